Source: an optimization exercise on an open RTL-to-GDS flow (aim: small area). Production flows keep margins and buffers that such runs may drop.
RTL that was checked went through simulation tests only; none was proved equivalent to the original.
Runs are listed by start time; runs that overlapped did not see each other's results, and the first one shown may already differ from the original design.
The series may have gaps, and a smaller design here may also do less where the tests do not look.
Only the layout flow was run in runs 4 to 6, 16 and 17; the RTL was not checked for function there.

==> design.v <==
`timescale 1ns/10ps
module firfilt (
    sig_in,
    sig_out,
    clk,
    rst
);
input signed [15:0] sig_in;
output signed [15:0] sig_out;
reg signed [15:0] sig_out;
input clk;
input rst;
reg signed [15:0] taps [0:33-1];
always @(posedge clk) begin: FIRFILT_HDL_SOP
    integer ii;
    integer sop;
    integer c;
    if (rst) begin
        for (ii=0; ii<33; ii=ii+1) begin
            taps[ii] <= 0;
        end
        sig_out <= 0;
    end
    else begin
        sop = 0;
        for (ii=0; ii<33; ii=ii+1) begin
            if ((ii == 0)) begin
                taps[ii] <= sig_in;
            end
            else begin
                taps[ii] <= taps[(ii - 1)];
            end
            case (ii)
                0: c = 7;
                1: c = 40;
                2: c = 82;
                3: c = 120;
                4: c = 117;
                5: c = 27;
                6: c = -174;
                7: c = -453;
                8: c = -701;
                9: c = -746;
                10: c = -416;
                11: c = 391;
                12: c = 1645;
                13: c = 3154;
                14: c = 4607;
                15: c = 5659;
                16: c = 6043;
                17: c = 5659;
                18: c = 4607;
                19: c = 3154;
                20: c = 1645;
                21: c = 391;
                22: c = -416;
                23: c = -746;
                24: c = -701;
                25: c = -453;
                26: c = -174;
                27: c = 27;
                28: c = 117;
                29: c = 120;
                30: c = 82;
                31: c = 40;
                default: c = 7;
            endcase
            sop = ($signed({1'b0, sop}) + (taps[ii] * c));
        end
        sig_out <= $signed(sop >>> 15);
    end
end
endmodule
==> run.sh <==
#!/bin/bash
# synth_recipe.tcl (not shown) runs the flow's synth.tcl, then flattens the netlist and writes it again
# the make line also repeats each setting of config.mk as NAME=value (left out here)
make -C /OpenROAD-flow-scripts/flow DESIGN_CONFIG=/design/flow/config.mk WORK_HOME=/design/flow/orfs CLKGATE_MAP_FILE= SYNTH_SCRIPT=/design/flow/synth_recipe.tcl finish
==> config.mk <==
export PLATFORM = sky130hd
export DESIGN_NAME = firfilt
export DESIGN_NICKNAME = firfilt
export VERILOG_FILES = /design/flow/design.v
export SDC_FILE = /design/flow/constraint.sdc
export NUM_CORES = 4
export LEC_CHECK = 0
export CAP_MARGIN = 20
export CORE_MARGIN = 2
export CORE_UTILIZATION = 40
export SLEW_MARGIN = 20
==> constraint.sdc <==
create_clock -name core_clock -period 14.0 [get_ports {clk}]
set_input_delay 2.8000 -clock core_clock [delete_from_list [all_inputs] [get_ports {clk}]]
set_output_delay 2.8000 -clock core_clock [all_outputs]
set_load 0.01 [all_outputs]
==> results of run 1 <==
per-stage QoR:
stage          setup slack (ns)  cell area, um2  hold slack (ns)  cells   util
2_1_floorplan              3.50          131000            0.445  11800      -
3_3_place_gp               2.68          136000            0.460  16100  0.420
3_5_place_dp               2.63          136000            0.461  16100  0.420
4_1_cts                    2.60          139000            0.469  16200  0.430
5_1_grt                    2.14          139000            0.492  16200  0.430
6_report                   2.60          139000            0.469  16200  0.430
cells in the mapped netlist (2+ instances only):
master and n:
nor3_1 8, nand2_1 13, fa_1 3352, xnor2_1 68, nand3_1 2, mux2i_1 2, o21ai_0 5, ha_1 2464
o21a_1 4, nand4_1 5, nor2_1 244, or2_2 14, clkbuf_1 59, o21bai_1 4, inv_1 4589, nand2b_1 2
a31oi_1 3, a21o_1 9, dfxtp_1 544, o31ai_4 2, o21ai_1 2, nor2b_1 327, and2_1 4, a21oi_1 20
xor2_1 13
final timing paths:
path	to	depth (start not counted)	from	slack, ns
worst min-delay path	taps[32][14]$_SDFF_PP0_	1	taps[31][14]$_SDFF_PP0_	0.47
worst min register to register	taps[32][14]$_SDFF_PP0_	1	taps[31][14]$_SDFF_PP0_	0.47
worst max register to register	sig_out[10]$_SDFF_PP0_	37	taps[25][1]$_SDFF_PP0_	2.60
worst max-delay path	sig_out[10]$_SDFF_PP0_	37	taps[25][1]$_SDFF_PP0_	2.60
sequential cells by signal, indices dropped and copies added, names as in the netlist:
name,flops
sig_out,16
taps,528
per-layer routing:
layer / GRT usage / routed length, um / vias up
met2: 0.381 / 173000 / 1388
met4: 0.0749 / 13600 / 2
met3: 0.0335 / 18200 / 353
li1: - / - / 33300
met5: 0 / 11 / -
met1: 0.316 / 160000 / 39000
layout make-up:
| class | count | area, um2 |
|---|---|---|
| timing repair buffer | 46 | 445 |
| tap | 4325 | 5410 |
| antenna | 2 | 5.00 |
| clock inverter | 49 | 733 |
| inverter | 4589 | 17200 |
| multi-input combinational | 6577 | 102000 |
| sequential | 544 | 10900 |
| clock buffer | 112 | 2450 |
| fill | 31000 | 185000 |
logic make-up after synthesis:
logic type      synth area share
simple gates              0.0250
flops                     0.0833
buf+inv                    0.134
xor+xnor                 0.00543
compound gates           0.00304
fa+ha+maj                  0.750
mux                     0.000153
==> flow_metrics.py, run 1 <==
metrics = {
    "global_route": {
        "grt_pass1_wl_um": 557000,
        "gr-usage-all-layers": 0.232,
        "grt_overflow": 0,
        "grt_start_max_net_pins": 116,
        "vias_in_the_first_global_route": 85600,
        "antenna_found_initial": 4,
    },
    "sta": {
        "finalSetupViolCount": 0,
        "timing_max_transition_violations_final": 0,
        "relSlewSlack": 0.200,
        "timing.final.crit_share": 0.814,
        "report.final.hold_viol_count": 0,
        "skew_ns": 0.0567,
        "setup_tns_ns": 0,
        "rsz0062_at_grt": "no",
        "timing_worst_slew_pin_value_ns": 1.19,
        "achievable-frequency_mhz": 87.8,
        "timing.final.crit_period_ns": 11.40,
    },
    "clocking": {
        "clkTransAtPathRegs_ns": 0.06,
        "cts.sink_count": 544,
        "cts_made_buffers": 88,
        "worst_skew_pair.late_latency_ns": 0.79,
        "tritoncts_clock_tree": "yes",
        "postCtsHoldBufs": 0,
        "cts-htree-levels": 3,
        "clock_tree.buffer_depth": 3,
        "ctsRootBufferMaster": "clkbuf_16",
        "cts_resized": 0,
        "post-cts-setup-buffer-count": 0,
    },
    "worst_setup_path": {
        "crit_path_top_delay_cell": "fa_1",
        "path_delay_family": "adder cells",
        "critPathKind": "reg -> reg",
        "crit_path_frequent_cell": "fa_1",
        "timing.critical_path.to_type": "register",
        "critical_path.max_stage_delay_ns": 0.75,
        "path_max_fanout": 6,
        "worst_ep_required_time_ns": 14.65,
        "crit_path_buffers_inverters": 12,
        "startpoint_type": "register",
        "critPathArrivalTime_ns": 12.05,
    },
    "run_status": {
        "status": "complete, no violations",
    },
    "floorplanning": {
        "die_y_um": 576,
        "die_width_um": 576,
        "placementRows": 209,
        "core_mm2": 0.325,
        "start_util": 0.403,
        "floorplan.io_pins": 34,
        "die_area_mm2": 0.331,
    },
    "yosys": {
        "netlist_top_cells_area": "fa_1, ha_1, inv_1",
        "flop_and_latch_count_out_of_synthesis": 544,
        "synth_cells": 11800,
        "synth.cell_area_mm2": 0.131,
        "synth_sequential_area_ratio": 0.0833,
        "synthDominantCellAreaShare": 0.514,
        "synth_cell_types": 36,
        "synth_enable_flop_cells": 0,
        "synthDominantAreaCellType": "fa_1",
        "synth-warning-count": 2,
        "syn_area_per_cell_um2": 11.1,
        "dominantRegCellSynth": "dfxtp_1",
        "asyncSetResetFlopFracSynth": 0,
    },
    "detailed_routing": {
        "detail_route.wl_per_cell_um": 22.4,
        "vias_per_cell": 4.56,
        "vias": 74100,
        "drtIter0Drc": 3857,
        "remaining_drc_errors": 0,
        "firstDrtPassIters": 7,
        "antenna_violating_nets_post_route": 0,
        "wl_um": 364000,
    },
    "final_layout": {
        "share_of_layout_cells_above_drive_strength_1": 0.0159,
        "final_common_cell": "inv_1",
        "layout_common_cells": "inv_1, fa_1, ha_1",
        "synthToLayoutAreaGrowth_pct": 6.75,
        "post_layout_net_count": 17700,
    },
    "placement": {
        "hpwlAfterDp_um": 335000,
        "routabilityCongestion": 0.976,
        "io_buffer_count": 33,
    },
    "flow_run": {
        "drv.max_cap_violation_count": 0,
    },
    "hold_path": {
        "hold_path_class": "reg -> reg",
    },
}
Power of run 1 is not shown: the default activity estimate is doubtful for this run.
--- run 2: outline of the changes from run 1 ---
design.v: 73 -> 2524 lines; modules unchanged: 0
  firfilt: edited, 72 -> 2516 lines, shown in part
  fa: new, 4 lines
  ha: new, 4 lines
  code outside the modules changed too, not shown
==> module firfilt as of run 2, first 68 of 2516 lines <==
module firfilt (sig_in, sig_out, clk, rst);
  input signed [15:0] sig_in;
  output signed [15:0] sig_out;
  input clk;
  input rst;
  reg signed [15:0] sig_out;
  reg [15:0] d0;   
  reg [15:0] d1;   
  reg [15:0] d2;   
  reg [15:0] d3;   
  reg [15:0] d4;   
  reg [15:0] d5;   
  reg [15:0] d6;   
  reg [15:0] d7;   
  reg [15:0] d8;   
  reg [15:0] d9;   
  reg [15:0] d10;   
  reg [15:0] d11;   
  reg [15:0] d12;   
  reg [15:0] d13;   
  reg [15:0] d14;   
  reg [15:0] d15;   
  reg [15:0] d16;   
  reg [15:0] d17;   
  reg [15:0] d18;   
  reg [15:0] d19;   
  reg [15:0] d20;   
  reg [15:0] d21;   
  reg [15:0] d22;   
  reg [15:0] d23;   
  reg [15:0] d24;   
  reg [15:0] d25;   
  reg [15:0] d26;   
  reg [15:0] d27;   
  reg [15:0] d28;   
  reg [15:0] d29;   
  reg [15:0] d30;   
  reg [15:0] d31;   
  reg [15:0] d32;   
  wire [15:0] sum;
  always @(posedge clk) begin
    d0 <= rst ? 16'hffff : ~sig_in;
    d1 <= rst ? 16'h0000 : ~d0;
    d2 <= rst ? 16'hffff : ~d1;
    d3 <= rst ? 16'h0000 : ~d2;
    d4 <= rst ? 16'hffff : ~d3;
    d5 <= rst ? 16'h0000 : ~d4;
    d6 <= rst ? 16'hffff : ~d5;
    d7 <= rst ? 16'h0000 : ~d6;
    d8 <= rst ? 16'hffff : ~d7;
    d9 <= rst ? 16'h0000 : ~d8;
    d10 <= rst ? 16'hffff : ~d9;
    d11 <= rst ? 16'h0000 : ~d10;
    d12 <= rst ? 16'hffff : ~d11;
    d13 <= rst ? 16'h0000 : ~d12;
    d14 <= rst ? 16'hffff : ~d13;
    d15 <= rst ? 16'h0000 : ~d14;
    d16 <= rst ? 16'hffff : ~d15;
    d17 <= rst ? 16'h0000 : ~d16;
    d18 <= rst ? 16'hffff : ~d17;
    d19 <= rst ? 16'h0000 : ~d18;
    d20 <= rst ? 16'hffff : ~d19;
    d21 <= rst ? 16'h0000 : ~d20;
    d22 <= rst ? 16'hffff : ~d21;
    d23 <= rst ? 16'h0000 : ~d22;
    d24 <= rst ? 16'hffff : ~d23;
    d25 <= rst ? 16'h0000 : ~d24;
    d26 <= rst ? 16'hffff : ~d25;
==> module fa as of run 2 <==
module fa (input a, input b, input c, output s, output co);
  assign s = a ^ b ^ c;
  assign co = (a & b) | (a & c) | (b & c);
endmodule
==> module ha as of run 2 <==
module ha (input a, input b, output s, output co);
  assign s = a ^ b;
  assign co = a & b;
endmodule
--- a/config.mk
+++ b/config.mk
@@ -7,5 +7,7 @@
 export LEC_CHECK = 0
+export ABC_AREA = 1
 export CAP_MARGIN = 20
 export CORE_MARGIN = 2
-export CORE_UTILIZATION = 40
+export CORE_UTILIZATION = 55
 export SLEW_MARGIN = 20
+export SYNTH_HIERARCHICAL = 1
==> run 2 against run 1 <==
Effect of this change: synthesized cell count decreased by 79%; synthesized area decreased by 72%; final cell count decreased by 79%; global-route usage increased by 12 points; first-iteration DRC count decreased by 69%; die area decreased by 79%; clock skew decreased by 0.034 ns; utilization increased by 17 points; non-clock buffer count decreased by 6; maximum frequency decreased by 14%; critical endpoint is now sig_out[12]$_SDFF_PP0_; largest cell class unchanged; highest routed layer is now met4.
==> flow_metrics.py, run 2 <==
metrics = {
    "sta": {
        "rsz0062_at_grt": "no",
        "timing_max_transition_violations_final": 0,
        "achievable-frequency_mhz": 75.5,
        "relSlewSlack": 0.270,
        "timing.final.crit_share": 0.946,
        "skew_ns": 0.0229,
        "finalHoldWorstSlack_ns": 0.382,
        "timing.final.crit_period_ns": 13.24,
        "report.final.hold_viol_count": 0,
        "timing_worst_slew_pin_value_ns": 1.10,
        "finalSetupViolCount": 0,
        "setup_tns_ns": 0,
    },
    "run_status": {
        "status": "complete, no violations",
    },
    "detailed_routing": {
        "detail_route.wl_per_cell_um": 31.8,
        "drtIter0Drc": 1184,
        "vias_per_cell": 5.36,
        "wl_um": 110000,
        "vias": 18500,
        "antenna_violating_nets_post_route": 0,
        "firstDrtPassIters": 7,
        "remaining_drc_errors": 0,
    },
    "yosys": {
        "largest_family_of_logic_cells_by_synthesized_area": "adder cells",
        "synth_cells": 2496,
        "asyncSetResetFlopFracSynth": 0,
        "flop_and_latch_count_out_of_synthesis": 544,
        "synth_sequential_area_ratio": 0.299,
        "synth_cell_types": 24,
        "dominantRegCellSynth": "dfxtp_1",
        "post_synthesis_xor_xnor_area_fraction": 0.000721,
        "post_synth_fa_ha_maj_area_fraction": 0.611,
        "synth_compound_area_frac": 0.00223,
        "netlist_top_cells_area": "fa_1, dfxtp_1, nand2_1",
        "synthDominantAreaCellType": "fa_1",
        "synth-warning-count": 7,
        "yosys.cell_count.top_type": "fa_1",
        "simple_logic_cell_fraction_of_the_synthesized_area": 0.0616,
        "synth.cell_area_mm2": 0.0364,
        "synthDominantCellAreaShare": 0.591,
        "syn_area_per_cell_um2": 14.6,
        "synth.mux.area_fraction": 0,
        "synth_top_cells_by_count": "fa_1, dfxtp_1, nand2_1, nor2_1, inv_1",
        "synth_enable_flop_cells": 0,
    },
    "global_route": {
        "gr-usage-all-layers": 0.351,
        "vias_in_the_first_global_route": 22600,
        "grt_pass1_wl_um": 161000,
        "grt_start_max_net_pins": 103,
        "antenna_found_initial": 0,
        "grt_overflow": 0,
    },
    "worst_setup_path": {
        "critPathArrivalTime_ns": 13.79,
        "path_max_fanout": 3,
        "crit_path_frequent_cell": "fa_1",
        "reg_to_reg_start": "d7[0]$_SDFF_PP0_",
        "critical_path.max_stage_delay_ns": 0.72,
        "setup.worst_path.start": "d7[0]$_SDFF_PP0_",
        "timing.critical_path.to_type": "register",
        "startpoint_type": "register",
        "worst_ep_required_time_ns": 14.55,
        "critPathKind": "reg -> reg",
        "crit_path_top_delay_cell": "fa_1",
    },
    "floorplanning": {
        "floorplan.io_pins": 34,
        "die_width_um": 261,
        "start_util": 0.555,
        "die_area_mm2": 0.0683,
        "die_y_um": 261,
        "core_mm2": 0.0656,
        "placementRows": 94,
    },
    "placement": {
        "hpwlAfterDp_um": 99500,
        "io_buffer_count": 33,
        "routabilityCongestion": 0.997,
    },
    "clocking": {
        "cts_made_buffers": 56,
        "cts_resized": 0,
        "tritoncts_clock_tree": "yes",
        "worst_skew_pair.late_latency_ns": 0.63,
        "post-cts-setup-buffer-count": 0,
        "clock_tree.buffer_depth": 3,
        "postCtsHoldBufs": 0,
        "ctsRootBufferMaster": "clkbuf_16",
        "cts-htree-levels": 2,
        "cts.sink_count": 544,
        "clkTransAtPathRegs_ns": 0.06,
    },
    "final_layout": {
        "final_common_cell": "fa_1",
        "synthToLayoutAreaGrowth_pct": 8.62,
        "layout_common_cells": "fa_1, dfxtp_1, nand2_1",
        "n_antenna_cell": 0,
        "share_of_layout_cells_above_drive_strength_1": 0.0417,
        "post_layout_net_count": 3700,
    },
    "hold_path": {
        "hold_path_class": "reg -> reg",
        "worst_hold_startpoint": "d27[15]$_SDFF_PP0_",
    },
    "flow_run": {
        "drv.max_cap_violation_count": 0,
    },
}
-- run 2: changes by cell type in the layout (fill, tap and decap cells not counted), moves of 17 or more --
cell / before / now
fa_1: 3352 / 1075
nand2_1: 13 / 299
a21oi_1: 20 / 3
ha_1: 2464 / 60
nor2_1: 244 / 274
clkbuf_16: 88 / 57
xnor2_1: 68 / 3
nor2b_1: 327 / 0
inv_1: 4589 / 151
-- run 2: kinds of logic (layout without fill, tap and decap cells) --
family,count (synthesis),in the layout
adder cells (fa/ha/maj),1135,1135
AO/OA/AOI/OAI,13,13
flip-flops,544,544
buffers and inverters,213,295
other,1,14
XOR/XNOR,3,3
AND/OR/NAND/NOR,587,587
-- run 2: Yosys stat by module (local to each module, per instance) --
module   cells inside  flops+latches  area, um2
ha                  1              0       12.5
fa                  1              0       20.0
firfilt          1381            544      14500
-- run 2: per-layer routing --
metal / GRT usage / wire length, um / up-vias
li1: - / - / 7544
met3: 0.0422 / 3350 / 343
met1: 0.366 / 34600 / 10100
met2: 0.633 / 59900 / 543
met4: 0.293 / 12100 / 0
met5: 0 / 0 / -
-- run 2: final cells by class --
cell class / count / area (um2)
Clock inverter: 18 / 253
Multi-Input combinational cell: 1752 / 24700
Inverter: 153 / 582
Clock buffer: 84 / 1700
Tap cell: 864 / 1080
Sequential cell: 544 / 10900
Fill cell: 5099 / 26100
Timing Repair Buffer: 40 / 388
-- run 2: worst max-delay path, delay by kind of cell, from the launching register on --
family,cells,cell delay (ns)
buffers and inverters,1,0.05
adders and majority gates,29,12.06
AOI/OAI and AO/OA,2,0.39
and+or+nand+nor,3,0.39
DFF,1,0.32
-- run 2: metrics by stage --
stage                     instances  utilization  worst slack (ns)  instance area, um2
after global placement         3353        0.573             0.732               37600
after global routing           3455        0.603             0.261               39600
after floorplan                2509            -              1.46               36500
after CTS                      3455        0.603             0.664               39600
after detailed placement       3353        0.573             0.670               37600
final                          3455        0.603             0.757               39600
-- run 2: final timing paths --
| kind | to | slack, ns | depth (start not counted) |
|---|---|---|---|
| worst max-delay path | sig_out[12]$_SDFF_PP0_ | 0.76 | 35 |
| worst min-delay path | d28[15]$_SDFF_PP1_ | 0.38 | 1 |
| worst max register to register | sig_out[12]$_SDFF_PP0_ | 0.76 | 35 |
| worst min register to register | d28[15]$_SDFF_PP1_ | 0.38 | 1 |
Power of run 2 is not shown: the default activity estimate is doubtful for this run.
==> run 3: changes to the inputs <==
--- a/config.mk
+++ b/config.mk
@@ -10,3 +10,4 @@
 export CORE_MARGIN = 2
-export CORE_UTILIZATION = 55
+export CORE_UTILIZATION = 65
+export GPL_TIMING_DRIVEN = 0
 export SLEW_MARGIN = 20
==> run 3 against run 2 <==
Effect of this change: still clean; worst hold slack better by 0.0093 ns; final area up 0.39%; routed wire length about the same; first-iteration DRC count up 42%; global-route usage up 5.7 points; synthesized area unchanged; sequential cell count unchanged; critical path type unchanged; critical endpoint unchanged.
==> flow_metrics.py, run 3 <==
metrics = {
    "detailed_routing": {
        "drtIter0Drc": 1678,
        "firstDrtPassIters": 5,
        "wl_um": 110000,
        "detail_route.wl_per_cell_um": 32.4,
        "vias_per_cell": 5.79,
        "remaining_drc_errors": 0,
        "antenna_violating_nets_post_route": 0,
        "vias": 19700,
    },
    "sta": {
        "rsz0062_at_grt": "no",
        "report.final.hold_viol_count": 0,
        "setup_tns_ns": 0,
        "relSlewSlack": 0.572,
        "achievable-frequency_mhz": 73.1,
        "timing_max_transition_violations_final": 0,
        "timing.final.crit_period_ns": 13.68,
        "skew_ns": 0.0273,
        "finalSetupViolCount": 0,
        "timing_worst_slew_pin_value_ns": 0.642,
        "fin_ws_ns": 0.321,
        "timing.final.crit_share": 0.977,
    },
    "hold_path": {
        "worst_hold_path.endpoint": "d22[15]$_SDFF_PP1_",
        "worst_hold_startpoint": "d21[15]$_SDFF_PP0_",
        "hold_path_class": "reg -> reg",
        "min_delay_path_depth": 1,
    },
    "clocking": {
        "clock_tree.buffer_depth": 3,
        "cts_made_buffers": 57,
        "cts.sink_count": 544,
        "worst_skew_pair.late_latency_ns": 0.63,
        "postCtsHoldBufs": 0,
        "post-cts-setup-buffer-count": 0,
        "cts-htree-levels": 2,
        "tritoncts_clock_tree": "yes",
        "ctsRootBufferMaster": "clkbuf_16",
        "clkTransAtPathRegs_ns": 0.06,
        "cts_resized": 0,
    },
    "worst_setup_path": {
        "critPathArrivalTime_ns": 14.21,
        "critical_path.max_stage_delay_ns": 0.73,
        "path_delay_family": "adder cells",
        "crit_path_top_delay_cell": "fa_1",
        "timing.critical_path.to_type": "register",
        "critPathKind": "reg -> reg",
        "number_of_cells_traversed_by_the_worst_register_to_register_path": 35,
        "critical_path.reg2reg.endpoint": "sig_out[12]$_SDFF_PP0_",
        "path_max_fanout": 4,
        "reg_to_reg_start": "d12[0]$_SDFF_PP1_",
        "crit_path_buffers_inverters": 1,
        "r2r_slack_ns": 0.32,
        "worst_ep_required_time_ns": 14.53,
        "crit_path_frequent_cell": "fa_1",
        "startpoint_type": "register",
    },
    "yosys": {
        "synthDominantAreaCellType": "fa_1",
        "yosys.cell_count.top_type": "fa_1",
        "synth_cells": 2496,
        "synthDominantCellAreaShare": 0.591,
        "synth_sequential_area_ratio": 0.299,
        "netlist_top_cells_area": "fa_1, dfxtp_1, nand2_1",
        "synth-warning-count": 7,
        "synth_cell_types": 24,
        "synth_enable_flop_cells": 0,
        "dominantRegCellSynth": "dfxtp_1",
        "flop_and_latch_count_out_of_synthesis": 544,
        "synth_top_cells_by_count": "fa_1, dfxtp_1, nand2_1, nor2_1, inv_1",
        "syn_area_per_cell_um2": 14.6,
        "synth.cell_area_mm2": 0.0364,
        "asyncSetResetFlopFracSynth": 0,
    },
    "final_layout": {
        "final_cell_area_mm2": 0.0397,
        "layout_common_cells": "fa_1, dfxtp_1, nand2_1",
        "final.fill_count": 3540,
        "post_layout_net_count": 3754,
        "final_common_cell": "fa_1",
        "synthToLayoutAreaGrowth_pct": 9.05,
        "share_of_layout_cells_above_drive_strength_1": 0.0624,
    },
    "global_route": {
        "grt_start_max_net_pins": 16,
        "grt_overflow": 0,
        "gr-usage-all-layers": 0.408,
        "grt_pass1_wl_um": 156000,
        "vias_in_the_first_global_route": 23500,
        "antenna_found_initial": 2,
    },
    "placement": {
        "pre_cts_slack_ns": 0.265,
        "hpwlAfterDp_um": 97300,
        "detailed_place.area_mm2": 0.0377,
        "io_buffer_count": 33,
        "routabilityCongestion": 1.03,
    },
    "floorplanning": {
        "die_area_mm2": 0.0580,
        "die_y_um": 241,
        "start_util": 0.660,
        "floorplan.io_pins": 34,
        "die_width_um": 241,
        "placementRows": 86,
        "core_mm2": 0.0552,
    },
    "flow_run": {
        "drv.max_cap_violation_count": 0,
    },
    "run_status": {
        "status": "complete, no violations",
    },
}
[run 3: kinds of logic after synthesis]
group / Yosys count / share of synthesized area
AO/OA/AOI/OAI: 13 / 0.00223
XOR/XNOR: 3 / 0.000721
adder cells (fa/ha/maj): 1135 / 0.611
buffers and inverters: 213 / 0.0249
flip-flops: 544 / 0.299
other: 1 / 0.000103
AND/OR/NAND/NOR: 587 / 0.0616
[run 3: worst max-delay path by stage]
stage                             end  cells after the start              start  slack (ns)
6_report       sig_out[12]$_SDFF_PP0_                     35  d12[0]$_SDFF_PP1_        0.32
4_1_cts        sig_out[12]$_SDFF_PP0_                     35  d15[0]$_SDFF_PP0_        0.16
3_3_place_gp   sig_out[12]$_SDFF_PP0_                     35  d15[0]$_SDFF_PP0_        0.54
3_5_place_dp   sig_out[12]$_SDFF_PP0_                     35  d15[0]$_SDFF_PP0_        0.26
2_1_floorplan  sig_out[12]$_SDFF_PP0_                     35  d15[0]$_SDFF_PP0_        1.46
5_1_grt        sig_out[12]$_SDFF_PP0_                     35  d11[0]$_SDFF_PP0_        0.02
[run 3: worst register-to-register path, delay by kind of cell (launching register included)]
kind | cells | cell delay (ns)
compound gates | 2 | 0.46
fa+ha+maj | 29 | 12.21
buf+inv | 1 | 0.06
flops | 1 | 0.32
simple gates | 3 | 0.51
[run 3: routing by layer]
| metal | wire length [um] | track usage |
|---|---|---|
| met2 | 46400 | 0.564 |
| met3 | 19500 | 0.276 |
| met5 | 127 | 0.0143 |
| met4 | 2470 | 0.0932 |
| met1 | 41500 | 0.536 |
[run 3: area by class of cell]
type                    count  area (um2)  area share
repair buffers             33         330     0.00832
flip-flops and latches    544       10900       0.274
well taps                 748         936      0.0236
plain buffers              60         334     0.00841
multi-input cells        1752       24700       0.622
diodes                      3        7.51    0.000189
inverters                 153         574      0.0145
clock inverters            26         375     0.00945
clock buffers              75        1580      0.0399
[run 3: per-module statistics from Yosys, one instance, submodules excluded]
module | times used | flip-flops and latches
ha | 56 | 0
firfilt | 1 | 544
fa | 1059 | 0
[run 3: metrics by stage]
step | hold WS (ns) | utilization | instances
2_1_floorplan | 0.366 | - | 2509
3_3_place_gp | 0.371 | 0.684 | 3290
3_5_place_dp | 0.375 | 0.684 | 3290
4_1_cts | 0.393 | 0.719 | 3391
5_1_grt | 0.396 | 0.719 | 3391
6_report | 0.392 | 0.720 | 3394
Power of run 3 is not shown: the default activity estimate is doubtful for this run.
==> run 4: changes to the inputs <==
--- a/design.v
+++ b/design.v
@@ -1783,4 +1783,4 @@
   wire n3550 = n3480 & n3547;
-  wire n3562, n3563;
-  fa un3562 (.a(1'b1), .b(d16[2]), .c(n1499), .s(n3562), .co(n3563));
+  wire n3562 = ~(d16[2] ^ n1499);
+  wire n3563 = d16[2] | n1499;
   wire n3565, n3566;
@@ -1803,8 +1803,8 @@
   wire n3603 = (n3600 & n3574) | (n3600 & n3482) | (n3574 & n3482);
-  wire n3620, n3621;
-  fa un3620 (.a(1'b1), .b(d16[4]), .c(n416), .s(n3620), .co(n3621));
+  wire n3620 = ~(d16[4] ^ n416);
+  wire n3621 = d16[4] | n416;
   wire n3623, n3624;
-  fa un3623 (.a(n3589), .b(n34), .c(n354), .s(n3623), .co(n3624));
+  fa un3623 (.a(n3620), .b(n3589), .c(n34), .s(n3623), .co(n3624));
   wire n3626, n3627;
-  fa un3626 (.a(n3620), .b(n3623), .c(n8), .s(n3626), .co(n3627));
+  fa un3626 (.a(n354), .b(n3623), .c(n8), .s(n3626), .co(n3627));
   wire n3629, n3630;
@@ -1821,7 +1821,7 @@
   wire n3666, n3667;
-  fa un3666 (.a(n320), .b(n619), .c(n3621), .s(n3666), .co(n3667));
+  fa un3666 (.a(n320), .b(n3621), .c(n619), .s(n3666), .co(n3667));
   wire n3669, n3670;
-  fa un3669 (.a(n3663), .b(n838), .c(n36), .s(n3669), .co(n3670));
+  fa un3669 (.a(n3663), .b(n838), .c(n3666), .s(n3669), .co(n3670));
   wire n3672, n3673;
-  fa un3672 (.a(n356), .b(n3666), .c(n3624), .s(n3672), .co(n3673));
+  fa un3672 (.a(n36), .b(n356), .c(n3624), .s(n3672), .co(n3673));
   wire n3675, n3676;
@@ -1844,5 +1844,5 @@
   wire n3725, n3726;
-  fa un3725 (.a(n624), .b(n3719), .c(n38), .s(n3725), .co(n3726));
+  fa un3725 (.a(n624), .b(n3719), .c(n3722), .s(n3725), .co(n3726));
   wire n3728, n3729;
-  fa un3728 (.a(n358), .b(n3722), .c(n3670), .s(n3728), .co(n3729));
+  fa un3728 (.a(n3670), .b(n38), .c(n358), .s(n3728), .co(n3729));
   wire n3731, n3732;
@@ -1860,6 +1860,6 @@
   wire n3749 = (n3485 & n3690) | (n3485 & n3746) | (n3690 & n3746);
-  wire n3779, n3780;
-  fa un3779 (.a(1'b1), .b(d16[7]), .c(n96), .s(n3779), .co(n3780));
+  wire n3779 = ~(d16[7] ^ n96);
+  wire n3780 = d16[7] | n96;
   wire n3782, n3783;
-  fa un3782 (.a(n3717), .b(n226), .c(n3779), .s(n3782), .co(n3783));
+  fa un3782 (.a(n3779), .b(n3717), .c(n226), .s(n3782), .co(n3783));
   wire n3785, n3786;
@@ -1871,5 +1871,5 @@
   wire n3794, n3795;
-  fa un3794 (.a(n1614), .b(n40), .c(n360), .s(n3794), .co(n3795));
+  fa un3794 (.a(n3726), .b(n1614), .c(n40), .s(n3794), .co(n3795));
   wire n3797, n3798;
-  fa un3797 (.a(n3726), .b(n3729), .c(n849), .s(n3797), .co(n3798));
+  fa un3797 (.a(n360), .b(n3729), .c(n849), .s(n3797), .co(n3798));
   wire n3800, n3801;
@@ -1918,6 +1918,6 @@
   wire n3896 = n3818 & n3893;
-  wire n3933, n3934;
-  fa un3933 (.a(1'b1), .b(d16[9]), .c(n320), .s(n3933), .co(n3934));
+  wire n3933 = ~(d16[9] ^ n320);
+  wire n3934 = d16[9] | n320;
   wire n3936, n3937;
-  fa un3936 (.a(n3852), .b(n290), .c(n3933), .s(n3936), .co(n3937));
+  fa un3936 (.a(n3933), .b(n3852), .c(n290), .s(n3936), .co(n3937));
   wire n3939, n3940;
@@ -2027,10 +2027,10 @@
   wire n4171 = (n4075 & n4168) | (n4075 & n4077) | (n4168 & n4077);
-  wire n4211, n4212;
-  fa un4211 (.a(1'b1), .b(d16[12]), .c(n326), .s(n4211), .co(n4212));
+  wire n4211 = ~(d16[12] ^ n326);
+  wire n4212 = d16[12] | n326;
   wire n4214, n4215;
-  fa un4214 (.a(n4118), .b(n296), .c(n4211), .s(n4214), .co(n4215));
+  fa un4214 (.a(n4118), .b(n4211), .c(n296), .s(n4214), .co(n4215));
   wire n4217, n4218;
-  fa un4217 (.a(n4121), .b(n106), .c(n4124), .s(n4217), .co(n4218));
+  fa un4217 (.a(n4121), .b(n106), .c(n4214), .s(n4217), .co(n4218));
   wire n4220, n4221;
-  fa un4220 (.a(n4214), .b(n236), .c(n4127), .s(n4220), .co(n4221));
+  fa un4220 (.a(n4124), .b(n236), .c(n4127), .s(n4220), .co(n4221));
   wire n4223, n4224;
@@ -2064,8 +2064,8 @@
   wire n4265 = (n4169 & n4171) | (n4169 & n4262) | (n4171 & n4262);
-  wire n4306, n4307;
-  fa un4306 (.a(1'b1), .b(d16[13]), .c(n328), .s(n4306), .co(n4307));
+  wire n4306 = ~(d16[13] ^ n4212);
+  wire n4307 = d16[13] | n4212;
   wire n4309, n4310;
-  fa un4309 (.a(n4212), .b(n298), .c(n4215), .s(n4309), .co(n4310));
+  fa un4309 (.a(n328), .b(n4306), .c(n298), .s(n4309), .co(n4310));
   wire n4312, n4313;
-  fa un4312 (.a(n4306), .b(n108), .c(n4218), .s(n4312), .co(n4313));
+  fa un4312 (.a(n4215), .b(n108), .c(n4218), .s(n4312), .co(n4313));
   wire n4315, n4316;
@@ -2103,8 +2103,8 @@
   wire n4363 = n4265 & n4360;
-  wire n4405, n4406;
-  fa un4405 (.a(1'b1), .b(d16[14]), .c(n330), .s(n4405), .co(n4406));
+  wire n4405 = ~(d16[14] ^ n4307);
+  wire n4406 = d16[14] | n4307;
   wire n4408, n4409;
-  fa un4408 (.a(n4307), .b(n300), .c(n4310), .s(n4408), .co(n4409));
+  fa un4408 (.a(n4405), .b(n330), .c(n300), .s(n4408), .co(n4409));
   wire n4411, n4412;
-  fa un4411 (.a(n4405), .b(n110), .c(n4313), .s(n4411), .co(n4412));
+  fa un4411 (.a(n4310), .b(n110), .c(n4313), .s(n4411), .co(n4412));
   wire n4414, n4415;
@@ -2112,3 +2112,3 @@
   wire n4417, n4418;
-  fa un4417 (.a(n1396), .b(n4411), .c(n50), .s(n4417), .co(n4418));
+  fa un4417 (.a(n4411), .b(n1396), .c(n50), .s(n4417), .co(n4418));
   wire n4420, n4421;
@@ -2143,7 +2143,7 @@
   wire n4501, n4502;
-  fa un4501 (.a(n332), .b(n4406), .c(n302), .s(n4501), .co(n4502));
+  fa un4501 (.a(n4406), .b(n332), .c(n302), .s(n4501), .co(n4502));
   wire n4504, n4505;
-  fa un4504 (.a(n4409), .b(n112), .c(n4501), .s(n4504), .co(n4505));
+  fa un4504 (.a(n4409), .b(n112), .c(n4412), .s(n4504), .co(n4505));
   wire n4507, n4508;
-  fa un4507 (.a(n4412), .b(n242), .c(n4415), .s(n4507), .co(n4508));
+  fa un4507 (.a(n4501), .b(n242), .c(n4415), .s(n4507), .co(n4508));
   wire n4510, n4511;
@@ -2248,6 +2248,6 @@
   fa un4727 (.a(n4721), .b(n4642), .c(n4724), .s(n4727), .co(n4728));
-  wire n4766, n4767;
-  fa un4766 (.a(1'b1), .b(n338), .c(n308), .s(n4766), .co(n4767));
+  wire n4766 = ~(n338 ^ n308);
+  wire n4767 = n338 | n308;
   wire n4769, n4770;
-  fa un4769 (.a(n4680), .b(n118), .c(n4766), .s(n4769), .co(n4770));
+  fa un4769 (.a(n4680), .b(n4766), .c(n118), .s(n4769), .co(n4770));
   wire n4772, n4773;
@@ -2284,8 +2284,8 @@
   ha un4817 (.a(n4728), .b(n4814), .s(n4817), .co(n4818));
-  wire n4854, n4855;
-  fa un4854 (.a(1'b1), .b(n340), .c(n310), .s(n4854), .co(n4855));
+  wire n4854 = ~(n340 ^ n4767);
+  wire n4855 = n340 | n4767;
   wire n4857, n4858;
-  fa un4857 (.a(n4767), .b(n120), .c(n4770), .s(n4857), .co(n4858));
+  fa un4857 (.a(n310), .b(n4854), .c(n120), .s(n4857), .co(n4858));
   wire n4860, n4861;
-  fa un4860 (.a(n4854), .b(n250), .c(n4773), .s(n4860), .co(n4861));
+  fa un4860 (.a(n4770), .b(n250), .c(n4773), .s(n4860), .co(n4861));
   wire n4863, n4864;
@@ -2319,3 +2319,3 @@
   wire n4936, n4937;
-  fa un4936 (.a(n342), .b(n312), .c(n4855), .s(n4936), .co(n4937));
+  fa un4936 (.a(n342), .b(n4855), .c(n312), .s(n4936), .co(n4937));
   wire n4939, n4940;
@@ -2388,4 +2388,4 @@
   fa un5082 (.a(n3511), .b(n5079), .c(n5033), .s(n5082), .co(n5083));
-  wire n5103, n5104;
-  fa un5103 (.a(1'b1), .b(n348), .c(n351), .s(n5103), .co(n5104));
+  wire n5103 = ~(n348 ^ n351);
+  wire n5104 = n348 | n351;
   wire n5106, n5107;
@@ -2393,3 +2393,3 @@
   wire n5109, n5110;
-  fa un5109 (.a(n5062), .b(n1589), .c(n5106), .s(n5109), .co(n5110));
+  fa un5109 (.a(n5062), .b(n5106), .c(n1589), .s(n5109), .co(n5110));
   wire n5112, n5113;
@@ -2407,3 +2407,3 @@
   wire n5142, n5143;
-  fa un5142 (.a(n5110), .b(n5139), .c(n1456), .s(n5142), .co(n5143));
+  fa un5142 (.a(n5139), .b(n5110), .c(n1456), .s(n5142), .co(n5143));
   wire n5145, n5146;
@@ -2414,4 +2414,4 @@
   fa un5151 (.a(n5148), .b(n3514), .c(n5122), .s(n5151), .co(n5152));
-  wire n5166, n5167;
-  fa un5166 (.a(1'b1), .b(n479), .c(n511), .s(n5166), .co(n5167));
+  wire n5166 = ~(n479 ^ n511);
+  wire n5167 = n479 | n511;
   wire n5169, n5170;
@@ -2424,4 +2424,4 @@
   fa un5178 (.a(n3515), .b(n3516), .c(n5175), .s(n5178), .co(n5179));
-  wire n5189, n5190;
-  fa un5189 (.a(1'b1), .b(n5167), .c(n1468), .s(n5189), .co(n5190));
+  wire n5189 = ~(n5167 ^ n1468);
+  wire n5190 = n5167 | n1468;
   wire n5192, n5193;
@@ -2430,4 +2430,4 @@
   fa un5195 (.a(n5192), .b(n5176), .c(n3517), .s(n5195), .co(n5196));
-  wire n5205, n5206;
-  fa un5205 (.a(1'b1), .b(n1474), .c(n5190), .s(n5205), .co(n5206));
+  wire n5205 = ~(n5190 ^ n1474);
+  wire n5206 = n5190 | n1474;
   wire n5208, n5209;
@@ -2436,6 +2436,6 @@
   fa un5211 (.a(n3519), .b(n5196), .c(n5208), .s(n5211), .co(n5212));
-  wire n5221, n5222;
-  fa un5221 (.a(1'b1), .b(n479), .c(n1479), .s(n5221), .co(n5222));
+  wire n5221 = ~(n479 ^ n5206);
+  wire n5222 = n479 | n5206;
   wire n5224, n5225;
-  fa un5224 (.a(n5206), .b(n5221), .c(n5209), .s(n5224), .co(n5225));
+  fa un5224 (.a(n1479), .b(n5221), .c(n5209), .s(n5224), .co(n5225));
   wire n5227, n5228;
@@ -2443,3 +2443,3 @@
   wire n5236, n5237;
-  fa un5236 (.a(n1483), .b(n5222), .c(n3521), .s(n5236), .co(n5237));
+  fa un5236 (.a(n5222), .b(n1483), .c(n3521), .s(n5236), .co(n5237));
   wire n5239, n5240;
--- a/config.mk
+++ b/config.mk
@@ -10,4 +10,6 @@
 export CORE_MARGIN = 2
-export CORE_UTILIZATION = 65
-export GPL_TIMING_DRIVEN = 0
+export CORE_UTILIZATION = 55
+export CTS_BUF_LIST = sky130_fd_sc_hd__clkbuf_4 sky130_fd_sc_hd__clkbuf_8
+export CTS_CLUSTER_DIAMETER = 50
+export CTS_CLUSTER_SIZE = 25
 export SLEW_MARGIN = 20
==> run 4 against run 3 <==
Effect of this change: still clean; critical path depth unchanged; utilization decreased by 13 points; worst hold slack got worse by 0.019 ns; first-iteration DRC count decreased by 32%; die area increased by 18%.
==> flow_metrics.py, run 4 <==
metrics = {
    "worst_setup_path": {
        "critical_path.reg2reg.endpoint": "sig_out[12]$_SDFF_PP0_",
        "critPathArrivalTime_ns": 13.82,
        "path_max_fanout": 3,
        "startpoint_type": "register",
        "reg_to_reg_start": "d7[0]$_SDFF_PP0_",
        "r2r_slack_ns": 0.75,
        "worst_ep_required_time_ns": 14.57,
        "crit_path_frequent_cell": "fa_1",
        "number_of_cells_traversed_by_the_worst_register_to_register_path": 35,
        "crit_path_top_delay_cell": "fa_1",
        "critical_path.max_stage_delay_ns": 0.72,
        "timing.critical_path.to_type": "register",
        "critPathKind": "reg -> reg",
    },
    "clocking": {
        "clkTransAtPathRegs_ns": 0.10,
        "post-cts-setup-buffer-count": 0,
        "cts_resized": 0,
        "cts_made_buffers": 57,
        "worst_skew_pair.late_latency_ns": 0.72,
        "clock_tree.buffer_depth": 3,
        "postCtsHoldBufs": 0,
        "cts-htree-levels": 2,
        "tritoncts_clock_tree": "yes",
        "ctsRootBufferMaster": "clkbuf_8",
        "cts.sink_count": 544,
    },
    "sta": {
        "achievable-frequency_mhz": 75.5,
        "skew_ns": 0.0658,
        "finalSetupViolCount": 0,
        "timing.final.crit_period_ns": 13.25,
        "relSlewSlack": 0.339,
        "timing_worst_slew_pin_value_ns": 0.991,
        "report.final.hold_viol_count": 0,
        "finalHoldWorstSlack_ns": 0.373,
        "timing_max_transition_violations_final": 0,
        "timing.final.crit_share": 0.947,
        "rsz0062_at_grt": "no",
        "setup_tns_ns": 0,
    },
    "final_layout": {
        "post_route_core_utilization": 0.594,
        "post_layout_net_count": 3719,
        "seq_cell_area_mm2": 0.0109,
        "layout_common_cells": "fa_1, dfxtp_1, nand2_1",
        "final_common_cell": "fa_1",
        "share_of_layout_cells_above_drive_strength_1": 0.0467,
        "multi_input_combinational_cell_area_mm2": 0.0245,
        "synthToLayoutAreaGrowth_pct": 6.93,
        "final.fill_count": 5174,
    },
    "yosys": {
        "synthDominantCellAreaShare": 0.583,
        "synthDominantAreaCellType": "fa_1",
        "synth_cell_types": 25,
        "dominantRegCellSynth": "dfxtp_1",
        "synth_sequential_area_ratio": 0.299,
        "asyncSetResetFlopFracSynth": 0,
        "synth_enable_flop_cells": 0,
        "syn_area_per_cell_um2": 14.4,
        "synth_cells": 2527,
        "synth.cell_area_mm2": 0.0364,
        "flop_and_latch_count_out_of_synthesis": 544,
        "synth_top_cells_by_count": "fa_1, dfxtp_1, nand2_1, nor2_1, inv_1",
        "yosys.cell_count.top_type": "fa_1",
        "netlist_top_cells_area": "fa_1, dfxtp_1, nand2_1",
        "synth-warning-count": 7,
    },
    "detailed_routing": {
        "antenna_violating_nets_post_route": 0,
        "detail_route.wl_per_cell_um": 31.4,
        "drtIter0Drc": 1141,
        "vias_per_cell": 5.33,
        "vias": 18500,
        "firstDrtPassIters": 5,
        "wl_um": 109000,
        "remaining_drc_errors": 0,
    },
    "placement": {
        "routabilityCongestion": 0.987,
        "io_buffer_count": 33,
        "hpwlAfterDp_um": 99100,
    },
    "global_route": {
        "grt_overflow": 0,
        "antenna_found_initial": 1,
        "vias_in_the_first_global_route": 22700,
        "grt_pass1_wl_um": 160000,
        "gr-usage-all-layers": 0.348,
        "grt_start_max_net_pins": 126,
    },
    "floorplanning": {
        "floorplan.io_pins": 34,
        "die_y_um": 261,
        "core_mm2": 0.0656,
        "die_area_mm2": 0.0683,
        "die_width_um": 261,
        "placementRows": 94,
        "start_util": 0.555,
    },
    "flow_run": {
        "drv.max_cap_violation_count": 0,
    },
    "hold_path": {
        "worst_hold_path.endpoint": "d4[8]$_SDFF_PP1_",
        "hold_path_class": "reg -> reg",
        "min_delay_path_depth": 1,
        "worst_hold_startpoint": "d3[8]$_SDFF_PP0_",
    },
    "run_status": {
        "status": "complete, no violations",
    },
}
[run 4: how the worst max path moves through the flow]
stage                      startpoint                     end  slack [ns]  cells past startpoint
finish               d7[0]$_SDFF_PP0_  sig_out[12]$_SDFF_PP0_        0.75                     35
global route         d7[0]$_SDFF_PP0_  sig_out[12]$_SDFF_PP0_        0.27                     35
CTS                  d7[0]$_SDFF_PP0_  sig_out[12]$_SDFF_PP0_        0.66                     35
detailed placement   d7[0]$_SDFF_PP0_  sig_out[12]$_SDFF_PP0_        0.67                     35
global placement     d7[0]$_SDFF_PP0_  sig_out[12]$_SDFF_PP0_        0.78                     35
floorplan           d15[0]$_SDFF_PP0_  sig_out[12]$_SDFF_PP0_        1.46                     35
[run 4: area by class of cell]
class,instances,share of cell area
Sequential cell,544,0.280
Timing Repair Buffer,40,0.00995
Clock inverter,42,0.0132
Clock buffer,64,0.0221
Antenna cell,1,0.0000642
Multi-Input combinational cell,1736,0.629
Inverter,187,0.0182
Tap cell,864,0.0277
[run 4: kinds of logic after synthesis]
family,after synthesis,share of synthesized area
DFF,544,0.299
adders and majority gates,1136,0.609
xor gates and xnor gates,3,0.000721
buffers and inverters,247,0.0284
AOI/OAI and AO/OA,12,0.00209
and+or+nand+nor,585,0.0614
[run 4: per-stage QoR]
stage / worst slack [ns] / instances / instance area [um2]
after detailed placement: 0.670 / 3371 / 37600
after floorplan: 1.46 / 2527 / 36400
after CTS: 0.660 / 3477 / 39000
final: 0.748 / 3478 / 39000
after global placement: 0.775 / 3371 / 37600
after global routing: 0.272 / 3478 / 39000
[run 4: routing by layer]
| metal | vias to the layer above | track usage | part of all wire |
|---|---|---|---|
| li1 | 7623 | - | - |
| met1 | 10100 | 0.362 | 0.32 |
| met2 | 532 | 0.638 | 0.55 |
| met3 | 308 | 0.0373 | 0.029 |
| met4 | 0 | 0.277 | 0.10 |
| met5 | - | 0 | 0 |
[run 4: per-module statistics from Yosys (local to each module, per instance)]
module   cells inside  area, um2  copies in the design  flops+latches
firfilt          1426      14800                     1            544
ha                  1       12.5                    56              0
fa                  1       20.0                  1045              0
[run 4: worst max-delay path, delay by kind of cell, from the launching register on]
kind	cells	cell delay, ns
buffers and inverters	1	0.05
flip-flops	1	0.33
AND/OR/NAND/NOR	4	0.47
AO/OA/AOI/OAI	1	0.22
adder cells (fa/ha/maj)	29	12.04
Power of run 4 is not shown: the default activity estimate is doubtful for this run.
==> run 5: changes to the inputs <==
--- a/config.mk
+++ b/config.mk
@@ -11,5 +11,5 @@
 export CORE_UTILIZATION = 55
-export CTS_BUF_LIST = sky130_fd_sc_hd__clkbuf_4 sky130_fd_sc_hd__clkbuf_8
-export CTS_CLUSTER_DIAMETER = 50
-export CTS_CLUSTER_SIZE = 25
+export CTS_BUF_LIST = sky130_fd_sc_hd__clkbuf_16
+export CTS_CLUSTER_DIAMETER = 45
+export CTS_CLUSTER_SIZE = 24
 export SLEW_MARGIN = 20
==> run 5 against run 4 <==
Effect of this change: still clean on timing, DRC and antenna; synthesized cell count unchanged; critical path depth unchanged; worst hold slack better by 0.019 ns; global-route usage up 0.35 points; final area up 2.8%; routed wire length up 0.98%; utilization up 1.6 points; highest routed layer unchanged.
==> flow_metrics.py, run 5 <==
metrics = {
    "run_status": {
        "status": "complete, no violations",
    },
    "final_layout": {
        "post_route_core_utilization": 0.610,
        "post_layout_net_count": 3731,
        "final_cell_area_mm2": 0.0400,
        "final_common_cell": "fa_1",
        "share_of_layout_cells_above_drive_strength_1": 0.0505,
        "n_antenna_cell": 0,
        "synthToLayoutAreaGrowth_pct": 9.88,
        "layout_common_cells": "fa_1, dfxtp_1, nand2_1",
    },
    "detailed_routing": {
        "drtIter0Drc": 1190,
        "wl_um": 110000,
        "vias_per_cell": 5.34,
        "detail_route.wl_per_cell_um": 31.5,
        "vias": 18700,
        "antenna_violating_nets_post_route": 0,
        "remaining_drc_errors": 0,
        "firstDrtPassIters": 7,
    },
    "sta": {
        "timing.final.crit_share": 0.951,
        "relSlewSlack": 0.363,
        "setup_tns_ns": 0,
        "timing_worst_slew_pin_value_ns": 0.955,
        "timing.final.crit_period_ns": 13.32,
        "finalSetupViolCount": 0,
        "timing_max_transition_violations_final": 0,
        "skew_ns": 0.0253,
        "report.final.hold_viol_count": 0,
        "rsz0062_at_grt": "no",
        "fin_ws_ns": 0.684,
        "achievable-frequency_mhz": 75.1,
    },
    "yosys": {
        "flop_and_latch_count_out_of_synthesis": 544,
        "synth_top_cells_by_count": "fa_1, dfxtp_1, nand2_1, nor2_1, inv_1",
        "yosys.cell_count.top_type": "fa_1",
        "synth.cell_area_mm2": 0.0364,
        "dominantRegCellSynth": "dfxtp_1",
        "synth-warning-count": 7,
        "syn_area_per_cell_um2": 14.4,
        "synthDominantCellAreaShare": 0.583,
        "synthDominantAreaCellType": "fa_1",
        "synth_sequential_area_ratio": 0.299,
        "synth_enable_flop_cells": 0,
        "asyncSetResetFlopFracSynth": 0,
        "netlist_top_cells_area": "fa_1, dfxtp_1, nand2_1",
        "synth_cell_types": 25,
        "synth_cells": 2527,
    },
    "worst_setup_path": {
        "timing.critical_path.to_type": "register",
        "critical_path.max_stage_delay_ns": 0.77,
        "path_delay_family": "adder cells",
        "path_max_fanout": 3,
        "critPathArrivalTime_ns": 13.77,
        "crit_path_top_delay_cell": "fa_1",
        "startpoint_type": "register",
        "critPathKind": "reg -> reg",
        "crit_path_buffers_inverters": 1,
        "crit_path_frequent_cell": "fa_1",
        "worst_ep_required_time_ns": 14.45,
    },
    "clocking": {
        "clock_tree.buffer_depth": 3,
        "cts_resized": 0,
        "ctsRootBufferMaster": "clkbuf_16",
        "postCtsHoldBufs": 0,
        "cts-htree-levels": 3,
        "worst_skew_pair.late_latency_ns": 0.61,
        "post-cts-setup-buffer-count": 0,
        "clkTransAtPathRegs_ns": 0.06,
        "cts_made_buffers": 69,
        "tritoncts_clock_tree": "yes",
        "cts.sink_count": 544,
    },
    "global_route": {
        "grt_pass1_wl_um": 161000,
        "grt_overflow": 0,
        "antenna_found_initial": 0,
        "gr-usage-all-layers": 0.351,
        "grt_start_max_net_pins": 126,
        "vias_in_the_first_global_route": 22800,
    },
    "floorplanning": {
        "die_area_mm2": 0.0683,
        "start_util": 0.555,
        "floorplan.io_pins": 34,
        "die_width_um": 261,
        "die_y_um": 261,
        "placementRows": 94,
        "core_mm2": 0.0656,
    },
    "placement": {
        "hpwlAfterDp_um": 99100,
        "detailed_place.area_mm2": 0.0376,
        "routabilityCongestion": 0.987,
        "io_buffer_count": 33,
        "pre_cts_slack_ns": 0.670,
    },
    "flow_run": {
        "drv.max_cap_violation_count": 0,
    },
    "hold_path": {
        "hold_path_class": "reg -> reg",
    },
}
-- run 5: worst paths after layout --
check | start | end | slack, ns | cells past startpoint
setup / recovery | d7[0]$_SDFF_PP0_ | sig_out[12]$_SDFF_PP0_ | 0.68 | 35
hold / removal | d25[15]$_SDFF_PP0_ | d26[15]$_SDFF_PP1_ | 0.39 | 1
setup reg to reg | d7[0]$_SDFF_PP0_ | sig_out[12]$_SDFF_PP0_ | 0.68 | 35
hold reg to reg | d25[15]$_SDFF_PP0_ | d26[15]$_SDFF_PP1_ | 0.39 | 1
-- run 5: cells by family after synthesis --
group | count (synthesis) | share of synthesized area
buf+inv | 247 | 0.0284
fa+ha+maj | 1136 | 0.609
flops | 544 | 0.299
xor+xnor | 3 | 0.000721
simple gates | 585 | 0.0614
compound gates | 12 | 0.00209
-- run 5: per-stage QoR --
stage          hold slack [ns]  instances
2_1_floorplan            0.366       2527
3_3_place_gp             0.375       3371
3_5_place_dp             0.379       3371
4_1_cts                  0.393       3496
5_1_grt                  0.403       3496
6_report                 0.393       3496
-- run 5: layout make-up --
class                      instances  area (um2)
tap                              864        1080
clock inverter                    55         704
fill                            5021       25600
clock buffer                      70        1750
inverter                         187         709
sequential                       544       10900
timing repair buffer              40         388
multi-input combinational       1736       24500
-- run 5: worst register-to-register path, delay by kind of cell (launching register included) --
family,cells,cell delay (ns)
fa+ha+maj,29,12.10
simple gates,4,0.47
flops,1,0.32
compound gates,1,0.22
buf+inv,1,0.05
-- run 5: modules after synthesis (local to each module, per instance) --
module   area [um2]  cells
fa             20.0      1
firfilt       14800   1426
ha             12.5      1
-- run 5: routing by layer --
layer | global-route usage | wire length, um | vias to the layer above
met1 | 0.362 | 34200 | 10100
met3 | 0.0424 | 3420 | 314
met4 | 0.281 | 11400 | 0
met5 | 0 | 0 | -
li1 | - | - | 7646
met2 | 0.645 | 61200 | 569
Power of run 5 is not shown: the default activity estimate is doubtful for this run.
==> run 6: changes to the inputs <==
--- a/config.mk
+++ b/config.mk
@@ -11,5 +11,5 @@
 export CORE_UTILIZATION = 55
-export CTS_BUF_LIST = sky130_fd_sc_hd__clkbuf_16
-export CTS_CLUSTER_DIAMETER = 45
-export CTS_CLUSTER_SIZE = 24
+export CTS_BUF_LIST = sky130_fd_sc_hd__clkbuf_8
+export CTS_CLUSTER_DIAMETER = 35
+export CTS_CLUSTER_SIZE = 16
 export SLEW_MARGIN = 20
==> run 6 against run 5 <==
Effect of this change: worst hold slack got worse by 0.0015 ns; highest routed layer unchanged; critical endpoint unchanged; critical path depth unchanged; largest cell class unchanged; count of clock-buffer cells in the layout up 29.
==> flow_metrics.py, run 6 <==
metrics = {
    "hold_path": {
        "min_delay_path_depth": 1,
        "hold_path_class": "reg -> reg",
        "worst_hold_startpoint": "d1[0]$_SDFF_PP0_",
        "worst_hold_path.endpoint": "d2[0]$_SDFF_PP1_",
    },
    "final_layout": {
        "post_layout_net_count": 3749,
        "synthToLayoutAreaGrowth_pct": 8.69,
        "layout_common_cells": "fa_1, dfxtp_1, nand2_1",
        "share_of_layout_cells_above_drive_strength_1": 0.0637,
        "final_common_cell": "fa_1",
        "final.fill_count": 5126,
    },
    "detailed_routing": {
        "detail_route.wl_per_cell_um": 31.1,
        "remaining_drc_errors": 0,
        "vias": 18700,
        "routed-wl-met2_um": 61000,
        "wl_um": 110000,
        "drt-met1-wl_um": 34400,
        "drtIter0Drc": 1194,
        "firstDrtPassIters": 7,
        "top_signal_layer_used": "met4",
        "antenna_violating_nets_post_route": 0,
        "wl_met3_um": 3500,
        "vias_per_cell": 5.29,
    },
    "sta": {
        "timing.final.crit_share": 0.945,
        "timing_worst_slew_pin_value_ns": 0.973,
        "setup_tns_ns": 0,
        "relSlewSlack": 0.351,
        "achievable-frequency_mhz": 75.6,
        "timing.final.crit_period_ns": 13.23,
        "rsz0062_at_grt": "no",
        "report.final.hold_viol_count": 0,
        "skew_ns": 0.0270,
        "timing_max_transition_violations_final": 0,
        "finalSetupViolCount": 0,
    },
    "yosys": {
        "synth_top_cells_by_count": "fa_1, dfxtp_1, nand2_1, nor2_1, inv_1",
        "synthDominantAreaCellType": "fa_1",
        "synth-warning-count": 7,
        "netlist_top_cells_area": "fa_1, dfxtp_1, nand2_1",
        "synth.cell_area_mm2": 0.0364,
        "dominantRegCellSynth": "dfxtp_1",
        "synth_sequential_area_ratio": 0.299,
        "asyncSetResetFlopFracSynth": 0,
        "flop_and_latch_count_out_of_synthesis": 544,
        "synthDominantCellAreaShare": 0.583,
        "syn_area_per_cell_um2": 14.4,
        "yosys.cell_count.top_type": "fa_1",
        "synth_cells": 2527,
        "synth_enable_flop_cells": 0,
        "synth_cell_types": 25,
    },
    "worst_setup_path": {
        "startpoint_type": "register",
        "critPathKind": "reg -> reg",
        "timing.critical_path.to_type": "register",
        "critical_path.max_stage_delay_ns": 0.71,
        "critical_path.reg2reg.endpoint": "sig_out[12]$_SDFF_PP0_",
        "crit_path_frequent_cell": "fa_1",
        "worst_ep_required_time_ns": 14.55,
        "reg_to_reg_start": "d7[0]$_SDFF_PP0_",
        "path_max_fanout": 3,
        "number_of_cells_traversed_by_the_worst_register_to_register_path": 35,
        "crit_path_top_delay_cell": "fa_1",
        "r2r_slack_ns": 0.77,
        "crit_path_buffers_inverters": 1,
        "critPathArrivalTime_ns": 13.78,
        "path_delay_family": "adder cells",
    },
    "run_status": {
        "status": "complete, no violations",
    },
    "clocking": {
        "ctsRootBufferMaster": "clkbuf_8",
        "cts_made_buffers": 87,
        "cts.sink_count": 544,
        "cts-htree-levels": 3,
        "postCtsHoldBufs": 0,
        "clkTransAtPathRegs_ns": 0.07,
        "worst_skew_pair.late_latency_ns": 0.71,
        "tritoncts_clock_tree": "yes",
        "post-cts-setup-buffer-count": 0,
        "cts_resized": 0,
        "clock_tree.buffer_depth": 3,
    },
    "placement": {
        "routabilityCongestion": 0.987,
        "hpwlAfterDp_um": 99100,
        "io_buffer_count": 33,
    },
    "global_route": {
        "vias_in_the_first_global_route": 23000,
        "grt_overflow": 0,
        "antenna_found_initial": 1,
        "grt_pass1_wl_um": 161000,
        "gr-usage-all-layers": 0.351,
        "grt_start_max_net_pins": 126,
    },
    "floorplanning": {
        "start_util": 0.555,
        "die_width_um": 261,
        "placementRows": 94,
        "die_y_um": 261,
        "die_area_mm2": 0.0683,
        "floorplan.io_pins": 34,
        "core_mm2": 0.0656,
    },
    "flow_run": {
        "drv.max_cap_violation_count": 0,
    },
}
==> run 6: cell counts after synthesis <==
No cell type changed its count.
==> run 6: cells by family after synthesis <==
group           synth area share
buf+inv                   0.0284
flops                      0.299
xor+xnor                0.000721
fa+ha+maj                  0.609
compound gates           0.00209
simple gates              0.0614
==> run 6: how the worst max path moves through the flow <==
stage                      startpoint                     end  slack (ns)  cells past startpoint
global placement     d7[0]$_SDFF_PP0_  sig_out[12]$_SDFF_PP0_        0.78                     35
detailed placement   d7[0]$_SDFF_PP0_  sig_out[12]$_SDFF_PP0_        0.67                     35
floorplan           d15[0]$_SDFF_PP0_  sig_out[12]$_SDFF_PP0_        1.46                     35
CTS                  d7[0]$_SDFF_PP0_  sig_out[12]$_SDFF_PP0_        0.66                     35
global route         d7[0]$_SDFF_PP0_  sig_out[12]$_SDFF_PP0_        0.28                     35
finish               d7[0]$_SDFF_PP0_  sig_out[12]$_SDFF_PP0_        0.77                     35
==> run 6: area by class of cell <==
class	count	area, um2	area share
clock buffer	99	1360	0.0344
timing repair buffer	40	388	0.00979
antenna	1	2.50	0.0000632
sequential	544	10900	0.275
multi-input combinational	1736	24500	0.619
inverter	187	709	0.0179
clock inverter	64	656	0.0166
tap	864	1080	0.0273
==> run 6: through the flow <==
step | setup slack (ns) | instances | instance area (um2) | utilization | hold WS, ns
final | 0.771 | 3535 | 39600 | 0.603 | 0.391
after global routing | 0.277 | 3535 | 39600 | 0.603 | 0.405
after CTS | 0.656 | 3534 | 39600 | 0.603 | 0.393
after detailed placement | 0.670 | 3371 | 37600 | 0.573 | 0.379
after global placement | 0.775 | 3371 | 37600 | 0.573 | 0.375
after floorplan | 1.46 | 2527 | 36400 | - | 0.366
==> run 6: layer usage <==
| metal | vias to the layer above | GRT usage |
|---|---|---|
| met5 | - | 0 |
| li1 | 7706 | - |
| met3 | 325 | 0.0457 |
| met2 | 561 | 0.642 |
| met1 | 10100 | 0.361 |
| met4 | 0 | 0.281 |
==> run 6: per-module statistics from Yosys (local to each module, per instance) <==
module / cell area [um2] / cells / copies in the design / flops+latches
firfilt: 14800 / 1426 / 1 / 544
fa: 20.0 / 1 / 1045 / 0
ha: 12.5 / 1 / 56 / 0
Power of run 6 is not shown: the default activity estimate is doubtful for this run.
## Run 7: large edit since run 6, in outline
design.v: 2524 -> 2442 lines; modules unchanged: 2
  firfilt: edited, 2516 -> 2434 lines, shown in part
==> module firfilt, changes in run 7, first 44 of 3478 lines <==
@@ -660,1857 +660,1775 @@
   fa un714 (.a(n615), .b(n616), .c(n709), .s(n714), .co(n715));
-  wire n718 = ~n223;
-  wire n719 = ~n287;
-  wire n724, n725;
-  ha un724 (.a(n256), .b(n196), .s(n724), .co(n725));
-  wire n729, n730;
-  fa un729 (.a(n258), .b(n725), .c(n198), .s(n729), .co(n730));
-  wire n735, n736;
-  fa un735 (.a(n260), .b(n200), .c(n730), .s(n735), .co(n736));
-  wire n741, n742;
-  fa un741 (.a(n262), .b(n202), .c(n736), .s(n741), .co(n742));
-  wire n747, n748;
-  fa un747 (.a(n264), .b(n204), .c(n742), .s(n747), .co(n748));
-  wire n753, n754;
-  fa un753 (.a(n266), .b(n206), .c(n748), .s(n753), .co(n754));
-  wire n759, n760;
-  fa un759 (.a(n268), .b(n208), .c(n754), .s(n759), .co(n760));
-  wire n765, n766;
-  fa un765 (.a(n270), .b(n210), .c(n760), .s(n765), .co(n766));
-  wire n771, n772;
-  fa un771 (.a(n272), .b(n212), .c(n766), .s(n771), .co(n772));
-  wire n777, n778;
-  fa un777 (.a(n274), .b(n214), .c(n772), .s(n777), .co(n778));
-  wire n783, n784;
-  fa un783 (.a(n276), .b(n216), .c(n778), .s(n783), .co(n784));
-  wire n789, n790;
-  fa un789 (.a(n278), .b(n218), .c(n784), .s(n789), .co(n790));
-  wire n795, n796;
-  fa un795 (.a(n280), .b(n220), .c(n790), .s(n795), .co(n796));
-  wire n801, n802;
-  fa un801 (.a(n282), .b(n222), .c(n796), .s(n801), .co(n802));
-  wire n807, n808;
-  fa un807 (.a(n284), .b(n718), .c(n802), .s(n807), .co(n808));
+  wire n718 = ~n255;
+  wire n723, n724;
+  ha un723 (.a(n224), .b(n527), .s(n723), .co(n724));
+  wire n728, n729;
+  fa un728 (.a(n226), .b(n724), .c(n533), .s(n728), .co(n729));
+  wire n734, n735;
+  fa un734 (.a(n228), .b(n539), .c(n729), .s(n734), .co(n735));
+  wire n740, n741;
+  fa un740 (.a(n230), .b(n545), .c(n735), .s(n740), .co(n741));
+  wire n746, n747;
removed: run.sh
==> flow/run.sh (new file) <==
#!/bin/bash
# Own flow: the standard layout (standard.sh), with CTS told not to add dummy
# loads and the port buffers made with the smallest buffer cell.
set -e
cp standard.sh standard_sh.log
cp config.mk config_mk_orig.log
cat >> config.mk <<'EOC'
export CTS_ARGS = -sink_clustering_enable -repair_clock_nets -dont_use_dummy_load -sink_clustering_size 18 -sink_clustering_max_diameter 45 -buf_list {sky130_fd_sc_hd__clkbuf_8 sky130_fd_sc_hd__clkbuf_16}
export BUFFER_PORTS_ARGS = -buffer_cell sky130_fd_sc_hd__buf_1
EOC
bash standard.sh > standard.log 2>&1
==> standard.sh (new file) <==
#!/bin/bash
# synth_recipe.tcl (not shown) runs the flow's synth.tcl, then flattens the netlist and writes it again
# the make line also repeats each setting of config.mk as NAME=value (left out here)
make -C /OpenROAD-flow-scripts/flow DESIGN_CONFIG=/design/flow/config.mk WORK_HOME=/design/flow/orfs CLKGATE_MAP_FILE= SYNTH_SCRIPT=/design/flow/synth_recipe.tcl "${@:-finish}"
--- a/config.mk
+++ b/config.mk
@@ -11,6 +11,8 @@
 export CORE_UTILIZATION = 55
-export CTS_BUF_LIST = sky130_fd_sc_hd__clkbuf_8
-export CTS_CLUSTER_DIAMETER = 35
-export CTS_CLUSTER_SIZE = 16
+export CTS_BUF_LIST = sky130_fd_sc_hd__clkbuf_4 sky130_fd_sc_hd__clkbuf_8
+export CTS_CLUSTER_DIAMETER = 50
+export CTS_CLUSTER_SIZE = 25
 export SLEW_MARGIN = 20
 export SYNTH_HIERARCHICAL = 1
+export CTS_ARGS = -sink_clustering_enable -repair_clock_nets -dont_use_dummy_load -sink_clustering_size 18 -sink_clustering_max_diameter 45 -buf_list {sky130_fd_sc_hd__clkbuf_8 sky130_fd_sc_hd__clkbuf_16}
+export BUFFER_PORTS_ARGS = -buffer_cell sky130_fd_sc_hd__buf_1
==> run 7 against run 6 <==
Effect of this change: maximum frequency shrank 3.7%; final cell count shrank 3.2%; synthesized cell count shrank 0.91%; clock skew grew 0.052 ns; register-to-register slack lost 0.50 ns; count of clock-buffer cells in the layout shrank 38; final area shrank 4.2%; sequential share of layout area grew 1.2 points; critical endpoint is now sig_out[9]$_SDFF_PP0_; critical path depth is the same; sequential cell count is the same.
==> flow_metrics.py, run 7 <==
metrics = {
    "yosys": {
        "synth_top_cells_by_count": "fa_1, dfxtp_1, nand2_1, nor2_1, inv_1",
        "synth_sequential_area_ratio": 0.309,
        "synth.cell_area_mm2": 0.0352,
        "synth_enable_flop_cells": 0,
        "synth-warning-count": 7,
        "syn_area_per_cell_um2": 14.1,
        "dominantRegCellSynth": "dfxtp_1",
        "flop_and_latch_count_out_of_synthesis": 544,
        "post_synth_fa_ha_maj_area_fraction": 0.590,
        "largest_family_of_logic_cells_by_synthesized_area": "adder cells",
        "simple_logic_cell_fraction_of_the_synthesized_area": 0.0642,
        "netlist_top_cells_area": "fa_1, dfxtp_1, nand2_1",
        "synthDominantAreaCellType": "fa_1",
        "synth_cell_types": 25,
        "asyncSetResetFlopFracSynth": 0,
        "synth_cells": 2504,
        "synthDominantCellAreaShare": 0.560,
        "synth_compound_area_frac": 0.00238,
        "post_synthesis_xor_xnor_area_fraction": 0.000995,
        "yosys.cell_count.top_type": "fa_1",
        "synth.mux.area_fraction": 0,
    },
    "detailed_routing": {
        "wl_um": 104000,
        "antenna_violating_nets_post_route": 0,
        "routed-wl-met2_um": 57500,
        "wl_met3_um": 3560,
        "firstDrtPassIters": 5,
        "drtIter0Drc": 1106,
        "vias": 18100,
        "detail_route.wl_per_cell_um": 30.3,
        "vias_per_cell": 5.29,
        "remaining_drc_errors": 0,
        "drt-met1-wl_um": 33100,
        "top_signal_layer_used": "met4",
    },
    "clocking": {
        "cts_resized": 0,
        "post-cts-setup-buffer-count": 0,
        "cts-htree-levels": 2,
        "clock_tree.buffer_depth": 3,
        "ctsRootBufferMaster": "clkbuf_16",
        "worst_skew_pair.late_latency_ns": 0.65,
        "cts.sink_count": 544,
        "tritoncts_clock_tree": "yes",
        "cts_made_buffers": 61,
        "postCtsHoldBufs": 0,
        "clkTransAtPathRegs_ns": 0.07,
    },
    "floorplanning": {
        "core_mm2": 0.0632,
        "die_area_mm2": 0.0661,
        "floorplan.io_pins": 34,
        "die_width_um": 257,
        "start_util": 0.557,
        "die_y_um": 257,
        "placementRows": 92,
    },
    "sta": {
        "timing_max_transition_violations_final": 0,
        "timing.final.crit_period_ns": 13.73,
        "finalSetupViolCount": 0,
        "relSlewSlack": 0.306,
        "rsz0062_at_grt": "no",
        "skew_ns": 0.0787,
        "timing_worst_slew_pin_value_ns": 1.04,
        "timing.final.crit_share": 0.981,
        "achievable-frequency_mhz": 72.8,
        "report.final.hold_viol_count": 0,
        "setup_tns_ns": 0,
    },
    "worst_setup_path": {
        "critPathArrivalTime_ns": 14.20,
        "critPathKind": "reg -> reg",
        "path_max_fanout": 2,
        "worst_ep_required_time_ns": 14.47,
        "crit_path_top_delay_cell": "fa_1",
        "critical_path.max_stage_delay_ns": 0.61,
        "crit_path_frequent_cell": "fa_1",
        "timing.critical_path.to_type": "register",
        "startpoint_type": "register",
    },
    "placement": {
        "routabilityCongestion": 0.995,
        "hpwlAfterDp_um": 93600,
        "io_buffer_count": 33,
    },
    "final_layout": {
        "synthToLayoutAreaGrowth_pct": 7.71,
        "post_layout_net_count": 3665,
        "final_common_cell": "fa_1",
        "n_antenna_cell": 0,
        "share_of_layout_cells_above_drive_strength_1": 0.0485,
        "layout_common_cells": "fa_1, dfxtp_1, nand2_1",
    },
    "global_route": {
        "grt_start_max_net_pins": 120,
        "grt_pass1_wl_um": 157000,
        "antenna_found_initial": 0,
        "grt_overflow": 0,
        "vias_in_the_first_global_route": 22700,
        "gr-usage-all-layers": 0.343,
    },
    "run_status": {
        "status": "complete, no violations",
    },
    "flow_run": {
        "drv.max_cap_violation_count": 0,
    },
    "hold_path": {
        "hold_path_class": "reg -> reg",
    },
}
==> run 7: layout make-up <==
cell class | instances | area (um2)
timing repair buffer | 70 | 405
multi-input combinational | 1677 | 23200
sequential | 544 | 10900
tap | 846 | 1060
clock buffer | 61 | 1530
inverter | 223 | 845
fill | 4835 | 25300
==> run 7: per-module statistics from Yosys, one instance, submodules excluded <==
| module | cells | times used | area [um2] |
|---|---|---|---|
| firfilt | 1467 | 1 | 15000 |
| ha | 1 | 68 | 12.5 |
| fa | 1 | 969 | 20.0 |
==> run 7: path summary, 6_finish.rpt <==
kind	from	endpoint	slack, ns	cells after the start
worst max register to register	d4[0]$_SDFF_PP1_	sig_out[9]$_SDFF_PP0_	0.27	35
worst min-delay path	d27[8]$_SDFF_PP0_	d28[8]$_SDFF_PP1_	0.34	1
worst min register to register	d27[8]$_SDFF_PP0_	d28[8]$_SDFF_PP1_	0.34	1
worst max-delay path	d4[0]$_SDFF_PP1_	sig_out[9]$_SDFF_PP0_	0.27	35
==> run 7: worst max-delay path: cells and delay by family (launching register included) <==
kind | cells | cell delay (ns)
adders and majority gates | 29 | 12.31
buffers and inverters | 3 | 0.28
DFF | 1 | 0.32
and+or+nand+nor | 3 | 0.65
==> run 7: stage by stage <==
stage          hold WS, ns   util  instances  area (um2)  setup slack, ns
4_1_cts              0.336  0.600       3421       37900           0.0154
3_3_place_gp         0.373  0.575       3360       36400            0.150
3_5_place_dp         0.376  0.575       3360       36400           0.0921
6_report             0.338  0.600       3421       37900            0.268
5_1_grt              0.379  0.600       3421       37900          0.00622
2_1_floorplan        0.366      -       2504       35200             1.23
==> run 7: metal layers <==
layer  GRT usage  up-vias
li1            -     7546
met1       0.361     9743
met2       0.635      520
met3      0.0429      300
met4       0.241        0
met5           0        -
==> run 7: cells by family (layout without fill, tap and decap cells) <==
family / count (synthesis) / after routing
adders and majority gates: 1070 / 1070
and+or+nand+nor: 589 / 589
buffers and inverters: 283 / 354
DFF: 544 / 544
AOI/OAI and AO/OA: 14 / 14
xor gates and xnor gates: 4 / 4
Power of run 7 is not shown: the default activity estimate is doubtful for this run.
==> run 8: changes to the inputs <==
--- a/flow/run.sh
+++ b/flow/run.sh
@@ -7,3 +7,3 @@
 cat >> config.mk <<'EOC'
-export CTS_ARGS = -sink_clustering_enable -repair_clock_nets -dont_use_dummy_load -sink_clustering_size 18 -sink_clustering_max_diameter 45 -buf_list {sky130_fd_sc_hd__clkbuf_8 sky130_fd_sc_hd__clkbuf_16}
+export CTS_ARGS = -sink_clustering_enable -repair_clock_nets -dont_use_dummy_load -sink_clustering_size 20 -sink_clustering_max_diameter 40 -buf_list {sky130_fd_sc_hd__clkbuf_8}
 export BUFFER_PORTS_ARGS = -buffer_cell sky130_fd_sc_hd__buf_1
--- a/config.mk
+++ b/config.mk
@@ -16,3 +16,3 @@
 export SYNTH_HIERARCHICAL = 1
-export CTS_ARGS = -sink_clustering_enable -repair_clock_nets -dont_use_dummy_load -sink_clustering_size 18 -sink_clustering_max_diameter 45 -buf_list {sky130_fd_sc_hd__clkbuf_8 sky130_fd_sc_hd__clkbuf_16}
+export CTS_ARGS = -sink_clustering_enable -repair_clock_nets -dont_use_dummy_load -sink_clustering_size 20 -sink_clustering_max_diameter 40 -buf_list {sky130_fd_sc_hd__clkbuf_8}
 export BUFFER_PORTS_ARGS = -buffer_cell sky130_fd_sc_hd__buf_1
==> run 8 against run 7 <==
Effect of this change: via count down 0.96%; clock skew decreased by 0.0068 ns; sequential share of layout area rose by 0.38 points; setup slack better by 0.11 ns; utilization shrank 0.78 points; sequential cell count stayed put; first-iteration DRC count down 9.2%; worst hold slack gained 0.017 ns; routed wire length is 0.30% lower; critical endpoint is now sig_out[14]$_SDFF_PP0_.
==> flow_metrics.py, run 8 <==
metrics = {
    "placement": {
        "routabilityCongestion": 0.995,
        "io_buffer_count": 33,
        "hpwlAfterDp_um": 93600,
    },
    "floorplanning": {
        "floorplan.io_pins": 34,
        "die_width_um": 257,
        "die_area_mm2": 0.0661,
        "placementRows": 92,
        "die_y_um": 257,
        "start_util": 0.557,
        "core_mm2": 0.0632,
    },
    "clocking": {
        "postCtsHoldBufs": 0,
        "clkTransAtPathRegs_ns": 0.08,
        "cts_made_buffers": 75,
        "cts.sink_count": 544,
        "tritoncts_clock_tree": "yes",
        "worst_skew_pair.late_latency_ns": 0.67,
        "cts-htree-levels": 3,
        "post-cts-setup-buffer-count": 0,
        "ctsRootBufferMaster": "clkbuf_8",
        "clock_tree.buffer_depth": 3,
    },
    "yosys": {
        "synthDominantCellAreaShare": 0.560,
        "asyncSetResetFlopFracSynth": 0,
        "yosys.cell_count.top_type": "fa_1",
        "synth_cells": 2504,
        "netlist_top_cells_area": "fa_1, dfxtp_1, nand2_1",
        "dominantRegCellSynth": "dfxtp_1",
        "flop_and_latch_count_out_of_synthesis": 544,
        "synth_top_cells_by_count": "fa_1, dfxtp_1, nand2_1, nor2_1, inv_1",
        "synth-warning-count": 7,
        "synth_sequential_area_ratio": 0.309,
        "synth_cell_types": 25,
        "syn_area_per_cell_um2": 14.1,
        "synthDominantAreaCellType": "fa_1",
        "synth_enable_flop_cells": 0,
        "synth.cell_area_mm2": 0.0352,
    },
    "detailed_routing": {
        "remaining_drc_errors": 0,
        "firstDrtPassIters": 5,
        "drtIter0Drc": 1004,
        "vias": 17900,
        "wl_um": 103000,
        "antenna_violating_nets_post_route": 0,
        "detail_route.wl_per_cell_um": 30.1,
        "vias_per_cell": 5.22,
    },
    "global_route": {
        "grt_overflow": 0,
        "vias_in_the_first_global_route": 22600,
        "grt_start_max_net_pins": 120,
        "grt_pass1_wl_um": 156000,
        "antenna_found_initial": 1,
        "gr-usage-all-layers": 0.344,
    },
    "sta": {
        "timing_max_transition_violations_final": 0,
        "timing.final.crit_share": 0.973,
        "achievable-frequency_mhz": 73.4,
        "skew_ns": 0.0719,
        "timing.final.crit_period_ns": 13.62,
        "relSlewSlack": 0.298,
        "finalSetupViolCount": 0,
        "rsz0062_at_grt": "no",
        "timing_worst_slew_pin_value_ns": 1.05,
        "setup_tns_ns": 0,
        "report.final.hold_viol_count": 0,
    },
    "worst_setup_path": {
        "worst_ep_required_time_ns": 14.47,
        "timing.critical_path.to_type": "register",
        "path_max_fanout": 2,
        "crit_path_frequent_cell": "fa_1",
        "critical_path.max_stage_delay_ns": 0.60,
        "startpoint_type": "register",
        "crit_path_top_delay_cell": "fa_1",
        "critPathKind": "reg -> reg",
        "critPathArrivalTime_ns": 14.09,
    },
    "flow_run": {
        "drv.max_cap_violation_count": 0,
    },
    "final_layout": {
        "final_common_cell": "fa_1",
        "layout_common_cells": "fa_1, dfxtp_1, nand2_1",
        "share_of_layout_cells_above_drive_strength_1": 0.0537,
        "synthToLayoutAreaGrowth_pct": 6.31,
        "post_layout_net_count": 3679,
    },
    "run_status": {
        "status": "complete, no violations",
    },
    "hold_path": {
        "hold_path_class": "reg -> reg",
    },
}
==> run 8: what timing repair did <==
action	4_1_cts	5_1_grt
setup endpoints to repair	0	7
endpoints found under the hold margin	0	0
gates resized for setup	0	18
==> run 8: path summary, 6_finish.rpt <==
check                         start                     end  slack (ns)  cells after the start
setup / recovery   d4[0]$_SDFF_PP1_  sig_out[14]$_SDFF_PP0_        0.38                     37
hold / removal    d27[8]$_SDFF_PP0_       d28[8]$_SDFF_PP1_        0.35                      1
setup reg to reg   d4[0]$_SDFF_PP1_  sig_out[14]$_SDFF_PP0_        0.38                     37
hold reg to reg   d27[8]$_SDFF_PP0_       d28[8]$_SDFF_PP1_        0.35                      1
==> run 8: final cells by class <==
cell class	count	area, um2
antenna	1	2.50
fill	4912	25800
inverter	223	845
sequential	544	10900
clock buffer	75	1030
timing repair buffer	70	405
multi-input combinational	1677	23200
tap	846	1060
==> run 8: cell families after synthesis <==
family	synth area share
adders and majority gates	0.590
and+or+nand+nor	0.0642
DFF	0.309
buffers and inverters	0.0331
AOI/OAI and AO/OA	0.00238
xor gates and xnor gates	0.000995
==> run 8: through the flow <==
step	util	setup slack (ns)	hold WS [ns]	instance area, um2	std cells
floorplan	-	1.23	0.366	35200	2504
detailed placement	0.575	0.0921	0.376	36400	3360
global placement	0.575	0.150	0.373	36400	3360
global route	0.592	0.0320	0.391	37400	3436
finish	0.592	0.382	0.355	37400	3436
CTS	0.592	0.0885	0.357	37400	3435
==> run 8: Yosys stat by module, one instance, submodules excluded <==
module	area, um2	flops+latches	copies in the design	cells inside
firfilt	15000	544	1	1467
fa	20.0	0	969	1
ha	12.5	0	68	1
==> run 8: worst max-delay path: cells and delay by family, from the launching register on <==
kind	cells	cell delay (ns)
flops	1	0.32
xor+xnor	1	0.16
simple gates	5	0.52
fa+ha+maj	29	12.15
buf+inv	2	0.25
==> run 8: per-layer routing <==
layer  track usage  vias to the layer above  wire, um
met3        0.0539                      282      3710
li1              -                     7559         -
met4         0.236                        0      8960
met2         0.636                      469     57700
met1         0.356                     9626     33000
met5             0                        -         0
Power of run 8 is not shown: the default activity estimate is doubtful for this run.
==> run 9: changes to the inputs <==
--- a/config.mk
+++ b/config.mk
@@ -8,9 +8,6 @@
 export ABC_AREA = 1
-export CAP_MARGIN = 20
+export CAP_MARGIN = 0
 export CORE_MARGIN = 2
-export CORE_UTILIZATION = 55
-export CTS_BUF_LIST = sky130_fd_sc_hd__clkbuf_4 sky130_fd_sc_hd__clkbuf_8
-export CTS_CLUSTER_DIAMETER = 50
-export CTS_CLUSTER_SIZE = 25
-export SLEW_MARGIN = 20
+export CORE_UTILIZATION = 65
+export SLEW_MARGIN = 0
 export SYNTH_HIERARCHICAL = 1
==> run 9 against run 8 <==
Effect of this change: still clean; worst hold slack better by 0.0017 ns; sequential share of layout area is 0.26 points higher; sequential cell count stayed put; final area is 0.87% lower; critical path depth is 3 lower; via count is 6.7% higher; routed wire length is 1.7% lower; maximum frequency is 0.12% lower; final cell count is 4.9% lower; highest routed layer is now met5.
==> flow_metrics.py, run 9 <==
metrics = {
    "run_status": {
        "status": "complete, no violations",
    },
    "yosys": {
        "yosys.cell_count.top_type": "fa_1",
        "flop_and_latch_count_out_of_synthesis": 544,
        "asyncSetResetFlopFracSynth": 0,
        "synth.cell_area_mm2": 0.0352,
        "syn_area_per_cell_um2": 14.1,
        "netlist_top_cells_area": "fa_1, dfxtp_1, nand2_1",
        "synthDominantCellAreaShare": 0.560,
        "synth_enable_flop_cells": 0,
        "synth_cells": 2504,
        "synth_sequential_area_ratio": 0.309,
        "synthDominantAreaCellType": "fa_1",
        "synth_cell_types": 25,
        "dominantRegCellSynth": "dfxtp_1",
        "synth-warning-count": 7,
        "synth_top_cells_by_count": "fa_1, dfxtp_1, nand2_1, nor2_1, inv_1",
    },
    "sta": {
        "timing_worst_slew_pin_value_ns": 1.03,
        "report.final.hold_viol_count": 0,
        "achievable-frequency_mhz": 73.3,
        "skew_ns": 0.0822,
        "relSlewSlack": 0.311,
        "timing_max_transition_violations_final": 0,
        "timing.final.crit_period_ns": 13.63,
        "finalSetupViolCount": 0,
        "timing.final.crit_share": 0.974,
    },
    "final_layout": {
        "layout_common_cells": "fa_1, dfxtp_1, nand2_1",
        "final_common_cell": "fa_1",
        "post_layout_net_count": 3660,
        "synthToLayoutAreaGrowth_pct": 5.39,
        "final_cell_area_mm2": 0.0371,
        "post_route_core_utilization": 0.691,
        "share_of_layout_cells_above_drive_strength_1": 0.0502,
    },
    "worst_setup_path": {
        "crit_path_frequent_cell": "fa_1",
        "startpoint_type": "register",
        "crit_path_top_delay_cell": "fa_1",
        "critPathKind": "reg -> reg",
        "timing.critical_path.to_type": "register",
        "path_delay_family": "adder cells",
        "worst_ep_required_time_ns": 14.48,
        "path_max_fanout": 3,
        "critical_path.max_stage_delay_ns": 0.81,
        "critPathArrivalTime_ns": 14.11,
        "crit_path_buffers_inverters": 0,
    },
    "floorplanning": {
        "die_area_mm2": 0.0561,
        "die_y_um": 237,
        "placementRows": 85,
        "floorplan.io_pins": 34,
        "die_width_um": 237,
        "core_mm2": 0.0537,
        "start_util": 0.656,
    },
    "placement": {
        "hpwlAfterDp_um": 88900,
        "detailed_place.area_mm2": 0.0360,
        "routabilityCongestion": 1.04,
        "io_buffer_count": 33,
    },
    "clocking": {
        "cts.sink_count": 544,
        "cts-htree-levels": 3,
        "ctsRootBufferMaster": "clkbuf_8",
        "postCtsHoldBufs": 0,
        "clkTransAtPathRegs_ns": 0.08,
        "tritoncts_clock_tree": "yes",
        "clock_tree.buffer_depth": 3,
        "worst_skew_pair.late_latency_ns": 0.65,
        "cts_made_buffers": 71,
    },
    "detailed_routing": {
        "detail_route.wl_per_cell_um": 31.1,
        "vias": 19100,
        "antenna_violating_nets_post_route": 0,
        "vias_per_cell": 5.86,
        "remaining_drc_errors": 0,
        "firstDrtPassIters": 6,
        "drtIter0Drc": 1683,
        "wl_um": 102000,
    },
    "global_route": {
        "grt_overflow": 0,
        "vias_in_the_first_global_route": 22100,
        "gr-usage-all-layers": 0.389,
        "antenna_found_initial": 2,
        "grt_pass1_wl_um": 149000,
        "grt_start_max_net_pins": 108,
    },
    "hold_path": {
        "hold_path_class": "reg -> reg",
    },
    "flow_run": {
        "drv.max_cap_violation_count": 0,
    },
}
[run 9: cell counts after synthesis]
No cell type changed its count.
[run 9: logic make-up after synthesis]
family	share of synthesized area
AO/OA/AOI/OAI	0.00238
XOR/XNOR	0.000995
adder cells (fa/ha/maj)	0.590
buffers and inverters	0.0331
flip-flops	0.309
AND/OR/NAND/NOR	0.0642
[run 9: Yosys stat by module, one instance, submodules excluded]
module	cells	area (um2)	copies in the design	flip-flops and latches
firfilt	1467	15000	1	544
fa	1	20.0	969	0
ha	1	12.5	68	0
[run 9: final timing paths]
kind	start	endpoint	slack, ns	cells after the start
worst min register to register	d29[12]$_SDFF_PP0_	d30[12]$_SDFF_PP1_	0.36	1
worst max-delay path	d8[0]$_SDFF_PP1_	sig_out[14]$_SDFF_PP0_	0.37	34
worst min-delay path	d29[12]$_SDFF_PP0_	d30[12]$_SDFF_PP1_	0.36	1
worst max register to register	d8[0]$_SDFF_PP1_	sig_out[14]$_SDFF_PP0_	0.37	34
[run 9: area by class of cell]
cell class / instances / area (um2)
fillers: 3645 / 16600
repair buffers: 55 / 293
inverters: 223 / 845
multi-input cells: 1677 / 23200
flip-flops and latches: 544 / 10900
clock buffers: 71 / 977
well taps: 696 / 871
diodes: 1 / 2.50
[run 9: per-layer routing]
layer  part of all wire  wire, um  GRT usage  up-vias
li1                   -         -          -     7531
met3               0.16     16500      0.216       62
met2               0.40     40200      0.492      982
met5            0.00013        13          0        -
met4             0.0099      1010     0.0556        2
met1               0.43     43900      0.603    10600
[run 9: repair_timing]
action / 4_1_cts / 5_1_grt
buffers inserted: 0 / 6
pin swaps: 0 / 6
endpoints found under the setup margin: 1 / 7
resized for setup: 1 / 26
[run 9: worst register-to-register path: cells and delay by family, from the launching register on]
kind                     cells  cell delay [ns]
AND/OR/NAND/NOR              5             0.45
flip-flops                   1             0.32
XOR/XNOR                     1             0.12
adder cells (fa/ha/maj)     28            12.61
[run 9: through the flow]
step | TNS (ns) | cells | worst slack (ns) | hold slack, ns
global route | -0.00825 | 3267 | -0.00825 | 0.376
CTS | 0 | 3260 | 0.0353 | 0.366
global placement | 0 | 3189 | 0.174 | 0.373
floorplan | 0 | 2504 | 1.23 | 0.366
finish | 0 | 3267 | 0.367 | 0.356
detailed placement | 0 | 3189 | 0.105 | 0.379
Power of run 9 is not shown: the default activity estimate is doubtful for this run.
--- run 10: outline of the changes from run 9 ---
design.v: 2442 -> 2426 lines; modules unchanged: 2
  firfilt: edited, 2434 -> 2418 lines, shown in part
==> module firfilt, changes in run 10, first 52 of 3579 lines <==
@@ -41,35 +41,35 @@
   always @(posedge clk) begin
-    d0 <= rst ? 16'hffff : ~sig_in;
-    d1 <= rst ? 16'h0000 : ~d0;
-    d2 <= rst ? 16'hffff : ~d1;
-    d3 <= rst ? 16'h0000 : ~d2;
-    d4 <= rst ? 16'hffff : ~d3;
-    d5 <= rst ? 16'h0000 : ~d4;
-    d6 <= rst ? 16'hffff : ~d5;
-    d7 <= rst ? 16'h0000 : ~d6;
-    d8 <= rst ? 16'hffff : ~d7;
-    d9 <= rst ? 16'h0000 : ~d8;
-    d10 <= rst ? 16'hffff : ~d9;
-    d11 <= rst ? 16'h0000 : ~d10;
-    d12 <= rst ? 16'hffff : ~d11;
-    d13 <= rst ? 16'h0000 : ~d12;
-    d14 <= rst ? 16'hffff : ~d13;
-    d15 <= rst ? 16'h0000 : ~d14;
-    d16 <= rst ? 16'hffff : ~d15;
-    d17 <= rst ? 16'h0000 : ~d16;
-    d18 <= rst ? 16'hffff : ~d17;
-    d19 <= rst ? 16'h0000 : ~d18;
-    d20 <= rst ? 16'hffff : ~d19;
-    d21 <= rst ? 16'h0000 : ~d20;
-    d22 <= rst ? 16'hffff : ~d21;
-    d23 <= rst ? 16'h0000 : ~d22;
-    d24 <= rst ? 16'hffff : ~d23;
-    d25 <= rst ? 16'h0000 : ~d24;
-    d26 <= rst ? 16'hffff : ~d25;
-    d27 <= rst ? 16'h0000 : ~d26;
-    d28 <= rst ? 16'hffff : ~d27;
-    d29 <= rst ? 16'h0000 : ~d28;
-    d30 <= rst ? 16'hffff : ~d29;
-    d31 <= rst ? 16'h0000 : ~d30;
-    d32 <= rst ? 16'hffff : ~d31;
+    d0 <= rst ? 16'h0000 : sig_in;
+    d1 <= rst ? 16'hffff : ~d0;
+    d2 <= rst ? 16'h0000 : ~d1;
+    d3 <= rst ? 16'hffff : ~d2;
+    d4 <= rst ? 16'h0000 : ~d3;
+    d5 <= rst ? 16'hffff : ~d4;
+    d6 <= rst ? 16'h0000 : ~d5;
+    d7 <= rst ? 16'hffff : ~d6;
+    d8 <= rst ? 16'h0000 : ~d7;
+    d9 <= rst ? 16'hffff : ~d8;
+    d10 <= rst ? 16'h0000 : ~d9;
+    d11 <= rst ? 16'hffff : ~d10;
+    d12 <= rst ? 16'h0000 : ~d11;
+    d13 <= rst ? 16'hffff : ~d12;
+    d14 <= rst ? 16'h0000 : ~d13;
+    d15 <= rst ? 16'hffff : ~d14;
+    d16 <= rst ? 16'h0000 : ~d15;
==> run 10 against run 9 <==
Effect of this change: still clean on timing, DRC and antenna; count of clock-buffer cells in the layout increased by 2; final cell count is 0.61% higher; utilization shrank 0.17 points; non-clock buffer count fell by 5; sequential cell count unchanged; clock skew rose by 0.053 ns; setup slack better by 0.0023 ns; final area fell by 0.45%; sequential share of layout area grew 0.13 points; die area down 0.22%; critical path type unchanged.
==> flow_metrics.py, run 10 <==
metrics = {
    "yosys": {
        "post_synthesis_xor_xnor_area_fraction": 0.000997,
        "synth_sequential_area_ratio": 0.310,
        "flop_and_latch_count_out_of_synthesis": 544,
        "post_synth_fa_ha_maj_area_fraction": 0.586,
        "netlist_top_cells_area": "fa_1, dfxtp_1, nand2_1",
        "synth_compound_area_frac": 0.00207,
        "dominantRegCellSynth": "dfxtp_1",
        "synth_cell_types": 24,
        "yosys.cell_count.top_type": "fa_1",
        "asyncSetResetFlopFracSynth": 0,
        "synth_top_cells_by_count": "fa_1, dfxtp_1, nand2_1, nor2_1, inv_1",
        "synthDominantAreaCellType": "fa_1",
        "synth_cells": 2525,
        "synth-warning-count": 7,
        "syn_area_per_cell_um2": 13.9,
        "simple_logic_cell_fraction_of_the_synthesized_area": 0.0650,
        "largest_family_of_logic_cells_by_synthesized_area": "adder cells",
        "synth.cell_area_mm2": 0.0351,
        "synthDominantCellAreaShare": 0.554,
        "synth.mux.area_fraction": 0,
        "synth_enable_flop_cells": 0,
    },
    "hold_path": {
        "hold_path_class": "reg -> reg",
        "worst_hold_startpoint": "d21[0]$_SDFF_PP1_",
    },
    "sta": {
        "timing_max_transition_violations_final": 0,
        "achievable-frequency_mhz": 73.4,
        "finalSetupViolCount": 0,
        "rsz0062_at_grt": "no",
        "report.final.hold_viol_count": 0,
        "timing.final.crit_share": 0.974,
        "timing_worst_slew_pin_value_ns": 1.16,
        "relSlewSlack": 0.227,
        "skew_ns": 0.135,
        "timing.final.crit_period_ns": 13.63,
        "setup_tns_ns": 0,
    },
    "placement": {
        "detailed_place.area_mm2": 0.0359,
        "hpwlAfterDp_um": 90600,
        "io_buffer_count": 33,
        "post-place-cells": 3211,
        "routabilityCongestion": 1.07,
    },
    "flow_run": {
        "drv.max_cap_violation_count": 0,
    },
    "worst_setup_path": {
        "startpoint_type": "register",
        "reg_to_reg_start": "d22[0]$_SDFF_PP0_",
        "critical_path.max_stage_delay_ns": 0.72,
        "critPathKind": "reg -> reg",
        "setup.worst_path.start": "d22[0]$_SDFF_PP0_",
        "critPathArrivalTime_ns": 14.13,
        "crit_path_frequent_cell": "fa_1",
        "crit_path_top_delay_cell": "fa_1",
        "timing.critical_path.to_type": "register",
        "path_delay_family": "adder cells",
        "worst_ep_required_time_ns": 14.50,
        "crit_path_buffers_inverters": 1,
        "path_max_fanout": 3,
    },
    "final_layout": {
        "final_cell_area_mm2": 0.0369,
        "post_layout_net_count": 3670,
        "synthToLayoutAreaGrowth_pct": 5.14,
        "final.fill_count": 3811,
        "stdcell_count": 3287,
        "final_common_cell": "fa_1",
        "share_of_layout_cells_above_drive_strength_1": 0.0398,
        "layout_common_cells": "fa_1, dfxtp_1, nand2_1",
    },
    "floorplanning": {
        "floorplan.io_pins": 34,
        "die_width_um": 237,
        "die_area_mm2": 0.0559,
        "placementRows": 85,
        "die_y_um": 237,
        "start_util": 0.656,
        "core_mm2": 0.0536,
    },
    "clocking": {
        "cts_made_buffers": 73,
        "tritoncts_clock_tree": "yes",
        "ctsRootBufferMaster": "clkbuf_8",
        "cts-htree-levels": 3,
        "cts.sink_count": 544,
        "clock_tree.buffer_depth": 3,
        "postCtsHoldBufs": 0,
        "clkTransAtPathRegs_ns": 0.10,
        "worst_skew_pair.late_latency_ns": 0.69,
    },
    "global_route": {
        "antenna_found_initial": 4,
        "vias_in_the_first_global_route": 21900,
        "grt_start_max_net_pins": 165,
        "grt_overflow": 0,
        "gr-usage-all-layers": 0.389,
        "grt_pass1_wl_um": 149000,
    },
    "detailed_routing": {
        "antenna_violating_nets_post_route": 0,
        "vias": 19000,
        "detail_route.wl_per_cell_um": 30.8,
        "wl_um": 101000,
        "remaining_drc_errors": 0,
        "drtIter0Drc": 1669,
        "vias_per_cell": 5.78,
        "firstDrtPassIters": 5,
    },
    "run_status": {
        "status": "complete, no violations",
    },
}
[run 10: changes by cell type in the layout (fill, tap and decap cells not counted), moves of 4 or more]
cell	before	now
nand3_1	2	7
fa_2	24	6
inv_1	222	237
buf_4	22	16
nor2_1	274	291
ha_1	85	89
a21oi_1	1	5
fa_1	961	967
[run 10: per-module statistics from Yosys (local to each module, per instance)]
module | times used | flip-flops and latches
firfilt | 1 | 544
fa | 957 | 0
ha | 74 | 0
[run 10: per-layer routing]
| metal | global-route usage | up-vias | wire length [um] |
|---|---|---|---|
| li1 | - | 7564 | - |
| met1 | 0.521 | 10400 | 38300 |
| met2 | 0.609 | 809 | 48000 |
| met3 | 0.0977 | 256 | 9140 |
| met4 | 0.183 | 0 | 5720 |
| met5 | 0 | - | 0 |
[run 10: cell type report]
type | instances | area [um2] | area share
Multi-Input combinational cell | 1681 | 23000 | 0.622
Sequential cell | 544 | 10900 | 0.295
Clock buffer | 73 | 1000 | 0.0272
Inverter | 240 | 908 | 0.0246
Tap cell | 696 | 871 | 0.0236
Timing Repair Buffer | 50 | 268 | 0.00725
Antenna cell | 3 | 7.51 | 0.000203
[run 10: final timing paths]
| check | endpoint | slack [ns] | depth (start not counted) |
|---|---|---|---|
| min reg2reg | d22[0]$_SDFF_PP0_ | 0.34 | 1 |
| max | sig_out[14]$_SDFF_PP0_ | 0.37 | 36 |
| min | d22[0]$_SDFF_PP0_ | 0.34 | 1 |
| max reg2reg | sig_out[14]$_SDFF_PP0_ | 0.37 | 36 |
[run 10: cell families (layout without fill, tap and decap cells)]
family,count (synthesis),after routing
compound gates,13,13
xor+xnor,4,4
fa+ha+maj,1062,1062
buf+inv,300,363
flops,544,544
other cells,0,3
simple gates,602,602
[run 10: metrics by stage]
stage | hold WS [ns] | util | setup WS [ns]
floorplan | 0.365 | - | 1.70
global placement | 0.372 | 0.670 | 0.541
detailed placement | 0.376 | 0.670 | 0.415
CTS | 0.333 | 0.689 | 0.271
global route | 0.349 | 0.689 | 0.00399
finish | 0.339 | 0.689 | 0.369
[run 10: what timing repair did]
| action | 4_1_cts | 5_1_grt |
|---|---|---|
| endpoints found under the setup margin | 0 | 3 |
| setup buffers | 0 | 0 |
| gates resized for setup | 0 | 6 |
Power of run 10 is not shown: the default activity estimate is doubtful for this run.
==> run 11: changes to the inputs <==
--- a/flow/run.sh
+++ b/flow/run.sh
@@ -7,3 +7,3 @@
 cat >> config.mk <<'EOC'
-export CTS_ARGS = -sink_clustering_enable -repair_clock_nets -dont_use_dummy_load -sink_clustering_size 20 -sink_clustering_max_diameter 40 -buf_list {sky130_fd_sc_hd__clkbuf_8}
+export CTS_ARGS = -sink_clustering_enable -repair_clock_nets -dont_use_dummy_load -sink_clustering_size 30 -sink_clustering_max_diameter 60 -buf_list {sky130_fd_sc_hd__clkbuf_16}
 export BUFFER_PORTS_ARGS = -buffer_cell sky130_fd_sc_hd__buf_1
--- a/config.mk
+++ b/config.mk
@@ -13,3 +13,3 @@
 export SYNTH_HIERARCHICAL = 1
-export CTS_ARGS = -sink_clustering_enable -repair_clock_nets -dont_use_dummy_load -sink_clustering_size 20 -sink_clustering_max_diameter 40 -buf_list {sky130_fd_sc_hd__clkbuf_8}
+export CTS_ARGS = -sink_clustering_enable -repair_clock_nets -dont_use_dummy_load -sink_clustering_size 30 -sink_clustering_max_diameter 60 -buf_list {sky130_fd_sc_hd__clkbuf_16}
 export BUFFER_PORTS_ARGS = -buffer_cell sky130_fd_sc_hd__buf_1
==> run 11 against run 10 <==
Effect of this change: sequential cell count unchanged; synthesized cell count stayed put; first-iteration DRC count is 7.4% lower; setup slack better by 0.036 ns; maximum frequency rose by 0.26%; critical path type unchanged.
==> flow_metrics.py, run 11 <==
metrics = {
    "placement": {
        "io_buffer_count": 33,
        "hpwlAfterDp_um": 90600,
        "routabilityCongestion": 1.07,
    },
    "worst_setup_path": {
        "critical_path.max_stage_delay_ns": 0.82,
        "worst_ep_required_time_ns": 14.45,
        "critPathKind": "reg -> reg",
        "reg_to_reg_start": "d12[0]$_SDFF_PP0_",
        "startpoint_type": "register",
        "path_max_fanout": 3,
        "crit_path_frequent_cell": "fa_1",
        "setup.worst_path.start": "d12[0]$_SDFF_PP0_",
        "number_of_cells_traversed_by_the_worst_register_to_register_path": 39,
        "critPathArrivalTime_ns": 14.04,
        "crit_path_top_delay_cell": "fa_1",
        "timing.critical_path.to_type": "register",
        "r2r_slack_ns": 0.40,
    },
    "yosys": {
        "largest_family_of_logic_cells_by_synthesized_area": "adder cells",
        "synth_compound_area_frac": 0.00207,
        "simple_logic_cell_fraction_of_the_synthesized_area": 0.0650,
        "post_synthesis_xor_xnor_area_fraction": 0.000997,
        "asyncSetResetFlopFracSynth": 0,
        "synthDominantAreaCellType": "fa_1",
        "synth_cells": 2525,
        "netlist_top_cells_area": "fa_1, dfxtp_1, nand2_1",
        "dominantRegCellSynth": "dfxtp_1",
        "flop_and_latch_count_out_of_synthesis": 544,
        "synth_enable_flop_cells": 0,
        "synth.mux.area_fraction": 0,
        "post_synth_fa_ha_maj_area_fraction": 0.586,
        "syn_area_per_cell_um2": 13.9,
        "synth_sequential_area_ratio": 0.310,
        "synth-warning-count": 7,
        "synthDominantCellAreaShare": 0.554,
        "yosys.cell_count.top_type": "fa_1",
        "synth.cell_area_mm2": 0.0351,
        "synth_cell_types": 24,
        "synth_top_cells_by_count": "fa_1, dfxtp_1, nand2_1, nor2_1, inv_1",
    },
    "sta": {
        "timing_worst_slew_pin_value_ns": 1.11,
        "timing.final.crit_period_ns": 13.60,
        "relSlewSlack": 0.258,
        "timing.final.crit_share": 0.971,
        "timing_max_transition_violations_final": 0,
        "finalSetupViolCount": 0,
        "skew_ns": 0.101,
        "report.final.hold_viol_count": 0,
        "rsz0062_at_grt": "no",
        "achievable-frequency_mhz": 73.6,
        "setup_tns_ns": 0,
    },
    "global_route": {
        "vias_in_the_first_global_route": 21600,
        "antenna_found_initial": 2,
        "grt_pass1_wl_um": 148000,
        "gr-usage-all-layers": 0.386,
        "grt_start_max_net_pins": 165,
        "grt_overflow": 0,
    },
    "floorplanning": {
        "die_area_mm2": 0.0559,
        "die_width_um": 237,
        "placementRows": 85,
        "core_mm2": 0.0536,
        "start_util": 0.656,
        "die_y_um": 237,
        "floorplan.io_pins": 34,
    },
    "clocking": {
        "cts-htree-levels": 2,
        "clkTransAtPathRegs_ns": 0.10,
        "cts.sink_count": 544,
        "post-cts-setup-buffer-count": 0,
        "clock_tree.buffer_depth": 3,
        "cts_resized": 0,
        "tritoncts_clock_tree": "yes",
        "ctsRootBufferMaster": "clkbuf_16",
        "cts_made_buffers": 35,
        "worst_skew_pair.late_latency_ns": 0.60,
        "postCtsHoldBufs": 0,
    },
    "final_layout": {
        "final.fill_count": 3811,
        "share_of_layout_cells_above_drive_strength_1": 0.0239,
        "layout_common_cells": "fa_1, dfxtp_1, nand2_1",
        "post_layout_net_count": 3632,
        "final_common_cell": "fa_1",
        "synthToLayoutAreaGrowth_pct": 4.74,
    },
    "detailed_routing": {
        "vias_per_cell": 5.78,
        "detail_route.wl_per_cell_um": 30.9,
        "remaining_drc_errors": 0,
        "wl_um": 100000,
        "firstDrtPassIters": 5,
        "drtIter0Drc": 1545,
        "antenna_violating_nets_post_route": 0,
        "vias": 18800,
    },
    "hold_path": {
        "hold_path_class": "reg -> reg",
        "min_delay_path_depth": 1,
        "worst_hold_startpoint": "d28[13]$_SDFF_PP0_",
    },
    "run_status": {
        "status": "complete, no violations",
    },
    "flow_run": {
        "drv.max_cap_violation_count": 0,
    },
}
## run 11: cell counts after synthesis
Identical to the previous run, type by type.
## run 11: final timing paths
check	end
worst max-delay path	sig_out[14]$_SDFF_PP0_
worst min-delay path	d29[13]$_SDFF_PP1_
worst max register to register	sig_out[14]$_SDFF_PP0_
worst min register to register	d29[13]$_SDFF_PP1_
## run 11: metal layers
metal	vias to the layer above	wire, um	GRT usage
met5	-	13	0
li1	7490	-	-
met4	2	5860	0.177
met3	253	9240	0.102
met1	10300	37800	0.517
met2	741	47400	0.602
## run 11: logic make-up (layout without fill, tap and decap cells)
| kind of cell | after synthesis | after routing |
|---|---|---|
| other | 0 | 1 |
| and+or+nand+nor | 602 | 602 |
| xor gates and xnor gates | 4 | 4 |
| DFF | 544 | 544 |
| AOI/OAI and AO/OA | 13 | 13 |
| adders and majority gates | 1062 | 1062 |
| buffers and inverters | 300 | 325 |
## run 11: through the flow
stage,worst slack (ns),util,cell area (um2),instances,hold WS [ns]
2_1_floorplan,1.70,-,35100,2525,0.365
3_3_place_gp,0.541,0.670,35900,3211,0.372
3_5_place_dp,0.415,0.670,35900,3211,0.376
4_1_cts,0.336,0.687,36800,3246,0.341
5_1_grt,0.0140,0.687,36800,3246,0.348
6_report,0.405,0.687,36800,3247,0.343
## run 11: final cells by class
cell class / instances / area (um2) / area share
Antenna cell: 1 / 2.50 / 0.0000680
Multi-Input combinational cell: 1681 / 23000 / 0.625
Clock buffer: 35 / 876 / 0.0238
Timing Repair Buffer: 50 / 268 / 0.00727
Tap cell: 696 / 871 / 0.0237
Inverter: 240 / 908 / 0.0247
Sequential cell: 544 / 10900 / 0.296
## run 11: worst max-delay path: cells and delay by family, from the launching register on
kind | cells | cell delay [ns]
flops | 1 | 0.33
buf+inv | 2 | 0.15
compound gates | 1 | 0.13
simple gates | 7 | 0.76
fa+ha+maj | 29 | 12.09
## run 11: per-module statistics from Yosys (local to each module, per instance)
module   times used  cells inside  flip-flops and latches
firfilt           1          1494                     544
fa              957             1                       0
ha               74             1                       0
Power of run 11 is not shown: the default activity estimate is doubtful for this run.
--- run 12: outline of the changes from run 11 ---
design.v: 2426 -> 2357 lines; modules unchanged: 2
  firfilt: edited, 2418 -> 2349 lines, shown in part
==> module firfilt, changes in run 12, first 52 of 3526 lines <==
@@ -41,35 +41,35 @@
   always @(posedge clk) begin
-    d0 <= rst ? 16'h0000 : sig_in;
-    d1 <= rst ? 16'hffff : ~d0;
-    d2 <= rst ? 16'h0000 : ~d1;
-    d3 <= rst ? 16'hffff : ~d2;
-    d4 <= rst ? 16'h0000 : ~d3;
-    d5 <= rst ? 16'hffff : ~d4;
-    d6 <= rst ? 16'h0000 : ~d5;
-    d7 <= rst ? 16'hffff : ~d6;
-    d8 <= rst ? 16'h0000 : ~d7;
-    d9 <= rst ? 16'hffff : ~d8;
-    d10 <= rst ? 16'h0000 : ~d9;
-    d11 <= rst ? 16'hffff : ~d10;
-    d12 <= rst ? 16'h0000 : ~d11;
-    d13 <= rst ? 16'hffff : ~d12;
-    d14 <= rst ? 16'h0000 : ~d13;
-    d15 <= rst ? 16'hffff : ~d14;
-    d16 <= rst ? 16'h0000 : ~d15;
-    d17 <= rst ? 16'hffff : ~d16;
-    d18 <= rst ? 16'h0000 : ~d17;
-    d19 <= rst ? 16'hffff : ~d18;
-    d20 <= rst ? 16'h0000 : ~d19;
-    d21 <= rst ? 16'hffff : ~d20;
-    d22 <= rst ? 16'h0000 : ~d21;
-    d23 <= rst ? 16'hffff : ~d22;
-    d24 <= rst ? 16'h0000 : ~d23;
-    d25 <= rst ? 16'hffff : ~d24;
-    d26 <= rst ? 16'h0000 : ~d25;
-    d27 <= rst ? 16'hffff : ~d26;
-    d28 <= rst ? 16'h0000 : ~d27;
-    d29 <= rst ? 16'hffff : ~d28;
-    d30 <= rst ? 16'h0000 : ~d29;
-    d31 <= rst ? 16'hffff : ~d30;
-    d32 <= rst ? 16'h0000 : ~d31;
+    d0 <= rst ? 16'hffff : ~sig_in;
+    d1 <= rst ? 16'h0000 : ~d0;
+    d2 <= rst ? 16'hffff : ~d1;
+    d3 <= rst ? 16'h0000 : ~d2;
+    d4 <= rst ? 16'hffff : ~d3;
+    d5 <= rst ? 16'h0000 : ~d4;
+    d6 <= rst ? 16'hffff : ~d5;
+    d7 <= rst ? 16'h0000 : ~d6;
+    d8 <= rst ? 16'hffff : ~d7;
+    d9 <= rst ? 16'h0000 : ~d8;
+    d10 <= rst ? 16'hffff : ~d9;
+    d11 <= rst ? 16'h0000 : ~d10;
+    d12 <= rst ? 16'hffff : ~d11;
+    d13 <= rst ? 16'h0000 : ~d12;
+    d14 <= rst ? 16'hffff : ~d13;
+    d15 <= rst ? 16'h0000 : ~d14;
+    d16 <= rst ? 16'hffff : ~d15;
==> run 12 against run 11 <==
Effect of this change: routed wire length shrank 7.2%; maximum frequency barely moved; still clean; utilization increased by 0.14 points.
==> flow_metrics.py, run 12 <==
metrics = {
    "final_layout": {
        "final_common_cell": "fa_1",
        "n_antenna_cell": 0,
        "layout_common_cells": "fa_1, dfxtp_1, nand2_1",
        "synthToLayoutAreaGrowth_pct": 4.80,
        "post_layout_net_count": 3544,
        "post_route_core_utilization": 0.688,
        "share_of_layout_cells_above_drive_strength_1": 0.0257,
    },
    "worst_setup_path": {
        "r2r_slack_ns": 0.40,
        "timing.critical_path.to_type": "register",
        "setup.worst_path.start": "d15[0]$_SDFF_PP0_",
        "path_max_fanout": 3,
        "critPathKind": "reg -> reg",
        "crit_path_top_delay_cell": "fa_1",
        "reg_to_reg_start": "d15[0]$_SDFF_PP0_",
        "critical_path.reg2reg.endpoint": "sig_out[12]$_SDFF_PP0_",
        "critical_path.max_stage_delay_ns": 0.65,
        "crit_path_frequent_cell": "fa_1",
        "startpoint_type": "register",
        "worst_ep_required_time_ns": 14.48,
        "number_of_cells_traversed_by_the_worst_register_to_register_path": 37,
        "critPathArrivalTime_ns": 14.07,
    },
    "detailed_routing": {
        "antenna_violating_nets_post_route": 0,
        "wl_um": 93000,
        "drtIter0Drc": 1141,
        "vias": 17500,
        "remaining_drc_errors": 0,
        "vias_per_cell": 5.51,
        "detail_route.wl_per_cell_um": 29.3,
        "firstDrtPassIters": 5,
    },
    "floorplanning": {
        "floorplan.io_pins": 34,
        "die_area_mm2": 0.0549,
        "die_width_um": 234,
        "core_mm2": 0.0526,
        "die_y_um": 234,
        "start_util": 0.657,
        "placementRows": 84,
    },
    "sta": {
        "setup_tns_ns": 0,
        "relSlewSlack": 0.273,
        "achievable-frequency_mhz": 73.5,
        "rsz0062_at_grt": "no",
        "timing_max_transition_violations_final": 0,
        "finalSetupViolCount": 0,
        "timing.final.crit_share": 0.971,
        "report.final.hold_viol_count": 0,
        "timing_worst_slew_pin_value_ns": 1.09,
        "skew_ns": 0.0944,
        "timing.final.crit_period_ns": 13.60,
    },
    "yosys": {
        "synth_top_cells_by_count": "fa_1, dfxtp_1, nand2_1, nor2_1, inv_1",
        "asyncSetResetFlopFracSynth": 0,
        "syn_area_per_cell_um2": 14.0,
        "synthDominantCellAreaShare": 0.546,
        "dominantRegCellSynth": "dfxtp_1",
        "simple_logic_cell_fraction_of_the_synthesized_area": 0.0651,
        "synth_enable_flop_cells": 0,
        "synth_cell_types": 27,
        "post_synthesis_xor_xnor_area_fraction": 0.00102,
        "synth_compound_area_frac": 0.00326,
        "flop_and_latch_count_out_of_synthesis": 544,
        "synth.cell_area_mm2": 0.0345,
        "largest_family_of_logic_cells_by_synthesized_area": "adder cells",
        "yosys.cell_count.top_type": "fa_1",
        "post_synth_fa_ha_maj_area_fraction": 0.580,
        "synthDominantAreaCellType": "fa_1",
        "synth-warning-count": 7,
        "synth_cells": 2471,
        "netlist_top_cells_area": "fa_1, dfxtp_1, ha_1",
        "synth_sequential_area_ratio": 0.316,
        "synth.mux.area_fraction": 0,
    },
    "global_route": {
        "gr-usage-all-layers": 0.371,
        "grt_pass1_wl_um": 138000,
        "grt_overflow": 0,
        "antenna_found_initial": 0,
        "vias_in_the_first_global_route": 21000,
        "grt_start_max_net_pins": 150,
    },
    "placement": {
        "hpwlAfterDp_um": 83300,
        "io_buffer_count": 33,
        "routabilityCongestion": 1.03,
    },
    "clocking": {
        "cts_made_buffers": 37,
        "cts.sink_count": 544,
        "post-cts-setup-buffer-count": 0,
        "worst_skew_pair.late_latency_ns": 0.60,
        "clock_tree.buffer_depth": 3,
        "ctsRootBufferMaster": "clkbuf_16",
        "tritoncts_clock_tree": "yes",
        "cts-htree-levels": 2,
        "clkTransAtPathRegs_ns": 0.10,
    },
    "run_status": {
        "status": "complete, no violations",
    },
    "hold_path": {
        "min_delay_path_depth": 1,
        "worst_hold_startpoint": "d8[15]$_SDFF_PP1_",
        "worst_hold_path.endpoint": "d9[15]$_SDFF_PP0_",
        "hold_path_class": "reg -> reg",
    },
    "flow_run": {
        "drv.max_cap_violation_count": 0,
    },
}
-- run 12: changes by cell type after synthesis, sizes merged, moves of 3 or more --
cell	delta
inv	-10
ha	+4
o21ai	+3
nor2	-18
nand3	-7
fa	-32
-- run 12: critical path, delay by kind of cell, from the launching register on --
kind,cells,cell delay [ns]
adders and majority gates,28,12.24
buffers and inverters,3,0.20
and+or+nand+nor,4,0.39
DFF,1,0.31
AOI/OAI and AO/OA,2,0.35
-- run 12: worst max path at each step --
stage / endpoint / slack [ns] / depth (start not counted)
after floorplan: sig_out[12]$_SDFF_PP0_ / 1.40 / 36
after global placement: sig_out[12]$_SDFF_PP0_ / 0.49 / 37
after detailed placement: sig_out[12]$_SDFF_PP0_ / 0.34 / 37
after CTS: sig_out[12]$_SDFF_PP0_ / 0.34 / 37
after global routing: sig_out[12]$_SDFF_PP0_ / 0.02 / 36
final: sig_out[12]$_SDFF_PP0_ / 0.40 / 37
-- run 12: area by class of cell --
type | instances | area [um2]
Tap cell | 688 | 861
Sequential cell | 544 | 10900
Inverter | 230 | 871
Clock buffer | 37 | 926
Timing Repair Buffer | 42 | 208
Fill cell | 3736 | 16400
Multi-Input combinational cell | 1637 | 22400
-- run 12: layer usage --
| metal | global-route usage | up-vias | share of wire |
|---|---|---|---|
| met1 | 0.404 | 9419 | 0.33 |
| met4 | 0.259 | 0 | 0.089 |
| met5 | 0 | - | 0 |
| met2 | 0.673 | 487 | 0.55 |
| met3 | 0.0463 | 287 | 0.035 |
| li1 | - | 7332 | - |
-- run 12: repair_timing --
item,CTS,global route
hold buffers,0,0
gates resized for setup,0,2
setup endpoints to repair,0,1
-- run 12: cell families (layout without fill, tap and decap cells) --
group	count (synthesis)	after routing
xor+xnor	4	4
compound gates	18	18
flops	544	544
fa+ha+maj	1034	1034
simple gates	581	581
buf+inv	290	309
-- run 12: stage by stage --
step	worst slack [ns]	hold slack, ns	instances	instance area [um2]
3_3_place_gp	0.489	0.372	3141	35200
2_1_floorplan	1.40	0.366	2471	34500
6_report	0.403	0.370	3178	36200
4_1_cts	0.339	0.376	3178	36200
3_5_place_dp	0.336	0.373	3141	35200
5_1_grt	0.0227	0.385	3178	36200
-- run 12: Yosys stat by module (local to each module, per instance) --
module | copies in the design | area, um2 | flops+latches | cells inside
firfilt | 1 | 15100 | 544 | 1476
fa | 925 | 20.0 | 0 | 1
ha | 70 | 12.5 | 0 | 1
Power of run 12 is not shown: the default activity estimate is doubtful for this run.
--- run 13: outline of the changes from run 12 ---
design.v: 2357 -> 2341 lines; modules unchanged: 2
  firfilt: edited, 2349 -> 2333 lines, shown in part
==> module firfilt, changes in run 13, first 52 of 3606 lines <==
@@ -41,35 +41,35 @@
   always @(posedge clk) begin
-    d0 <= rst ? 16'hffff : ~sig_in;
-    d1 <= rst ? 16'h0000 : ~d0;
-    d2 <= rst ? 16'hffff : ~d1;
-    d3 <= rst ? 16'h0000 : ~d2;
-    d4 <= rst ? 16'hffff : ~d3;
-    d5 <= rst ? 16'h0000 : ~d4;
-    d6 <= rst ? 16'hffff : ~d5;
-    d7 <= rst ? 16'h0000 : ~d6;
-    d8 <= rst ? 16'hffff : ~d7;
-    d9 <= rst ? 16'h0000 : ~d8;
-    d10 <= rst ? 16'hffff : ~d9;
-    d11 <= rst ? 16'h0000 : ~d10;
-    d12 <= rst ? 16'hffff : ~d11;
-    d13 <= rst ? 16'h0000 : ~d12;
-    d14 <= rst ? 16'hffff : ~d13;
-    d15 <= rst ? 16'h0000 : ~d14;
-    d16 <= rst ? 16'hffff : ~d15;
-    d17 <= rst ? 16'h0000 : ~d16;
-    d18 <= rst ? 16'hffff : ~d17;
-    d19 <= rst ? 16'h0000 : ~d18;
-    d20 <= rst ? 16'hffff : ~d19;
-    d21 <= rst ? 16'h0000 : ~d20;
-    d22 <= rst ? 16'hffff : ~d21;
-    d23 <= rst ? 16'h0000 : ~d22;
-    d24 <= rst ? 16'hffff : ~d23;
-    d25 <= rst ? 16'h0000 : ~d24;
-    d26 <= rst ? 16'hffff : ~d25;
-    d27 <= rst ? 16'h0000 : ~d26;
-    d28 <= rst ? 16'hffff : ~d27;
-    d29 <= rst ? 16'h0000 : ~d28;
-    d30 <= rst ? 16'hffff : ~d29;
-    d31 <= rst ? 16'h0000 : ~d30;
-    d32 <= rst ? 16'hffff : ~d31;
+    d0 <= rst ? 16'h7fff : sig_in ^ 16'h7fff;
+    d1 <= rst ? 16'h8000 : ~d0;
+    d2 <= rst ? 16'h7fff : ~d1;
+    d3 <= rst ? 16'h8000 : ~d2;
+    d4 <= rst ? 16'h7fff : ~d3;
+    d5 <= rst ? 16'h8000 : ~d4;
+    d6 <= rst ? 16'h7fff : ~d5;
+    d7 <= rst ? 16'h8000 : ~d6;
+    d8 <= rst ? 16'h7fff : ~d7;
+    d9 <= rst ? 16'h8000 : ~d8;
+    d10 <= rst ? 16'h7fff : ~d9;
+    d11 <= rst ? 16'h8000 : ~d10;
+    d12 <= rst ? 16'h7fff : ~d11;
+    d13 <= rst ? 16'h8000 : ~d12;
+    d14 <= rst ? 16'h7fff : ~d13;
+    d15 <= rst ? 16'h8000 : ~d14;
+    d16 <= rst ? 16'h7fff : ~d15;
==> run 13 against run 12 <==
Effect of this change: setup slack better by 0.0049 ns; critical path depth unchanged; die area down 0.50%; worst hold slack worse by 0.065 ns; maximum frequency about the same; sequential cell count unchanged; sequential share of layout area up 0.071 points; synthesized area down 0.51%; via count down 0.35%; routed wire length up 0.70%; synthesized cell count down 1.5%; utilization up 0.11 points.
==> flow_metrics.py, run 13 <==
metrics = {
    "final_layout": {
        "seq_cell_area_mm2": 0.0109,
        "synthToLayoutAreaGrowth_pct": 5.09,
        "post_layout_net_count": 3508,
        "multi_input_combinational_cell_area_mm2": 0.0224,
        "final.fill_count": 3602,
        "n_antenna_cell": 0,
        "final_common_cell": "fa_1",
        "share_of_layout_cells_above_drive_strength_1": 0.0399,
        "post_route_core_utilization": 0.689,
        "layout_common_cells": "fa_1, dfxtp_1, nand2_1",
    },
    "detailed_routing": {
        "drt-met1-wl_um": 30200,
        "drtIter0Drc": 1227,
        "antenna_violating_nets_post_route": 0,
        "vias_per_cell": 5.55,
        "top_signal_layer_used": "met4",
        "routed-wl-met2_um": 50400,
        "firstDrtPassIters": 5,
        "vias": 17500,
        "wl_met3_um": 3160,
        "detail_route.wl_per_cell_um": 29.8,
        "remaining_drc_errors": 0,
        "wl_um": 93600,
    },
    "sta": {
        "fin_ws_ns": 0.408,
        "setup_tns_ns": 0,
        "report.final.hold_viol_count": 0,
        "rsz0062_at_grt": "no",
        "timing_max_transition_violations_final": 0,
        "relSlewSlack": 0.256,
        "timing_worst_slew_pin_value_ns": 1.12,
        "achievable-frequency_mhz": 73.6,
        "timing.final.crit_share": 0.971,
        "timing.final.crit_period_ns": 13.59,
        "skew_ns": 0.103,
        "finalSetupViolCount": 0,
    },
    "clocking": {
        "clock_tree.buffer_depth": 3,
        "cts_made_buffers": 37,
        "clkTransAtPathRegs_ns": 0.11,
        "postCtsHoldBufs": 0,
        "cts.sink_count": 544,
        "worst_skew_pair.late_latency_ns": 0.61,
        "cts-htree-levels": 2,
        "tritoncts_clock_tree": "yes",
        "ctsRootBufferMaster": "clkbuf_16",
    },
    "worst_setup_path": {
        "path_delay_family": "adder cells",
        "critPathArrivalTime_ns": 14.06,
        "r2r_slack_ns": 0.41,
        "crit_path_frequent_cell": "fa_1",
        "critPathKind": "reg -> reg",
        "timing.critical_path.to_type": "register",
        "number_of_cells_traversed_by_the_worst_register_to_register_path": 37,
        "cp_num_cells": 37,
        "crit_path_top_delay_cell": "fa_2",
        "critical_path.max_stage_delay_ns": 0.64,
        "crit_path_buffers_inverters": 3,
        "startpoint_type": "register",
        "path_max_fanout": 3,
        "worst_ep_required_time_ns": 14.47,
    },
    "global_route": {
        "gr-usage-all-layers": 0.377,
        "grt_pass1_wl_um": 140000,
        "antenna_found_initial": 0,
        "grt_overflow": 0,
        "vias_in_the_first_global_route": 21000,
        "grt_start_max_net_pins": 107,
    },
    "yosys": {
        "synth_cells": 2434,
        "dominantRegCellSynth": "dfxtp_1",
        "synth.cell_area_mm2": 0.0343,
        "netlist_top_cells_area": "fa_1, dfxtp_1, ha_1",
        "asyncSetResetFlopFracSynth": 0,
        "synthDominantCellAreaShare": 0.549,
        "flop_and_latch_count_out_of_synthesis": 544,
        "synth_top_cells_by_count": "fa_1, dfxtp_1, nand2_1, nor2_1, inv_1",
        "yosys.cell_count.top_type": "fa_1",
        "synth_enable_flop_cells": 0,
        "synth_cell_types": 25,
        "synthDominantAreaCellType": "fa_1",
        "synth_sequential_area_ratio": 0.317,
        "syn_area_per_cell_um2": 14.1,
        "synth-warning-count": 7,
    },
    "hold_path": {
        "hold_path_class": "reg -> reg",
        "min_delay_path_depth": 1,
    },
    "floorplanning": {
        "die_area_mm2": 0.0547,
        "floorplan.io_pins": 34,
        "core_mm2": 0.0523,
        "start_util": 0.656,
        "die_width_um": 234,
        "die_y_um": 234,
        "placementRows": 84,
    },
    "run_status": {
        "status": "complete, no violations",
    },
    "placement": {
        "routabilityCongestion": 1.02,
        "hpwlAfterDp_um": 83500,
        "pre_cts_slack_ns": 0.105,
        "io_buffer_count": 33,
    },
    "flow_run": {
        "drv.max_cap_violation_count": 0,
    },
}
run 13: changes by cell type after synthesis, sizes merged:
cell and delta:
nand2b -2, ha -3, inv -32, o22ai -1, nor2 +1, nand2 -1, fa +1, a21oi -1
o221a +1
run 13: what timing repair did:
action / in CTS / in global routing
resized for setup: 0 / 38
setup endpoints to repair: 0 / 6
setup buffers: 0 / 3
run 13: per-layer routing:
metal | track usage | vias to the layer above
met2 | 0.667 | 527
met5 | 0 | -
met3 | 0.0479 | 310
li1 | - | 7259
met1 | 0.409 | 9368
met4 | 0.304 | 0
run 13: area by class of cell:
| class | instances | share of cell area |
|---|---|---|
| Tap cell | 688 | 0.0239 |
| Inverter | 198 | 0.0208 |
| Multi-Input combinational cell | 1632 | 0.622 |
| Clock buffer | 37 | 0.0257 |
| Sequential cell | 544 | 0.302 |
| Timing Repair Buffer | 45 | 0.00604 |
run 13: worst register-to-register path: cells and delay by family (launching register included):
kind | cells | cell delay [ns]
flip-flops | 1 | 0.33
buffers and inverters | 3 | 0.20
AND/OR/NAND/NOR | 4 | 0.40
AO/OA/AOI/OAI | 2 | 0.37
adder cells (fa/ha/maj) | 28 | 12.16
run 13: per-module statistics from Yosys (local to each module, per instance):
module   cell area (um2)  times used
fa                  20.0         942
firfilt            14600           1
ha                  12.5          67
run 13: final timing paths:
path	startpoint	to
worst max-delay path	d15[0]$_SDFF_PP0_	sig_out[12]$_SDFF_PP0_
worst min-delay path	d17[5]$_SDFF_PP0_	d18[5]$_SDFF_PP1_
worst max register to register	d15[0]$_SDFF_PP0_	sig_out[12]$_SDFF_PP0_
worst min register to register	d17[5]$_SDFF_PP0_	d18[5]$_SDFF_PP1_
run 13: cell families (layout without fill, tap and decap cells):
logic type / Yosys count / count (layout) / synth area share
AO/OA/AOI/OAI: 17 / 17 / 0.00306
XOR/XNOR: 4 / 4 / 0.00102
adder cells (fa/ha/maj): 1032 / 1032 / 0.582
buffers and inverters: 258 / 280 / 0.0321
flip-flops: 544 / 544 / 0.317
AND/OR/NAND/NOR: 579 / 579 / 0.0643
run 13: per-stage QoR:
step                instance area, um2  hold slack [ns]  cells
finish                           36100            0.305   3144
CTS                              36000            0.303   3141
detailed placement               35000            0.381   3104
global route                     36100            0.322   3144
global placement                 35000            0.375   3104
floorplan                        34300            0.370   2434
Power of run 13 is not shown: the default activity estimate is doubtful for this run.
==> run 14: changes to the inputs <==
--- a/config.mk
+++ b/config.mk
@@ -10,3 +10,3 @@
 export CORE_MARGIN = 2
-export CORE_UTILIZATION = 65
+export CORE_UTILIZATION = 75
 export SLEW_MARGIN = 0
==> run 14 against run 13 <==
Effect of this change: critical path depth grew 1; global-route usage grew 5.5 points; register-to-register slack lost 0.13 ns; clock skew shrank 0.020 ns; first-iteration DRC count grew 13%; critical path type unchanged.
==> flow_metrics.py, run 14 <==
metrics = {
    "run_status": {
        "status": "complete, no violations",
    },
    "worst_setup_path": {
        "crit_path_frequent_cell": "fa_1",
        "worst_ep_required_time_ns": 14.50,
        "crit_path_top_delay_cell": "fa_1",
        "r2r_slack_ns": 0.28,
        "critical_path.max_stage_delay_ns": 0.66,
        "path_max_fanout": 3,
        "startpoint_type": "register",
        "critPathKind": "reg -> reg",
        "timing.critical_path.to_type": "register",
        "critPathArrivalTime_ns": 14.22,
    },
    "floorplanning": {
        "die_y_um": 218,
        "placementRows": 78,
        "core_mm2": 0.0453,
        "start_util": 0.758,
        "die_width_um": 218,
        "die_area_mm2": 0.0475,
        "floorplan.io_pins": 34,
    },
    "detailed_routing": {
        "antenna_violating_nets_post_route": 0,
        "wl_um": 93800,
        "remaining_drc_errors": 0,
        "detail_route.wl_per_cell_um": 30.7,
        "vias_per_cell": 5.99,
        "firstDrtPassIters": 5,
        "drtIter0Drc": 1381,
        "vias": 18300,
    },
    "clocking": {
        "clkTransAtPathRegs_ns": 0.11,
        "tritoncts_clock_tree": "yes",
        "worst_skew_pair.late_latency_ns": 0.62,
        "cts-htree-levels": 2,
        "postCtsHoldBufs": 0,
        "ctsRootBufferMaster": "clkbuf_16",
        "clock_tree.buffer_depth": 3,
        "cts.sink_count": 544,
        "cts_made_buffers": 35,
    },
    "yosys": {
        "yosys.cell_count.top_type": "fa_1",
        "synth_enable_flop_cells": 0,
        "synth_cells": 2434,
        "flop_and_latch_count_out_of_synthesis": 544,
        "netlist_top_cells_area": "fa_1, dfxtp_1, ha_1",
        "synth_top_cells_by_count": "fa_1, dfxtp_1, nand2_1, nor2_1, inv_1",
        "synth.cell_area_mm2": 0.0343,
        "dominantRegCellSynth": "dfxtp_1",
        "synth_cell_types": 25,
        "synthDominantCellAreaShare": 0.549,
        "asyncSetResetFlopFracSynth": 0,
        "synth-warning-count": 7,
        "synthDominantAreaCellType": "fa_1",
        "synth_sequential_area_ratio": 0.317,
        "syn_area_per_cell_um2": 14.1,
    },
    "sta": {
        "report.final.hold_viol_count": 0,
        "achievable-frequency_mhz": 72.9,
        "timing.final.crit_share": 0.980,
        "relSlewSlack": 0.195,
        "skew_ns": 0.0834,
        "timing_worst_slew_pin_value_ns": 1.21,
        "fin_ws_ns": 0.282,
        "setup_tns_ns": 0,
        "timing_max_transition_violations_final": 0,
        "timing.final.crit_period_ns": 13.72,
        "finalSetupViolCount": 0,
    },
    "global_route": {
        "vias_in_the_first_global_route": 22100,
        "gr-usage-all-layers": 0.432,
        "antenna_found_initial": 0,
        "grt_overflow": 0,
        "grt_pass1_wl_um": 140000,
        "grt_start_max_net_pins": 196,
    },
    "placement": {
        "io_buffer_count": 33,
        "post-place-cells": 3016,
        "detailed_place.area_mm2": 0.0349,
        "pre_cts_slack_ns": -0.0453,
        "routabilityCongestion": 1.03,
        "hpwlAfterDp_um": 80900,
    },
    "final_layout": {
        "final_common_cell": "fa_1",
        "final_cell_area_mm2": 0.0359,
        "stdcell_count": 3057,
        "share_of_layout_cells_above_drive_strength_1": 0.0399,
        "post_layout_net_count": 3509,
        "layout_common_cells": "fa_1, dfxtp_1, nand2_1",
        "n_antenna_cell": 0,
        "seq_cell_area_mm2": 0.0109,
        "final.fill_count": 2469,
        "multi_input_combinational_cell_area_mm2": 0.0224,
        "synthToLayoutAreaGrowth_pct": 4.74,
    },
    "flow_run": {
        "drv.max_cap_violation_count": 0,
    },
    "hold_path": {
        "hold_path_class": "reg -> reg",
    },
}
==> run 14: worst paths after layout <==
| check | start | to | cells after the start |
|---|---|---|---|
| worst max-delay path | d15[0]$_SDFF_PP0_ | sig_out[12]$_SDFF_PP0_ | 38 |
| worst min-delay path | d17[7]$_SDFF_PP0_ | d18[7]$_SDFF_PP1_ | 1 |
| worst max register to register | d15[0]$_SDFF_PP0_ | sig_out[12]$_SDFF_PP0_ | 38 |
| worst min register to register | d17[7]$_SDFF_PP0_ | d18[7]$_SDFF_PP1_ | 1 |
==> run 14: cells by family after synthesis <==
logic type	after synthesis	share of synthesized area
compound gates	17	0.00306
fa+ha+maj	1032	0.582
xor+xnor	4	0.00102
simple gates	579	0.0643
flops	544	0.317
buf+inv	258	0.0321
==> run 14: metrics by stage <==
stage / hold slack (ns) / util
2_1_floorplan: 0.370 / -
3_3_place_gp: 0.373 / 0.771
3_5_place_dp: 0.383 / 0.771
4_1_cts: 0.345 / 0.791
5_1_grt: 0.361 / 0.794
6_report: 0.340 / 0.794
==> run 14: per-layer routing <==
layer / vias up / global-route usage / share of wire
met3: 462 / 0.0704 / 0.054
met2: 860 / 0.724 / 0.51
met4: 0 / 0.432 / 0.13
li1: 7255 / - / -
met1: 9737 / 0.457 / 0.30
met5: - / 0 / 0
==> run 14: critical path: cells and delay by family (launching register included) <==
| kind | cells | cell delay [ns] |
|---|---|---|
| AO/OA/AOI/OAI | 2 | 0.40 |
| AND/OR/NAND/NOR | 4 | 0.41 |
| flip-flops | 1 | 0.34 |
| buffers and inverters | 2 | 0.12 |
| adder cells (fa/ha/maj) | 30 | 12.33 |
==> run 14: modules after synthesis, one instance, submodules excluded <==
module / flip-flops and latches / area (um2) / cells inside
fa: 0 / 20.0 / 1
firfilt: 544 / 14600 / 1425
ha: 0 / 12.5 / 1
==> run 14: layout make-up <==
| type | instances | area share |
|---|---|---|
| Inverter | 198 | 0.0209 |
| Clock buffer | 35 | 0.0244 |
| Timing Repair Buffer | 48 | 0.00703 |
| Sequential cell | 544 | 0.303 |
| Multi-Input combinational cell | 1632 | 0.624 |
| Tap cell | 600 | 0.0209 |
==> run 14: repair_timing <==
item	CTS	global route
buffers inserted	0	6
gates resized for setup	9	28
endpoints found under the setup margin	1	5
gates cloned	0	0
pin swaps	0	7
Power of run 14 is not shown: the default activity estimate is doubtful for this run.
==> run 15: changes to the inputs <==
--- a/flow/run.sh
+++ b/flow/run.sh
@@ -7,3 +7,3 @@
 cat >> config.mk <<'EOC'
-export CTS_ARGS = -sink_clustering_enable -repair_clock_nets -dont_use_dummy_load -sink_clustering_size 30 -sink_clustering_max_diameter 60 -buf_list {sky130_fd_sc_hd__clkbuf_16}
+export CTS_ARGS = -sink_clustering_enable -repair_clock_nets -dont_use_dummy_load -sink_clustering_size 34 -sink_clustering_max_diameter 64 -buf_list {sky130_fd_sc_hd__clkbuf_16}
 export BUFFER_PORTS_ARGS = -buffer_cell sky130_fd_sc_hd__buf_1
==> config.mk (replaced) <==
export PLATFORM = sky130hd
export DESIGN_NAME = firfilt
export DESIGN_NICKNAME = firfilt
export VERILOG_FILES = /design/flow/design.v
export SDC_FILE = /design/flow/constraint.sdc
export NUM_CORES = 4
export LEC_CHECK = 0
export ABC_AREA = 1
export CAP_MARGIN = 0
export CORE_MARGIN = 2
export CORE_UTILIZATION = 65
export SLEW_MARGIN = 0
export SYNTH_HIERARCHICAL = 1
export CTS_ARGS = -sink_clustering_enable -repair_clock_nets -dont_use_dummy_load -sink_clustering_size 34 -sink_clustering_max_diameter 64 -buf_list {sky130_fd_sc_hd__clkbuf_16}
export BUFFER_PORTS_ARGS = -buffer_cell sky130_fd_sc_hd__buf_1
==> run 15 against run 14 <==
Effect of this change: critical path depth shrank 1; via count shrank 5.2%; first-iteration DRC count shrank 13%; largest cell class unchanged; worst hold slack lost 0.0033 ns; critical endpoint unchanged; synthesized cell count is the same; still clean on timing, DRC and antenna; die area grew 15%; maximum frequency grew 1.1%.
==> flow_metrics.py, run 15 <==
metrics = {
    "worst_setup_path": {
        "worst_ep_required_time_ns": 14.50,
        "critPathArrivalTime_ns": 14.07,
        "critical_path.max_stage_delay_ns": 0.64,
        "crit_path_frequent_cell": "fa_1",
        "crit_path_buffers_inverters": 3,
        "path_delay_family": "adder cells",
        "crit_path_top_delay_cell": "fa_2",
        "timing.critical_path.to_type": "register",
        "path_max_fanout": 3,
        "startpoint_type": "register",
        "critPathKind": "reg -> reg",
    },
    "placement": {
        "routabilityCongestion": 1.02,
        "post-place-cells": 3104,
        "hpwlAfterDp_um": 83500,
        "io_buffer_count": 33,
    },
    "detailed_routing": {
        "vias_per_cell": 5.53,
        "vias": 17400,
        "remaining_drc_errors": 0,
        "detail_route.wl_per_cell_um": 29.6,
        "drtIter0Drc": 1198,
        "firstDrtPassIters": 5,
        "antenna_violating_nets_post_route": 0,
        "wl_um": 92700,
    },
    "global_route": {
        "vias_in_the_first_global_route": 20800,
        "antenna_found_initial": 0,
        "grt_overflow": 0,
        "grt_start_max_net_pins": 107,
        "gr-usage-all-layers": 0.372,
        "grt_pass1_wl_um": 139000,
    },
    "floorplanning": {
        "start_util": 0.656,
        "die_area_mm2": 0.0547,
        "placementRows": 84,
        "die_y_um": 234,
        "floorplan.io_pins": 34,
        "core_mm2": 0.0523,
        "die_width_um": 234,
    },
    "yosys": {
        "asyncSetResetFlopFracSynth": 0,
        "synth_enable_flop_cells": 0,
        "netlist_top_cells_area": "fa_1, dfxtp_1, ha_1",
        "synthDominantCellAreaShare": 0.549,
        "syn_area_per_cell_um2": 14.1,
        "synth_top_cells_by_count": "fa_1, dfxtp_1, nand2_1, nor2_1, inv_1",
        "synth_sequential_area_ratio": 0.317,
        "yosys.cell_count.top_type": "fa_1",
        "synth.cell_area_mm2": 0.0343,
        "synth-warning-count": 7,
        "synthDominantAreaCellType": "fa_1",
        "dominantRegCellSynth": "dfxtp_1",
        "synth_cells": 2434,
        "synth_cell_types": 25,
        "flop_and_latch_count_out_of_synthesis": 544,
    },
    "clocking": {
        "tritoncts_clock_tree": "yes",
        "cts-htree-levels": 1,
        "cts_made_buffers": 30,
        "postCtsHoldBufs": 0,
        "clkTransAtPathRegs_ns": 0.12,
        "cts.sink_count": 544,
        "clock_tree.buffer_depth": 3,
        "worst_skew_pair.late_latency_ns": 0.63,
        "ctsRootBufferMaster": "clkbuf_16",
    },
    "sta": {
        "achievable-frequency_mhz": 73.7,
        "timing.final.crit_period_ns": 13.57,
        "timing_max_transition_violations_final": 0,
        "finalSetupViolCount": 0,
        "timing_worst_slew_pin_value_ns": 1.11,
        "skew_ns": 0.0905,
        "timing.final.crit_share": 0.969,
        "report.final.hold_viol_count": 0,
        "relSlewSlack": 0.257,
    },
    "final_layout": {
        "stdcell_count": 3137,
        "final.fill_count": 3635,
        "synthToLayoutAreaGrowth_pct": 4.62,
        "layout_common_cells": "fa_1, dfxtp_1, nand2_1",
        "multi_input_combinational_cell_area_mm2": 0.0224,
        "seq_cell_area_mm2": 0.0109,
        "final_common_cell": "fa_1",
        "share_of_layout_cells_above_drive_strength_1": 0.0392,
        "n_antenna_cell": 0,
        "post_route_core_utilization": 0.686,
        "post_layout_net_count": 3501,
    },
    "run_status": {
        "status": "complete, no violations",
    },
    "flow_run": {
        "drv.max_cap_violation_count": 0,
    },
    "hold_path": {
        "hold_path_class": "reg -> reg",
    },
}
## run 15: cell count changes in the layout (fill, tap and decap cells not counted)
cell       previous run  this run
nor3_2                1         0
nor3_1                1         2
fa_1                907       899
nor3b_2               1         0
fa_2                 35        43
buf_4                14        12
clkbuf_16            35        30
buf_12                1         0
nor3b_1               1         2
## run 15: kinds of logic after synthesis
kind of cell,synth area share
XOR/XNOR,0.00102
adder cells (fa/ha/maj),0.582
buffers and inverters,0.0321
AND/OR/NAND/NOR,0.0643
flip-flops,0.317
AO/OA/AOI/OAI,0.00306
## run 15: final cells by class
cell class                 count  share of cell area
clock buffer                  30              0.0209
tap                          688              0.0240
inverter                     198              0.0209
timing repair buffer          45             0.00606
sequential                   544               0.303
multi-input combinational   1632               0.625
## run 15: layer usage
layer  routed length (um)  GRT usage
met4                 9490      0.285
met3                 3380     0.0415
met1                29500      0.410
met5                    0          0
met2                50300      0.664
## run 15: through the flow
stage | cell area (um2) | setup TNS (ns) | setup slack [ns] | hold slack (ns)
3_3_place_gp | 35000 | 0 | 0.0717 | 0.375
3_5_place_dp | 35000 | 0 | 0.105 | 0.381
5_1_grt | 35900 | -0.00638 | -0.00638 | 0.350
4_1_cts | 35800 | 0 | 0.0327 | 0.340
6_report | 35900 | 0 | 0.429 | 0.337
2_1_floorplan | 34300 | 0 | 1.26 | 0.370
## run 15: repair_timing
action / 4_1_cts / 5_1_grt
gates resized for setup: 0 / 43
setup buffers: 0 / 3
endpoints found under the setup margin: 0 / 6
## run 15: worst paths after layout
path	start	endpoint	slack [ns]	depth (start not counted)
worst max register to register	d15[0]$_SDFF_PP0_	sig_out[12]$_SDFF_PP0_	0.43	37
worst max-delay path	d15[0]$_SDFF_PP0_	sig_out[12]$_SDFF_PP0_	0.43	37
worst min-delay path	d17[5]$_SDFF_PP0_	d18[5]$_SDFF_PP1_	0.34	1
worst min register to register	d17[5]$_SDFF_PP0_	d18[5]$_SDFF_PP1_	0.34	1
## run 15: modules after synthesis, one instance, submodules excluded
| module | cell area, um2 | cells inside |
|---|---|---|
| ha | 12.5 | 1 |
| fa | 20.0 | 1 |
| firfilt | 14600 | 1425 |
## run 15: worst reg2reg max path, delay by kind of cell (launching register included)
kind | cells | cell delay (ns)
fa+ha+maj | 28 | 12.13
simple gates | 4 | 0.40
compound gates | 2 | 0.37
flops | 1 | 0.33
buf+inv | 3 | 0.20
Power of run 15 is not shown: the default activity estimate is doubtful for this run.
--- run 16: outline of the changes from run 15 ---
design.v: 2341 -> 2328 lines; modules unchanged: 2
  firfilt: edited, 2333 -> 2320 lines, shown in part
==> module firfilt as of run 16, first 67 of 2320 lines <==
module firfilt (sig_in, sig_out, clk, rst);
  input signed [15:0] sig_in;
  output signed [15:0] sig_out;
  input clk;
  input rst;
  reg signed [15:0] sig_out;
  reg [15:0] d0;   
  reg [15:0] d1;   
  reg [15:0] d2;   
  reg [15:0] d3;   
  reg [15:0] d4;   
  reg [15:0] d5;   
  reg [15:0] d6;   
  reg [15:0] d7;   
  reg [15:0] d8;   
  reg [15:0] d9;   
  reg [15:0] d10;   
  reg [15:0] d11;   
  reg [15:0] d12;   
  reg [15:0] d13;   
  reg [15:0] d14;   
  reg [15:0] d15;   
  reg [15:0] d16;   
  reg [15:0] d17;   
  reg [15:0] d18;   
  reg [15:0] d19;   
  reg [15:0] d20;   
  reg [15:0] d21;   
  reg [15:0] d22;   
  reg [15:0] d23;   
  reg [15:0] d24;   
  reg [15:0] d25;   
  reg [15:0] d26;   
  reg [15:0] d27;   
  reg [15:0] d28;   
  reg [15:0] d29;   
  reg [15:0] d30;   
  reg [15:0] d31;   
  reg [15:0] d32;   
  wire [15:0] sum;
  always @(posedge clk) begin
    d0 <= rst ? 16'h7fff : sig_in ^ 16'h7fff;
    d1 <= rst ? 16'h8000 : ~d0;
    d2 <= rst ? 16'h7fff : ~d1;
    d3 <= rst ? 16'h8000 : ~d2;
    d4 <= rst ? 16'h7fff : ~d3;
    d5 <= rst ? 16'h8000 : ~d4;
    d6 <= rst ? 16'h7fff : ~d5;
    d7 <= rst ? 16'h8000 : ~d6;
    d8 <= rst ? 16'h7fff : ~d7;
    d9 <= rst ? 16'h8000 : ~d8;
    d10 <= rst ? 16'h7fff : ~d9;
    d11 <= rst ? 16'h8000 : ~d10;
    d12 <= rst ? 16'h7fff : ~d11;
    d13 <= rst ? 16'h8000 : ~d12;
    d14 <= rst ? 16'h7fff : ~d13;
    d15 <= rst ? 16'h8000 : ~d14;
    d16 <= rst ? 16'h7fff : ~d15;
    d17 <= rst ? 16'h8000 : ~d16;
    d18 <= rst ? 16'h7fff : ~d17;
    d19 <= rst ? 16'h8000 : ~d18;
    d20 <= rst ? 16'h7fff : ~d19;
    d21 <= rst ? 16'h8000 : ~d20;
    d22 <= rst ? 16'h7fff : ~d21;
    d23 <= rst ? 16'h8000 : ~d22;
    d24 <= rst ? 16'h7fff : ~d23;
    d25 <= rst ? 16'h8000 : ~d24;
==> run 16 against run 15 <==
Effect of this change: register-to-register slack worse by 0.06 ns; synthesized area is 0.30% lower; routed wire length is 1.2% higher; largest cell class unchanged; critical endpoint is now sig_out[15]$_SDFF_PP0_; clock skew is 0.0016 ns lower; sequential share of layout area hardly changed; final cell count is 0.41% lower; critical path depth is 1 lower; worst hold slack better by 0.022 ns; still clean; sequential cell count stayed put; critical path type unchanged; synthesized cell count is 0.82% lower; utilization is 0.072 points higher; global-route usage is 0.58 points higher.
==> flow_metrics.py, run 16 <==
metrics = {
    "placement": {
        "routabilityCongestion": 1.03,
        "hpwlAfterDp_um": 84500,
        "io_buffer_count": 33,
    },
    "detailed_routing": {
        "wl_met3_um": 3830,
        "drt-met1-wl_um": 29800,
        "detail_route.wl_per_cell_um": 30.0,
        "routed-wl-met2_um": 51000,
        "wl_um": 93900,
        "antenna_violating_nets_post_route": 0,
        "vias_per_cell": 5.57,
        "vias": 17400,
        "drtIter0Drc": 947,
        "remaining_drc_errors": 0,
        "top_signal_layer_used": "met4",
        "firstDrtPassIters": 5,
    },
    "global_route": {
        "vias_in_the_first_global_route": 20900,
        "gr-usage-all-layers": 0.378,
        "grt_pass1_wl_um": 139000,
        "grt_start_max_net_pins": 138,
        "antenna_found_initial": 0,
        "grt_overflow": 0,
    },
    "final_layout": {
        "layout_common_cells": "fa_1, dfxtp_1, nand2_1",
        "n_antenna_cell": 0,
        "final_common_cell": "fa_1",
        "share_of_layout_cells_above_drive_strength_1": 0.0390,
        "synthToLayoutAreaGrowth_pct": 5.05,
        "post_route_core_utilization": 0.687,
        "post_layout_net_count": 3490,
    },
    "worst_setup_path": {
        "path_max_fanout": 2,
        "critPathArrivalTime_ns": 14.08,
        "crit_path_frequent_cell": "fa_1",
        "startpoint_type": "register",
        "critical_path.max_stage_delay_ns": 0.62,
        "crit_path_top_delay_cell": "fa_2",
        "critPathKind": "reg -> reg",
        "worst_ep_required_time_ns": 14.45,
        "timing.critical_path.to_type": "register",
    },
    "yosys": {
        "syn_area_per_cell_um2": 14.2,
        "synth-warning-count": 7,
        "synth_sequential_area_ratio": 0.318,
        "dominantRegCellSynth": "dfxtp_1",
        "synth.cell_area_mm2": 0.0342,
        "netlist_top_cells_area": "fa_1, dfxtp_1, ha_1",
        "synthDominantCellAreaShare": 0.549,
        "synth_cells": 2414,
        "synth_top_cells_by_count": "fa_1, dfxtp_1, nand2_1, nor2_1, inv_1",
        "asyncSetResetFlopFracSynth": 0,
        "synth_enable_flop_cells": 0,
        "synth_cell_types": 28,
        "yosys.cell_count.top_type": "fa_1",
        "synthDominantAreaCellType": "fa_1",
        "flop_and_latch_count_out_of_synthesis": 544,
    },
    "clocking": {
        "cts_made_buffers": 34,
        "clkTransAtPathRegs_ns": 0.09,
        "worst_skew_pair.late_latency_ns": 0.59,
        "tritoncts_clock_tree": "yes",
        "cts.sink_count": 544,
        "ctsRootBufferMaster": "clkbuf_16",
        "clock_tree.buffer_depth": 3,
        "cts-htree-levels": 2,
    },
    "sta": {
        "relSlewSlack": 0.288,
        "skew_ns": 0.0889,
        "timing_max_transition_violations_final": 0,
        "timing.final.crit_period_ns": 13.63,
        "finalSetupViolCount": 0,
        "achievable-frequency_mhz": 73.4,
        "timing.final.crit_share": 0.974,
        "timing_worst_slew_pin_value_ns": 1.07,
        "report.final.hold_viol_count": 0,
    },
    "floorplanning": {
        "die_y_um": 233,
        "placementRows": 84,
        "die_area_mm2": 0.0545,
        "start_util": 0.654,
        "floorplan.io_pins": 34,
        "core_mm2": 0.0523,
        "die_width_um": 233,
    },
    "hold_path": {
        "hold_path_class": "reg -> reg",
    },
    "flow_run": {
        "drv.max_cap_violation_count": 0,
    },
    "run_status": {
        "status": "complete, no violations",
    },
}
## run 16: worst max-delay path: cells and delay by family, from the launching register on
kind | cells | cell delay, ns
adders and majority gates | 30 | 12.71
buffers and inverters | 2 | 0.11
AOI/OAI and AO/OA | 1 | 0.14
DFF | 1 | 0.33
and+or+nand+nor | 3 | 0.17
## run 16: cell type report
type	instances	area [um2]
Multi-Input combinational cell	1641	22500
Fill cell	3616	16400
Sequential cell	544	10900
Tap cell	688	861
Clock buffer	34	851
Inverter	169	642
Timing Repair Buffer	48	240
## run 16: final timing paths
kind,startpoint,to,slack (ns),cells after the start
setup reg to reg,d11[0]$_SDFF_PP0_,sig_out[15]$_SDFF_PP0_,0.37,36
hold reg to reg,d5[4]$_SDFF_PP0_,d6[4]$_SDFF_PP1_,0.36,1
hold / removal,d5[4]$_SDFF_PP0_,d6[4]$_SDFF_PP1_,0.36,1
setup / recovery,d11[0]$_SDFF_PP0_,sig_out[15]$_SDFF_PP0_,0.37,36
## run 16: cell families (layout without fill, tap and decap cells)
family / after synthesis / in the layout / share of synthesized area
compound gates: 20 / 20 / 0.00369
xor+xnor: 3 / 3 / 0.000768
fa+ha+maj: 1034 / 1034 / 0.584
buf+inv: 229 / 251 / 0.0280
flops: 544 / 544 / 0.318
simple gates: 584 / 584 / 0.0652
## run 16: timing repair
item / in CTS / in global routing
setup buffers: 1 / 5
hold buffers: 0 / 0
pin swaps: 1 / 7
endpoints found under the setup margin: 5 / 6
resized for setup: 3 / 33
endpoints found under the hold margin: 0 / 0
## run 16: metrics by stage
step / instances / area (um2) / TNS [ns] / hold slack, ns / worst slack [ns]
floorplan: 2414 / 34200 / 0 / 0.369 / 1.11
global placement: 3084 / 35000 / -0.133 / 0.377 / -0.110
detailed placement: 3084 / 35000 / -0.151 / 0.382 / -0.103
CTS: 3119 / 35800 / 0 / 0.366 / 0.00469
global route: 3124 / 35900 / -0.00358 / 0.374 / -0.00358
finish: 3124 / 35900 / 0 / 0.359 / 0.370
## run 16: per-module statistics from Yosys (local to each module, per instance)
module / times used / flops+latches / area, um2
ha: 75 / 0 / 12.5
fa: 939 / 0 / 20.0
firfilt: 1 / 544 / 14500
## run 16: layer usage
metal  GRT usage  vias up
met1       0.410     9308
met3      0.0522      310
met5           0        -
met2       0.673      559
met4       0.289        0
li1            -     7234
Power of run 16 is not shown: the default activity estimate is doubtful for this run.
## Run 17: large edit since run 16, in outline
design.v: 2328 -> 2344 lines; modules unchanged: 2
  firfilt: edited, 2320 -> 2336 lines, shown in part
==> module firfilt as of run 17, first 67 of 2336 lines <==
module firfilt (sig_in, sig_out, clk, rst);
  input signed [15:0] sig_in;
  output signed [15:0] sig_out;
  input clk;
  input rst;
  reg signed [15:0] sig_out;
  reg [15:0] d0;   
  reg [15:0] d1;   
  reg [15:0] d2;   
  reg [15:0] d3;   
  reg [15:0] d4;   
  reg [15:0] d5;   
  reg [15:0] d6;   
  reg [15:0] d7;   
  reg [15:0] d8;   
  reg [15:0] d9;   
  reg [15:0] d10;   
  reg [15:0] d11;   
  reg [15:0] d12;   
  reg [15:0] d13;   
  reg [15:0] d14;   
  reg [15:0] d15;   
  reg [15:0] d16;   
  reg [15:0] d17;   
  reg [15:0] d18;   
  reg [15:0] d19;   
  reg [15:0] d20;   
  reg [15:0] d21;   
  reg [15:0] d22;   
  reg [15:0] d23;   
  reg [15:0] d24;   
  reg [15:0] d25;   
  reg [15:0] d26;   
  reg [15:0] d27;   
  reg [15:0] d28;   
  reg [15:0] d29;   
  reg [15:0] d30;   
  reg [15:0] d31;   
  reg [15:0] d32;   
  wire [15:0] sum;
  always @(posedge clk) begin
    d0 <= rst ? 16'h7fff : sig_in ^ 16'h7fff;
    d1 <= rst ? 16'h8000 : ~d0;
    d2 <= rst ? 16'h7fff : ~d1;
    d3 <= rst ? 16'h8000 : ~d2;
    d4 <= rst ? 16'h7fff : ~d3;
    d5 <= rst ? 16'h8000 : ~d4;
    d6 <= rst ? 16'h7fff : ~d5;
    d7 <= rst ? 16'h8000 : ~d6;
    d8 <= rst ? 16'h7fff : ~d7;
    d9 <= rst ? 16'h8000 : ~d8;
    d10 <= rst ? 16'h7fff : ~d9;
    d11 <= rst ? 16'h8000 : ~d10;
    d12 <= rst ? 16'h7fff : ~d11;
    d13 <= rst ? 16'h8000 : ~d12;
    d14 <= rst ? 16'h7fff : ~d13;
    d15 <= rst ? 16'h8000 : ~d14;
    d16 <= rst ? 16'h7fff : ~d15;
    d17 <= rst ? 16'h8000 : ~d16;
    d18 <= rst ? 16'h7fff : ~d17;
    d19 <= rst ? 16'h8000 : ~d18;
    d20 <= rst ? 16'h7fff : ~d19;
    d21 <= rst ? 16'h8000 : ~d20;
    d22 <= rst ? 16'h7fff : ~d21;
    d23 <= rst ? 16'h8000 : ~d22;
    d24 <= rst ? 16'h7fff : ~d23;
    d25 <= rst ? 16'h8000 : ~d24;
==> run 17 against run 16 <==
Effect of this change: setup slack worse by 0.060 ns; synthesized area down 0.75%; critical path depth up 2; global-route usage down 1.1 points; non-clock buffer count up 64; count of clock-buffer cells in the layout up 2; maximum frequency down 0.44%; final area up 1.3%; worst hold slack worse by 0.024 ns; synthesized cell count up 1.6%; final cell count up 3.1%; via count up 1.6%; critical endpoint is now sig_out[14]$_SDFF_PP0_.
==> flow_metrics.py, run 17 <==
metrics = {
    "run_status": {
        "status": "complete, no violations",
    },
    "yosys": {
        "synth_top_cells_by_count": "fa_1, dfxtp_1, nand2_1, nor2_1, inv_1",
        "flop_and_latch_count_out_of_synthesis": 544,
        "dominantRegCellSynth": "dfxtp_1",
        "synth_sequential_area_ratio": 0.321,
        "syn_area_per_cell_um2": 13.8,
        "netlist_top_cells_area": "fa_1, dfxtp_1, ha_1",
        "synthDominantCellAreaShare": 0.534,
        "synthDominantAreaCellType": "fa_1",
        "synth.cell_area_mm2": 0.0340,
        "synth-warning-count": 7,
        "asyncSetResetFlopFracSynth": 0,
        "synth_cells": 2453,
        "synth_enable_flop_cells": 0,
        "yosys.cell_count.top_type": "fa_1",
        "synth_cell_types": 24,
    },
    "final_layout": {
        "n_antenna_cell": 0,
        "post_layout_net_count": 3578,
        "layout_common_cells": "fa_1, dfxtp_1, nand2_1",
        "share_of_layout_cells_above_drive_strength_1": 0.0945,
        "final.fill_count": 3536,
        "synthToLayoutAreaGrowth_pct": 7.26,
        "final_common_cell": "fa_1",
    },
    "clocking": {
        "cts_made_buffers": 36,
        "cts.sink_count": 544,
        "cts-htree-levels": 2,
        "clkTransAtPathRegs_ns": 0.12,
        "ctsRootBufferMaster": "clkbuf_16",
        "postCtsHoldBufs": 0,
        "tritoncts_clock_tree": "yes",
        "clock_tree.buffer_depth": 3,
        "worst_skew_pair.late_latency_ns": 0.62,
    },
    "hold_path": {
        "worst_hold_path.endpoint": "d17[11]$_SDFF_PP0_",
        "worst_hold_startpoint": "d16[11]$_SDFF_PP1_",
        "hold_path_class": "reg -> reg",
        "min_delay_path_depth": 1,
    },
    "worst_setup_path": {
        "number_of_cells_traversed_by_the_worst_register_to_register_path": 38,
        "r2r_slack_ns": 0.31,
        "critical_path.reg2reg.endpoint": "sig_out[14]$_SDFF_PP0_",
        "critical_path.max_stage_delay_ns": 0.59,
        "reg_to_reg_start": "d15[0]$_SDFF_PP0_",
        "path_max_fanout": 3,
        "startpoint_type": "register",
        "worst_ep_required_time_ns": 14.47,
        "critPathKind": "reg -> reg",
        "timing.critical_path.to_type": "register",
        "crit_path_top_delay_cell": "fa_1",
        "crit_path_frequent_cell": "fa_1",
        "critPathArrivalTime_ns": 14.16,
    },
    "floorplanning": {
        "die_width_um": 233,
        "die_y_um": 233,
        "core_mm2": 0.0515,
        "placementRows": 83,
        "die_area_mm2": 0.0541,
        "start_util": 0.659,
        "floorplan.io_pins": 34,
    },
    "sta": {
        "finalSetupViolCount": 0,
        "skew_ns": 0.0927,
        "timing_worst_slew_pin_value_ns": 1.09,
        "fin_ws_ns": 0.310,
        "timing_max_transition_violations_final": 0,
        "timing.final.crit_share": 0.978,
        "timing.final.crit_period_ns": 13.69,
        "finalHoldWorstSlack_ns": 0.334,
        "relSlewSlack": 0.273,
        "achievable-frequency_mhz": 73.0,
        "report.final.hold_viol_count": 0,
    },
    "detailed_routing": {
        "antenna_violating_nets_post_route": 0,
        "remaining_drc_errors": 0,
        "vias": 17700,
        "vias_per_cell": 5.49,
        "firstDrtPassIters": 5,
        "drtIter0Drc": 990,
        "detail_route.wl_per_cell_um": 28.1,
        "wl_um": 90700,
    },
    "placement": {
        "pre_cts_slack_ns": -0.125,
        "routabilityCongestion": 0.994,
        "io_buffer_count": 33,
        "hpwlAfterDp_um": 80400,
    },
    "global_route": {
        "vias_in_the_first_global_route": 21300,
        "gr-usage-all-layers": 0.368,
        "grt_pass1_wl_um": 137000,
        "grt_start_max_net_pins": 101,
        "antenna_found_initial": 0,
        "grt_overflow": 0,
    },
    "flow_run": {
        "drv.max_cap_violation_count": 0,
    },
}
[run 17: cell count changes in the layout (fill, tap and decap cells not counted), sizes merged, moves of 6 or more]
cell   delta
buf      +64
ha       +16
nand2     +6
inv      +50
o21ai     -6
fa       -33
[run 17: how the worst max path moves through the flow]
| stage | to | startpoint | depth (start not counted) | slack, ns |
|---|---|---|---|---|
| final | sig_out[14]$_SDFF_PP0_ | d15[0]$_SDFF_PP0_ | 38 | 0.31 |
| after global routing | sig_out[14]$_SDFF_PP0_ | d9[0]$_SDFF_PP0_ | 39 | -0.03 |
| after CTS | sig_out[14]$_SDFF_PP0_ | d15[0]$_SDFF_PP0_ | 38 | 0.003 |
| after detailed placement | sig_out[15]$_SDFF_PP0_ | d9[0]$_SDFF_PP0_ | 43 | -0.13 |
| after global placement | sig_out[14]$_SDFF_PP0_ | d15[0]$_SDFF_PP0_ | 38 | 0.002 |
| after floorplan | sig_out[14]$_SDFF_PP0_ | d15[0]$_SDFF_PP0_ | 38 | 0.68 |
[run 17: metrics by stage]
| step | setup TNS, ns | utilization | instance area (um2) | cells |
|---|---|---|---|---|
| detailed placement | -0.217 | 0.682 | 35100 | 3174 |
| finish | 0 | 0.707 | 36400 | 3221 |
| global placement | 0 | 0.682 | 35100 | 3174 |
| CTS | 0 | 0.701 | 36100 | 3212 |
| floorplan | 0 | - | 34000 | 2453 |
| global route | -0.0615 | 0.707 | 36400 | 3221 |
[run 17: cells by family (layout without fill, tap and decap cells)]
logic type               Yosys count  in the layout  share of synthesized area
adder cells (fa/ha/maj)         1017           1017                      0.575
AND/OR/NAND/NOR                  595            595                     0.0666
flip-flops                       544            544                      0.321
buffers and inverters            279            367                     0.0339
AO/OA/AOI/OAI                     12             12                    0.00228
XOR/XNOR                           6              6                    0.00155
[run 17: cell type report]
class	instances	area, um2	area share
multi-input combinational	1630	22200	0.610
sequential	544	10900	0.299
clock buffer	36	901	0.0247
tap	680	851	0.0234
inverter	219	830	0.0228
timing repair buffer	112	721	0.0198
[run 17: critical path: cells and delay by family, from the launching register on]
kind,cells,cell delay [ns]
AOI/OAI and AO/OA,1,0.15
adders and majority gates,31,12.61
buffers and inverters,1,0.05
DFF,1,0.32
and+or+nand+nor,5,0.48
[run 17: modules after synthesis, one instance, submodules excluded]
module	copies in the design	cells inside
firfilt	1	1458
fa	906	1
ha	89	1
[run 17: routing by layer]
layer / track usage / wire, um / vias to the layer above
met4: 0.246 / 7710 / 0
li1: - / - / 7443
met5: 0 / 0 / -
met3: 0.0413 / 3690 / 254
met2: 0.669 / 50100 / 528
met1: 0.405 / 29200 / 9461
[run 17: what timing repair did]
action	in CTS	in global routing
setup buffers	2	9
gates resized for setup	25	96
setup endpoints to repair	4	7
pin swaps	4	30
Power of run 17 is not shown: the default activity estimate is doubtful for this run.

==> port drivers added, routing unchanged <==
In the flow no input, the clock included, has a driving cell. The finished layouts below were timed again as built, in two steps. Step 1: set_driving_cell puts a clkbuf_16 on clk and a buf_2 on each other input, an assumption about the parent block. Step 2 times the ports against the registers' clock, not the clock port: input delays grow and output delays shrink by t, the midpoint of the rising clock arrivals with the driver on. Slacks: ideal / step 1 / step 2; pairs: ideal / step 1.
run | t, ns | slack for setup (ns) | hold slack, ns | worst register clock-pin slew, ns
run 1 | 0.867 | 2.604 / 2.604 / 2.604 | 0.469 / 0.469 / 0.469 | 0.07 / 0.07
run 2 | 0.691 | 0.757 / 0.757 / 0.757 | 0.382 / 0.382 / 0.382 | 0.07 / 0.07
run 3 | 0.674 | 0.321 / 0.321 / 0.321 | 0.392 / 0.392 / 0.392 | 0.07 / 0.07
run 4 | 0.744 | 0.748 / 0.748 / 0.748 | 0.373 / 0.373 / 0.373 | 0.12 / 0.12
run 5 | 0.665 | 0.684 / 0.684 / 0.684 | 0.393 / 0.393 / 0.393 | 0.07 / 0.07
run 6 | 0.762 | 0.771 / 0.771 / 0.771 | 0.391 / 0.391 / 0.391 | 0.08 / 0.08
run 7 | 0.677 | 0.268 / 0.268 / 0.268 | 0.338 / 0.338 / 0.338 | 0.08 / 0.08
run 8 | 0.703 | 0.382 / 0.382 / 0.382 | 0.355 / 0.355 / 0.355 | 0.09 / 0.09
run 9 | 0.678 | 0.367 / 0.367 / 0.367 | 0.356 / 0.356 / 0.356 | 0.11 / 0.11
run 10 | 0.690 | 0.369 / 0.369 / 0.369 | 0.339 / 0.339 / 0.339 | 0.10 / 0.10
run 11 | 0.604 | 0.405 / 0.405 / 0.405 | 0.343 / 0.343 / 0.343 | 0.11 / 0.11
run 12 | 0.619 | 0.403 / 0.403 / 0.403 | 0.370 / 0.370 / 0.370 | 0.11 / 0.11
run 13 | 0.625 | 0.408 / 0.408 / 0.408 | 0.305 / 0.305 / 0.305 | 0.11 / 0.11
run 14 | 0.630 | 0.282 / 0.282 / 0.282 | 0.340 / 0.340 / 0.340 | 0.11 / 0.11
run 15 | 0.651 | 0.429 / 0.429 / 0.429 | 0.337 / 0.337 / 0.337 | 0.12 / 0.12
run 16 | 0.623 | 0.370 / 0.370 / 0.370 | 0.359 / 0.359 / 0.359 | 0.11 / 0.11
run 17 | 0.625 | 0.310 / 0.310 / 0.310 | 0.334 / 0.334 / 0.334 | 0.12 / 0.12
After both steps every run listed still meets setup and hold.
